From an optimization exercise on the open Yosys and OpenROAD flow, aimed at small area; shortcuts taken in it are not production practice. At most, simulation tests tie the RTL to the original design; equivalence was not proved. Order is by start time. A run may have started before the one above it ended, and the first run may already hold edits. Not every run is shown, and edits may drop behaviour that the tests do not exercise. Function not checked in runs 3, 5 and 11: the RTL went through the layout flow alone. The clock port is modelled as an ideal driver; clocking choices that lean on that would not hold on a real chip.

--- flow/run.sh ---
#!/bin/bash
# synth_recipe.tcl (not shown) runs the flow's synth.tcl, then flattens the netlist and writes it again
# the make line also repeats each setting of config.mk as NAME=value (left out here)
make -C /OpenROAD-flow-scripts/flow DESIGN_CONFIG=/design/flow/config.mk WORK_HOME=/design/flow/orfs CLKGATE_MAP_FILE= SYNTH_SCRIPT=/design/flow/synth_recipe.tcl finish
--- flow/design.v ---
module GPS
(
input clk,
input rst,  
input  rx,  
output reg err,  
output reg [7:0] Din,
output reg RS, RW,
output reg EN  
);
(* fsm_encoding = "none" *) reg [4:0] a1;  
(* fsm_encoding = "none" *) reg [5:0] state1, nextstate1;  
reg [23:0] count;
parameter init =3'b001;  
parameter up =3'b010;  
parameter clear =3'b011;  
parameter addr_incr =3'b100;  
parameter data_writing =3'b110;  
parameter idle = 2'b00;  
parameter startbit = 2'b01;  
parameter databit = 2'b10;  
parameter stopbit = 2'b11;  
parameter divider = 13'd5208; 
(* fsm_encoding = "none" *) reg [3:0] state, nextstate;  
reg [3:0] bitcount;  
reg [12:0] tickcount;  
reg [7:0] rd;  
(* fsm_encoding = "none" *) reg [4:0] a;
reg [15:0] shirota;
reg [23:0] dolgota;
reg [15:0] hour;
reg [15:0] min;
reg [15:0] sec;
reg [7:0] ZnakDolgoti, ZnakShiroti;
always @(posedge clk)
if (rst)
begin
	state = idle;
	nextstate = idle;
	rd = 0;
	bitcount = 4'b0000;
	tickcount = 0;
	err = 1'b0;
	a <= 0;
	sec <= 0; min <= 0; hour <= 0; shirota <= 0; dolgota <= 0;
	ZnakDolgoti <= 0; ZnakShiroti <= 0;
end
else
begin
	state = nextstate;  
	case (state) 
		idle: 
		begin 
			rd = 8'h00;
			tickcount = 0;
			bitcount = 0;
			err = 1'b0;
			if (rx == 1'b0) 
				nextstate = startbit;
		end
		startbit:
		begin
			tickcount = tickcount + 1;  
			if ( tickcount == divider/2) 
			begin
				if (rx == 1'b0)
				begin
					err = 1'b0;
				end else
				begin 
					err = 1'b1;
					nextstate = idle;
				end 
			end else 	
					if (tickcount == divider)
					begin
						tickcount = 0;
						nextstate = databit;
					end
		end
		databit:
		begin
			tickcount = tickcount + 1;  
			if ( tickcount == divider/2 )
			begin
				rd[bitcount] = rx; 
				bitcount = bitcount + 1;  
			end else			
			if (tickcount == divider) 
			begin
				tickcount = 0;  
				if (bitcount == 4'b1000)
				begin
					bitcount = 0;  
					nextstate = stopbit;  
				end
				else nextstate = databit;
			end
		end	
		stopbit:
		begin	
			tickcount = tickcount + 1;
			if ( tickcount == divider/2 )
			begin
				if (rx == 1'b1)
				begin
					err = 1'b0;
					if (rd==8'b00100100)  
						a<=0;
					else
					if (rd==8'b01000111 & a==0)  
						a<=19;
					else
					if (rd==8'b01010000 & a==19)  
						a<=20;
					else
					if (rd==8'b01000111 & a==20)  
						a<=21;
					else
					if (rd==8'b01000111 & a==21)  
						a<=22;
					else
					if (rd==8'b01000001 & a==22)  
						a<=1;
					else
					if (rd==8'b00101100 & a==1)  
						a <= 2;  
					else
					if (a==2)
					begin
						a<=3;  
						hour[7:0] <= rd;
					end
					else
					if (a==3)
					begin
						a<=4;  
						hour[15:8] <= rd;
					end
					else
					if (a==4)
					begin
						a<=5;  
						min[7:0] <= rd;
					end
					else
					if (a==5)
					begin
						a<=6;  
						min[15:8] <= rd;
					end
					else 
					if (a==6)
					begin
						a<=7;  
						sec[7:0] <= rd;
					end
					else 
					if (a==7)
					begin
						a<=8;  
						sec[15:8] <= rd;
					end	
					else
					if (rd==8'b00101100 & a==8)  
						a <= 9;  
					else
					if (a==9)
					begin
						a<=10;  
						shirota[7:0] <= rd;
					end
					else
					if (a==10)
					begin
						a<=11;  
						shirota[15:8] <= rd;
					end
					else
					if (rd==8'b00101100 & a==11)  
						a <= 12;  
					else
					if (a==12)
					begin 
						a<=13; 
						ZnakShiroti <= rd;
					end
					if (rd==8'b00101100 & a==13)  
						a <= 14;  
					else
					if (a==14)
					begin
						a<=15;  
						dolgota[7:0] <= rd;
					end
					else
					if (a==15)
					begin
						a<=16;  
						dolgota[15:8] <= rd;
					end
					else
					if (a==16)
					begin
						a<=17; 
						dolgota[23:16] <= rd; 
					end		
					if (rd==8'b00101100 & a==17)  
					a <= 18;  
					else
					if (a==18)
					begin  
						ZnakDolgoti <= rd;
						a<=0;  
					end	
					nextstate = stopbit;
				end else
				begin
					err = 1'b1;
					rd=0;
					nextstate = idle;
				end
			end else
			if (tickcount == divider) 
			begin
				tickcount = 0;
				nextstate = idle;
			end else
				nextstate = stopbit;
		end
	default: state = idle;
	endcase;
end
always @(posedge clk)
if (rst)
begin
	state1 = init;
	nextstate1 = init;
	a1 <= 0;
	count = 0;
	RW = 0;
	RS = 0;
	EN = 0;
	Din = 0;
end
else
begin 
state1 = nextstate1;
	case (state1)
		init: 
		begin
			EN = 1;
			Din = 8'b00111000;
			count = count + 1;
			if (count==1000000)
			begin
				EN = 0;
				count=0;
				nextstate1 = clear;
			end
			else 
				nextstate1 = state1;
		end
		clear:
		begin
			EN = 1;
			Din = 8'b00000001;
			count = count + 1;
			if (count==1000000)
			begin
				EN = 0;
				count=0;
				nextstate1 = addr_incr;
			end
			else 
				nextstate1 = state1;
		end
		addr_incr:
		begin
			EN = 1;
			Din = 8'b00000110;
			count = count + 1;
			if (count==1000000)
			begin
				EN = 0;
				count=0;
				nextstate1 = up;
			end
			else 
				nextstate1 = state1;
		end
		up:
		begin
			EN = 1;
			Din = 8'b00001100;
			count = count + 1;
			if (count==1000000)
			begin
				EN = 0;
				count=0;
				nextstate1 = data_writing; 
			end
			else 
				nextstate1 = state1;
		end
		data_writing:
		begin
			RS = 1;
			if (a1==0) 
			begin
				RS=0;
				EN = 1;
				Din = 8'b10000000;
				count = count + 1;
				if (count==125000)
				begin
					RS=1;
					EN = 0;
					count=0;
					a1<=1;
				end
				else 
					nextstate1 = state1;	
			end	
			if (a1==1)
			begin
				EN = 1;
				Din = shirota[7:0];
				count = count + 1;
				if (count==125000)
				begin
					EN = 0;
					count=0;
					a1 <= 2;
				end
				else 
					nextstate1 = state1;
			end	
			if (a1==2)
			begin
				EN = 1;
				Din = shirota[15:8];
				count = count + 1;
				if (count==125000)
				begin
					EN = 0;
					count=0;
					a1<=3;
				end
				else 
					nextstate1 = state1;			
			end
			if (a1==3)
			begin
				EN = 1;
				Din = 8'b11011111;
				count = count + 1;
				if (count==125000)
				begin
					EN = 0;
					count=0;
					a1<=4;
				end
				else 
					nextstate1 = state1;			
			end
			if (a1==4)
			begin
				EN = 1;
				Din = ZnakShiroti; 
				count = count + 1;
				if (count==125000)
				begin
					EN = 0;
					count=0;
					a1<=5;
				end
				else 
					nextstate1 = state1;
			end
			if (a1==5)
			begin
				EN = 1;
				Din = 8'b00100000;
				count = count + 1;
				if (count==125000)
				begin
					EN = 0;
					count=0;
					a1<=6;
				end
				else 
					nextstate1 = state1;
			end	
			if (a1==6)
			begin
				EN = 1;
				Din = dolgota[7:0];
				count = count + 1;
				if (count==125000)
				begin
					EN = 0;
					count=0;
					a1<=7;
				end
				else 
					nextstate1 = state1;
			end	
			if (a1==7)
			begin
				EN = 1;
				Din = dolgota[15:8];
				count = count + 1;
				if (count==125000)
				begin
					EN = 0;
					count=0;
					a1<=8;
				end
				else 
					nextstate1 = state1;
			end	
			if (a1==8)
			begin
				EN = 1;
				Din = dolgota[23:16];
				count = count + 1;
				if (count==125000)
				begin
					EN = 0;
					count=0;
					a1<=9;
				end
				else 
					nextstate1 = state1;
			end
			if (a1==9)
			begin
				EN = 1;
				Din = 8'b11011111;
				count = count + 1;
				if (count==125000)
				begin
					EN = 0;
					count=0;
					a1<=10;
				end
				else 
					nextstate1 = state1;			
			end
			if (a1==10)
			begin
				EN = 1;
				Din = ZnakDolgoti;
				count = count + 1;
				if (count==125000)
				begin
					EN = 0;
					count=0;
					a1<=11;
				end
				else 
					nextstate1 = state1;
			end		
			if (a1==11) 
			begin
				RS=0;
				EN = 1;
				Din = 8'b11000000;
				count = count + 1;
				if (count==125000)
				begin
					RS=1;
					EN = 0;
					count=0;
					a1<=12;
				end
				else 
					nextstate1 = state1;	
			end	
			if (a1==12)
			begin
				EN = 1; 
				Din = hour[7:0];
				count = count + 1;
				if (count==125000)
				begin
					EN = 0;
					count=0;
					a1<=13;
				end
				else 
					nextstate1 = state1;
			end	
			if (a1==13)
			begin
				EN = 1;
				Din = hour[15:8];
				count = count + 1;
				if (count==125000)
				begin
					EN = 0;
					count=0;
					a1<=14;
				end
				else 
					nextstate1 = state1;
			end	
			if (a1==14)
			begin
				EN = 1;
				Din = 8'b00111010;
				count = count + 1;
				if (count==125000)
				begin
					EN = 0;
					count=0;
					a1<=15;
				end
				else 
					nextstate1 = state1;
			end
			if (a1==15)
			begin
				EN = 1;
				Din = min[7:0];
				count = count + 1;
				if (count==125000)
				begin
					EN = 0;
					count=0;
					a1<=16;
				end
				else 
					nextstate1 = state1;
			end
			if (a1==16)
			begin
				EN = 1;
				Din = min[15:8];
				count = count + 1;
				if (count==125000)
				begin
					EN = 0;
					count=0;
					a1<=17;
				end
				else 
					nextstate1 = state1;
			end
			if (a1==17)
			begin
				EN = 1;
				Din = 8'b00111010;
				count = count + 1;
				if (count==125000)
				begin
					EN = 0;
					count=0;
					a1<=18;
				end
				else 
					nextstate1 = state1;
			end
			if (a1==18)
			begin
				EN = 1;
				Din = sec[7:0];
				count = count + 1;
				if (count==125000)
				begin
					EN = 0;
					count=0;
					a1<=19;
				end
				else 
					nextstate1 = state1;
			end
			if (a1==19)
			begin
				EN = 1;
				Din = sec[15:8];
				count = count + 1;
				if (count==125000)
				begin
					EN = 0;
					count=0;
					a1<=0;  
				end
				else 
					nextstate1 = state1;
			end
		end
	endcase;	
end
endmodule 
--- flow/config.mk ---
export PLATFORM = sky130hd
export DESIGN_NAME = GPS
export DESIGN_NICKNAME = GPS
export VERILOG_FILES = /design/flow/design.v
export SDC_FILE = /design/flow/constraint.sdc
export NUM_CORES = 4
export LEC_CHECK = 0
export CAP_MARGIN = 20
export CORE_MARGIN = 2
export CORE_UTILIZATION = 40
export SLEW_MARGIN = 20
--- flow/constraint.sdc ---
create_clock -name core_clock -period 48.0 [get_ports {clk}]
set_input_delay 9.6000 -clock core_clock [delete_from_list [all_inputs] [get_ports {clk}]]
set_output_delay 9.6000 -clock core_clock [all_outputs]
set_load 0.01 [all_outputs]
==> results_tabular.tex, run 1 <==
\begin{tabular}{lr}
\hline
Metric & Value \\
\hline
\multicolumn{2}{l}{\textbf{Route}} \\
\quad Final wirelength & 159000 um \\
\quad Detailed-route via count & 45890 \\
\quad First-pass detailed-route iteration total & 8 \\
\quad Number of design-rule violations left by the first detailed-router iteration & 4992 \\
\quad Vias/cell & 6.553 \\
\quad DRC violations left & 0 \\
\quad Remaining number of nets flagged by the antenna check after routing & 0 \\
\quad Detailed-route wire length per cell & 22.71 um \\
\multicolumn{2}{l}{\textbf{Layout}} \\
\quad Fraction of final layout cells with drive strength greater than 1 & 13.83\% \\
\quad Layout overhead on the synthesized area & 12.32\% \\
\quad Number of standard cells in the final layout excluding fillers & 7003 \\
\quad Antenna Cells & 0 \\
\quad Fill cell instance count of the final layout & 9997 \\
\quad Final Net Count & 5765 \\
\multicolumn{2}{l}{\textbf{Synthesis}} \\
\quad Distinct cell type count after synthesis & 147 \\
\quad Cell area after synthesis & 37860 um2 \\
\quad Number of synthesized flops with an enable pin & 0 \\
\quad Mapped Cells & 5658 \\
\quad Post-synthesis sequential element count & 179 \\
\quad Average footprint of a synthesized cell & 6.692 um2 \\
\quad Number of warning messages in the yosys log & 1 \\
\quad Fraction of registers with async set/reset & 0\% \\
\quad Most used flip-flop cell after synthesis & sky130\_fd\_sc\_hd\_\_dfxtp\_1 \\
\quad Post-Synthesis Net Count & 5687 \\
\quad Share of synthesized area occupied by flip-flops and latches & 9.464\% \\
\multicolumn{2}{l}{\textbf{Critical path}} \\
\quad Worst path max stage delay & 630 ps \\
\quad Timing endpoint of the critical path & count[3]\$\_SDFFE\_PP0P\_ \\
\quad Critical path capture point type & register \\
\quad Critical Setup Path Class & reg2reg \\
\quad Critical path data required time & 48320 ps \\
\quad Max stage delay cell, worst path & sky130\_fd\_sc\_hd\_\_or4\_4 \\
\quad Critical register-to-register path endpoint & count[3]\$\_SDFFE\_PP0P\_ \\
\quad Element type at the critical path start & register \\
\quad Maximum fanout count along the critical path & 9 \\
\quad Critical register-to-register path startpoint & count[7]\$\_SDFFE\_PP0P\_ \\
\quad Data arrival time of the critical path & 45990 ps \\
\quad Register-to-register setup slack & 2340 ps \\
\quad Count of cells along the worst register-to-register path & 236 \\
\quad Most frequent CP cell & sky130\_fd\_sc\_hd\_\_nand2\_1 \\
\quad Startpoint of the most critical setup path & count[7]\$\_SDFFE\_PP0P\_ \\
\multicolumn{2}{l}{\textbf{GRT}} \\
\quad Routing usage on met3 & 2.509\% \\
\quad Largest net degree at the start of global routing & 107 \\
\quad Met2 Track Usage GR & 50.65\% \\
\quad Antenna violations before repair & 1 \\
\quad Overflow left after global routing & 0 \\
\quad Routing layer with the top usage in global route & met2 \\
\quad Via count of the first global-routing pass & 41490 \\
\quad Total Routing Usage GR & 30.73\% \\
\quad Routing usage on met1 & 43.10\% \\
\quad Wire length of the first global-routing pass & 244900 um \\
\multicolumn{2}{l}{\textbf{Floorplan}} \\
\quad Initial core utilization & 40.45\% \\
\quad Cell row count & 112 \\
\quad Die Footprint & 97140 um2 \\
\quad Core box area & 93610 um2 \\
\quad Die outline width & 311.7 um \\
\quad Chip Height & 311.7 um \\
\quad Number of top-level design ports & 15 \\
\multicolumn{2}{l}{\textbf{Status}} \\
\quad Status & complete, no violations \\
\multicolumn{2}{l}{\textbf{CTS}} \\
\quad Cell at the root of the clock tree & sky130\_fd\_sc\_hd\_\_clkbuf\_16 \\
\quad Clock latency reported for the late side of the worst-skew pair & 470 ps \\
\quad Num CTS Buffers & 17 \\
\quad Number of buffers between clock root and the deepest sink & 2 \\
\quad Count of clock tree sinks & 179 \\
\quad H-tree level count & 4 \\
\quad Clock tree from TritonCTS & yes \\
\quad Reg clk slew, reported paths & 80 ps \\
\multicolumn{2}{l}{\textbf{Timing}} \\
\quad Slew margin rel. & 18.12\% \\
\quad Peak Freq & 0.02190 GHz \\
\quad Final setup violation count & 0 \\
\quad Hold violation total from the final report & 0 \\
\quad Transition at the pin with the smallest max-transition slack & 1209 ps \\
\quad Number of max-slew violations in the final report & 0 \\
\quad Layout Skew & 14.24 ps \\
\quad Share of the clock period used by the worst path & 95.13\% \\
\quad Minimum period implied by the final worst setup slack & 45660 ps \\
\multicolumn{2}{l}{\textbf{Min path}} \\
\quad Path type of the worst min-delay path & reg2reg \\
\quad Cell depth of the worst hold path & 1 \\
\multicolumn{2}{l}{\textbf{Place}} \\
\quad Placer's final routability congestion estimate & 0.9982 \\
\quad PortBufs & 13 \\
\quad Number of placed cells counting well taps & 6884 \\
\quad HPWL after detailed placement & 124000 um \\
\multicolumn{2}{l}{\textbf{Job}} \\
\quad Count of maximum capacitance violations & 0 \\
\hline
\end{tabular}
-- cells in the mapped netlist, types with 49 or more instances --
cell type | number | area [um2]
sky130_fd_sc_hd__a211oi_1 | 62 | 465.5
sky130_fd_sc_hd__nand2_1 | 572 | 2147
sky130_fd_sc_hd__nand2b_1 | 63 | 394.1
sky130_fd_sc_hd__xnor2_1 | 369 | 3232
sky130_fd_sc_hd__nand4_1 | 174 | 1089
sky130_fd_sc_hd__or3_1 | 79 | 494.2
sky130_fd_sc_hd__mux2i_1 | 153 | 1531
sky130_fd_sc_hd__nor3_1 | 273 | 1366
sky130_fd_sc_hd__o21ai_0 | 230 | 1151
sky130_fd_sc_hd__dfxtp_1 | 179 | 3583
sky130_fd_sc_hd__a21oi_1 | 271 | 1356
sky130_fd_sc_hd__a31oi_1 | 101 | 631.9
sky130_fd_sc_hd__nand3_1 | 277 | 1386
sky130_fd_sc_hd__o21a_1 | 60 | 450.4
sky130_fd_sc_hd__o31ai_1 | 49 | 367.9
sky130_fd_sc_hd__inv_1 | 81 | 304.0
sky130_fd_sc_hd__clkbuf_1 | 226 | 848.3
sky130_fd_sc_hd__o211ai_1 | 76 | 570.6
sky130_fd_sc_hd__nor2_1 | 656 | 2462
sky130_fd_sc_hd__and2_1 | 100 | 625.6
sky130_fd_sc_hd__xor2_1 | 173 | 1515
sky130_fd_sc_hd__and3_1 | 99 | 619.3
sky130_fd_sc_hd__or4_1 | 52 | 390.4
sky130_fd_sc_hd__nor4_1 | 124 | 775.7
sky130_fd_sc_hd__o21ai_1 | 67 | 335.3
-- logic make-up (layout without fill, tap and decap cells) --
| group | count (synthesis) | after routing | synth area share, % |
|---|---|---|---|
| compound gates | 1505 | 1505 | 28.28 |
| fa+ha+maj | 26 | 26 | 0.8592 |
| mux | 177 | 177 | 4.778 |
| flops | 179 | 179 | 9.464 |
| buf+inv | 376 | 466 | 4.025 |
| simple gates | 2845 | 2846 | 39.74 |
| other cells | 1 | 1 | 0.009904 |
| xor+xnor | 549 | 549 | 12.84 |
-- state kept, by name (all words and copies together), names as in the netlist, 13 cells and up --
signal	cells
hour	16
sec	16
min	16
count	24
dolgota	24
tickcount	13
shirota	16
-- area by class of cell --
cell class | count | area [um2] | area share, %
tap | 1254 | 1569 | 3.689
sequential | 179 | 3583 | 8.426
multi-input combinational | 5104 | 33800 | 79.48
inverter | 85 | 319.1 | 0.7502
clock inverter | 14 | 153.9 | 0.3619
clock buffer | 18 | 429.2 | 1.009
timing repair buffer | 349 | 2673 | 6.284
-- what timing repair did --
item                       CTS  global route
gates resized for setup     25           183
cloned                       0             1
buffers inserted             9            77
pin swaps                    7            93
hold buffers                 0             0
setup endpoints to repair   29            30
-- through the flow --
step | worst slack [ps] | hold WS, ps | utilization [%] | cell area (um2) | TNS [ps]
after floorplan | 73.51 | 426.2 | - | 37900 | 0
after global placement | -361.6 | 440.8 | 43.09 | 40340 | -3449
after detailed placement | -1746 | 450.1 | 43.09 | 40340 | -31170
after CTS | 68.87 | 461.8 | 43.92 | 41110 | 0
after global routing | -210.6 | 486.9 | 45.43 | 42530 | -1637
final | 2338 | 462.3 | 45.43 | 42530 | 0
-- worst max-delay path: cells and delay by family, from the launching register on --
family	cells	cell delay [ps]
and+or+nand+nor	119	23950
AOI/OAI and AO/OA	67	12500
adders and majority gates	19	3960
buffers and inverters	24	3220
muxes	3	870
xor gates and xnor gates	4	520
DFF	1	350
-- cells in the final DEF, fill, tap and decap left out, drive strengths merged, types with 30 or more instances in the layout --
| cell type | n |
|---|---|
| a211oi | 68 |
| dfxtp | 179 |
| xor2 | 175 |
| nor4b | 49 |
| nand4 | 177 |
| buf | 337 |
| and3 | 100 |
| a21boi | 32 |
| o21ai | 311 |
| a31oi | 105 |
| nand2 | 576 |
| nor4 | 142 |
| a21o | 46 |
| xnor2 | 374 |
| o22ai | 45 |
| or2 | 67 |
| nor2b | 41 |
| and4 | 44 |
| a22oi | 33 |
| o21a | 61 |
| nand2b | 63 |
| and2 | 103 |
| o31ai | 52 |
| nor2 | 660 |
| or3 | 79 |
| nand3 | 279 |
| nand4b | 34 |
| mux2i | 156 |
| inv | 93 |
| o2111ai | 30 |
| or4 | 54 |
| nor3 | 282 |
| a2111oi | 30 |
| o211ai | 84 |
| a21oi | 284 |
-- layer usage --
layer  share of wire, %  vias to the layer above
met1                 46                    22090
met3                6.2                      270
met2                 46                     1936
met5                  0                        -
met4                2.4                        0
li1                   -                    21600
-- how the worst min path moves through the flow --
stage,startpoint,slack (ps),to
finish,tickcount[0]$_SDFFE_PP0P_,460,tickcount[0]$_SDFFE_PP0P_
global route,tickcount[0]$_SDFFE_PP0P_,490,tickcount[0]$_SDFFE_PP0P_
CTS,RS$_SDFFE_PP0P_,460,RS$_SDFFE_PP0P_
detailed placement,RS$_SDFFE_PP0P_,450,RS$_SDFFE_PP0P_
global placement,RS$_SDFFE_PP0P_,440,RS$_SDFFE_PP0P_
floorplan,tickcount[0]$_SDFFE_PP0P_,430,tickcount[0]$_SDFFE_PP0P_
Power of run 1 is not shown: the default activity estimate is doubtful for this run.
==> run 2, diff against run 1 <==
==> flow/design.v (replaced) <==
module GPS
(
input clk,
input rst,             
input  rx,             
output err,            
output [7:0] Din,      
output RS, RW,
output EN
);
localparam [4:0] STOPA = 5'd20, ERRI = 5'd21, IDLE = 5'd22;
reg [4:0]  hp;
reg [11:0] h;      
reg [7:0]  rd;     
wire idle  = (hp == IDLE) | (hp == ERRI);
wire hterm = (h == 12'd3233);           
wire hload = idle | hterm;
always @(posedge clk) begin
	if (hload) h <= 12'd0;
	else       h <= {~h[10:0], h[11] ^ h[0]};
end
always @(posedge clk) begin
	if (rst) hp <= IDLE;
	else if (idle) begin
		if (!rx) hp <= 5'd0;
		else     hp <= IDLE;
	end else if (hp == STOPA)
		hp <= 5'd19;
	else if (hterm) begin
		if (hp == 5'd0)       hp <= rx ? ERRI : 5'd1;
		else if (hp == 5'd18) hp <= rx ? STOPA : ERRI;
		else if (hp == 5'd19) hp <= IDLE;
		else                  hp <= hp + 5'd1;
	end
end
always @(posedge clk)
	if (!idle && hterm && !hp[0] && hp != 5'd0 && hp != 5'd18)
		rd <= {rx, rd[7:1]};
assign err = (hp == ERRI);
wire pstrobe = (hp == STOPA);
reg [4:0] s;
wire is_dollar = (rd == 8'h24);
wire is_comma  = (rd == 8'h2C);
wire is_G      = (rd == 8'h47);
wire is_P      = (rd == 8'h50);
wire is_A      = (rd == 8'h41);
wire take_d = (s >= 5'd6 && s <= 5'd11) || s == 5'd13 || s == 5'd14 || s == 5'd16;
wire take_n = (s >= 5'd18 && s <= 5'd20);
wire match  = ((s == 5'd0 || s == 5'd2 || s == 5'd3) && is_G) ||
              (s == 5'd1 && is_P) || (s == 5'd4 && is_A) ||
              ((s == 5'd5 || s == 5'd12 || s == 5'd15 || s == 5'd17 || s == 5'd21) && is_comma);
always @(posedge clk) begin
	if (rst) s <= 5'd0;
	else if (pstrobe) begin
		if (take_n)                 s <= s + 5'd1;
		else if (s == 5'd22)        s <= 5'd0;
		else if (is_dollar)         s <= 5'd0;
		else if (take_d || match)   s <= s + 5'd1;
	end
end
wire wr  = pstrobe & ~is_dollar;
wire [7:0] wd = rd & {8{~rst}};
reg [7:0] hr0, hr1, mn0, mn1, sc0, sc1, la0, la1, zs, lo0, lo1, lo2, zd;
always @(posedge clk) begin
	if (rst | (wr & s == 5'd6))  hr0 <= wd;
	if (rst | (wr & s == 5'd7))  hr1 <= wd;
	if (rst | (wr & s == 5'd8))  mn0 <= wd;
	if (rst | (wr & s == 5'd9))  mn1 <= wd;
	if (rst | (wr & s == 5'd10)) sc0 <= wd;
	if (rst | (wr & s == 5'd11)) sc1 <= wd;
	if (rst | (wr & s == 5'd13)) la0 <= wd;
	if (rst | (wr & s == 5'd14)) la1 <= wd;
	if (rst | (wr & s == 5'd16)) zs  <= wd;
	if (rst | (pstrobe & s == 5'd18)) lo0 <= wd;
	if (rst | (pstrobe & s == 5'd19)) lo1 <= wd;
	if (rst | (pstrobe & s == 5'd20)) lo2 <= wd;
	if (rst | (pstrobe & s == 5'd22)) zd  <= wd;
end
reg [16:0] c;
reg [5:0]  pos;
wire cterm = (c == 17'd112661);         
always @(posedge clk) begin
	if (rst)        c <= 17'd112661;
	else if (cterm) c <= 17'd0;
	else            c <= {~c[15:0], c[16] ^ c[2]};
end
always @(posedge clk) begin
	if (rst) pos <= 6'd31;
	else if (cterm) begin
		if (pos == 6'd19) pos <= 6'd0;
		else              pos <= pos + 6'd1;
	end
end
reg [7:0] dsel;
always @* begin
	case (pos)
	6'd0:  dsel = 8'h80;
	6'd1:  dsel = la0;
	6'd2:  dsel = la1;
	6'd3:  dsel = 8'hDF;
	6'd4:  dsel = zs;
	6'd5:  dsel = 8'h20;
	6'd6:  dsel = lo0;
	6'd7:  dsel = lo1;
	6'd8:  dsel = lo2;
	6'd9:  dsel = 8'hDF;
	6'd10: dsel = zd;
	6'd11: dsel = 8'hC0;
	6'd12: dsel = hr0;
	6'd13: dsel = hr1;
	6'd14: dsel = 8'h3A;
	6'd15: dsel = mn0;
	6'd16: dsel = mn1;
	6'd17: dsel = 8'h3A;
	6'd18: dsel = sc0;
	6'd19: dsel = sc1;
	default:
		case (pos[5:3])
		3'd4: dsel = 8'h38;
		3'd5: dsel = 8'h01;
		3'd6: dsel = 8'h06;
		3'd7: dsel = 8'h0C;
		default: dsel = 8'h00;
		endcase
	endcase
end
assign Din = dsel;
assign EN  = ~(cterm & (~pos[5] | (pos[2:0] == 3'd7)));
assign RS  = ~pos[5] & (pos != 6'd31) & ((pos != 6'd0 && pos != 6'd11) | cterm);
assign RW  = 1'b0;
endmodule
==> results_tabular.tex, run 2 <==
\begin{tabular}{lr}
\hline
Metric & Value \\
\hline
\multicolumn{2}{l}{\textbf{Critical path}} \\
\quad Number of stages on the worst setup path & 9 (-96\%) \\
\quad Critical path capture point type & output pin \\
\quad Critical path data required time & 38400 ps (-9920 ps) \\
\quad Cell-by-cell trace of the critical path & inv\_1, ha\_1, or3b\_2, nor3\_1, a22oi\_1, nand2\_1, a221oi\_1, nand4\_1, clkdlybuf4s50\_1 \\
\quad Maximum fanout count along the critical path & 7 (-2) \\
\quad Critical Setup Path Class & reg2out \\
\quad Timing endpoint of the critical path & Din[6] \\
\quad Critical register-to-register path startpoint & rd[1]\$\_DFFE\_PP\_ \\
\quad Buf/Inv on CP & 2 (-92\%) \\
\quad Data arrival time of the critical path & 3530 ps (-42460 ps) \\
\quad Count of cells along the worst register-to-register path & 6 (-97\%) \\
\quad Startpoint of the most critical setup path & pos[0]\$\_SDFFE\_PP1P\_ \\
\quad Element type at the critical path start & register \\
\quad Critical register-to-register path endpoint & sc1[1]\$\_DFFE\_PP\_ \\
\quad Register-to-register setup slack & 45200 ps (+42860 ps) \\
\quad Top Family by Delay on Critical Path & simple AND/OR/NAND/NOR gates \\
\quad Worst path max stage delay & 830 ps (+200 ps) \\
\quad Max stage delay cell, worst path & sky130\_fd\_sc\_hd\_\_nor3\_1 \\
\multicolumn{2}{l}{\textbf{Min path}} \\
\quad Path type of the worst min-delay path & reg2reg \\
\multicolumn{2}{l}{\textbf{Synthesis}} \\
\quad Number of warning messages in the yosys log & 1 (unchanged) \\
\quad Post-synth top area share & 51.42\% (+42 points) \\
\quad Number of synthesized flops with an enable pin & 112 (+112) \\
\quad Biggest area consumer among synthesized cells & sky130\_fd\_sc\_hd\_\_edfxtp\_1 \\
\quad Biggest area contributors in the synthesized netlist & sky130\_fd\_sc\_hd\_\_edfxtp\_1 51\%, sky130\_fd\_sc\_hd\_\_dfxtp\_1 14\%, sky130\_fd\_sc\_hd\_\_a22oi\_1 3.1\% \\
\quad Cell area after synthesis & 6541 um2 (-83\%) \\
\quad Fraction of registers with async set/reset & 0\% (unchanged) \\
\quad Mapped Cells & 522 (-91\%) \\
\quad Multiplexer share of the synthesized area & 0.1530\% (-4.6 points) \\
\quad XOR/XNOR share of the synthesized area & 0.5356\% (-12 points) \\
\quad Simple-gate share of the synthesized area & 15.11\% (-25 points) \\
\quad Share of synthesized area occupied by flip-flops and latches & 65.19\% (+56 points) \\
\quad Most used standard cells in the synthesized netlist & 112 x sky130\_fd\_sc\_hd\_\_edfxtp\_1, 45 x sky130\_fd\_sc\_hd\_\_dfxtp\_1, 38 x sky130\_fd\_sc\_hd\_\_nand2\_1, 38 x sky130\_fd\_sc\_hd\_\_nor2\_1 \\
\quad Distinct cell type count after synthesis & 68 (-54\%) \\
\quad Complex-gate fraction of the synthesized area & 13.62\% (-15 points) \\
\quad Most numerous cell in the Yosys netlist & sky130\_fd\_sc\_hd\_\_edfxtp\_1 \\
\quad Average footprint of a synthesized cell & 12.53 um2 (+87\%) \\
\quad Most used flip-flop cell after synthesis & sky130\_fd\_sc\_hd\_\_edfxtp\_1 \\
\quad Adder-cell share of the synthesized area & 2.678\% (+1.8 points) \\
\quad Post-Synthesis Net Count & 539 (-91\%) \\
\quad Dominant combinational cell family by area after synthesis & simple AND/OR/NAND/NOR gates \\
\quad Post-synthesis sequential element count & 157 (-12\%) \\
\multicolumn{2}{l}{\textbf{GRT}} \\
\quad Overflow left after global routing & 0 (unchanged) \\
\quad Total Routing Usage GR & 18.44\% (-12 points) \\
\quad Via count of the first global-routing pass & 4185 (-90\%) \\
\quad Largest net degree at the start of global routing & 27 (-75\%) \\
\quad Antenna violations before repair & 0 (-1) \\
\quad Wire length of the first global-routing pass & 24290 um (-90\%) \\
\multicolumn{2}{l}{\textbf{Floorplan}} \\
\quad Cell row count & 46 (-59\%) \\
\quad Number of top-level design ports & 15 (unchanged) \\
\quad Die outline width & 131.9 um (-58\%) \\
\quad Die Footprint & 17390 um2 (-82\%) \\
\quad Core box area & 15940 um2 (-83\%) \\
\quad Initial core utilization & 41.03\% (+0.58 points) \\
\quad Chip Height & 131.9 um (-58\%) \\
\multicolumn{2}{l}{\textbf{CTS}} \\
\quad Num CTS Buffers & 17 (unchanged) \\
\quad Clock tree from TritonCTS & yes \\
\quad H-tree level count & 4 (unchanged) \\
\quad Clock latency reported for the late side of the worst-skew pair & 420 ps (-50 ps) \\
\quad Cell at the root of the clock tree & sky130\_fd\_sc\_hd\_\_clkbuf\_16 \\
\quad Number of buffers between clock root and the deepest sink & 2 (unchanged) \\
\quad Post-cts gate resize count & 0 (-100\%) \\
\quad Count of clock tree sinks & 157 (-12\%) \\
\quad Number of buffers added for setup after CTS & 0 (-9) \\
\quad Reg clk slew, reported paths & 60 ps (-20 ps) \\
\quad Hold buffers post-CTS & 0 (unchanged) \\
\multicolumn{2}{l}{\textbf{Route}} \\
\quad Detailed-route wire length per cell & 20.91 um (-7.9\%) \\
\quad Vias/cell & 5.904 (-9.9\%) \\
\quad First-pass detailed-route iteration total & 6 (-2) \\
\quad DRC violations left & 0 (unchanged) \\
\quad Final wirelength & 15890 um (-90\%) \\
\quad Remaining number of nets flagged by the antenna check after routing & 0 (unchanged) \\
\quad Detailed-route via count & 4487 (-90\%) \\
\quad Number of design-rule violations left by the first detailed-router iteration & 717 (-86\%) \\
\multicolumn{2}{l}{\textbf{Layout}} \\
\quad Most flop-heavy register & c \\
\quad Final Net Count & 548 (-90\%) \\
\quad Fill cell instance count of the final layout & 1425 (-86\%) \\
\quad Most used cells in the layout excluding fill and tap cells & 112 x sky130\_fd\_sc\_hd\_\_edfxtp\_1, 45 x sky130\_fd\_sc\_hd\_\_dfxtp\_1, 38 x sky130\_fd\_sc\_hd\_\_nor2\_1, 38 x sky130\_fd\_sc\_hd\_\_nand2\_1, 27 x sky130\_fd\_sc\_hd\_\_a22oi\_1 \\
\quad Fraction of final layout cells with drive strength greater than 1 & 8.456\% (-5.4 points) \\
\quad Commonest non-fill, non-tap cell in the layout & sky130\_fd\_sc\_hd\_\_edfxtp\_1 \\
\quad Antenna Cells & 0 (unchanged) \\
\quad Number of standard cells in the final layout excluding fillers & 760 (-89\%) \\
\quad Layout overhead on the synthesized area & 14.08\% \\
\quad Largest register FFs & 17 \\
\quad Core Util, Final & 46.81\% (+1.4 points) \\
\multicolumn{2}{l}{\textbf{Timing}} \\
\quad Unrepaired setup endpoints after global routing & false \\
\quad Transition at the pin with the smallest max-transition slack & 1070 ps (-139.2 ps) \\
\quad Slew margin rel. & 28.12\% (+10 points) \\
\quad Minimum period implied by the final worst setup slack & 13130 ps (-32540 ps) \\
\quad Slack of the critical path & 34870 ps (+32540 ps) \\
\quad Final setup violation count & 0 (unchanged) \\
\quad Peak Freq & 0.07618 GHz (+250\%) \\
\quad Share of the clock period used by the worst path & 27.35\% (-68 points) \\
\quad Hold violation total from the final report & 0 (unchanged) \\
\quad Number of max-slew violations in the final report & 0 (unchanged) \\
\quad Total Neg Setup Slack & 0 ps (unchanged) \\
\quad Layout Skew & 7.474 ps (-6.763 ps) \\
\multicolumn{2}{l}{\textbf{Place}} \\
\quad Placer's final routability congestion estimate & 0.8959 (-10\%) \\
\quad HPWL after detailed placement & 10420 um (-92\%) \\
\quad PortBufs & 13 (unchanged) \\
\quad Number of placed cells counting well taps & 728 (-89\%) \\
\quad Pre-CTS WS & 35340 ps (+37090 ps) \\
\multicolumn{2}{l}{\textbf{Job}} \\
\quad Count of maximum capacitance violations & 0 (unchanged) \\
\multicolumn{2}{l}{\textbf{Status}} \\
\quad Status & complete, no violations \\
\hline
\end{tabular}
## run 2: cell types whose count changed after synthesis, sizes merged, moves of 200 or more
cell / delta
a21oi: -271
clkbuf: -200
nand2: -538
nand3: -267
nor2: -622
nor3: -276
o21ai: -293
xnor2: -370
## run 2: layer usage
layer / part of all wire (%) / vias to the layer above / GRT usage, % / routed length [um]
li1: - / 2041 / - / -
met4: 2.0 / 0 / 6.763 / 317
met1: 45 / 2236 / 25.64 / 7117
met2: 46 / 189 / 27.69 / 7329
met3: 7.1 / 21 / 5.037 / 1129
met5: 0 / - / 0 / 0
## run 2: final cells by class
cell class	count	area, um2	area share [%]
clock buffer	22	496.7	6.657
clock inverter	10	77.57	1.040
inverter	16	60.06	0.8048
multi-input combinational	320	2118	28.39
sequential	157	4264	57.14
tap	216	270.3	3.622
timing repair buffer	19	175.2	2.347
## run 2: worst reg2reg max path: stages (launching register included)
cell and delay [ps]:
sky130_fd_sc_hd__edfxtp_1 450, sky130_fd_sc_hd__or4b_1 550, sky130_fd_sc_hd__or4_1 560, sky130_fd_sc_hd__and3_1 250, sky130_fd_sc_hd__and3b_1 230, sky130_fd_sc_hd__nand2_1 80, sky130_fd_sc_hd__nand2_1 300
## run 2: metrics by stage
stage	hold WS, ps	instance area (um2)
after global routing	401.3	7462
final	377.0	7462
after CTS	382.0	7460
after global placement	366.6	6880
after detailed placement	366.2	6885
after floorplan	353.0	6541
## run 2: logic make-up (layout without fill, tap and decap cells)
family | after synthesis | in the layout
simple gates | 179 | 179
flops | 157 | 157
compound gates | 121 | 121
buf+inv | 45 | 67
fa+ha+maj | 14 | 14
xor+xnor | 4 | 4
other cells | 1 | 1
mux | 1 | 1
## run 2: worst min-delay path by stage
stage	endpoint	startpoint	cells after the start	slack (ps)
final	c[12]$_SDFF_PP1_	c[11]$_SDFF_PP1_	1	380
after global routing	c[12]$_SDFF_PP1_	c[11]$_SDFF_PP1_	1	400
after CTS	c[12]$_SDFF_PP1_	c[11]$_SDFF_PP1_	1	380
after detailed placement	c[16]$_SDFF_PP1_	c[15]$_SDFF_PP1_	1	370
after global placement	c[12]$_SDFF_PP1_	c[11]$_SDFF_PP1_	1	370
after floorplan	c[12]$_SDFF_PP1_	c[11]$_SDFF_PP1_	1	350
Power of run 2 is not shown: the default activity estimate is doubtful for this run.
==> run 3, diff against run 2 <==
==> flow/design.v (replaced) <==
module GPS
(
input clk,
input rst,             
input  rx,             
output err,            
output [7:0] Din,      
output RS, RW,
output EN
);
localparam [3:0] F0 = 4'd0,  F1 = 4'd1,  F2 = 4'd3,  F3 = 4'd7,  F4 = 4'd15,
                 F5 = 4'd14, F6 = 4'd13, F7 = 4'd10, F8 = 4'd5,  F9 = 4'd11,
                 F10 = 4'd6, F11 = 4'd12, F12 = 4'd8;
function [3:0] succ;
	input [3:0] x;
	succ = {x[2:0], (~x[0] & x[1]) ^ ~x[3]};
endfunction
localparam [4:0] STOPA = 5'd20, ERRI = 5'd21, IDLE = 5'd22;
reg [4:0]  hp;
reg [11:0] h;      
reg [7:0]  rd;     
reg [3:0]  ph;     
reg [4:0]  s;      
wire idle  = (hp == IDLE) | (hp == ERRI);
wire hterm = (h == 12'd3233);           
wire hload = idle | hterm;
always @(posedge clk) begin
	if (hload) h <= 12'd0;
	else       h <= {~h[10:0], h[11] ^ h[0]};
end
wire is_dollar = (rd == 8'h24);
wire [3:0] sf = s[3:0];
wire sdol    = (sf == F3) | (sf == F4) | (sf == F5) | (sf == F6);
wire writing = s[4] & (sdol | ~is_dollar);
wire pend    = (hp == STOPA);
wire wr_now  = pend & writing & (ph == sf);
always @(posedge clk) begin
	if (rst) hp <= IDLE;
	else if (idle) begin
		if (!rx) hp <= 5'd0;
		else     hp <= IDLE;
	end else if (pend) begin
		if (!writing || ph == sf) hp <= 5'd19;
	end else if (hterm) begin
		if (hp == 5'd0)       hp <= rx ? ERRI : 5'd1;
		else if (hp == 5'd18) hp <= rx ? STOPA : ERRI;
		else if (hp == 5'd19) hp <= IDLE;
		else                  hp <= hp + 5'd1;
	end
end
always @(posedge clk)
	if (!idle && hterm && !hp[0] && hp != 5'd0 && hp != 5'd18)
		rd <= {rx, rd[7:1]};
assign err = (hp == ERRI);
localparam [4:0] W0 = {1'b0, F8},  W1 = {1'b0, F9},  W2 = {1'b0, F10},
                 W3 = {1'b0, F11},    W4 = {1'b0, F12},
                 W5 = {1'b0, F7},    W6 = {1'b0, F0},    W7 = {1'b0, F2},
                 W8 = {1'b0, F3},    W9 = {1'b0, F6};
wire is_comma  = (rd == 8'h2C);
wire is_G      = (rd == 8'h47);
wire is_P      = (rd == 8'h50);
wire is_A      = (rd == 8'h41);
reg match;
reg [4:0] wnext;
always @* begin
	case (s)
	W0: begin match = is_G;     wnext = W1; end
	W1: begin match = is_P;     wnext = W2; end
	W2: begin match = is_G;     wnext = W3; end
	W3: begin match = is_G;     wnext = W4; end
	W4: begin match = is_A;     wnext = W5; end
	default: begin match = is_comma; wnext = {1'b1, sf}; end
	endcase
end
reg [4:0] tnext;
always @* begin
	case (sf)
	F12:     tnext = W6;
	F1:      tnext = W7;
	F2:      tnext = W8;
	F5:      tnext = W9;
	F6:      tnext = W0;
	default: tnext = {1'b1, succ(sf)};
	endcase
end
always @(posedge clk) begin
	if (rst) s <= W0;
	else if (pend) begin
		if (writing) begin
			if (ph == sf) s <= tnext;
		end else if (is_dollar) s <= W0;
		else if (match && !s[4]) s <= wnext;
	end
end
reg [103:0] ring;
reg clr;           
always @(posedge clk) begin
	if (rst) ph <= F0;
	else     ph <= succ(ph);
	clr <= rst | (clr & (ph != F12));
end
wire [7:0] rin = wr_now ? rd : (clr ? 8'h00 : ring[7:0]);
always @(posedge clk) ring <= {rin, ring[103:8]};
localparam [5:0] RSTP = {2'b01, F1};
reg [16:0] c;
reg [5:0]  pos;
wire cterm = (c == 17'd112661);         
always @(posedge clk) begin
	if (rst)        c <= 17'd112661;
	else if (cterm) c <= 17'd0;
	else            c <= {~c[15:0], c[16] ^ c[2]};
end
wire [3:0] pf = pos[3:0];
wire [3:0] pn = succ(pf);
wire cbefore = (pn == F0) | (pn == F2) | (pn == F3) | (pn == F6) |
               (pn == F7) | (pn == F9) | (pn == F11);
always @(posedge clk) begin
	if (rst) pos <= RSTP;
	else if (cterm) begin
		if (pos == RSTP)        pos <= 6'd32;
		else if (pos == 6'd63)  pos <= {2'b01, F0};
		else if (pos[5])        pos <= pos + 6'd1;
		else if (pos[4])        pos <= {2'b00, pf};
		else                    pos <= {1'b0, cbefore, pn};
	end
end
wire [3:0] nf = pos[4] ? pf : pn;
reg [7:0] N, DR;
wire wt  = pend & writing;
wire [7:0] N_in = (wt & (sf == nf)) ? rd : ((ph == nf) ? rin : N);
always @(posedge clk) begin
	N <= N_in;
	if (cterm)                                   DR <= N_in;
	else if (wt & (sf == pf) & (pos[5:4] == 2'b00)) DR <= rd;
end
reg [7:0] cval;
always @* begin
	if (pos[5])
		case (pos[4:3])
		2'd0: cval = 8'h38;
		2'd1: cval = 8'h01;
		2'd2: cval = 8'h06;
		default: cval = 8'h0C;
		endcase
	else
		case (pf)
		F0:  cval = 8'h80;
		F2:  cval = 8'hDF;
		F3:  cval = 8'h20;
		F6:  cval = 8'hDF;
		F7:  cval = 8'hC0;
		F9:  cval = 8'h3A;
		F11: cval = 8'h3A;
		default: cval = 8'h00;
		endcase
end
assign Din = (pos[5] | pos[4]) ? cval : DR;
assign EN  = ~(cterm & (~pos[5] | (pos[2:0] == 3'd7)));
assign RS  = ~pos[5] & (pos != RSTP) &
             ~(pos[4] & ((pf == F0) | (pf == F7)) & ~cterm);
assign RW  = 1'b0;
endmodule
==> flow/flow/run.sh (new file) <==
#!/bin/bash
# Standard ORFS layout, with CTS dummy loads off, smaller clock buffers and
# minimum-size port buffers. Full tool output goes to flow.log here and to
# ORFS's own per-step logs under orfs/logs.
set -euo pipefail
export CTS_ARGS="-sink_clustering_enable -repair_clock_nets -dont_use_dummy_load -buf_list {sky130_fd_sc_hd__clkbuf_4 sky130_fd_sc_hd__clkbuf_8}"
export BUFFER_PORTS_ARGS="-buffer_cell sky130_fd_sc_hd__buf_1"
bash standard.sh finish > flow.log 2>&1
==> flow/standard.sh (new file) <==
#!/bin/bash
# synth_recipe.tcl (not shown) runs the flow's synth.tcl, then flattens the netlist and writes it again
# the make line also repeats each setting of config.mk as NAME=value (left out here)
make -C /OpenROAD-flow-scripts/flow DESIGN_CONFIG=/design/flow/config.mk WORK_HOME=/design/flow/orfs CLKGATE_MAP_FILE= SYNTH_SCRIPT=/design/flow/synth_recipe.tcl "${@:-finish}"
removed: flow/run.sh
==> results_tabular.tex, run 3 <==
\begin{tabular}{lr}
\hline
Metric & Value \\
\hline
\multicolumn{2}{l}{\textbf{Floorplan}} \\
\quad Cell row count & 46 (unchanged) \\
\quad Die Footprint & 16980 um2 (-2.4\%) \\
\quad Die outline width & 130.3 um (-1.2\%) \\
\quad Number of top-level design ports & 15 (unchanged) \\
\quad Initial core utilization & 40.60\% (-0.43 points) \\
\quad Core box area & 15710 um2 (-1.4\%) \\
\quad Chip Height & 130.3 um (-1.2\%) \\
\multicolumn{2}{l}{\textbf{Timing}} \\
\quad Final setup violation count & 0 (unchanged) \\
\quad Unrepaired setup endpoints after global routing & false \\
\quad Hold violation total from the final report & 0 (unchanged) \\
\quad Minimum period implied by the final worst setup slack & 11910 ps (-1220 ps) \\
\quad Number of max-slew violations in the final report & 0 (unchanged) \\
\quad Share of the clock period used by the worst path & 24.81\% (-2.5 points) \\
\quad Total Neg Setup Slack & 0 ps (unchanged) \\
\quad Transition at the pin with the smallest max-transition slack & 795.5 ps (-274.4 ps) \\
\quad Layout Skew & 36.10 ps (+28.63 ps) \\
\quad Peak Freq & 0.08399 GHz (+10\%) \\
\quad Slew margin rel. & 46.89\% (+19 points) \\
\multicolumn{2}{l}{\textbf{CTS}} \\
\quad Clock tree from TritonCTS & yes \\
\quad Cell at the root of the clock tree & sky130\_fd\_sc\_hd\_\_clkbuf\_8 \\
\quad Number of buffers between clock root and the deepest sink & 2 (unchanged) \\
\quad Clock latency reported for the late side of the worst-skew pair & 470 ps (+50 ps) \\
\quad Num CTS Buffers & 17 (unchanged) \\
\quad Count of clock tree sinks & 178 (+13\%) \\
\quad Number of buffers added for setup after CTS & 0 (unchanged) \\
\quad H-tree level count & 4 (unchanged) \\
\quad Reg clk slew, reported paths & 110 ps (+50 ps) \\
\quad Post-cts gate resize count & 0 (unchanged) \\
\quad Hold buffers post-CTS & 0 (unchanged) \\
\multicolumn{2}{l}{\textbf{Route}} \\
\quad Final wirelength & 11010 um (-31\%) \\
\quad Vias/cell & 5.075 (-14\%) \\
\quad Number of design-rule violations left by the first detailed-router iteration & 279 (-61\%) \\
\quad DRC violations left & 0 (unchanged) \\
\quad Detailed-route via count & 4040 (-10\%) \\
\quad Detailed-route wire length per cell & 13.83 um (-34\%) \\
\quad First-pass detailed-route iteration total & 4 (-2) \\
\quad Remaining number of nets flagged by the antenna check after routing & 0 (unchanged) \\
\multicolumn{2}{l}{\textbf{Layout}} \\
\quad Commonest non-fill, non-tap cell in the layout & sky130\_fd\_sc\_hd\_\_dfxtp\_1 \\
\quad Fill cell instance count of the final layout & 1519 (+6.6\%) \\
\quad Fraction of final layout cells with drive strength greater than 1 & 10.52\% (+2.1 points) \\
\quad Register area & 3724 um2 (-13\%) \\
\quad Largest register FFs & 104 (+87) \\
\quad Most used cells in the layout excluding fill and tap cells & 162 x sky130\_fd\_sc\_hd\_\_dfxtp\_1, 53 x sky130\_fd\_sc\_hd\_\_nor2\_1, 29 x sky130\_fd\_sc\_hd\_\_nand2\_1 \\
\quad Antenna Cells & 0 (unchanged) \\
\quad Multi-input logic area & 2470 um2 (+17\%) \\
\quad Final Net Count & 598 (+9.1\%) \\
\quad Most flop-heavy register & ring \\
\quad Layout overhead on the synthesized area & 7.001\% \\
\multicolumn{2}{l}{\textbf{Job}} \\
\quad Count of maximum capacitance violations & 0 (unchanged) \\
\multicolumn{2}{l}{\textbf{Synthesis}} \\
\quad Biggest area consumer among synthesized cells & sky130\_fd\_sc\_hd\_\_dfxtp\_1 \\
\quad Fraction of registers with async set/reset & 0\% (unchanged) \\
\quad Distinct cell type count after synthesis & 73 (+7.4\%) \\
\quad Biggest area contributors in the synthesized netlist & sky130\_fd\_sc\_hd\_\_dfxtp\_1 51\%, sky130\_fd\_sc\_hd\_\_edfxtp\_1 7.5\%, sky130\_fd\_sc\_hd\_\_mux2\_2 4.4\% \\
\quad Post-synth top area share & 50.83\% (-0.58 points) \\
\quad Average footprint of a synthesized cell & 11.06 um2 (-12\%) \\
\quad Most numerous cell in the Yosys netlist & sky130\_fd\_sc\_hd\_\_dfxtp\_1 \\
\quad Number of synthesized flops with an enable pin & 16 (-86\%) \\
\quad Post-Synthesis Net Count & 593 (+10\%) \\
\quad Most used flip-flop cell after synthesis & sky130\_fd\_sc\_hd\_\_dfxtp\_1 \\
\quad Most used standard cells in the synthesized netlist & 162 x sky130\_fd\_sc\_hd\_\_dfxtp\_1, 53 x sky130\_fd\_sc\_hd\_\_nor2\_1, 29 x sky130\_fd\_sc\_hd\_\_nand2\_1 \\
\quad Number of warning messages in the yosys log & 1 (unchanged) \\
\quad Share of synthesized area occupied by flip-flops and latches & 58.36\% (-6.8 points) \\
\quad Post-synthesis sequential element count & 178 (+13\%) \\
\quad Cell area after synthesis & 6380 um2 (-2.5\%) \\
\quad Mapped Cells & 577 (+11\%) \\
\multicolumn{2}{l}{\textbf{Critical path}} \\
\quad Maximum fanout count along the critical path & 12 (+5) \\
\quad Element type at the critical path start & register \\
\quad Critical Setup Path Class & reg2out \\
\quad Top Family by Delay on Critical Path & flip-flops \\
\quad Critical path data required time & 38400 ps (about the same) \\
\quad Cell-by-cell trace of the critical path & inv\_1, ha\_1, mux2i\_1, nor2\_1, a311o\_1, o21ai\_0, o21ai\_0, buf\_1 \\
\quad Critical register-to-register path startpoint & pos[0]\$\_SDFFE\_PP1P\_ \\
\quad Critical path capture point type & output pin \\
\quad Max stage delay cell, worst path & sky130\_fd\_sc\_hd\_\_dfxtp\_1 \\
\quad Data arrival time of the critical path & 2310 ps (-1220 ps) \\
\quad Worst path max stage delay & 590 ps (-240 ps) \\
\quad Most frequent CP cell & sky130\_fd\_sc\_hd\_\_o21ai\_0 \\
\quad Buf/Inv on CP & 2 (unchanged) \\
\quad Critical register-to-register path endpoint & DR[2]\$\_DFFE\_PP\_ \\
\quad Count of cells along the worst register-to-register path & 9 (+3) \\
\quad Register-to-register setup slack & 44690 ps (-510 ps) \\
\multicolumn{2}{l}{\textbf{GRT}} \\
\quad Overflow left after global routing & 0 (unchanged) \\
\quad Via count of the first global-routing pass & 3833 (-8.4\%) \\
\quad Wire length of the first global-routing pass & 18490 um (-24\%) \\
\quad Largest net degree at the start of global routing & 36 (+33\%) \\
\quad Total Routing Usage GR & 13.90\% (-4.5 points) \\
\quad Antenna violations before repair & 0 (unchanged) \\
\multicolumn{2}{l}{\textbf{Status}} \\
\quad Status & complete, no violations \\
\multicolumn{2}{l}{\textbf{Place}} \\
\quad HPWL after detailed placement & 7288 um (-30\%) \\
\quad PortBufs & 13 (unchanged) \\
\quad Placer's final routability congestion estimate & 0.8210 (-8.4\%) \\
\multicolumn{2}{l}{\textbf{Min path}} \\
\quad Hold Path Origin & ring[88]\$\_DFF\_P\_ \\
\quad Cell depth of the worst hold path & 0 (-1) \\
\quad Path type of the worst min-delay path & reg2reg \\
\quad Worst Hold Endpoint & ring[80]\$\_DFF\_P\_ \\
\hline
\end{tabular}
run 3: worst max path at each step:
stage,cells after the start,startpoint,to
6_report,8,pos[0]$_SDFFE_PP1P_,Din[5]
5_1_grt,8,pos[1]$_SDFFE_PP0P_,Din[6]
4_1_cts,5,pos[4]$_SDFFE_PP1N_,Din[3]
3_5_place_dp,5,pos[4]$_SDFFE_PP1N_,Din[3]
3_3_place_gp,5,pos[4]$_SDFFE_PP1N_,Din[3]
2_1_floorplan,8,pos[0]$_SDFFE_PP1P_,Din[5]
run 3: cells by family (layout without fill, tap and decap cells):
kind of cell               count (synthesis)  count (layout)  share of synthesized area [%]
AOI/OAI and AO/OA                        123             123                          13.75
xor gates and xnor gates                  25              25                          3.432
DFF                                      178             178                          58.36
other                                      1               1                        0.05878
and+or+nand+nor                          160             160                          13.36
muxes                                     32              32                          5.570
buffers and inverters                     45              48                          2.922
adders and majority gates                 13              13                          2.550
run 3: layout make-up:
class / count / share of cell area [%]
repair buffers: 17 / 1.118
flip-flops and latches: 178 / 54.55
inverters: 14 / 0.7698
clock buffers: 17 / 3.427
multi-input cells: 354 / 36.18
well taps: 216 / 3.959
run 3: per-layer routing:
layer | global-route usage [%] | part of all wire (%) | vias up
li1 | - | - | 2028
met1 | 18.93 | 51 | 1921
met5 | 0 | 0 | -
met4 | 5.250 | 1.2 | 0
met3 | 4.715 | 4.5 | 12
met2 | 20.45 | 43 | 79
run 3: through the flow:
stage	utilization, %	setup WS, ps	std cells	cell area (um2)	hold WS (ps)
final	43.45	36090	796	6827	308.7
after global routing	43.45	35880	796	6827	308.9
after CTS	43.45	36070	796	6827	309.9
after detailed placement	41.96	36550	779	6593	312.1
after global placement	41.93	36580	778	6588	311.6
after floorplan	-	36700	577	6380	309.6
Power of run 3 is not shown: the default activity estimate is doubtful for this run.
==> run 4, diff against run 3 <==
--- a/flow/design.v
+++ b/flow/design.v
@@ -101,7 +101,7 @@
 end
 wire [7:0] rin = wr_now ? rd : (clr ? 8'h00 : ring[7:0]);
 always @(posedge clk) ring <= {rin, ring[103:8]};
-localparam [5:0] RSTP = {2'b01, F1};
+localparam [5:0] RSTP = {2'b01, F0};
 reg [16:0] c;
 reg [5:0]  pos;
 wire cterm = (c == 17'd112661);         
@@ -112,25 +112,24 @@
 end
 wire [3:0] pf = pos[3:0];
 wire [3:0] pn = succ(pf);
-wire cbefore = (pn == F0) | (pn == F2) | (pn == F3) | (pn == F6) |
-               (pn == F7) | (pn == F9) | (pn == F11);
+wire cafter = (pf == F12) | (pf == F1) | (pf == F2) | (pf == F5) |
+              (pf == F6) | (pf == F8) | (pf == F10);
 always @(posedge clk) begin
 	if (rst) pos <= RSTP;
 	else if (cterm) begin
 		if (pos == RSTP)        pos <= 6'd32;
-		else if (pos == 6'd63)  pos <= {2'b01, F0};
+		else if (pos == 6'd63)  pos <= {2'b01, F12};
 		else if (pos[5])        pos <= pos + 6'd1;
-		else if (pos[4])        pos <= {2'b00, pf};
-		else                    pos <= {1'b0, cbefore, pn};
+		else if (pos[4] | ~cafter) pos <= {2'b00, pn};
+		else                    pos <= {2'b01, pf};
 	end
 end
-wire [3:0] nf = pos[4] ? pf : pn;
 reg [7:0] N, DR;
 wire wt  = pend & writing;
-wire [7:0] N_in = (wt & (sf == nf)) ? rd : ((ph == nf) ? rin : N);
+wire [7:0] N_in = (wt & (sf == pn)) ? rd : ((ph == pf) ? ring[15:8] : N);
 always @(posedge clk) begin
 	N <= N_in;
-	if (cterm)                                   DR <= N_in;
+	if (cterm)                                      DR <= N_in;
 	else if (wt & (sf == pf) & (pos[5:4] == 2'b00)) DR <= rd;
 end
 reg [7:0] cval;
@@ -144,19 +143,19 @@
 		endcase
 	else
 		case (pf)
-		F0:  cval = 8'h80;
-		F2:  cval = 8'hDF;
-		F3:  cval = 8'h20;
-		F6:  cval = 8'hDF;
-		F7:  cval = 8'hC0;
-		F9:  cval = 8'h3A;
-		F11: cval = 8'h3A;
+		F12: cval = 8'h80;
+		F1:  cval = 8'hDF;
+		F2:  cval = 8'h20;
+		F5:  cval = 8'hDF;
+		F6:  cval = 8'hC0;
+		F8:  cval = 8'h3A;
+		F10: cval = 8'h3A;
 		default: cval = 8'h00;
 		endcase
 end
 assign Din = (pos[5] | pos[4]) ? cval : DR;
 assign EN  = ~(cterm & (~pos[5] | (pos[2:0] == 3'd7)));
 assign RS  = ~pos[5] & (pos != RSTP) &
-             ~(pos[4] & ((pf == F0) | (pf == F7)) & ~cterm);
+             ~(pos[4] & ((pf == F12) | (pf == F6)) & ~cterm);
 assign RW  = 1'b0;
 endmodule
==> flow/flow/run.sh (replaced) <==
#!/bin/bash
set -euo pipefail
HERE=$(pwd)
export CTS_ARGS="-sink_clustering_enable -repair_clock_nets -dont_use_dummy_load -buf_list sky130_fd_sc_hd__clkbuf_4"
export BUFFER_PORTS_ARGS="-buffer_cell sky130_fd_sc_hd__buf_1"
export POST_CTS_TCL="$HERE/flow/post_cts.tcl"
export PC_SLEW_PS=125
bash standard.sh finish > flow.log 2>&1
==> flow/flow/post_cts.tcl (new file) <==
proc pc_worst_sink_slew {inst} {
  set worst 0
  foreach pin [get_pins -of_objects $inst -filter "direction == output"] {
    set net [get_nets -of_objects $pin]
    foreach load [get_pins -of_objects $net -filter "direction == input"] {
      if {![get_property $load is_clock]} { continue }
      foreach e {rise fall} { foreach a {min max} {
        set s [get_property $load slew_${a}_$e]
        set worst [expr {max($worst, [sta::time_ui_sta $s] * 1e12)}]
      } }
    }
  }
  return $worst
}
set pc_lib [get_name [get_property [lindex [get_lib_cells sky130_fd_sc_hd__inv_1] 0] library]]
proc pc_master {inst} { return [get_property [get_cells $inst] ref_name] }
estimate_parasitics -placement
puts "POSTCTS area before [format %.1f [expr {[rsz::design_area] * 1e12}]]"
if {[info exists ::env(PC_NODOWN)]} { set skipdown 1 } else { set skipdown 0 }
# 1. logic cells to their smallest drive strength
set n 0
foreach inst [expr {$skipdown ? {} : [get_cells *]}] {
  set m [pc_master $inst]
  if {[string match "*df*" $m] || [string match "*clkbuf*" $m] || [string match "*tap*" $m] || [string match "*fill*" $m] || [string match "*conb*" $m]} { continue }
  if {![regexp {^(sky130_fd_sc_hd__\w+)_(\d+)$} $m -> base sz]} { continue }
  foreach cand [list ${base}_0 ${base}_1] {
    if {$cand eq $m} { break }
    if {[llength [get_lib_cells -quiet $cand]] && ![get_property [lindex [get_lib_cells $cand] 0] dont_use]} {
      replace_cell $inst $pc_lib/$cand
      incr n
      break
    }
  }
}
puts "POSTCTS downsized $n"
estimate_parasitics -placement
repair_design -slew_margin 20 -cap_margin 20
estimate_parasitics -placement
# 2. clock buffers
for {set pass 0} {$pass < 4} {incr pass} {
  set changed 0
  foreach inst [get_cells *] {
    set m [pc_master $inst]
    if {![string match "*clkbuf*" $m]} { continue }
    if {[pc_worst_sink_slew $inst] > $::env(PC_SLEW_PS)} {
      set up ""
      switch -glob $m {
        *clkbuf_1 { set up sky130_fd_sc_hd__clkbuf_2 }
        *clkbuf_2 { set up sky130_fd_sc_hd__clkbuf_4 }
        *clkbuf_4 { set up sky130_fd_sc_hd__clkbuf_8 }
        *clkbuf_8 { set up sky130_fd_sc_hd__clkbuf_16 }
      }
      if {$up ne ""} { replace_cell $inst $pc_lib/$up; incr changed }
    }
  }
  puts "POSTCTS clock buffers upsized: $changed"
  if {!$changed} { break }
  estimate_parasitics -placement
}
detailed_placement
check_placement -verbose
estimate_parasitics -placement
puts "POSTCTS area after [format %.1f [expr {[rsz::design_area] * 1e12}]]"
--- a/flow/config.mk
+++ b/flow/config.mk
@@ -5,6 +5,7 @@
 export SDC_FILE = /design/flow/constraint.sdc
 export NUM_CORES = 4
 export LEC_CHECK = 0
+export ABC_AREA = 1
 export CAP_MARGIN = 20
 export CORE_MARGIN = 2
 export CORE_UTILIZATION = 40
==> results_tabular.tex, run 4 <==
\begin{tabular}{lr}
\hline
Metric & Value \\
\hline
\multicolumn{2}{l}{\textbf{Layout}} \\
\quad Fill cell instance count of the final layout & 1481 (-2.5\%) \\
\quad Final Net Count & 676 (+13\%) \\
\quad Fraction of final layout cells with drive strength greater than 1 & 2.588\% (-7.9 points) \\
\quad Commonest non-fill, non-tap cell in the layout & sky130\_fd\_sc\_hd\_\_dfxtp\_1 \\
\quad Layout overhead on the synthesized area & 4.436\% \\
\quad Most flop-heavy register & ring \\
\quad Largest register FFs & 104 (unchanged) \\
\quad Most used cells in the layout excluding fill and tap cells & 162 x sky130\_fd\_sc\_hd\_\_dfxtp\_1, 99 x sky130\_fd\_sc\_hd\_\_nand2\_1, 71 x sky130\_fd\_sc\_hd\_\_inv\_1 \\
\multicolumn{2}{l}{\textbf{Place}} \\
\quad PortBufs & 13 (unchanged) \\
\quad HPWL after detailed placement & 7497 um (+2.9\%) \\
\quad Placer's final routability congestion estimate & 0.8797 (+7.1\%) \\
\multicolumn{2}{l}{\textbf{Synthesis}} \\
\quad Most used flip-flop cell after synthesis & sky130\_fd\_sc\_hd\_\_dfxtp\_1 \\
\quad Post-synth top area share & 52.98\% (+2.2 points) \\
\quad Cell area after synthesis & 6121 um2 (-4.1\%) \\
\quad Post-Synthesis Net Count & 657 (+11\%) \\
\quad Share of synthesized area occupied by flip-flops and latches & 60.83\% (+2.5 points) \\
\quad Fraction of registers with async set/reset & 0\% (unchanged) \\
\quad Average footprint of a synthesized cell & 9.564 um2 (-14\%) \\
\quad Distinct cell type count after synthesis & 42 (-42\%) \\
\quad Mapped Cells & 640 (+11\%) \\
\quad Number of synthesized flops with an enable pin & 16 (unchanged) \\
\quad Biggest area consumer among synthesized cells & sky130\_fd\_sc\_hd\_\_dfxtp\_1 \\
\quad Most used standard cells in the synthesized netlist & 162 x sky130\_fd\_sc\_hd\_\_dfxtp\_1, 95 x sky130\_fd\_sc\_hd\_\_nand2\_1, 66 x sky130\_fd\_sc\_hd\_\_inv\_1, 59 x sky130\_fd\_sc\_hd\_\_nor2\_1, 42 x sky130\_fd\_sc\_hd\_\_o21ai\_0 \\
\quad Number of warning messages in the yosys log & 1 (unchanged) \\
\quad Post-synthesis sequential element count & 178 (unchanged) \\
\quad Biggest area contributors in the synthesized netlist & sky130\_fd\_sc\_hd\_\_dfxtp\_1 53\%, sky130\_fd\_sc\_hd\_\_edfxtp\_1 7.8\%, sky130\_fd\_sc\_hd\_\_nand2\_1 5.8\% \\
\quad Most numerous cell in the Yosys netlist & sky130\_fd\_sc\_hd\_\_dfxtp\_1 \\
\multicolumn{2}{l}{\textbf{Timing}} \\
\quad Layout Skew & 37.57 ps (+1.467 ps) \\
\quad Minimum period implied by the final worst setup slack & 12030 ps (+125.0 ps) \\
\quad Final setup violation count & 0 (unchanged) \\
\quad Peak Freq & 0.08311 GHz (-1.0\%) \\
\quad Hold violation total from the final report & 0 (unchanged) \\
\quad Slew margin rel. & 59.02\% (+12 points) \\
\quad Number of max-slew violations in the final report & 0 (unchanged) \\
\quad Total Neg Setup Slack & 0 ps (unchanged) \\
\quad Unrepaired setup endpoints after global routing & false \\
\quad Transition at the pin with the smallest max-transition slack & 614.7 ps (-180.8 ps) \\
\quad Share of the clock period used by the worst path & 25.07\% (+0.26 points) \\
\multicolumn{2}{l}{\textbf{Floorplan}} \\
\quad Die Footprint & 16310 um2 (-3.9\%) \\
\quad Number of top-level design ports & 15 (unchanged) \\
\quad Initial core utilization & 40.56\% (about the same) \\
\quad Die outline width & 127.7 um (-2.0\%) \\
\quad Core box area & 15090 um2 (-4.0\%) \\
\quad Cell row count & 45 (-2.2\%) \\
\quad Chip Height & 127.7 um (-2.0\%) \\
\multicolumn{2}{l}{\textbf{CTS}} \\
\quad Reg clk slew, reported paths & 120 ps (about the same) \\
\quad Clock latency reported for the late side of the worst-skew pair & 550 ps (+80 ps) \\
\quad Clock tree from TritonCTS & yes \\
\quad Count of clock tree sinks & 178 (unchanged) \\
\multicolumn{2}{l}{\textbf{Route}} \\
\quad Vias/cell & 4.890 (-3.7\%) \\
\quad DRC violations left & 0 (unchanged) \\
\quad Number of design-rule violations left by the first detailed-router iteration & 242 (-13\%) \\
\quad Detailed-route wire length per cell & 12.64 um (-8.6\%) \\
\quad Detailed-route via count & 4137 (+2.4\%) \\
\quad First-pass detailed-route iteration total & 8 (+4) \\
\quad Final wirelength & 10690 um (-2.8\%) \\
\quad Remaining number of nets flagged by the antenna check after routing & 0 (unchanged) \\
\multicolumn{2}{l}{\textbf{Critical path}} \\
\quad Cell-by-cell trace of the critical path & nand2\_1, nor4\_1, nand4\_1, clkinv\_1, nor2\_1, a21boi\_0, buf\_1 \\
\quad Maximum fanout count along the critical path & 18 (+6) \\
\quad Buf/Inv on CP & 2 (unchanged) \\
\quad Critical register-to-register path startpoint & s[0]\$\_SDFFE\_PP1P\_ \\
\quad Critical Setup Path Class & reg2out \\
\quad Top Family by Delay on Critical Path & simple AND/OR/NAND/NOR gates \\
\quad Timing endpoint of the critical path & RS \\
\quad Max stage delay cell, worst path & sky130\_fd\_sc\_hd\_\_clkinv\_1 \\
\quad Register-to-register setup slack & 44960 ps (+270 ps) \\
\quad Critical path data required time & 38400 ps (about the same) \\
\quad Startpoint of the most critical setup path & c[2]\$\_SDFF\_PP1\_ \\
\quad Number of stages on the worst setup path & 7 (-1) \\
\quad Element type at the critical path start & register \\
\quad Data arrival time of the critical path & 2430 ps (+120 ps) \\
\quad Worst path max stage delay & 380 ps (-210 ps) \\
\quad Critical register-to-register path endpoint & DR[6]\$\_DFFE\_PP\_ \\
\quad Critical path capture point type & output pin \\
\quad Count of cells along the worst register-to-register path & 9 (unchanged) \\
\multicolumn{2}{l}{\textbf{Status}} \\
\quad Status & complete, no violations \\
\multicolumn{2}{l}{\textbf{GRT}} \\
\quad Via count of the first global-routing pass & 3925 (+2.4\%) \\
\quad Total Routing Usage GR & 13.97\% (+0.073 points) \\
\quad Antenna violations before repair & 1 (+1) \\
\quad Overflow left after global routing & 0 (unchanged) \\
\quad Wire length of the first global-routing pass & 18140 um (-1.9\%) \\
\quad Largest net degree at the start of global routing & 22 (-39\%) \\
\multicolumn{2}{l}{\textbf{Min path}} \\
\quad Hold Path Origin & ring[16]\$\_DFF\_P\_ \\
\quad Path type of the worst min-delay path & reg2reg \\
\multicolumn{2}{l}{\textbf{Job}} \\
\quad Count of maximum capacitance violations & 0 (unchanged) \\
\hline
\end{tabular}
-- run 4: cell types whose count changed after synthesis, sizes merged, moves of 9 or more --
cell | previous run | this run
o22a | 9 | 0
xnor2 | 19 | 5
clkbuf | 18 | 7
nor2b | 13 | 0
inv | 12 | 71
nand3 | 5 | 46
mux2 | 25 | 8
nand2 | 29 | 99
nand2b | 10 | 0
nor2 | 53 | 65
o21ai | 27 | 56
-- run 4: through the flow --
stage	cells	setup WS [ps]	hold slack, ps	util (%)	cell area, um2
finish	846	35970	299.1	42.36	6392
global placement	828	36560	310.1	42.01	6339
detailed placement	828	36500	312.1	42.01	6339
global route	846	35700	303.0	42.36	6392
floorplan	640	36900	309.6	-	6121
-- run 4: how the worst min path moves through the flow --
stage / slack [ps] / end / cells after the start
5_1_grt: 300 / ring[8]$_DFF_P_ / 0
3_5_place_dp: 310 / ring[10]$_DFF_P_ / 0
6_report: 300 / ring[8]$_DFF_P_ / 0
2_1_floorplan: 310 / ring[10]$_DFF_P_ / 0
3_3_place_gp: 310 / ring[42]$_DFF_P_ / 0
-- run 4: logic make-up (layout without fill, tap and decap cells) --
family / after synthesis / count (layout) / share of synthesized area (%)
AND/OR/NAND/NOR: 239 / 239 / 18.13
adder cells (fa/ha/maj): 14 / 14 / 2.862
other: 1 / 2 / 0.06127
buffers and inverters: 88 / 105 / 5.744
multiplexers: 8 / 8 / 1.472
flip-flops: 178 / 178 / 60.83
XOR/XNOR: 12 / 12 / 1.717
AO/OA/AOI/OAI: 100 / 100 / 9.178
-- run 4: layout make-up --
class | instances | area, um2 | area share [%]
Timing Repair Buffer | 14 | 52.55 | 0.8221
Tap cell | 188 | 235.2 | 3.680
Sequential cell | 178 | 3724 | 58.25
Clock buffer | 17 | 158.9 | 2.486
Multi-Input combinational cell | 374 | 1942 | 30.38
Antenna cell | 1 | 2.502 | 0.03915
Inverter | 74 | 277.8 | 4.345
-- run 4: metal layers --
layer,vias up,global-route usage [%],part of all wire [%]
met5,-,0,0
met4,0,5.365,0.89
met3,10,4.549,4.1
met2,71,21.14,44
met1,1933,18.65,51
li1,2123,-,-
Power of run 4 is not shown: the default activity estimate is doubtful for this run.
==> run 5, diff against run 4 <==
--- a/flow/design.v
+++ b/flow/design.v
@@ -60,38 +60,21 @@
 wire is_G      = (rd == 8'h47);
 wire is_P      = (rd == 8'h50);
 wire is_A      = (rd == 8'h41);
-reg match;
-reg [4:0] wnext;
-always @* begin
-	case (s)
-	W0: begin match = is_G;     wnext = W1; end
-	W1: begin match = is_P;     wnext = W2; end
-	W2: begin match = is_G;     wnext = W3; end
-	W3: begin match = is_G;     wnext = W4; end
-	W4: begin match = is_A;     wnext = W5; end
-	default: begin match = is_comma; wnext = {1'b1, sf}; end
-	endcase
-end
-reg [4:0] tnext;
-always @* begin
-	case (sf)
-	F12:     tnext = W6;
-	F1:      tnext = W7;
-	F2:      tnext = W8;
-	F5:      tnext = W9;
-	F6:      tnext = W0;
-	default: tnext = {1'b1, succ(sf)};
-	endcase
-end
-always @(posedge clk) begin
-	if (rst) s <= W0;
-	else if (pend) begin
-		if (writing) begin
-			if (ph == sf) s <= tnext;
-		end else if (is_dollar) s <= W0;
-		else if (match && !s[4]) s <= wnext;
-	end
-end
+wire tk    = s[4];
+wire wcom  = (sf == F7) | (sf == F0) | (sf == F2) | (sf == F3) | (sf == F6);
+wire m_G   = (sf == F8) | (sf == F10) | (sf == F11);
+wire match = ~tk & ((m_G & is_G) | ((sf == F9) & is_P) | ((sf == F12) & is_A) |
+                    (~m_G & (sf != F9) & (sf != F12) & is_comma));
+wire [3:0] ssucc = succ(sf);
+wire [3:0] ncode = (~tk & wcom) ? sf :
+                   (~tk & (sf == F12)) ? F7 :
+                   (tk & (sf == F6)) ? F8 : ssucc;
+wire ntk = ~tk ? wcom : ~((sf == F12) | (sf == F1) | (sf == F2) | (sf == F5) | (sf == F6));
+wire adv  = pend & (writing ? (ph == sf) : match);
+wire dres = rst | (pend & ~writing & is_dollar);
+always @(posedge clk)
+	if (dres)     s <= W0;
+	else if (adv) s <= {ntk, ncode};
 reg [103:0] ring;
 reg clr;           
 always @(posedge clk) begin
==> flow/flow/run.sh (replaced) <==
#!/bin/bash
# The standard ORFS layout with these changes:
#  - synthesis: the standard script, but abc uses flow/area.abc (area
#    oriented) for the combinational logic; registers are unchanged;
#  - port buffers: buf_1.
# Full tool output: flow.log here, and ORFS's per-step logs under orfs/logs.
set -euo pipefail
HERE=$(pwd)
export AREA_ABC_SCRIPT="$HERE/flow/area.abc"
export CTS_ARGS="-sink_clustering_enable -repair_clock_nets -dont_use_dummy_load -buf_list sky130_fd_sc_hd__clkbuf_4"
export BUFFER_PORTS_ARGS="-buffer_cell sky130_fd_sc_hd__buf_1"
export POST_CTS_TCL="$HERE/flow/post_cts.tcl"
export PC_SLEW_PS=122
bash standard.sh SYNTH_SCRIPT="$HERE/flow/synth.tcl" finish > flow.log 2>&1
==> flow/flow/area.abc (new file) <==
strash
dc2
strash
dch -f
map -a
strash
dch -f
map -a
strash
dc2
dch -f
amap
topo
==> flow/flow/synth.tcl (new file) <==
# synth_recipe.tcl (the standard synthesis) with one change: abc maps the
# combinational logic with flow/area.abc, an area-oriented script, in place
# of ORFS's speed script. Everything before abc (and so every register, its
# name and its cell) is as in the standard synthesis.
proc synth {args} { yosys synth -nofsm -noshare {*}$args }
proc abc {args} {
  set i [lsearch $args -script]
  if {$i >= 0} { lset args [expr {$i + 1}] $::env(AREA_ABC_SCRIPT) }
  yosys abc {*}$args
}
source $::env(SCRIPTS_DIR)/synth.tcl
# left out here: clear keep_hierarchy, flatten, clean up, hide names made inside functions, write 1_2_yosys.v
--- a/flow/config.mk
+++ b/flow/config.mk
@@ -5,7 +5,6 @@
 export SDC_FILE = /design/flow/constraint.sdc
 export NUM_CORES = 4
 export LEC_CHECK = 0
-export ABC_AREA = 1
 export CAP_MARGIN = 20
 export CORE_MARGIN = 2
 export CORE_UTILIZATION = 40
==> results_tabular.tex, run 5 <==
\begin{tabular}{lr}
\hline
Metric & Value \\
\hline
\multicolumn{2}{l}{\textbf{Place}} \\
\quad HPWL after detailed placement & 7089 um (-5.4\%) \\
\quad Placer's final routability congestion estimate & 0.8852 (+0.63\%) \\
\quad PortBufs & 13 (unchanged) \\
\multicolumn{2}{l}{\textbf{Timing}} \\
\quad Worst Hold Slack & 289.1 ps (-9.997 ps) \\
\quad Number of max-slew violations in the final report & 0 (unchanged) \\
\quad Total Neg Setup Slack & 0 ps (unchanged) \\
\quad Minimum period implied by the final worst setup slack & 12360 ps (+325.6 ps) \\
\quad Unrepaired setup endpoints after global routing & false \\
\quad Peak Freq & 0.08092 GHz (-2.6\%) \\
\quad Layout Skew & 38.10 ps (+0.5292 ps) \\
\quad Transition at the pin with the smallest max-transition slack & 607.4 ps (-7.356 ps) \\
\quad Share of the clock period used by the worst path & 25.74\% (+0.68 points) \\
\quad Hold violation total from the final report & 0 (unchanged) \\
\quad Slew margin rel. & 59.51\% (+0.49 points) \\
\quad Final setup violation count & 0 (unchanged) \\
\multicolumn{2}{l}{\textbf{Critical path}} \\
\quad Critical path capture point type & output pin \\
\quad Cell-by-cell trace of the critical path & clkinv\_1, or4\_1, nor4\_1, clkinv\_1, a31oi\_1, buf\_1 \\
\quad Max stage delay cell, worst path & sky130\_fd\_sc\_hd\_\_or4\_1 \\
\quad Data arrival time of the critical path & 2760 ps (+330 ps) \\
\quad Worst path max stage delay & 510 ps (+130 ps) \\
\quad Maximum fanout count along the critical path & 12 (-6) \\
\quad Element type at the critical path start & register \\
\quad Critical path data required time & 38400 ps (about the same) \\
\quad Most frequent CP cell & sky130\_fd\_sc\_hd\_\_clkinv\_1 \\
\quad Critical Setup Path Class & reg2out \\
\multicolumn{2}{l}{\textbf{Route}} \\
\quad Final wirelength & 10300 um (-3.7\%) \\
\quad Detailed-route wire length per cell & 14.04 um (+11\%) \\
\quad Detailed-route via count & 3845 (-7.1\%) \\
\quad DRC violations left & 0 (unchanged) \\
\quad Number of design-rule violations left by the first detailed-router iteration & 279 (+15\%) \\
\quad Remaining number of nets flagged by the antenna check after routing & 0 (unchanged) \\
\quad First-pass detailed-route iteration total & 6 (-2) \\
\quad Vias/cell & 5.238 (+7.1\%) \\
\multicolumn{2}{l}{\textbf{Status}} \\
\quad Status & complete, no violations \\
\multicolumn{2}{l}{\textbf{Layout}} \\
\quad Core Util, Final & 43.89\% (+1.5 points) \\
\quad Layout overhead on the synthesized area & 7.898\% \\
\quad Largest register FFs & 104 (unchanged) \\
\quad Fraction of final layout cells with drive strength greater than 1 & 3.069\% (+0.48 points) \\
\quad Most used cells in the layout excluding fill and tap cells & 162 x sky130\_fd\_sc\_hd\_\_dfxtp\_1, 67 x sky130\_fd\_sc\_hd\_\_nor2\_1, 64 x sky130\_fd\_sc\_hd\_\_clkinv\_1 \\
\quad Most flop-heavy register & ring \\
\quad Fill cell instance count of the final layout & 1322 (-11\%) \\
\quad Commonest non-fill, non-tap cell in the layout & sky130\_fd\_sc\_hd\_\_dfxtp\_1 \\
\quad Antenna Cells & 0 (-1) \\
\quad Final Net Count & 573 (-15\%) \\
\quad Multi-input logic area & 1653 um2 (-15\%) \\
\quad Register area & 3724 um2 (unchanged) \\
\multicolumn{2}{l}{\textbf{Synthesis}} \\
\quad Most used standard cells in the synthesized netlist & 162 x sky130\_fd\_sc\_hd\_\_dfxtp\_1, 67 x sky130\_fd\_sc\_hd\_\_nor2\_1, 64 x sky130\_fd\_sc\_hd\_\_clkinv\_1, 29 x sky130\_fd\_sc\_hd\_\_o22ai\_1, 24 x sky130\_fd\_sc\_hd\_\_nand2\_1 \\
\quad Post-synthesis sequential element count & 178 (unchanged) \\
\quad Most numerous cell in the Yosys netlist & sky130\_fd\_sc\_hd\_\_dfxtp\_1 \\
\quad Share of synthesized area occupied by flip-flops and latches & 66.21\% (+5.4 points) \\
\quad Biggest area contributors in the synthesized netlist & sky130\_fd\_sc\_hd\_\_dfxtp\_1 58\%, sky130\_fd\_sc\_hd\_\_edfxtp\_1 8.5\%, sky130\_fd\_sc\_hd\_\_nor2\_1 4.5\% \\
\quad Post-synth top area share & 57.66\% (+4.7 points) \\
\quad Average footprint of a synthesized cell & 10.82 um2 (+13\%) \\
\quad Most used flip-flop cell after synthesis & sky130\_fd\_sc\_hd\_\_dfxtp\_1 \\
\quad Number of synthesized flops with an enable pin & 16 (unchanged) \\
\quad Cell area after synthesis & 5624 um2 (-8.1\%) \\
\quad Post-Synthesis Net Count & 537 (-18\%) \\
\quad Fraction of registers with async set/reset & 0\% (unchanged) \\
\quad Distinct cell type count after synthesis & 42 (unchanged) \\
\quad Number of warning messages in the yosys log & 1 (unchanged) \\
\quad Mapped Cells & 520 (-19\%) \\
\quad Biggest area consumer among synthesized cells & sky130\_fd\_sc\_hd\_\_dfxtp\_1 \\
\multicolumn{2}{l}{\textbf{GRT}} \\
\quad Routing layer with the top usage in global route & met2 \\
\quad Via count of the first global-routing pass & 3496 (-11\%) \\
\quad Routing usage on met3 & 4.322\% (-0.23 points) \\
\quad Antenna violations before repair & 0 (-1) \\
\quad Met2 Track Usage GR & 20.76\% (-0.37 points) \\
\quad Total Routing Usage GR & 14.69\% (+0.72 points) \\
\quad Largest net degree at the start of global routing & 20 (-9.1\%) \\
\quad Wire length of the first global-routing pass & 17040 um (-6.1\%) \\
\quad Overflow left after global routing & 0 (unchanged) \\
\quad Routing usage on met1 & 20.47\% (+1.8 points) \\
\multicolumn{2}{l}{\textbf{CTS}} \\
\quad Count of clock tree sinks & 178 (unchanged) \\
\quad Clock latency reported for the late side of the worst-skew pair & 560 ps (about the same) \\
\quad Reg clk slew, reported paths & 120 ps (about the same) \\
\quad Clock tree from TritonCTS & yes \\
\multicolumn{2}{l}{\textbf{Job}} \\
\quad Count of maximum capacitance violations & 0 (unchanged) \\
\multicolumn{2}{l}{\textbf{Floorplan}} \\
\quad Number of top-level design ports & 15 (unchanged) \\
\quad Cell row count & 43 (-4.4\%) \\
\quad Initial core utilization & 40.68\% (+0.11 points) \\
\quad Chip Height & 122.6 um (-4.0\%) \\
\quad Die outline width & 122.6 um (-4.0\%) \\
\quad Core box area & 13830 um2 (-8.4\%) \\
\quad Die Footprint & 15020 um2 (-7.9\%) \\
\multicolumn{2}{l}{\textbf{Min path}} \\
\quad Path type of the worst min-delay path & reg2reg \\
\hline
\end{tabular}
[run 5: cell types whose count changed after synthesis, sizes merged, moves of 8 or more]
cell	before	now
inv	71	0
clkinv	3	64
o21ai	56	19
nand2	99	24
o22ai	2	29
mux2	8	0
a21oi	25	13
a22oi	2	14
nand3	46	10
a31oi	0	8
[run 5: layout make-up]
type / count / area share (%)
sequential: 178 / 61.36
multi-input combinational: 277 / 27.24
inverter: 64 / 3.959
tap: 180 / 3.711
clock buffer: 17 / 2.619
timing repair buffer: 18 / 1.113
[run 5: critical path: cells and delay by family (launching register included)]
| family | cells | cell delay [ps] |
|---|---|---|
| simple gates | 2 | 870 |
| flops | 1 | 350 |
| compound gates | 1 | 290 |
| buf+inv | 3 | 680 |
[run 5: cell families after synthesis]
| logic type | synth area share, % |
|---|---|
| compound gates | 15.28 |
| fa+ha+maj | 3.115 |
| buf+inv | 4.405 |
| flops | 66.21 |
| other cells | 0.06668 |
| simple gates | 10.92 |
[run 5: final timing paths]
check / end / slack (ps) / startpoint / cells after the start
worst max-delay path: RS / 35640 / c[2]$_SDFF_PP1_ / 6
worst min-delay path: ring[36]$_DFF_P_ / 290 / ring[44]$_DFF_P_ / 0
worst max register to register: DR[3]$_DFFE_PP_ / 44490 / hp[2]$_SDFFE_PP1P_ / 11
worst min register to register: ring[36]$_DFF_P_ / 290 / ring[44]$_DFF_P_ / 0
[run 5: through the flow]
step	cell area, um2	std cells	setup WS, ps
final	6068	734	35640
after global routing	6068	734	35400
after detailed placement	5929	717	36220
after floorplan	5624	520	36060
after global placement	5929	717	36270
[run 5: metal layers]
layer	wire length (um)	share of wire, %	vias to the layer above
li1	-	-	1920
met1	5095	49	1792
met2	4509	44	111
met3	506	4.9	22
met4	192	1.9	0
met5	0	0	-
Power of run 5 is not shown: the default activity estimate is doubtful for this run.
==> run 6, diff against run 5 <==
--- a/flow/design.v
+++ b/flow/design.v
@@ -15,13 +15,14 @@
 	input [3:0] x;
 	succ = {x[2:0], (~x[0] & x[1]) ^ ~x[3]};
 endfunction
-localparam [4:0] STOPA = 5'd20, ERRI = 5'd21, IDLE = 5'd22;
-reg [4:0]  hp;
+reg [3:0]  rb;
+reg        half;
 reg [11:0] h;      
 reg [7:0]  rd;     
 reg [3:0]  ph;     
 reg [4:0]  s;      
-wire idle  = (hp == IDLE) | (hp == ERRI);
+wire idle  = (rb == F10);
+wire pend  = (rb == F11);
 wire hterm = (h == 12'd3233);           
 wire hload = idle | hterm;
 always @(posedge clk) begin
@@ -32,26 +33,28 @@
 wire [3:0] sf = s[3:0];
 wire sdol    = (sf == F3) | (sf == F4) | (sf == F5) | (sf == F6);
 wire writing = s[4] & (sdol | ~is_dollar);
-wire pend    = (hp == STOPA);
 wire wr_now  = pend & writing & (ph == sf);
 always @(posedge clk) begin
-	if (rst) hp <= IDLE;
-	else if (idle) begin
-		if (!rx) hp <= 5'd0;
-		else     hp <= IDLE;
+	if (rst) begin
+		rb <= F10; half <= 1'b0;
+	end else if (idle) begin
+		rb <= rx ? F10 : F0; half <= 1'b0;
 	end else if (pend) begin
-		if (!writing || ph == sf) hp <= 5'd19;
+		if (!writing || ph == sf) begin rb <= F9; half <= 1'b1; end
 	end else if (hterm) begin
-		if (hp == 5'd0)       hp <= rx ? ERRI : 5'd1;
-		else if (hp == 5'd18) hp <= rx ? STOPA : ERRI;
-		else if (hp == 5'd19) hp <= IDLE;
-		else                  hp <= hp + 5'd1;
+		if (!half) begin
+			if (rb == F0 && rx)   begin rb <= F10; half <= 1'b1; end
+			else if (rb == F9)    begin rb <= rx ? F11 : F10; half <= ~rx; end
+			else                  half <= 1'b1;
+		end else begin
+			rb <= (rb == F9) ? F10 : succ(rb); half <= 1'b0;
+		end
 	end
 end
 always @(posedge clk)
-	if (!idle && hterm && !hp[0] && hp != 5'd0 && hp != 5'd18)
+	if (hterm && !half && rb != F9)
 		rd <= {rx, rd[7:1]};
-assign err = (hp == ERRI);
+assign err = idle & half;
 localparam [4:0] W0 = {1'b0, F8},  W1 = {1'b0, F9},  W2 = {1'b0, F10},
                  W3 = {1'b0, F11},    W4 = {1'b0, F12},
                  W5 = {1'b0, F7},    W6 = {1'b0, F0},    W7 = {1'b0, F2},
@@ -97,14 +100,17 @@
 wire [3:0] pn = succ(pf);
 wire cafter = (pf == F12) | (pf == F1) | (pf == F2) | (pf == F5) |
               (pf == F6) | (pf == F8) | (pf == F10);
+wire [2:0] unit = pos[2:0];
+wire ulast = (unit == 3'd4);
 always @(posedge clk) begin
 	if (rst) pos <= RSTP;
 	else if (cterm) begin
-		if (pos == RSTP)        pos <= 6'd32;
-		else if (pos == 6'd63)  pos <= {2'b01, F12};
-		else if (pos[5])        pos <= pos + 6'd1;
-		else if (pos[4] | ~cafter) pos <= {2'b00, pn};
-		else                    pos <= {2'b01, pf};
+		if (pos == RSTP)                      pos <= 6'd32;
+		else if (pos[5] & ulast & (pos[4:3] == 2'b10)) pos <= {2'b01, F12};
+		else if (pos[5])                      pos <= {1'b1, ulast ? {pos[3], ~pos[4]} : pos[4:3],
+		                                              unit[1:0], ~(unit[2] ^ (unit[0] & ~unit[1]))};
+		else if (pos[4] | ~cafter)            pos <= {2'b00, pn};
+		else                                  pos <= {2'b01, pf};
 	end
 end
 reg [7:0] N, DR;
@@ -119,9 +125,9 @@
 always @* begin
 	if (pos[5])
 		case (pos[4:3])
-		2'd0: cval = 8'h38;
-		2'd1: cval = 8'h01;
-		2'd2: cval = 8'h06;
+		2'b00: cval = 8'h38;
+		2'b01: cval = 8'h01;
+		2'b11: cval = 8'h06;
 		default: cval = 8'h0C;
 		endcase
 	else
@@ -137,7 +143,7 @@
 		endcase
 end
 assign Din = (pos[5] | pos[4]) ? cval : DR;
-assign EN  = ~(cterm & (~pos[5] | (pos[2:0] == 3'd7)));
+assign EN  = ~(cterm & (~pos[5] | ulast));
 assign RS  = ~pos[5] & (pos != RSTP) &
              ~(pos[4] & ((pf == F12) | (pf == F6)) & ~cterm);
 assign RW  = 1'b0;
==> results_tabular.tex, run 6 <==
\begin{tabular}{lr}
\hline
Metric & Value \\
\hline
\multicolumn{2}{l}{\textbf{Critical path}} \\
\quad Critical register-to-register path endpoint & pos[4]\$\_SDFFE\_PP1P\_ \\
\quad Critical path data required time & 38400 ps (about the same) \\
\quad Critical Setup Path Class & reg2out \\
\quad Critical register-to-register path startpoint & c[12]\$\_SDFF\_PP1\_ \\
\quad Critical path capture point type & output pin \\
\quad Count of cells along the worst register-to-register path & 10 (-1) \\
\quad Maximum fanout count along the critical path & 20 (+8) \\
\quad Register-to-register setup slack & 44590 ps (+100 ps) \\
\quad Data arrival time of the critical path & 3200 ps (+440 ps) \\
\quad Element type at the critical path start & register \\
\multicolumn{2}{l}{\textbf{CTS}} \\
\quad Count of clock tree sinks & 178 (unchanged) \\
\quad Clock tree from TritonCTS & yes \\
\quad Reg clk slew, reported paths & 110 ps (about the same) \\
\quad Clock latency reported for the late side of the worst-skew pair & 550 ps (about the same) \\
\multicolumn{2}{l}{\textbf{Route}} \\
\quad First-pass detailed-route iteration total & 5 (-1) \\
\quad DRC violations left & 0 (unchanged) \\
\quad Remaining number of nets flagged by the antenna check after routing & 0 (unchanged) \\
\quad Number of design-rule violations left by the first detailed-router iteration & 278 (-0.36\%) \\
\quad Final wirelength & 10130 um (-1.7\%) \\
\quad Vias/cell & 5.182 (-1.1\%) \\
\quad Detailed-route via count & 3731 (-3.0\%) \\
\quad Detailed-route wire length per cell & 14.07 um (+0.24\%) \\
\multicolumn{2}{l}{\textbf{Layout}} \\
\quad Fraction of final layout cells with drive strength greater than 1 & 3.131\% (+0.062 points) \\
\quad Layout overhead on the synthesized area & 8.069\% \\
\quad Most flop-heavy register & ring \\
\quad Register area & 3724 um2 (unchanged) \\
\quad Largest register FFs & 104 (unchanged) \\
\quad Most used cells in the layout excluding fill and tap cells & 162 x sky130\_fd\_sc\_hd\_\_dfxtp\_1, 91 x sky130\_fd\_sc\_hd\_\_nor2\_1, 62 x sky130\_fd\_sc\_hd\_\_clkinv\_1 \\
\quad Multi-input logic area & 1448 um2 (-12\%) \\
\quad Fill cell instance count of the final layout & 1263 (-4.5\%) \\
\quad Final Net Count & 548 (-4.4\%) \\
\quad Number of standard cells in the final layout excluding fillers & 720 (-1.9\%) \\
\quad Commonest non-fill, non-tap cell in the layout & sky130\_fd\_sc\_hd\_\_dfxtp\_1 \\
\multicolumn{2}{l}{\textbf{Job}} \\
\quad Count of maximum capacitance violations & 0 (unchanged) \\
\multicolumn{2}{l}{\textbf{Synthesis}} \\
\quad Dominant combinational cell family by area after synthesis & compound AO/OA/AOI/OAI gates \\
\quad Post-synth top area share & 59.93\% (+2.3 points) \\
\quad Complex-gate fraction of the synthesized area & 14.06\% (-1.2 points) \\
\quad Biggest area consumer among synthesized cells & sky130\_fd\_sc\_hd\_\_dfxtp\_1 \\
\quad Share of synthesized area occupied by flip-flops and latches & 68.81\% (+2.6 points) \\
\quad Multiplexer share of the synthesized area & 0\% (unchanged) \\
\quad Number of warning messages in the yosys log & 1 (unchanged) \\
\quad XOR/XNOR share of the synthesized area & 0\% (unchanged) \\
\quad Most used flip-flop cell after synthesis & sky130\_fd\_sc\_hd\_\_dfxtp\_1 \\
\quad Simple-gate share of the synthesized area & 12.62\% (+1.7 points) \\
\quad Post-synthesis sequential element count & 178 (unchanged) \\
\quad Distinct cell type count after synthesis & 36 (-14\%) \\
\quad Number of synthesized flops with an enable pin & 16 (unchanged) \\
\quad Most numerous cell in the Yosys netlist & sky130\_fd\_sc\_hd\_\_dfxtp\_1 \\
\quad Post-Synthesis Net Count & 515 (-4.1\%) \\
\quad Biggest area contributors in the synthesized netlist & sky130\_fd\_sc\_hd\_\_dfxtp\_1 60\%, sky130\_fd\_sc\_hd\_\_edfxtp\_1 8.9\%, sky130\_fd\_sc\_hd\_\_nor2\_1 6.3\% \\
\quad Average footprint of a synthesized cell & 10.57 um2 (-2.3\%) \\
\quad Fraction of registers with async set/reset & 0\% (unchanged) \\
\quad Most used standard cells in the synthesized netlist & 162 x sky130\_fd\_sc\_hd\_\_dfxtp\_1, 91 x sky130\_fd\_sc\_hd\_\_nor2\_1, 62 x sky130\_fd\_sc\_hd\_\_clkinv\_1, 27 x sky130\_fd\_sc\_hd\_\_nand2\_1, 23 x sky130\_fd\_sc\_hd\_\_a21oi\_1 \\
\quad Mapped Cells & 512 (-1.5\%) \\
\quad Cell area after synthesis & 5411 um2 (-3.8\%) \\
\quad Adder-cell share of the synthesized area & 0\% (-3.1 points) \\
\multicolumn{2}{l}{\textbf{Place}} \\
\quad Placer's final routability congestion estimate & 0.8735 (-1.3\%) \\
\quad HPWL after detailed placement & 6840 um (-3.5\%) \\
\quad Number of placed cells counting well taps & 702 (-2.1\%) \\
\quad PortBufs & 13 (unchanged) \\
\multicolumn{2}{l}{\textbf{Floorplan}} \\
\quad Cell row count & 42 (-2.3\%) \\
\quad Initial core utilization & 40.86\% (+0.19 points) \\
\quad Chip Height & 120.3 um (-1.8\%) \\
\quad Die Footprint & 14470 um2 (-3.7\%) \\
\quad Die outline width & 120.3 um (-1.8\%) \\
\quad Number of top-level design ports & 15 (unchanged) \\
\quad Core box area & 13240 um2 (-4.2\%) \\
\multicolumn{2}{l}{\textbf{Timing}} \\
\quad Slew margin rel. & 44.20\% (-15 points) \\
\quad Total Neg Setup Slack & 0 ps (unchanged) \\
\quad Layout Skew & 29.17 ps (-8.924 ps) \\
\quad Peak Freq & 0.07810 GHz (-3.5\%) \\
\quad Final setup violation count & 0 (unchanged) \\
\quad Unrepaired setup endpoints after global routing & false \\
\quad Number of max-slew violations in the final report & 0 (unchanged) \\
\quad Hold violation total from the final report & 0 (unchanged) \\
\quad Minimum period implied by the final worst setup slack & 12800 ps (+447.0 ps) \\
\quad Share of the clock period used by the worst path & 26.68\% (+0.93 points) \\
\quad Transition at the pin with the smallest max-transition slack & 832.5 ps (+225.2 ps) \\
\multicolumn{2}{l}{\textbf{GRT}} \\
\quad Wire length of the first global-routing pass & 17170 um (+0.77\%) \\
\quad Largest net degree at the start of global routing & 21 (+5.0\%) \\
\quad Overflow left after global routing & 0 (unchanged) \\
\quad Total Routing Usage GR & 14.98\% (+0.29 points) \\
\quad Antenna violations before repair & 1 (+1) \\
\quad Via count of the first global-routing pass & 3584 (+2.5\%) \\
\multicolumn{2}{l}{\textbf{Min path}} \\
\quad Hold Path Origin & ring[16]\$\_DFF\_P\_ \\
\quad Cell depth of the worst hold path & 0 (unchanged) \\
\quad Path type of the worst min-delay path & reg2reg \\
\quad Worst Hold Endpoint & ring[8]\$\_DFF\_P\_ \\
\multicolumn{2}{l}{\textbf{Status}} \\
\quad Status & complete, no violations \\
\hline
\end{tabular}
-- run 6: changes by cell type after synthesis, moves of 4 or more --
cell	previous run	this run
sky130_fd_sc_hd__a21oi_1	13	23
sky130_fd_sc_hd__a22oi_1	14	7
sky130_fd_sc_hd__a31oi_1	8	4
sky130_fd_sc_hd__ha_1	14	0
sky130_fd_sc_hd__nand3_1	10	4
sky130_fd_sc_hd__nor2_1	67	91
sky130_fd_sc_hd__o22a_1	4	0
sky130_fd_sc_hd__o22ai_1	29	20
sky130_fd_sc_hd__o32ai_1	1	9
-- run 6: kinds of logic after synthesis --
| family | after synthesis |
|---|---|
| flops | 178 |
| buf+inv | 63 |
| other cells | 1 |
| compound gates | 112 |
| simple gates | 158 |
-- run 6: final cells by class --
class	instances	share of cell area (%)
clock buffers	17	2.824
diodes	1	0.04279
flip-flops and latches	178	63.67
well taps	176	3.766
repair buffers	15	0.9628
multi-input cells	271	24.75
inverters	62	3.979
-- run 6: stage by stage --
step / instance area, um2 / worst slack [ps] / util [%] / hold slack (ps)
after detailed placement: 5688 / 35820 / 42.95 / 312.1
after floorplan: 5411 / 36260 / - / 309.6
after global routing: 5848 / 34830 / 44.16 / 315.8
after global placement: 5688 / 35860 / 42.95 / 310.7
final: 5848 / 35200 / 44.16 / 310.8
-- run 6: critical path: stages (launching register included) --
cell	delay [ps]
sky130_fd_sc_hd__dfxtp_1	350
sky130_fd_sc_hd__clkinv_1	80
sky130_fd_sc_hd__or4_1	490
sky130_fd_sc_hd__nor4_1	240
sky130_fd_sc_hd__nand4b_1	700
sky130_fd_sc_hd__clkinv_1	410
sky130_fd_sc_hd__nor3_1	80
sky130_fd_sc_hd__nor3_1	150
sky130_fd_sc_hd__buf_1	180
-- run 6: how the worst max path moves through the flow --
stage / start / end / slack [ps] / cells past startpoint
final: c[12]$_SDFF_PP1_ / RS / 35200 / 8
after global placement: c[12]$_SDFF_PP1_ / RS / 35860 / 8
after detailed placement: c[12]$_SDFF_PP1_ / RS / 35820 / 8
after floorplan: c[12]$_SDFF_PP1_ / RS / 36260 / 7
after global routing: c[12]$_SDFF_PP1_ / RS / 34830 / 8
-- run 6: layer usage --
| layer | track usage [%] | share of wire, % | vias to the layer above |
|---|---|---|---|
| li1 | - | - | 1848 |
| met1 | 20.57 | 51 | 1739 |
| met2 | 21.80 | 42 | 114 |
| met3 | 4.623 | 4.8 | 30 |
| met4 | 6.468 | 2.4 | 0 |
| met5 | 0 | 0 | - |
Power of run 6 is not shown: the default activity estimate is doubtful for this run.
==> run 7, diff against run 6 <==
--- a/flow/config.mk
+++ b/flow/config.mk
@@ -7,5 +7,6 @@
 export LEC_CHECK = 0
 export CAP_MARGIN = 20
 export CORE_MARGIN = 2
-export CORE_UTILIZATION = 40
+export CORE_UTILIZATION = 70
+export PLACE_DENSITY = 0.85
 export SLEW_MARGIN = 20
==> results_tabular.tex, run 7 <==
\begin{tabular}{lr}
\hline
Metric & Value \\
\hline
\multicolumn{2}{l}{\textbf{Status}} \\
\quad Status & complete, no violations \\
\multicolumn{2}{l}{\textbf{Timing}} \\
\quad Minimum period implied by the final worst setup slack & 12810 ps (+7.500 ps) \\
\quad Transition at the pin with the smallest max-transition slack & 832.7 ps (+0.1614 ps) \\
\quad Layout Skew & 33.48 ps (+4.306 ps) \\
\quad Share of the clock period used by the worst path & 26.69\% (about the same) \\
\quad Peak Freq & 0.07805 GHz (about the same) \\
\quad Hold violation total from the final report & 0 (unchanged) \\
\quad Slew margin rel. & 44.19\% (about the same) \\
\quad Number of max-slew violations in the final report & 0 (unchanged) \\
\quad Final setup violation count & 0 (unchanged) \\
\quad Unrepaired setup endpoints after global routing & false \\
\quad Total Neg Setup Slack & 0 ps (unchanged) \\
\multicolumn{2}{l}{\textbf{Job}} \\
\quad Count of maximum capacitance violations & 0 (unchanged) \\
\multicolumn{2}{l}{\textbf{Layout}} \\
\quad Antenna Cells & 0 (-1) \\
\quad Register area & 3724 um2 (unchanged) \\
\quad Commonest non-fill, non-tap cell in the layout & sky130\_fd\_sc\_hd\_\_dfxtp\_1 \\
\quad Final Net Count & 548 (unchanged) \\
\quad Multi-input logic area & 1448 um2 (unchanged) \\
\quad Fill cell instance count of the final layout & 489 (-61\%) \\
\quad Final design area excluding fillers & 5759 um2 (-1.5\%) \\
\quad Layout overhead on the synthesized area & 6.428\% \\
\quad Most used cells in the layout excluding fill and tap cells & 162 x sky130\_fd\_sc\_hd\_\_dfxtp\_1, 91 x sky130\_fd\_sc\_hd\_\_nor2\_1, 62 x sky130\_fd\_sc\_hd\_\_clkinv\_1 \\
\quad Fraction of final layout cells with drive strength greater than 1 & 3.131\% (unchanged) \\
\quad Largest register FFs & 104 (unchanged) \\
\quad Most flop-heavy register & ring \\
\multicolumn{2}{l}{\textbf{Route}} \\
\quad First-pass detailed-route iteration total & 7 (+2) \\
\quad Detailed-route wire length per cell & 16.18 um (+15\%) \\
\quad Detailed-route via count & 3882 (+4.0\%) \\
\quad Remaining number of nets flagged by the antenna check after routing & 0 (unchanged) \\
\quad Final wirelength & 10440 um (+3.0\%) \\
\quad DRC violations left & 0 (unchanged) \\
\quad Vias/cell & 6.019 (+16\%) \\
\quad Number of design-rule violations left by the first detailed-router iteration & 392 (+41\%) \\
\multicolumn{2}{l}{\textbf{Critical path}} \\
\quad Critical Setup Path Class & reg2out \\
\quad Cell-by-cell trace of the critical path & clkinv\_1, or4\_1, nor4\_1, nand4b\_1, clkinv\_1, nor3\_1, nor3\_1, buf\_1 \\
\quad Critical path capture point type & output pin \\
\quad Critical path data required time & 38400 ps (about the same) \\
\quad Data arrival time of the critical path & 3210 ps (about the same) \\
\quad Worst path max stage delay & 700 ps (about the same) \\
\quad Register-to-register setup slack & 44590 ps (about the same) \\
\quad Max stage delay cell, worst path & sky130\_fd\_sc\_hd\_\_nand4b\_1 \\
\quad Maximum fanout count along the critical path & 20 (unchanged) \\
\quad Critical register-to-register path endpoint & pos[4]\$\_SDFFE\_PP1P\_ \\
\quad Element type at the critical path start & register \\
\quad Critical register-to-register path startpoint & c[12]\$\_SDFF\_PP1\_ \\
\quad Count of cells along the worst register-to-register path & 10 (unchanged) \\
\multicolumn{2}{l}{\textbf{Place}} \\
\quad HPWL after detailed placement & 6971 um (+1.9\%) \\
\quad PortBufs & 13 (unchanged) \\
\quad Placer's final routability congestion estimate & 0.8642 (-1.1\%) \\
\quad Area of placed instances & 5595 um2 (-1.6\%) \\
\multicolumn{2}{l}{\textbf{CTS}} \\
\quad Count of clock tree sinks & 178 (unchanged) \\
\quad Reg clk slew, reported paths & 110 ps (about the same) \\
\quad Clock latency reported for the late side of the worst-skew pair & 540 ps (about the same) \\
\quad Clock tree from TritonCTS & yes \\
\multicolumn{2}{l}{\textbf{GRT}} \\
\quad Largest net degree at the start of global routing & 21 (unchanged) \\
\quad Antenna violations before repair & 0 (-1) \\
\quad Via count of the first global-routing pass & 3713 (+3.6\%) \\
\quad Overflow left after global routing & 0 (unchanged) \\
\quad Wire length of the first global-routing pass & 17190 um (+0.16\%) \\
\quad Total Routing Usage GR & 25.86\% (+11 points) \\
\multicolumn{2}{l}{\textbf{Synthesis}} \\
\quad Most numerous cell in the Yosys netlist & sky130\_fd\_sc\_hd\_\_dfxtp\_1 \\
\quad Post-synth top area share & 59.93\% (unchanged) \\
\quad Distinct cell type count after synthesis & 36 (unchanged) \\
\quad Number of synthesized flops with an enable pin & 16 (unchanged) \\
\quad Share of synthesized area occupied by flip-flops and latches & 68.81\% (unchanged) \\
\quad Mapped Cells & 512 (unchanged) \\
\quad Biggest area contributors in the synthesized netlist & sky130\_fd\_sc\_hd\_\_dfxtp\_1 60\%, sky130\_fd\_sc\_hd\_\_edfxtp\_1 8.9\%, sky130\_fd\_sc\_hd\_\_nor2\_1 6.3\% \\
\quad Fraction of registers with async set/reset & 0\% (unchanged) \\
\quad Most used flip-flop cell after synthesis & sky130\_fd\_sc\_hd\_\_dfxtp\_1 \\
\quad Post-synthesis sequential element count & 178 (unchanged) \\
\quad Average footprint of a synthesized cell & 10.57 um2 (unchanged) \\
\quad Post-Synthesis Net Count & 515 (unchanged) \\
\quad Number of warning messages in the yosys log & 1 (unchanged) \\
\quad Biggest area consumer among synthesized cells & sky130\_fd\_sc\_hd\_\_dfxtp\_1 \\
\quad Most used standard cells in the synthesized netlist & 162 x sky130\_fd\_sc\_hd\_\_dfxtp\_1, 91 x sky130\_fd\_sc\_hd\_\_nor2\_1, 62 x sky130\_fd\_sc\_hd\_\_clkinv\_1, 27 x sky130\_fd\_sc\_hd\_\_nand2\_1, 23 x sky130\_fd\_sc\_hd\_\_a21oi\_1 \\
\quad Cell area after synthesis & 5411 um2 (unchanged) \\
\multicolumn{2}{l}{\textbf{Floorplan}} \\
\quad Number of top-level design ports & 15 (unchanged) \\
\quad Die outline width & 91.93 um (-24\%) \\
\quad Cell row count & 32 (-24\%) \\
\quad Initial core utilization & 71.13\% (+30 points) \\
\quad Core box area & 7607 um2 (-43\%) \\
\quad Die Footprint & 8450 um2 (-42\%) \\
\quad Chip Height & 91.93 um (-24\%) \\
\multicolumn{2}{l}{\textbf{Min path}} \\
\quad Hold Path Origin & ring[18]\$\_DFF\_P\_ \\
\quad Cell depth of the worst hold path & 0 (unchanged) \\
\quad Worst Hold Endpoint & ring[10]\$\_DFF\_P\_ \\
\quad Path type of the worst min-delay path & reg2reg \\
\hline
\end{tabular}
## run 7: cell counts after synthesis
No cell type changed its count.
## run 7: cell families after synthesis
family | synth area share (%)
and+or+nand+nor | 12.62
buffers and inverters | 4.439
other | 0.06930
DFF | 68.81
AOI/OAI and AO/OA | 14.06
## run 7: worst max-delay path: cells and delay by family, from the launching register on
family	cells	cell delay [ps]
buf+inv	3	660
flops	1	360
simple gates	5	1660
## run 7: area by class of cell
cell class / count / share of cell area (%)
Timing Repair Buffer: 15 / 0.9776
Clock buffer: 17 / 2.976
Tap cell: 102 / 2.216
Sequential cell: 178 / 64.65
Inverter: 62 / 4.041
Multi-Input combinational cell: 271 / 25.14
## run 7: worst max-delay path by stage
stage / startpoint / end / slack [ps]
2_1_floorplan: c[12]$_SDFF_PP1_ / RS / 36260
3_3_place_gp: c[12]$_SDFF_PP1_ / RS / 35910
3_5_place_dp: c[12]$_SDFF_PP1_ / RS / 35800
5_1_grt: c[12]$_SDFF_PP1_ / RS / 34890
6_report: c[12]$_SDFF_PP1_ / RS / 35190
## run 7: through the flow
step / setup WS [ps] / std cells / utilization, % / hold slack, ps
final: 35190 / 645 / 75.71 / 317.6
after global routing: 34890 / 645 / 75.71 / 319.7
after detailed placement: 35800 / 628 / 73.55 / 312.1
after global placement: 35910 / 628 / 73.55 / 311.5
after floorplan: 36260 / 512 / - / 309.6
## run 7: routing by layer
metal	wire (um)	track usage (%)
met5	0	0
met4	280	12.06
met3	640	5.998
met2	5052	42.28
met1	4465	32.76
Power of run 7 is not shown: the default activity estimate is doubtful for this run.
==> run 8, diff against run 7 <==
--- a/flow/config.mk
+++ b/flow/config.mk
@@ -7,6 +7,6 @@
 export LEC_CHECK = 0
 export CAP_MARGIN = 20
 export CORE_MARGIN = 2
-export CORE_UTILIZATION = 70
-export PLACE_DENSITY = 0.85
+export CORE_UTILIZATION = 60
+export PLACE_DENSITY = 0.75
 export SLEW_MARGIN = 20
==> results_tabular.tex, run 8 <==
\begin{tabular}{lr}
\hline
Metric & Value \\
\hline
\multicolumn{2}{l}{\textbf{Status}} \\
\quad Status & complete, no violations \\
\multicolumn{2}{l}{\textbf{Synthesis}} \\
\quad Most used flip-flop cell after synthesis & sky130\_fd\_sc\_hd\_\_dfxtp\_1 \\
\quad Most numerous cell in the Yosys netlist & sky130\_fd\_sc\_hd\_\_dfxtp\_1 \\
\quad Post-Synthesis Net Count & 515 (unchanged) \\
\quad Number of synthesized flops with an enable pin & 16 (unchanged) \\
\quad Mapped Cells & 512 (unchanged) \\
\quad Post-synth top area share & 59.93\% (unchanged) \\
\quad Cell area after synthesis & 5411 um2 (unchanged) \\
\quad Average footprint of a synthesized cell & 10.57 um2 (unchanged) \\
\quad Fraction of registers with async set/reset & 0\% (unchanged) \\
\quad Distinct cell type count after synthesis & 36 (unchanged) \\
\quad Most used standard cells in the synthesized netlist & 162 x sky130\_fd\_sc\_hd\_\_dfxtp\_1, 91 x sky130\_fd\_sc\_hd\_\_nor2\_1, 62 x sky130\_fd\_sc\_hd\_\_clkinv\_1, 27 x sky130\_fd\_sc\_hd\_\_nand2\_1, 23 x sky130\_fd\_sc\_hd\_\_a21oi\_1 \\
\quad Biggest area consumer among synthesized cells & sky130\_fd\_sc\_hd\_\_dfxtp\_1 \\
\quad Share of synthesized area occupied by flip-flops and latches & 68.81\% (unchanged) \\
\quad Biggest area contributors in the synthesized netlist & sky130\_fd\_sc\_hd\_\_dfxtp\_1 60\%, sky130\_fd\_sc\_hd\_\_edfxtp\_1 8.9\%, sky130\_fd\_sc\_hd\_\_nor2\_1 6.3\% \\
\quad Number of warning messages in the yosys log & 1 (unchanged) \\
\quad Post-synthesis sequential element count & 178 (unchanged) \\
\multicolumn{2}{l}{\textbf{Min path}} \\
\quad Hold Path Origin & ring[35]\$\_DFF\_P\_ \\
\quad Path type of the worst min-delay path & reg2reg \\
\multicolumn{2}{l}{\textbf{Place}} \\
\quad HPWL after detailed placement & 6568 um (-5.8\%) \\
\quad PortBufs & 13 (unchanged) \\
\quad Placer's final routability congestion estimate & 0.8868 (+2.6\%) \\
\multicolumn{2}{l}{\textbf{CTS}} \\
\quad Count of clock tree sinks & 178 (unchanged) \\
\quad Clock tree from TritonCTS & yes \\
\quad Reg clk slew, reported paths & 120 ps (about the same) \\
\quad Clock latency reported for the late side of the worst-skew pair & 520 ps (-20 ps) \\
\multicolumn{2}{l}{\textbf{Layout}} \\
\quad Commonest non-fill, non-tap cell in the layout & sky130\_fd\_sc\_hd\_\_dfxtp\_1 \\
\quad Register area & 3724 um2 (unchanged) \\
\quad Multi-input logic area & 1448 um2 (unchanged) \\
\quad Layout overhead on the synthesized area & 6.150\% \\
\quad Largest register FFs & 104 (unchanged) \\
\quad Antenna Cells & 0 (unchanged) \\
\quad Most used cells in the layout excluding fill and tap cells & 162 x sky130\_fd\_sc\_hd\_\_dfxtp\_1, 91 x sky130\_fd\_sc\_hd\_\_nor2\_1, 62 x sky130\_fd\_sc\_hd\_\_clkinv\_1 \\
\quad Final Net Count & 547 (-0.18\%) \\
\quad Fraction of final layout cells with drive strength greater than 1 & 3.137\% (+0.0058 points) \\
\quad Fill cell instance count of the final layout & 683 (+40\%) \\
\quad Most flop-heavy register & ring \\
\multicolumn{2}{l}{\textbf{Critical path}} \\
\quad Element type at the critical path start & register \\
\quad Critical register-to-register path startpoint & c[12]\$\_SDFF\_PP1\_ \\
\quad Critical Setup Path Class & reg2out \\
\quad Register-to-register setup slack & 44640 ps (+50 ps) \\
\quad Maximum fanout count along the critical path & 20 (unchanged) \\
\quad Data arrival time of the critical path & 3160 ps (-50 ps) \\
\quad Startpoint of the most critical setup path & c[12]\$\_SDFF\_PP1\_ \\
\quad Critical path capture point type & output pin \\
\quad Critical path data required time & 38400 ps (about the same) \\
\multicolumn{2}{l}{\textbf{Route}} \\
\quad Remaining number of nets flagged by the antenna check after routing & 0 (unchanged) \\
\quad First-pass detailed-route iteration total & 6 (-1) \\
\quad Final wirelength & 9800 um (-6.1\%) \\
\quad Number of design-rule violations left by the first detailed-router iteration & 301 (-23\%) \\
\quad DRC violations left & 0 (unchanged) \\
\quad Detailed-route via count & 3771 (-2.9\%) \\
\quad Detailed-route wire length per cell & 15.08 um (-6.8\%) \\
\quad Vias/cell & 5.802 (-3.6\%) \\
\multicolumn{2}{l}{\textbf{Timing}} \\
\quad Number of max-slew violations in the final report & 0 (unchanged) \\
\quad Total Neg Setup Slack & 0 ps (unchanged) \\
\quad Minimum period implied by the final worst setup slack & 12760 ps (-51.90 ps) \\
\quad Hold violation total from the final report & 0 (unchanged) \\
\quad Peak Freq & 0.07837 GHz (+0.41\%) \\
\quad Unrepaired setup endpoints after global routing & false \\
\quad Slew margin rel. & 44.85\% (+0.66 points) \\
\quad Layout Skew & 43.09 ps (+9.608 ps) \\
\quad Share of the clock period used by the worst path & 26.58\% (-0.11 points) \\
\quad Transition at the pin with the smallest max-transition slack & 822.9 ps (-9.788 ps) \\
\quad Final setup violation count & 0 (unchanged) \\
\multicolumn{2}{l}{\textbf{GRT}} \\
\quad Via count of the first global-routing pass & 3528 (-5.0\%) \\
\quad Largest net degree at the start of global routing & 21 (unchanged) \\
\quad Antenna violations before repair & 0 (unchanged) \\
\quad Overflow left after global routing & 0 (unchanged) \\
\quad Routing layer with the top usage in global route & met2 \\
\quad Met2 Track Usage GR & 31.76\% (-11 points) \\
\quad Routing usage on met1 & 28.82\% (-3.9 points) \\
\quad Wire length of the first global-routing pass & 16350 um (-4.9\%) \\
\quad Routing usage on met3 & 6.383\% (+0.38 points) \\
\quad Total Routing Usage GR & 21.05\% (-4.8 points) \\
\multicolumn{2}{l}{\textbf{Floorplan}} \\
\quad Cell row count & 34 (+6.3\%) \\
\quad Initial core utilization & 62.05\% (-9.1 points) \\
\quad Die outline width & 98.97 um (+7.7\%) \\
\quad Die Footprint & 9795 um2 (+16\%) \\
\quad Chip Height & 98.97 um (+7.7\%) \\
\quad Number of top-level design ports & 15 (unchanged) \\
\quad Core box area & 8721 um2 (+15\%) \\
\multicolumn{2}{l}{\textbf{Job}} \\
\quad Count of maximum capacitance violations & 0 (unchanged) \\
\hline
\end{tabular}
==> run 8: cell counts after synthesis <==
No cell type changed its count.
==> run 8: worst paths after layout <==
check | end | cells past startpoint
worst max-delay path | RS | 8
worst min-delay path | ring[27]$_DFF_P_ | 0
worst max register to register | pos[4]$_SDFFE_PP1P_ | 10
worst min register to register | ring[27]$_DFF_P_ | 0
==> run 8: through the flow <==
stage,std cells,worst slack [ps],hold WS [ps],utilization [%],area (um2)
after floorplan,512,36260,309.6,-,5411
after global placement,633,35880,310.6,64.16,5595
after detailed placement,633,35800,312.1,64.16,5595
after global routing,650,34970,293.3,65.87,5744
final,650,35240,298.7,65.87,5744
==> run 8: layer usage <==
metal | vias to the layer above | share of wire (%)
met1 | 1772 | 48
met4 | 0 | 1.4
met5 | - | 0
met2 | 141 | 45
met3 | 19 | 5.3
li1 | 1839 | -
==> run 8: layout make-up <==
type	instances	share of cell area (%)
inverter	62	4.051
clock buffer	17	2.657
sequential	178	64.82
multi-input combinational	271	25.20
tap	108	2.352
timing repair buffer	14	0.9148
==> run 8: kinds of logic (layout without fill, tap and decap cells) <==
kind of cell / Yosys count / in the layout / synth area share [%]
AND/OR/NAND/NOR: 158 / 158 / 12.62
flip-flops: 178 / 178 / 68.81
buffers and inverters: 63 / 93 / 4.439
other: 1 / 1 / 0.06930
AO/OA/AOI/OAI: 112 / 112 / 14.06
==> run 8: worst max-delay path, stage by stage, from the launching register on <==
cell                       delay [ps]
sky130_fd_sc_hd__dfxtp_1          350
sky130_fd_sc_hd__clkinv_1          70
sky130_fd_sc_hd__or4_1            500
sky130_fd_sc_hd__nor4_1           260
sky130_fd_sc_hd__nand4b_1         690
sky130_fd_sc_hd__clkinv_1         390
sky130_fd_sc_hd__nor3_1            80
sky130_fd_sc_hd__nor3_1           160
sky130_fd_sc_hd__buf_1            180
Power of run 8 is not shown: the default activity estimate is doubtful for this run.
==> run 9, diff against run 8 <==
--- a/flow/design.v
+++ b/flow/design.v
@@ -115,10 +115,10 @@
 end
 reg [7:0] N, DR;
 wire wt  = pend & writing;
-wire [7:0] N_in = (wt & (sf == pn)) ? rd : ((ph == pf) ? ring[15:8] : N);
+wire [7:0] N_in = (ph == pn) ? rin : N;
 always @(posedge clk) begin
 	N <= N_in;
-	if (cterm)                                      DR <= N_in;
+	if (cterm)                                      DR <= (wt & (sf == pn)) ? rd : N_in;
 	else if (wt & (sf == pf) & (pos[5:4] == 2'b00)) DR <= rd;
 end
 reg [7:0] cval;
==> flow/flow/area.abc (replaced) <==
strash
dc2
dch -f
amap
strash
dch -f
amap
topo
--- a/flow/config.mk
+++ b/flow/config.mk
@@ -7,6 +7,5 @@
 export LEC_CHECK = 0
 export CAP_MARGIN = 20
 export CORE_MARGIN = 2
-export CORE_UTILIZATION = 60
-export PLACE_DENSITY = 0.75
+export CORE_UTILIZATION = 40
 export SLEW_MARGIN = 20
==> results_tabular.tex, run 9 <==
\begin{tabular}{lr}
\hline
Metric & Value \\
\hline
\multicolumn{2}{l}{\textbf{CTS}} \\
\quad Reg clk slew, reported paths & 110 ps (about the same) \\
\quad Count of clock tree sinks & 178 (unchanged) \\
\quad Clock latency reported for the late side of the worst-skew pair & 550 ps (+30 ps) \\
\quad Clock tree from TritonCTS & yes \\
\multicolumn{2}{l}{\textbf{GRT}} \\
\quad Antenna violations before repair & 1 (+1) \\
\quad Wire length of the first global-routing pass & 16190 um (-1.0\%) \\
\quad Total Routing Usage GR & 14.47\% (-6.6 points) \\
\quad Largest net degree at the start of global routing & 19 (-9.5\%) \\
\quad Overflow left after global routing & 0 (unchanged) \\
\quad Via count of the first global-routing pass & 3419 (-3.1\%) \\
\multicolumn{2}{l}{\textbf{Synthesis}} \\
\quad Post-synth top area share & 60.50\% (+0.57 points) \\
\quad Biggest area contributors in the synthesized netlist & sky130\_fd\_sc\_hd\_\_dfxtp\_1 61\%, sky130\_fd\_sc\_hd\_\_edfxtp\_1 9.0\%, sky130\_fd\_sc\_hd\_\_nor2\_1 5.5\% \\
\quad Most used standard cells in the synthesized netlist & 162 x sky130\_fd\_sc\_hd\_\_dfxtp\_1, 78 x sky130\_fd\_sc\_hd\_\_nor2\_1, 55 x sky130\_fd\_sc\_hd\_\_clkinv\_1, 27 x sky130\_fd\_sc\_hd\_\_a21oi\_1, 23 x sky130\_fd\_sc\_hd\_\_o21ai\_0 \\
\quad Mapped Cells & 492 (-3.9\%) \\
\quad Biggest area consumer among synthesized cells & sky130\_fd\_sc\_hd\_\_dfxtp\_1 \\
\quad Fraction of registers with async set/reset & 0\% (unchanged) \\
\quad Most numerous cell in the Yosys netlist & sky130\_fd\_sc\_hd\_\_dfxtp\_1 \\
\quad Number of warning messages in the yosys log & 1 (unchanged) \\
\quad Share of synthesized area occupied by flip-flops and latches & 69.47\% (+0.66 points) \\
\quad Number of synthesized flops with an enable pin & 16 (unchanged) \\
\quad Most used flip-flop cell after synthesis & sky130\_fd\_sc\_hd\_\_dfxtp\_1 \\
\quad Cell area after synthesis & 5360 um2 (-0.95\%) \\
\quad Post-Synthesis Net Count & 495 (-3.9\%) \\
\quad Post-synthesis sequential element count & 178 (unchanged) \\
\quad Average footprint of a synthesized cell & 10.89 um2 (+3.1\%) \\
\quad Distinct cell type count after synthesis & 42 (+17\%) \\
\multicolumn{2}{l}{\textbf{Timing}} \\
\quad Minimum period implied by the final worst setup slack & 12050 ps (-711.5 ps) \\
\quad Transition at the pin with the smallest max-transition slack & 743.7 ps (-79.24 ps) \\
\quad Number of max-slew violations in the final report & 0 (unchanged) \\
\quad Hold violation total from the final report & 0 (unchanged) \\
\quad Layout Skew & 33.35 ps (-9.742 ps) \\
\quad Unrepaired setup endpoints after global routing & false \\
\quad Slew margin rel. & 50.24\% (+5.4 points) \\
\quad Peak Freq & 0.08300 GHz (+5.9\%) \\
\quad Final setup violation count & 0 (unchanged) \\
\quad Share of the clock period used by the worst path & 25.10\% (-1.5 points) \\
\quad Total Neg Setup Slack & 0 ps (unchanged) \\
\multicolumn{2}{l}{\textbf{Floorplan}} \\
\quad Initial core utilization & 40.64\% (-21 points) \\
\quad Number of top-level design ports & 15 (unchanged) \\
\quad Chip Height & 119.8 um (+21\%) \\
\quad Core box area & 13190 um2 (+51\%) \\
\quad Cell row count & 42 (+24\%) \\
\quad Die Footprint & 14340 um2 (+46\%) \\
\quad Die outline width & 119.8 um (+21\%) \\
\multicolumn{2}{l}{\textbf{Place}} \\
\quad PortBufs & 13 (unchanged) \\
\quad HPWL after detailed placement & 6524 um (-0.66\%) \\
\quad Number of placed cells counting well taps & 682 (+7.7\%) \\
\quad Placer's final routability congestion estimate & 0.8393 (-5.4\%) \\
\multicolumn{2}{l}{\textbf{Critical path}} \\
\quad Maximum fanout count along the critical path & 4 (-80\%) \\
\quad Element type at the critical path start & register \\
\quad Register-to-register setup slack & 44400 ps (-240 ps) \\
\quad Critical register-to-register path startpoint & rd[1]\$\_DFFE\_PP\_ \\
\quad Count of cells along the worst register-to-register path & 13 (+3) \\
\quad Critical Setup Path Class & reg2out \\
\quad Critical path capture point type & output pin \\
\quad Critical register-to-register path endpoint & DR[3]\$\_DFFE\_PP\_ \\
\quad Critical path data required time & 38400 ps (about the same) \\
\quad Data arrival time of the critical path & 2450 ps (-710 ps) \\
\multicolumn{2}{l}{\textbf{Layout}} \\
\quad Commonest non-fill, non-tap cell in the layout & sky130\_fd\_sc\_hd\_\_dfxtp\_1 \\
\quad Final Net Count & 528 (-3.5\%) \\
\quad Most flop-heavy register & ring \\
\quad Layout overhead on the synthesized area & 8.147\% \\
\quad Most used cells in the layout excluding fill and tap cells & 162 x sky130\_fd\_sc\_hd\_\_dfxtp\_1, 78 x sky130\_fd\_sc\_hd\_\_nor2\_1, 55 x sky130\_fd\_sc\_hd\_\_clkinv\_1 \\
\quad Fraction of final layout cells with drive strength greater than 1 & 3.250\% (+0.11 points) \\
\quad Largest register FFs & 104 (unchanged) \\
\quad Fill cell instance count of the final layout & 1251 (+83\%) \\
\quad Number of standard cells in the final layout excluding fillers & 700 (+7.7\%) \\
\multicolumn{2}{l}{\textbf{Min path}} \\
\quad Path type of the worst min-delay path & reg2reg \\
\quad Cell depth of the worst hold path & 0 (unchanged) \\
\quad Worst Hold Endpoint & ring[18]\$\_DFF\_P\_ \\
\quad Hold Path Origin & ring[26]\$\_DFF\_P\_ \\
\multicolumn{2}{l}{\textbf{Route}} \\
\quad Number of design-rule violations left by the first detailed-router iteration & 260 (-14\%) \\
\quad Remaining number of nets flagged by the antenna check after routing & 0 (unchanged) \\
\quad Detailed-route wire length per cell & 13.74 um (-8.9\%) \\
\quad Detailed-route via count & 3625 (-3.9\%) \\
\quad First-pass detailed-route iteration total & 8 (+2) \\
\quad DRC violations left & 0 (unchanged) \\
\quad Vias/cell & 5.179 (-11\%) \\
\quad Final wirelength & 9615 um (-1.9\%) \\
\multicolumn{2}{l}{\textbf{Job}} \\
\quad Count of maximum capacitance violations & 0 (unchanged) \\
\multicolumn{2}{l}{\textbf{Status}} \\
\quad Status & complete, no violations \\
\hline
\end{tabular}
-- run 9: cell count changes after synthesis, moves of 5 or more --
cell	change
sky130_fd_sc_hd__clkinv_1	-7
sky130_fd_sc_hd__o21ai_0	+5
sky130_fd_sc_hd__nand2_1	-7
sky130_fd_sc_hd__o22ai_1	-10
sky130_fd_sc_hd__o32ai_1	-9
sky130_fd_sc_hd__a32oi_1	+5
sky130_fd_sc_hd__nor2_1	-13
-- run 9: how the worst max path moves through the flow --
stage                                from  end  slack (ps)  depth (start not counted)
after floorplan           c[8]$_SDFF_PP0_   RS       36760                          5
after global placement    c[8]$_SDFF_PP0_   RS       36610                          6
after detailed placement  c[8]$_SDFF_PP0_   RS       36510                          6
after global routing      c[8]$_SDFF_PP0_   RS       35730                          6
final                     c[8]$_SDFF_PP0_   RS       35950                          6
-- run 9: area by class of cell --
cell class	count	area, um2	area share [%]
inverters	55	206.4	3.561
well taps	176	220.2	3.799
flip-flops and latches	178	3724	64.23
repair buffers	15	56.30	0.9713
diodes	1	2.502	0.04317
multi-input cells	258	1423	24.54
clock buffers	17	165.2	2.849
-- run 9: kinds of logic after synthesis --
group / synth area share [%]
simple gates: 11.18
buf+inv: 3.992
flops: 69.47
other cells: 0.06996
compound gates: 15.29
-- run 9: routing by layer --
layer / up-vias / global-route usage, % / share of wire (%)
met5: - / 0 / 0
met4: 0 / 8.162 / 3.1
met3: 26 / 4.990 / 4.6
met2: 99 / 21.39 / 44
met1: 1705 / 18.47 / 49
li1: 1795 / - / -
-- run 9: worst max-delay path, cell delays in order (launching register included) --
cell,delay (ps)
sky130_fd_sc_hd__dfxtp_1,320
sky130_fd_sc_hd__or2_0,220
sky130_fd_sc_hd__or3_1,310
sky130_fd_sc_hd__nor4_1,250
sky130_fd_sc_hd__nand4b_1,240
sky130_fd_sc_hd__a311oi_1,370
sky130_fd_sc_hd__buf_1,190
-- run 9: metrics by stage --
step | utilization, % | hold WS, ps | setup slack [ps] | instance area, um2
after floorplan | - | 309.6 | 36760 | 5360
after global placement | 42.73 | 310.5 | 36610 | 5637
after detailed placement | 42.73 | 312.1 | 36510 | 5637
after global routing | 43.95 | 308.0 | 35730 | 5797
final | 43.95 | 304.3 | 35950 | 5797
Power of run 9 is not shown: the default activity estimate is doubtful for this run.
==> run 10, diff against run 9 <==
==> flow/flow/area.abc (replaced) <==
strash
dc2
&get -n
&deepsyn -T 60 -I 4
&put
dch -f
amap
strash
dch -f
amap
topo
==> results_tabular.tex, run 10 <==
\begin{tabular}{lr}
\hline
Metric & Value \\
\hline
\multicolumn{2}{l}{\textbf{Critical path}} \\
\quad Critical path data required time & 38400 ps (about the same) \\
\quad Critical register-to-register path endpoint & rb[1]\$\_SDFFE\_PP1P\_ \\
\quad Critical Setup Path Class & reg2out \\
\quad Register-to-register setup slack & 42740 ps (-1660 ps) \\
\quad Critical path capture point type & output pin \\
\quad Element type at the critical path start & register \\
\quad Count of cells along the worst register-to-register path & 20 (+7) \\
\quad Maximum fanout count along the critical path & 9 (+5) \\
\quad Startpoint of the most critical setup path & pos[1]\$\_SDFFE\_PP0P\_ \\
\quad Data arrival time of the critical path & 2800 ps (+350 ps) \\
\quad Critical register-to-register path startpoint & s[3]\$\_SDFFE\_PP0P\_ \\
\multicolumn{2}{l}{\textbf{Timing}} \\
\quad Unrepaired setup endpoints after global routing & false \\
\quad Number of max-slew violations in the final report & 0 (unchanged) \\
\quad Total Neg Setup Slack & 0 ps (unchanged) \\
\quad Slew margin rel. & 49.02\% (-1.2 points) \\
\quad Hold violation total from the final report & 0 (unchanged) \\
\quad Minimum period implied by the final worst setup slack & 12400 ps (+346.8 ps) \\
\quad Layout Skew & 40.49 ps (+7.144 ps) \\
\quad Peak Freq & 0.08068 GHz (-2.8\%) \\
\quad Slack of the critical path & 35600 ps (-346.8 ps) \\
\quad Transition at the pin with the smallest max-transition slack & 758.9 ps (+15.23 ps) \\
\quad Final setup violation count & 0 (unchanged) \\
\quad Share of the clock period used by the worst path & 25.82\% (+0.72 points) \\
\multicolumn{2}{l}{\textbf{Route}} \\
\quad Detailed-route via count & 3377 (-6.8\%) \\
\quad DRC violations left & 0 (unchanged) \\
\quad Vias/cell & 4.923 (-4.9\%) \\
\quad Detailed-route wire length per cell & 13.13 um (-4.4\%) \\
\quad Routed wire length on met3 & 434 um (-2.3\%) \\
\quad Routed met1 length & 4570 um (-2.3\%) \\
\quad Final wirelength & 9005 um (-6.3\%) \\
\quad Remaining number of nets flagged by the antenna check after routing & 0 (unchanged) \\
\quad Number of design-rule violations left by the first detailed-router iteration & 239 (-8.1\%) \\
\quad Met2 wirelength from detailed routing & 3876 um (-7.6\%) \\
\quad Top layer in use & met4 \\
\quad First-pass detailed-route iteration total & 5 (-3) \\
\multicolumn{2}{l}{\textbf{Synthesis}} \\
\quad Average footprint of a synthesized cell & 10.90 um2 (about the same) \\
\quad Biggest area consumer among synthesized cells & sky130\_fd\_sc\_hd\_\_dfxtp\_1 \\
\quad Most used standard cells in the synthesized netlist & 162 x sky130\_fd\_sc\_hd\_\_dfxtp\_1, 64 x sky130\_fd\_sc\_hd\_\_nor2\_1, 54 x sky130\_fd\_sc\_hd\_\_clkinv\_1, 30 x sky130\_fd\_sc\_hd\_\_nand2\_1, 28 x sky130\_fd\_sc\_hd\_\_o21ai\_0 \\
\quad Most used flip-flop cell after synthesis & sky130\_fd\_sc\_hd\_\_dfxtp\_1 \\
\quad XOR/XNOR share of the synthesized area & 0\% (unchanged) \\
\quad Simple-gate share of the synthesized area & 11.04\% (-0.14 points) \\
\quad Complex-gate fraction of the synthesized area & 13.72\% (-1.6 points) \\
\quad Fraction of registers with async set/reset & 0\% (unchanged) \\
\quad Number of synthesized flops with an enable pin & 16 (unchanged) \\
\quad Post-synthesis sequential element count & 178 (unchanged) \\
\quad Share of synthesized area occupied by flip-flops and latches & 71.15\% (+1.7 points) \\
\quad Mapped Cells & 480 (-2.4\%) \\
\quad Post-Synthesis Net Count & 483 (-2.4\%) \\
\quad Distinct cell type count after synthesis & 35 (-17\%) \\
\quad Cell area after synthesis & 5234 um2 (-2.4\%) \\
\quad Dominant combinational cell family by area after synthesis & compound AO/OA/AOI/OAI gates \\
\quad Multiplexer share of the synthesized area & 0\% (unchanged) \\
\quad Biggest area contributors in the synthesized netlist & sky130\_fd\_sc\_hd\_\_dfxtp\_1 62\%, sky130\_fd\_sc\_hd\_\_edfxtp\_1 9.2\%, sky130\_fd\_sc\_hd\_\_nor2\_1 4.6\% \\
\quad Post-synth top area share & 61.97\% (+1.5 points) \\
\quad Most numerous cell in the Yosys netlist & sky130\_fd\_sc\_hd\_\_dfxtp\_1 \\
\quad Number of warning messages in the yosys log & 1 (unchanged) \\
\quad Adder-cell share of the synthesized area & 0\% (unchanged) \\
\multicolumn{2}{l}{\textbf{Min path}} \\
\quad Path type of the worst min-delay path & reg2reg \\
\quad Hold Path Origin & ring[98]\$\_DFF\_P\_ \\
\quad Worst Hold Endpoint & ring[90]\$\_DFF\_P\_ \\
\quad Cell depth of the worst hold path & 0 (unchanged) \\
\multicolumn{2}{l}{\textbf{GRT}} \\
\quad Overflow left after global routing & 0 (unchanged) \\
\quad Largest net degree at the start of global routing & 18 (-1) \\
\quad Via count of the first global-routing pass & 3168 (-7.3\%) \\
\quad Antenna violations before repair & 1 (unchanged) \\
\quad Wire length of the first global-routing pass & 15210 um (-6.0\%) \\
\quad Total Routing Usage GR & 13.86\% (-0.62 points) \\
\multicolumn{2}{l}{\textbf{Place}} \\
\quad Placer's final routability congestion estimate & 0.9525 (+13\%) \\
\quad PortBufs & 13 (unchanged) \\
\quad HPWL after detailed placement & 6218 um (-4.7\%) \\
\quad Number of placed cells counting well taps & 668 (-2.1\%) \\
\quad Pre-CTS WS & 36200 ps (-303.0 ps) \\
\multicolumn{2}{l}{\textbf{Layout}} \\
\quad Largest register FFs & 104 (unchanged) \\
\quad Fraction of final layout cells with drive strength greater than 1 & 3.314\% (+0.063 points) \\
\quad Core Util, Final & 44.54\% (+0.59 points) \\
\quad Most flop-heavy register & ring \\
\quad Commonest non-fill, non-tap cell in the layout & sky130\_fd\_sc\_hd\_\_dfxtp\_1 \\
\quad Number of standard cells in the final layout excluding fillers & 686 (-2.0\%) \\
\quad Layout overhead on the synthesized area & 8.271\% \\
\quad Final Net Count & 518 (-1.9\%) \\
\quad Most used cells in the layout excluding fill and tap cells & 162 x sky130\_fd\_sc\_hd\_\_dfxtp\_1, 64 x sky130\_fd\_sc\_hd\_\_nor2\_1, 54 x sky130\_fd\_sc\_hd\_\_clkinv\_1 \\
\multicolumn{2}{l}{\textbf{Floorplan}} \\
\quad Cell row count & 41 (-2.4\%) \\
\quad Core box area & 12720 um2 (-3.5\%) \\
\quad Die Footprint & 14020 um2 (-2.3\%) \\
\quad Initial core utilization & 41.14\% (+0.50 points) \\
\quad Die outline width & 118.4 um (-1.1\%) \\
\quad Number of top-level design ports & 15 (unchanged) \\
\quad Chip Height & 118.4 um (-1.1\%) \\
\multicolumn{2}{l}{\textbf{CTS}} \\
\quad Reg clk slew, reported paths & 110 ps (about the same) \\
\quad Clock tree from TritonCTS & yes \\
\quad Count of clock tree sinks & 178 (unchanged) \\
\quad Clock latency reported for the late side of the worst-skew pair & 540 ps (about the same) \\
\multicolumn{2}{l}{\textbf{Job}} \\
\quad Count of maximum capacitance violations & 0 (unchanged) \\
\multicolumn{2}{l}{\textbf{Status}} \\
\quad Status & complete, no violations \\
\hline
\end{tabular}
run 10: cell count changes in the layout (fill, tap and decap cells not counted), moves of 4 or more:
cell,delta
sky130_fd_sc_hd__a21oi_1,-4
sky130_fd_sc_hd__nand2_1,+10
sky130_fd_sc_hd__o22ai_1,+15
sky130_fd_sc_hd__a32oi_1,-8
sky130_fd_sc_hd__o21a_1,-4
sky130_fd_sc_hd__nor2_1,-14
sky130_fd_sc_hd__o21ai_0,+5
run 10: per-stage QoR:
| stage | cell area [um2] | hold WS (ps) |
|---|---|---|
| after global routing | 5667 | 314.3 |
| final | 5667 | 302.5 |
| after global placement | 5527 | 311.6 |
| after detailed placement | 5527 | 312.1 |
| after floorplan | 5234 | 309.6 |
run 10: area by class of cell:
| type | instances | area (um2) |
|---|---|---|
| Multi-Input combinational cell | 247 | 1300 |
| Fill cell | 1239 | 7056 |
| Clock buffer | 17 | 158.9 |
| Inverter | 54 | 202.7 |
| Tap cell | 172 | 215.2 |
| Sequential cell | 178 | 3724 |
| Antenna cell | 1 | 2.502 |
| Timing Repair Buffer | 17 | 63.81 |
run 10: how the worst max path moves through the flow:
stage               slack, ps  endpoint
floorplan               36530        RS
global placement        36290    Din[4]
detailed placement      36200    Din[2]
global route            35280    Din[4]
finish                  35600        RS
run 10: cells by family (layout without fill, tap and decap cells):
| kind of cell | count (synthesis) | count (layout) |
|---|---|---|
| other | 1 | 2 |
| DFF | 178 | 178 |
| buffers and inverters | 55 | 88 |
| and+or+nand+nor | 132 | 132 |
| AOI/OAI and AO/OA | 114 | 114 |
run 10: layer usage:
layer	global-route usage (%)	vias to the layer above
met5	0	-
met3	4.826	9
met2	19.91	85
met4	5.878	0
li1	-	1732
met1	18.94	1551
run 10: critical path: stages, from the launching register on:
cell                       delay [ps]
sky130_fd_sc_hd__dfxtp_1          490
sky130_fd_sc_hd__clkinv_1         210
sky130_fd_sc_hd__nor2_1           220
sky130_fd_sc_hd__nor2_1            80
sky130_fd_sc_hd__nor2_1           130
sky130_fd_sc_hd__a31oi_1           70
sky130_fd_sc_hd__or3_1            410
sky130_fd_sc_hd__nand2b_1         200
sky130_fd_sc_hd__nor2_1           150
sky130_fd_sc_hd__nand2_1           60
sky130_fd_sc_hd__o21ai_0           90
sky130_fd_sc_hd__buf_1            170
Power of run 10 is not shown: the default activity estimate is doubtful for this run.
==> run 11, diff against run 10 <==
--- a/flow/design.v
+++ b/flow/design.v
@@ -8,12 +8,22 @@
 output RS, RW,
 output EN
 );
-localparam [3:0] F0 = 4'd0,  F1 = 4'd1,  F2 = 4'd3,  F3 = 4'd7,  F4 = 4'd15,
-                 F5 = 4'd14, F6 = 4'd13, F7 = 4'd10, F8 = 4'd5,  F9 = 4'd11,
-                 F10 = 4'd6, F11 = 4'd12, F12 = 4'd8;
+localparam [3:0] F0 = 4'd0,
+                 F1 = 4'd1,
+                 F2 = 4'd3,
+                 F3 = 4'd7,
+                 F4 = 4'd15,
+                 F5 = 4'd14,
+                 F6 = 4'd12,
+                 F7 = 4'd9,
+                 F8 = 4'd2,
+                 F9 = 4'd5,
+                 F10 = 4'd10,
+                 F11 = 4'd4,
+                 F12 = 4'd8;
 function [3:0] succ;
 	input [3:0] x;
-	succ = {x[2:0], (~x[0] & x[1]) ^ ~x[3]};
+	succ = {x[2:0], ~(x[1] | ~x[2]) ^ ~x[3]};
 endfunction
 reg [3:0]  rb;
 reg        half;
==> results_tabular.tex, run 11 <==
\begin{tabular}{lr}
\hline
Metric & Value \\
\hline
\multicolumn{2}{l}{\textbf{Synthesis}} \\
\quad Mapped Cells & 472 (-1.7\%) \\
\quad Number of warning messages in the yosys log & 1 (unchanged) \\
\quad Cell area after synthesis & 5212 um2 (-0.41\%) \\
\quad Fraction of registers with async set/reset & 0\% (unchanged) \\
\quad Average footprint of a synthesized cell & 11.04 um2 (+1.3\%) \\
\quad Distinct cell type count after synthesis & 40 (+14\%) \\
\quad Post-Synthesis Net Count & 475 (-1.7\%) \\
\quad Number of synthesized flops with an enable pin & 16 (unchanged) \\
\quad Post-synth top area share & 62.22\% (+0.25 points) \\
\quad Most used standard cells in the synthesized netlist & 162 x sky130\_fd\_sc\_hd\_\_dfxtp\_1, 71 x sky130\_fd\_sc\_hd\_\_nor2\_1, 57 x sky130\_fd\_sc\_hd\_\_clkinv\_1, 29 x sky130\_fd\_sc\_hd\_\_o22ai\_1, 26 x sky130\_fd\_sc\_hd\_\_a21oi\_1 \\
\quad Biggest area consumer among synthesized cells & sky130\_fd\_sc\_hd\_\_dfxtp\_1 \\
\quad Most used flip-flop cell after synthesis & sky130\_fd\_sc\_hd\_\_dfxtp\_1 \\
\quad Post-synthesis sequential element count & 178 (unchanged) \\
\quad Share of synthesized area occupied by flip-flops and latches & 71.44\% (+0.29 points) \\
\quad Biggest area contributors in the synthesized netlist & sky130\_fd\_sc\_hd\_\_dfxtp\_1 62\%, sky130\_fd\_sc\_hd\_\_edfxtp\_1 9.2\%, sky130\_fd\_sc\_hd\_\_nor2\_1 5.1\% \\
\quad Most numerous cell in the Yosys netlist & sky130\_fd\_sc\_hd\_\_dfxtp\_1 \\
\multicolumn{2}{l}{\textbf{Critical path}} \\
\quad Cell-by-cell trace of the critical path & clkinv\_1, o21ai\_0, nor3\_1, clkinv\_1, a211oi\_1, nor2b\_1, a211o\_1, buf\_1 \\
\quad Element type at the critical path start & register \\
\quad Max stage delay cell, worst path & sky130\_fd\_sc\_hd\_\_a211oi\_1 \\
\quad Top Family by Delay on Critical Path & compound AO/OA/AOI/OAI gates \\
\quad Worst path max stage delay & 410 ps (-80 ps) \\
\quad Critical register-to-register path endpoint & s[3]\$\_SDFFE\_PP0P\_ \\
\quad Data arrival time of the critical path & 2550 ps (-250 ps) \\
\quad Critical Setup Path Class & reg2out \\
\quad Buf/Inv on CP & 3 (+1) \\
\quad Register-to-register setup slack & 43470 ps (+730 ps) \\
\quad Critical path data required time & 38400 ps (about the same) \\
\quad Count of cells along the worst register-to-register path & 16 (-20\%) \\
\quad Maximum fanout count along the critical path & 8 (-1) \\
\quad Critical path capture point type & output pin \\
\quad Most frequent CP cell & sky130\_fd\_sc\_hd\_\_clkinv\_1 \\
\quad Critical register-to-register path startpoint & s[2]\$\_SDFFE\_PP0P\_ \\
\multicolumn{2}{l}{\textbf{Timing}} \\
\quad Layout Skew & 40.68 ps (+0.1847 ps) \\
\quad Transition at the pin with the smallest max-transition slack & 795.9 ps (+37.01 ps) \\
\quad Final setup violation count & 0 (unchanged) \\
\quad Peak Freq & 0.08228 GHz (+2.0\%) \\
\quad Unrepaired setup endpoints after global routing & false \\
\quad Share of the clock period used by the worst path & 25.32\% (-0.50 points) \\
\quad Hold violation total from the final report & 0 (unchanged) \\
\quad Number of max-slew violations in the final report & 0 (unchanged) \\
\quad Total Neg Setup Slack & 0 ps (unchanged) \\
\quad Worst Hold Slack & 304.3 ps (+1.779 ps) \\
\quad Minimum period implied by the final worst setup slack & 12150 ps (-242.3 ps) \\
\quad Slew margin rel. & 46.45\% (-2.6 points) \\
\multicolumn{2}{l}{\textbf{Place}} \\
\quad Area of placed instances & 5498 um2 (-0.52\%) \\
\quad Placer's final routability congestion estimate & 0.8772 (-7.9\%) \\
\quad HPWL after detailed placement & 6266 um (+0.77\%) \\
\quad Number of placed cells counting well taps & 659 (-1.3\%) \\
\quad PortBufs & 13 (unchanged) \\
\multicolumn{2}{l}{\textbf{Job}} \\
\quad Count of maximum capacitance violations & 0 (unchanged) \\
\multicolumn{2}{l}{\textbf{Layout}} \\
\quad Layout overhead on the synthesized area & 8.185\% (about the same) \\
\quad Final Net Count & 509 (-1.7\%) \\
\quad Number of standard cells in the final layout excluding fillers & 676 (-1.5\%) \\
\quad Largest register FFs & 104 (unchanged) \\
\quad Multi-input logic area & 1267 um2 (-2.5\%) \\
\quad Fill cell instance count of the final layout & 1239 (unchanged) \\
\quad Register area & 3724 um2 (unchanged) \\
\quad Most used cells in the layout excluding fill and tap cells & 162 x sky130\_fd\_sc\_hd\_\_dfxtp\_1, 71 x sky130\_fd\_sc\_hd\_\_nor2\_1, 57 x sky130\_fd\_sc\_hd\_\_clkinv\_1 \\
\quad Antenna Cells & 0 (-1) \\
\quad Final design area excluding fillers & 5639 um2 (-0.49\%) \\
\quad Fraction of final layout cells with drive strength greater than 1 & 3.373\% (+0.059 points) \\
\quad Most flop-heavy register & ring \\
\quad Commonest non-fill, non-tap cell in the layout & sky130\_fd\_sc\_hd\_\_dfxtp\_1 \\
\multicolumn{2}{l}{\textbf{GRT}} \\
\quad Met2 Track Usage GR & 20.05\% (+0.14 points) \\
\quad Routing usage on met3 & 4.875\% (+0.048 points) \\
\quad Routing layer with the top usage in global route & met2 \\
\quad Wire length of the first global-routing pass & 15280 um (+0.41\%) \\
\quad Overflow left after global routing & 0 (unchanged) \\
\quad Via count of the first global-routing pass & 3161 (-0.22\%) \\
\quad Total Routing Usage GR & 13.93\% (+0.070 points) \\
\quad Routing usage on met1 & 18.66\% (-0.28 points) \\
\quad Antenna violations before repair & 0 (-1) \\
\quad Largest net degree at the start of global routing & 19 (+1) \\
\multicolumn{2}{l}{\textbf{Route}} \\
\quad DRC violations left & 0 (unchanged) \\
\quad Detailed-route wire length per cell & 13.51 um (+2.9\%) \\
\quad Remaining number of nets flagged by the antenna check after routing & 0 (unchanged) \\
\quad Number of design-rule violations left by the first detailed-router iteration & 250 (+4.6\%) \\
\quad Vias/cell & 5.044 (+2.5\%) \\
\quad Final wirelength & 9134 um (+1.4\%) \\
\quad Detailed-route via count & 3410 (+0.98\%) \\
\quad First-pass detailed-route iteration total & 7 (+2) \\
\multicolumn{2}{l}{\textbf{Floorplan}} \\
\quad Number of top-level design ports & 15 (unchanged) \\
\quad Die Footprint & 13960 um2 (-0.39\%) \\
\quad Chip Height & 118.2 um (-0.19\%) \\
\quad Die outline width & 118.2 um (-0.19\%) \\
\quad Core box area & 12670 um2 (-0.40\%) \\
\quad Cell row count & 41 (unchanged) \\
\quad Initial core utilization & 41.14\% (about the same) \\
\multicolumn{2}{l}{\textbf{Min path}} \\
\quad Path type of the worst min-delay path & reg2reg \\
\quad Cell depth of the worst hold path & 0 (unchanged) \\
\quad Worst Hold Endpoint & ring[11]\$\_DFF\_P\_ \\
\quad Hold Path Origin & ring[19]\$\_DFF\_P\_ \\
\multicolumn{2}{l}{\textbf{Status}} \\
\quad Status & complete, no violations \\
\multicolumn{2}{l}{\textbf{CTS}} \\
\quad Clock latency reported for the late side of the worst-skew pair & 550 ps (about the same) \\
\quad Count of clock tree sinks & 178 (unchanged) \\
\quad Clock tree from TritonCTS & yes \\
\quad Reg clk slew, reported paths & 110 ps (about the same) \\
\hline
\end{tabular}
[run 11: area by class of cell]
type / count / area share (%)
inverters: 57 / 3.794
well taps: 172 / 3.816
clock buffers: 17 / 2.818
multi-input cells: 236 / 22.48
repair buffers: 16 / 1.065
flip-flops and latches: 178 / 66.03
[run 11: cell families (layout without fill, tap and decap cells)]
kind of cell    Yosys count  in the layout  share of synthesized area, %
flops                   178            178                         71.44
compound gates          114            114                         14.02
other cells               1              1                       0.07194
simple gates            121            121                         10.23
buf+inv                  58             90                         4.249
[run 11: worst max path at each step]
stage,start,cells past startpoint,to,slack (ps)
detailed placement,pos[2]$_SDFFE_PP0P_,8,Din[2],36420
global placement,pos[2]$_SDFFE_PP0P_,8,Din[2],36470
global route,pos[2]$_SDFFE_PP0P_,8,Din[2],35550
finish,pos[2]$_SDFFE_PP0P_,8,Din[2],35850
floorplan,pos[2]$_SDFFE_PP0P_,7,Din[0],36760
[run 11: metal layers]
layer	part of all wire, %	wire (um)
met3	5.9	539
met4	2.1	189
met5	0	0
met2	43	3912
met1	49	4493
[run 11: per-stage QoR]
stage               setup WS, ps  utilization (%)
finish                     35850            44.50
global route               35550            44.50
floorplan                  36760                -
detailed placement         36420            43.39
global placement           36470            43.39
[run 11: worst reg2reg max path, cell delays in order, from the launching register on]
cell	delay [ps]
sky130_fd_sc_hd__dfxtp_1	510
sky130_fd_sc_hd__clkinv_1	350
sky130_fd_sc_hd__nor3_1	370
sky130_fd_sc_hd__nor2_1	90
sky130_fd_sc_hd__o21ai_0	120
sky130_fd_sc_hd__nor2_1	60
sky130_fd_sc_hd__nor2_1	100
sky130_fd_sc_hd__o21ai_0	110
sky130_fd_sc_hd__nor3_1	400
sky130_fd_sc_hd__clkinv_1	210
sky130_fd_sc_hd__nor4_1	210
sky130_fd_sc_hd__buf_1	580
sky130_fd_sc_hd__clkinv_1	270
sky130_fd_sc_hd__o21ai_0	240
sky130_fd_sc_hd__o21ai_0	200
sky130_fd_sc_hd__or2_0	310
sky130_fd_sc_hd__o32ai_1	310
Power of run 11 is not shown: the default activity estimate is doubtful for this run.
==> run 12, diff against run 11 <==
--- a/flow/design.v
+++ b/flow/design.v
@@ -8,22 +8,22 @@
 output RS, RW,
 output EN
 );
-localparam [3:0] F0 = 4'd0,
-                 F1 = 4'd1,
-                 F2 = 4'd3,
-                 F3 = 4'd7,
-                 F4 = 4'd15,
-                 F5 = 4'd14,
-                 F6 = 4'd12,
-                 F7 = 4'd9,
-                 F8 = 4'd2,
-                 F9 = 4'd5,
-                 F10 = 4'd10,
-                 F11 = 4'd4,
-                 F12 = 4'd8;
+localparam [3:0] F0 = 4'd13,
+                 F1 = 4'd10,
+                 F2 = 4'd5,
+                 F3 = 4'd11,
+                 F4 = 4'd6,
+                 F5 = 4'd12,
+                 F6 = 4'd8,
+                 F7 = 4'd0,
+                 F8 = 4'd1,
+                 F9 = 4'd3,
+                 F10 = 4'd7,
+                 F11 = 4'd15,
+                 F12 = 4'd14;
 function [3:0] succ;
 	input [3:0] x;
-	succ = {x[2:0], ~(x[1] | ~x[2]) ^ ~x[3]};
+	succ = {x[2:0], ~(~(x[0] | ~x[1]) ^ x[3])};
 endfunction
 reg [3:0]  rb;
 reg        half;
==> results_tabular.tex, run 12 <==
\begin{tabular}{lr}
\hline
Metric & Value \\
\hline
\multicolumn{2}{l}{\textbf{CTS}} \\
\quad Count of clock tree sinks & 178 (unchanged) \\
\quad Reg clk slew, reported paths & 110 ps (about the same) \\
\quad Clock latency reported for the late side of the worst-skew pair & 560 ps (about the same) \\
\quad Clock tree from TritonCTS & yes \\
\multicolumn{2}{l}{\textbf{Timing}} \\
\quad Worst Hold Slack & 305.4 ps (+1.085 ps) \\
\quad Slack of the critical path & 35490 ps (-357.6 ps) \\
\quad Hold violation total from the final report & 0 (unchanged) \\
\quad Final setup violation count & 0 (unchanged) \\
\quad Slew margin rel. & 60.03\% (+14 points) \\
\quad Layout Skew & 32.50 ps (-8.173 ps) \\
\quad Total Neg Setup Slack & 0 ps (unchanged) \\
\quad Share of the clock period used by the worst path & 26.06\% (+0.74 points) \\
\quad Minimum period implied by the final worst setup slack & 12510 ps (+357.6 ps) \\
\quad Transition at the pin with the smallest max-transition slack & 595.8 ps (-200.1 ps) \\
\quad Number of max-slew violations in the final report & 0 (unchanged) \\
\quad Peak Freq & 0.07993 GHz (-2.9\%) \\
\quad Unrepaired setup endpoints after global routing & false \\
\multicolumn{2}{l}{\textbf{Layout}} \\
\quad Fraction of final layout cells with drive strength greater than 1 & 3.314\% (-0.059 points) \\
\quad Commonest non-fill, non-tap cell in the layout & sky130\_fd\_sc\_hd\_\_dfxtp\_1 \\
\quad Most flop-heavy register & ring \\
\quad Layout overhead on the synthesized area & 8.193\% (about the same) \\
\quad Antenna Cells & 0 (unchanged) \\
\quad Final design area excluding fillers & 5634 um2 (about the same) \\
\quad Multi-input logic area & 1255 um2 (-0.99\%) \\
\quad Fill cell instance count of the final layout & 1209 (-2.4\%) \\
\quad Final Net Count & 518 (+1.8\%) \\
\quad Most used cells in the layout excluding fill and tap cells & 162 x sky130\_fd\_sc\_hd\_\_dfxtp\_1, 64 x sky130\_fd\_sc\_hd\_\_nor2\_1, 59 x sky130\_fd\_sc\_hd\_\_clkinv\_1 \\
\quad Register area & 3724 um2 (unchanged) \\
\quad Largest register FFs & 104 (unchanged) \\
\multicolumn{2}{l}{\textbf{GRT}} \\
\quad Total Routing Usage GR & 14.43\% (+0.50 points) \\
\quad Via count of the first global-routing pass & 3302 (+4.5\%) \\
\quad Wire length of the first global-routing pass & 15820 um (+3.6\%) \\
\quad Antenna violations before repair & 0 (unchanged) \\
\quad Largest net degree at the start of global routing & 21 (+2) \\
\quad Overflow left after global routing & 0 (unchanged) \\
\multicolumn{2}{l}{\textbf{Critical path}} \\
\quad Count of cells along the worst register-to-register path & 11 (-5) \\
\quad Critical register-to-register path endpoint & DR[2]\$\_DFFE\_PP\_ \\
\quad Data arrival time of the critical path & 2910 ps (+360 ps) \\
\quad Buf/Inv on CP & 3 (unchanged) \\
\quad Maximum fanout count along the critical path & 8 (unchanged) \\
\quad Max stage delay cell, worst path & sky130\_fd\_sc\_hd\_\_or4\_1 \\
\quad Critical path capture point type & output pin \\
\quad Top Family by Delay on Critical Path & simple AND/OR/NAND/NOR gates \\
\quad Critical Setup Path Class & reg2out \\
\quad Element type at the critical path start & register \\
\quad Cell-by-cell trace of the critical path & or4\_1, nor4\_1, buf\_1, clkinv\_1, a31oi\_1, nor2\_1, nor2\_1, buf\_1 \\
\quad Critical register-to-register path startpoint & s[0]\$\_SDFFE\_PP1P\_ \\
\quad Register-to-register setup slack & 44290 ps (+820 ps) \\
\quad Critical path data required time & 38400 ps (about the same) \\
\quad Worst path max stage delay & 530 ps (+120 ps) \\
\multicolumn{2}{l}{\textbf{Floorplan}} \\
\quad Number of top-level design ports & 15 (unchanged) \\
\quad Chip Height & 118.1 um (about the same) \\
\quad Core box area & 12670 um2 (unchanged) \\
\quad Cell row count & 41 (unchanged) \\
\quad Die outline width & 118.1 um (about the same) \\
\quad Die Footprint & 13950 um2 (about the same) \\
\quad Initial core utilization & 41.10\% (about the same) \\
\multicolumn{2}{l}{\textbf{Synthesis}} \\
\quad Biggest area contributors in the synthesized netlist & sky130\_fd\_sc\_hd\_\_dfxtp\_1 62\%, sky130\_fd\_sc\_hd\_\_edfxtp\_1 9.2\%, sky130\_fd\_sc\_hd\_\_nor2\_1 4.6\% \\
\quad Cell area after synthesis & 5207 um2 (about the same) \\
\quad Average footprint of a synthesized cell & 10.83 um2 (-2.0\%) \\
\quad Biggest area consumer among synthesized cells & sky130\_fd\_sc\_hd\_\_dfxtp\_1 \\
\quad Most used standard cells in the synthesized netlist & 162 x sky130\_fd\_sc\_hd\_\_dfxtp\_1, 64 x sky130\_fd\_sc\_hd\_\_nor2\_1, 59 x sky130\_fd\_sc\_hd\_\_clkinv\_1, 41 x sky130\_fd\_sc\_hd\_\_nand2\_1, 37 x sky130\_fd\_sc\_hd\_\_o22ai\_1 \\
\quad Distinct cell type count after synthesis & 39 (-2.5\%) \\
\quad Fraction of registers with async set/reset & 0\% (unchanged) \\
\quad Most numerous cell in the Yosys netlist & sky130\_fd\_sc\_hd\_\_dfxtp\_1 \\
\quad Mapped Cells & 481 (+1.9\%) \\
\quad Most used flip-flop cell after synthesis & sky130\_fd\_sc\_hd\_\_dfxtp\_1 \\
\quad Number of synthesized flops with an enable pin & 16 (unchanged) \\
\quad Share of synthesized area occupied by flip-flops and latches & 71.50\% (about the same) \\
\quad Post-Synthesis Net Count & 484 (+1.9\%) \\
\quad Post-synth top area share & 62.28\% (about the same) \\
\quad Post-synthesis sequential element count & 178 (unchanged) \\
\quad Number of warning messages in the yosys log & 1 (unchanged) \\
\multicolumn{2}{l}{\textbf{Route}} \\
\quad Detailed-route wire length per cell & 13.35 um (-1.2\%) \\
\quad Detailed-route via count & 3404 (-0.18\%) \\
\quad Number of design-rule violations left by the first detailed-router iteration & 305 (+22\%) \\
\quad Remaining number of nets flagged by the antenna check after routing & 0 (unchanged) \\
\quad Final wirelength & 9146 um (+0.13\%) \\
\quad DRC violations left & 0 (unchanged) \\
\quad Vias/cell & 4.969 (-1.5\%) \\
\quad First-pass detailed-route iteration total & 5 (-2) \\
\multicolumn{2}{l}{\textbf{Place}} \\
\quad PortBufs & 13 (unchanged) \\
\quad HPWL after detailed placement & 6129 um (-2.2\%) \\
\quad Area of placed instances & 5487 um2 (-0.20\%) \\
\quad Pre-CTS WS & 36420 ps (-2.600 ps) \\
\quad Placer's final routability congestion estimate & 0.8993 (+2.5\%) \\
\multicolumn{2}{l}{\textbf{Job}} \\
\quad Count of maximum capacitance violations & 0 (unchanged) \\
\multicolumn{2}{l}{\textbf{Status}} \\
\quad Status & complete, no violations \\
\multicolumn{2}{l}{\textbf{Min path}} \\
\quad Hold Path Origin & ring[23]\$\_DFF\_P\_ \\
\quad Path type of the worst min-delay path & reg2reg \\
\quad Cell depth of the worst hold path & 0 (unchanged) \\
\quad Worst Hold Endpoint & ring[15]\$\_DFF\_P\_ \\
\hline
\end{tabular}
run 12: cell types whose count changed after synthesis, moves of 3 or more:
cell	before	now
sky130_fd_sc_hd__nor2_1	71	64
sky130_fd_sc_hd__a21oi_1	26	15
sky130_fd_sc_hd__o211ai_1	0	3
sky130_fd_sc_hd__nand3b_1	3	0
sky130_fd_sc_hd__nand3_1	5	8
sky130_fd_sc_hd__o22ai_1	29	37
sky130_fd_sc_hd__a221oi_1	5	1
sky130_fd_sc_hd__o21ai_0	23	19
sky130_fd_sc_hd__nand2_1	15	41
sky130_fd_sc_hd__a22oi_1	5	1
sky130_fd_sc_hd__nor4_1	9	2
sky130_fd_sc_hd__or3_1	1	4
sky130_fd_sc_hd__nor3_1	8	11
run 12: through the flow:
stage	util, %	cells
2_1_floorplan	-	481
3_3_place_gp	43.30	668
3_5_place_dp	43.30	668
5_1_grt	44.47	685
6_report	44.47	685
run 12: routing by layer:
metal | global-route usage [%] | wire [um]
met2 | 20.81 | 3961
met5 | 0 | 0
met1 | 18.86 | 4449
met3 | 5.184 | 520
met4 | 7.681 | 214
run 12: area by class of cell:
| class | instances | share of cell area [%] |
|---|---|---|
| Tap cell | 172 | 3.820 |
| Multi-Input combinational cell | 243 | 22.27 |
| Clock buffer | 17 | 2.820 |
| Sequential cell | 178 | 66.09 |
| Inverter | 59 | 3.931 |
| Timing Repair Buffer | 16 | 1.066 |
run 12: worst max-delay path by stage:
stage / cells past startpoint / to / slack, ps / from
final: 8 / RS / 35490 / c[6]$_SDFF_PP0_
after global routing: 8 / RS / 35240 / c[6]$_SDFF_PP0_
after global placement: 8 / RS / 36480 / c[6]$_SDFF_PP0_
after floorplan: 6 / RS / 36220 / c[6]$_SDFF_PP0_
after detailed placement: 8 / RS / 36420 / c[6]$_SDFF_PP0_
run 12: kinds of logic after synthesis:
logic type	synth area share [%]
AOI/OAI and AO/OA	12.59
buffers and inverters	4.397
DFF	71.50
other	0.07201
and+or+nand+nor	11.44
Power of run 12 is not shown: the default activity estimate is doubtful for this run.

## afterwards: timing with drivers on the ports
The results above use ideal ports. As a check the final layouts listed here were re-extracted and re-timed, cells and wires unchanged.
Step 1 sets driving cells, clkbuf_16 on the clock port and buf_2 on the other inputs (assumed; they add their load-dependent delay and slew).
Step 2, shift: input delay + t, output delay - t, t = (earliest + latest rising clock arrival at the registers) / 2. This alone moves slack from input paths to output paths.
a / b / c = no drivers / after step 1 / after step 2; a / b = the first two.
run	t, ns	slack for setup (ns)	hold slack, ns	worst setup path after step 2	slew at the worst register clock pin (ns)
run 1	0.524	2.338 / 2.338 / 2.338	0.462 / 0.462 / 0.462	register to register	0.09 / 0.09
run 2	0.460	34.874 / 34.830 / 35.289	0.377 / 0.377 / 0.377	register to output	0.07 / 0.07
run 3	0.482	36.093 / 36.057 / 36.539	0.309 / 0.309 / 0.309	register to output	0.11 / 0.11
run 4	0.564	35.968 / 35.932 / 36.496	0.299 / 0.299 / 0.299	register to output	0.12 / 0.12
run 5	0.575	35.643 / 35.609 / 36.184	0.289 / 0.289 / 0.289	register to output	0.12 / 0.12
run 6	0.574	35.196 / 35.158 / 35.732	0.311 / 0.311 / 0.311	register to output	0.11 / 0.11
run 7	0.551	35.188 / 35.161 / 35.712	0.318 / 0.318 / 0.318	register to output	0.11 / 0.11
run 8	0.534	35.240 / 35.209 / 35.742	0.299 / 0.299 / 0.299	register to output	0.12 / 0.12
run 9	0.568	35.952 / 35.916 / 36.483	0.304 / 0.304 / 0.304	register to output	0.11 / 0.11
run 10	0.556	35.605 / 35.572 / 36.128	0.303 / 0.303 / 0.303	register to output	0.11 / 0.11
run 11	0.565	35.847 / 35.815 / 36.379	0.304 / 0.304 / 0.304	register to output	0.12 / 0.12
run 12	0.579	35.489 / 35.456 / 36.035	0.305 / 0.305 / 0.305	register to output	0.11 / 0.11
After both steps every run listed still meets setup and hold.
